Context: an optimization exercise on an open-source flow, tuned for small area. The choices shown serve that exercise and are no tape-out recipe. Where RTL was checked, it was by simulation tests only, not by an equivalence proof against the original. Runs are listed by start time; runs that overlapped did not see each other's results, and the first one shown may already differ from the original design. Some runs may be left out. An edit can pass the tests and still lose a function that they never use. Function not checked in runs 1, 6 and 7: the RTL went through the layout flow alone. The clock port is modelled as an ideal driver; clocking choices that lean on that would not hold on a real chip. Power and IR drop assume default switching activity.

==> flow/design.v <==
module generic_adder_tree #(
    parameter INPUT_COUNT = 32,
    parameter DATA_WIDTH  = 16
) (
    input clk,
    input rst_n,
    input [INPUT_COUNT-1:0] [DATA_WIDTH-1:0] i_data,
    output reg [$clog2(INPUT_COUNT)+DATA_WIDTH-1:0] o_sum
);
    localparam STAGES = $clog2(INPUT_COUNT); 
    localparam FINAL_WIDTH = DATA_WIDTH + STAGES;
    wire [FINAL_WIDTH-1:0] sums_stage_0 [0:INPUT_COUNT-1];
    reg [FINAL_WIDTH-1:0] sums_pipe_reg [1:STAGES-1][0:INPUT_COUNT-1];
    genvar s, i;  
    generate
        for (i = 0; i < INPUT_COUNT; i = i + 1) begin : INPUT_PADDING
            assign sums_stage_0[i] = {{(FINAL_WIDTH-DATA_WIDTH){1'b0}}, i_data[i]};
        end
        for (s = 0; s < STAGES; s = s + 1) begin : STAGE_LOOP
            localparam NUM_ADDERS = INPUT_COUNT / (2**(s+1));
            for (i = 0; i < NUM_ADDERS; i = i + 1) begin : ADDER_LOOP
                wire [FINAL_WIDTH-1:0] in_a, in_b;
                assign in_a = (s == 0) ? sums_stage_0[2*i]   : sums_pipe_reg[s][2*i];
                assign in_b = (s == 0) ? sums_stage_0[2*i+1] : sums_pipe_reg[s][2*i+1];
                if (s == STAGES - 1) begin : FINAL_STAGE_REG
                    always @(posedge clk or negedge rst_n) begin
                        if (!rst_n) begin
                            o_sum <= 0;
                        end else begin
                            o_sum <= in_a + in_b;
                        end
                    end
                end else begin : INTERMEDIATE_STAGE_REG
                    always @(posedge clk or negedge rst_n) begin
                        if (!rst_n) begin
                            sums_pipe_reg[s+1][i] <= 0;
                        end else begin
                            sums_pipe_reg[s+1][i] <= in_a + in_b;
                        end
                    end
                end  
            end  
        end  
    endgenerate
endmodule
==> flow/run.sh <==
#!/bin/bash
# synth_recipe.tcl (not shown) runs the flow's synth.tcl, then flattens the netlist and writes it again
# the make line also repeats each setting of config.mk as NAME=value (left out here)
make -C /OpenROAD-flow-scripts/flow DESIGN_CONFIG=/design/flow/config.mk WORK_HOME=/design/flow/orfs CLKGATE_MAP_FILE= SYNTH_SCRIPT=/design/flow/synth_recipe.tcl finish
==> flow/config.mk <==
export PLATFORM = sky130hd
export DESIGN_NAME = generic_adder_tree
export DESIGN_NICKNAME = generic_adder_tree
export VERILOG_FILES = /design/flow/design.v
export SDC_FILE = /design/flow/constraint.sdc
export NUM_CORES = 4
export LEC_CHECK = 0
export CAP_MARGIN = 20
export CORE_MARGIN = 2
export CORE_UTILIZATION = 40
export SLEW_MARGIN = 20
==> flow/constraint.sdc <==
create_clock -name core_clock -period 4.0 [get_ports {clk}]
set_input_delay 0.8000 -clock core_clock [delete_from_list [all_inputs] [get_ports {clk}]]
set_output_delay 0.8000 -clock core_clock [all_outputs]
set_load 0.01 [all_outputs]
==> impl_metrics.yaml, run 1 <==
drt:
  drt_iter0_markers: 1555
  iteration_count_of_the_initial_detailed_routing_pass: 5
  via_count: 28260
  wirelength_um: 88800
  drt-wirelength-per-cell_um: 16.4
  per_cell_via_count_in_the_routed_design: 5.21
  drc: 0
  route.antenna.remaining_nets: 0
global_route:
  globalRouteMet2Util_pct: 31.0
  antenna_found_initial: 2
  grt_pass1_wl_um: 143000
  grt_start_max_net_pins: 105
  first_global_vias: 28193
  gr_util_all_layers_pct: 18.8
  met3_usage_pct: 3.01
  grt_most_used_layer: "met2"
  met1_usage_pct: 25.9
  gr-total-overflow: 0
min_path:
  timing.hold.worst.class: "in2async"
pwr:
  design_power_total_mw: 31.6
  switching_component_of_the_power_mw: 12.4
  power_leakage_nw: 20.6
  combinationalPowerShare_pct: 52.9
  pwr-share-clk_pct: 19.3
  power.share.switching_pct: 39.4
  power_per_cell_area_nw_per_um2: 694
  p_seq_share_pct: 27.9
  p_int_mw: 19.1
  worst_ir_drop_vdd_mv: 0.350
yosys:
  synth-async-reset-ratio_pct: 100
  ys.flop_type: "sky130_fd_sc_hd__dfrtp_1"
  synth_cell_type_count: 70
  post_synthesis_sequential_area_ratio_pct: 37.9
  synth-seq-cells: 553
  synthTopCellsByArea: "sky130_fd_sc_hd__dfrtp_1 38%, sky130_fd_sc_hd__ha_1 18%, sky130_fd_sc_hd__xnor2_1 6.3%"
  syn_area_um2: 36500
  synth_top_area_share_pct: 37.9
  postSynthNetCount: 4689
  most_frequently_used_cell_type_in_the_post_synthesis_netlist: "sky130_fd_sc_hd__dfrtp_1"
  count_of_flip_flops_with_a_built_in_enable_after_synthesis: 0
  ys.warnings.count: 2
  synth_common_cells: "553 x sky130_fd_sc_hd__dfrtp_1, 522 x sky130_fd_sc_hd__ha_1, 353 x sky130_fd_sc_hd__a21oi_1, 263 x sky130_fd_sc_hd__xnor2_1, 253 x sky130_fd_sc_hd__nor2_1"
  synthesis.area_per_instance_um2: 10.1
  syn-instance-count: 3622
  dominant_cell_type_by_area_after_synthesis: "sky130_fd_sc_hd__dfrtp_1"
finish:
  largest_register_ffs: 260
  fin_area_um2: 45500
  drive_gt1_share_pct: 3.70
  syn2layout_area_growth_pct: 24.8
  final_net_count: 5264
sta:
  rsz0062_at_grt: "false"
  fin_skew_ns: 0.0250
  fin_crit_sh_pct: 76.7
  fin_hold_ws_ns: 0.0751
  max-slew-margin-rel_pct: 48.8
  fin_crit_ns: 3.07
  finalMaxSlewViolations: 0
  timing_worst_slew_pin_value_ns: 0.748
  hold_viol_final: 0
  tns_ns: 0
  setup_viol_count_final: 0
  fmax_ghz: 0.326
critical_path:
  critPathArrivalTime_ns: 3.54
  reg2reg_slack_ns: 1.20
  path_class: "in2reg"
  max_stage_delay_ns: 0.43
  critPathCaptureType: "flip-flop"
  critical-path-slowest-cell: "sky130_fd_sc_hd__fa_1"
  crit_path_start_kind: "primary input"
  crit_path_cell_trace: "clkdlybuf4s50_1, ha_1, fa_1, a211o_1, a21oi_1, o21ai_1, o21ai_0, a211oi_1, a221o_1, a31o_2"
  worstPathRequired_ns: 4.48
  critical_path_peak_fanout: 3
clock_tree:
  numCtsBuffers: 66
  clk_pin_slew_ns: 0.06
  tritoncts_clock_tree: "built"
  clk_lat_worst_skew_ns: 0.59
  post_cts.repair.setup_buffers: 0
  cts_max_path_buffers: 3
  cts.repair.resized: 0
  clkSinkCount: 553
  clk_root_buffer_cell: "sky130_fd_sc_hd__clkbuf_16"
  cts-htree-levels: 3
  cts_hold_repair.buffers: 0
placed_design:
  placed_cell_area_um2: 43300
  gp_routability_congestion: 0.869
  dpl.hpwl_um: 72600
  port-buffer-count: 534
die:
  core_area_um2: 90300
  die_height_um: 306
  chipWidth_um: 306
  io-pin-count: 535
  row_count: 110
  die_area_um2: 93700
  initial_utilization_pct: 40.4
run_status:
  run_status: "finished clean"
run:
  max-cap-violations: 0
==> logic make-up (layout without fill, tap and decap cells) <==
logic type | count (synthesis) | count (layout) | synth area share (%)
muxes | 5 | 5 | 0.137
other | 0 | 3 | 0
AOI/OAI and AO/OA | 1162 | 1162 | 20.8
DFF | 553 | 553 | 37.9
buffers and inverters | 197 | 818 | 2.03
and+or+nand+nor | 746 | 746 | 9.78
xor gates and xnor gates | 406 | 406 | 9.74
adders and majority gates | 553 | 553 | 19.6
==> per-layer routing <==
layer  vias up  part of all wire, %
met5         -                    0
met4         0                  1.8
met3       102                  4.2
met2       518                   47
met1     13265                   47
li1      14375                    -
==> power groups by stage <==
stage	clock network [mW]	registers (mW)	logic (mW)
global placement	0	8.92	16.5
CTS	6.26	8.84	16.8
finish	6.09	8.80	16.7
floorplan	0	8.43	12.4
detailed placement	0	8.91	16.6
global route	6.49	9.00	18.8
==> layout make-up <==
cell class              count  area (µm²)
clock inverters            18         262
clock buffers              96        1960
inverters                 160         601
well taps                1176        1470
flip-flops and latches    553       13800
repair buffers            544        5480
fillers                  8394       44700
diodes                      3        7.51
multi-input cells        2872       21900
==> worst max-delay path, delay by kind of cell <==
kind                     cells  cell delay, ns
AO/OA/AOI/OAI                7            1.67
adder cells (fa/ha/maj)      2            0.66
buffers and inverters        1            0.41
==> path summary, 6_finish.rpt <==
kind | from | to | cells past startpoint
max | i_data[480] | STAGE_LOOP[1].ADDER_LOOP[7].in_b[16] | 10
min | rst_n | STAGE_LOOP[1].ADDER_LOOP[0].in_b[2] | 1
max reg2reg | sums_pipe_reg[96][0] | o_sum[18] | 9
min reg2reg | sums_pipe_reg[33][0] | sums_pipe_reg[64][0] | 1
max in group asynchronous | rst_n | sums_pipe_reg[34][8] | 3
min in group core_clock | sums_pipe_reg[33][0] | sums_pipe_reg[64][0] | 1
==> cells in the final DEF (no fill, tap or decap), types with 137 or more instances in the layout <==
| cell | Yosys | layout |
|---|---|---|
| sky130_fd_sc_hd__xnor2_1 | 263 | 263 |
| sky130_fd_sc_hd__inv_1 | 160 | 160 |
| sky130_fd_sc_hd__dfrtp_1 | 553 | 553 |
| sky130_fd_sc_hd__clkdlybuf4s50_1 | 0 | 533 |
| sky130_fd_sc_hd__xor2_1 | 143 | 143 |
| sky130_fd_sc_hd__ha_1 | 522 | 522 |
| sky130_fd_sc_hd__a21o_1 | 170 | 170 |
| sky130_fd_sc_hd__nor2_1 | 253 | 253 |
| sky130_fd_sc_hd__nand2_1 | 137 | 137 |
| sky130_fd_sc_hd__o21ai_0 | 175 | 175 |
| sky130_fd_sc_hd__a21oi_1 | 353 | 353 |
==> per-stage QoR <==
step / instances / utilization [%] / worst slack, ns
global route: 5420 / 50.4 / 0.789
CTS: 5419 / 50.4 / 0.965
finish: 5422 / 50.4 / 0.931
global placement: 5305 / 48.0 / 0.327
floorplan: 3622 / - / 1.04
detailed placement: 5305 / 48.0 / 0.323
==> inputs of run 2 (changes only) <==
==> flow/design.v (replaced) <==
module generic_adder_tree #(
    parameter INPUT_COUNT = 32,
    parameter DATA_WIDTH  = 16
) (
    input clk,
    input rst_n,
    input [INPUT_COUNT-1:0] [DATA_WIDTH-1:0] i_data,
    output [$clog2(INPUT_COUNT)+DATA_WIDTH-1:0] o_sum
);
reg [82:0] r1;
reg [32:0] r2;
reg [25:0] r3;
reg [20:0] r4;
reg [20:0] r5;
reg [4:0] vld;
always @(posedge clk or negedge rst_n)
    if (!rst_n) vld <= 5'd0;
    else vld <= {vld[3:0], 1'b1};
wire s1, c2;
adt_fa u_s1 (.a(i_data[0][0]), .b(i_data[1][0]), .c(i_data[2][0]), .s(s1), .co(c2));
wire s3, c4;
adt_fa u_s3 (.a(i_data[3][0]), .b(i_data[4][0]), .c(i_data[5][0]), .s(s3), .co(c4));
wire s5, c6;
adt_fa u_s5 (.a(i_data[6][0]), .b(i_data[7][0]), .c(i_data[8][0]), .s(s5), .co(c6));
wire s7, c8;
adt_fa u_s7 (.a(i_data[9][0]), .b(i_data[10][0]), .c(i_data[11][0]), .s(s7), .co(c8));
wire s9, c10;
adt_fa u_s9 (.a(i_data[12][0]), .b(i_data[13][0]), .c(i_data[14][0]), .s(s9), .co(c10));
wire s11, c12;
adt_fa u_s11 (.a(i_data[15][0]), .b(i_data[16][0]), .c(i_data[17][0]), .s(s11), .co(c12));
wire s13, c14;
adt_fa u_s13 (.a(i_data[18][0]), .b(i_data[19][0]), .c(i_data[20][0]), .s(s13), .co(c14));
wire s15, c16;
adt_fa u_s15 (.a(i_data[21][0]), .b(i_data[22][0]), .c(i_data[23][0]), .s(s15), .co(c16));
wire s17, c18;
adt_fa u_s17 (.a(i_data[24][0]), .b(i_data[25][0]), .c(i_data[26][0]), .s(s17), .co(c18));
wire s19, c20;
adt_fa u_s19 (.a(i_data[27][0]), .b(i_data[28][0]), .c(i_data[29][0]), .s(s19), .co(c20));
wire s21, c22;
adt_fa u_s21 (.a(i_data[30][0]), .b(i_data[31][0]), .c(s1), .s(s21), .co(c22));
wire s23, c24;
adt_fa u_s23 (.a(s3), .b(s5), .c(s7), .s(s23), .co(c24));
wire s25, c26;
adt_fa u_s25 (.a(s9), .b(s11), .c(s13), .s(s25), .co(c26));
wire s27, c28;
adt_fa u_s27 (.a(s15), .b(s17), .c(s19), .s(s27), .co(c28));
wire s29, c30;
adt_fa u_s29 (.a(s21), .b(s23), .c(s25), .s(s29), .co(c30));
wire s31, c32;
adt_ha u_s31 (.a(s27), .b(s29), .s(s31), .co(c32));
wire s33, c34;
adt_fa u_s33 (.a(i_data[0][1]), .b(i_data[1][1]), .c(i_data[2][1]), .s(s33), .co(c34));
wire s35, c36;
adt_fa u_s35 (.a(i_data[3][1]), .b(i_data[4][1]), .c(i_data[5][1]), .s(s35), .co(c36));
wire s37, c38;
adt_fa u_s37 (.a(i_data[6][1]), .b(i_data[7][1]), .c(i_data[8][1]), .s(s37), .co(c38));
wire s39, c40;
adt_fa u_s39 (.a(i_data[9][1]), .b(i_data[10][1]), .c(i_data[11][1]), .s(s39), .co(c40));
wire s41, c42;
adt_fa u_s41 (.a(i_data[12][1]), .b(i_data[13][1]), .c(i_data[14][1]), .s(s41), .co(c42));
wire s43, c44;
adt_fa u_s43 (.a(i_data[15][1]), .b(i_data[16][1]), .c(i_data[17][1]), .s(s43), .co(c44));
wire s45, c46;
adt_fa u_s45 (.a(i_data[18][1]), .b(i_data[19][1]), .c(i_data[20][1]), .s(s45), .co(c46));
wire s47, c48;
adt_fa u_s47 (.a(i_data[21][1]), .b(i_data[22][1]), .c(i_data[23][1]), .s(s47), .co(c48));
wire s49, c50;
adt_fa u_s49 (.a(i_data[24][1]), .b(i_data[25][1]), .c(i_data[26][1]), .s(s49), .co(c50));
wire s51, c52;
adt_fa u_s51 (.a(i_data[27][1]), .b(i_data[28][1]), .c(i_data[29][1]), .s(s51), .co(c52));
wire s53, c54;
adt_fa u_s53 (.a(i_data[30][1]), .b(i_data[31][1]), .c(c2), .s(s53), .co(c54));
wire s55, c56;
adt_fa u_s55 (.a(c4), .b(c6), .c(c8), .s(s55), .co(c56));
wire s57, c58;
adt_fa u_s57 (.a(c10), .b(c12), .c(c14), .s(s57), .co(c58));
wire s59, c60;
adt_fa u_s59 (.a(c16), .b(c18), .c(c20), .s(s59), .co(c60));
wire s61, c62;
adt_fa u_s61 (.a(s33), .b(s35), .c(s37), .s(s61), .co(c62));
wire s63, c64;
adt_fa u_s63 (.a(s39), .b(s41), .c(s43), .s(s63), .co(c64));
wire s65, c66;
adt_fa u_s65 (.a(s45), .b(s47), .c(s49), .s(s65), .co(c66));
wire s67, c68;
adt_fa u_s67 (.a(s51), .b(c22), .c(s53), .s(s67), .co(c68));
wire s69, c70;
adt_fa u_s69 (.a(c24), .b(c26), .c(c28), .s(s69), .co(c70));
wire s71, c72;
adt_fa u_s71 (.a(s55), .b(s57), .c(s59), .s(s71), .co(c72));
wire s73, c74;
adt_fa u_s73 (.a(s61), .b(s63), .c(s65), .s(s73), .co(c74));
wire s75, c76;
adt_fa u_s75 (.a(s67), .b(c30), .c(s69), .s(s75), .co(c76));
wire s77, c78;
adt_fa u_s77 (.a(s71), .b(s73), .c(c32), .s(s77), .co(c78));
wire s79, c80;
adt_fa u_s79 (.a(i_data[0][2]), .b(i_data[1][2]), .c(i_data[2][2]), .s(s79), .co(c80));
wire s81, c82;
adt_fa u_s81 (.a(i_data[3][2]), .b(i_data[4][2]), .c(i_data[5][2]), .s(s81), .co(c82));
wire s83, c84;
adt_fa u_s83 (.a(i_data[6][2]), .b(i_data[7][2]), .c(i_data[8][2]), .s(s83), .co(c84));
wire s85, c86;
adt_fa u_s85 (.a(i_data[9][2]), .b(i_data[10][2]), .c(i_data[11][2]), .s(s85), .co(c86));
wire s87, c88;
adt_fa u_s87 (.a(i_data[12][2]), .b(i_data[13][2]), .c(i_data[14][2]), .s(s87), .co(c88));
wire s89, c90;
adt_fa u_s89 (.a(i_data[15][2]), .b(i_data[16][2]), .c(i_data[17][2]), .s(s89), .co(c90));
wire s91, c92;
adt_fa u_s91 (.a(i_data[18][2]), .b(i_data[19][2]), .c(i_data[20][2]), .s(s91), .co(c92));
wire s93, c94;
adt_fa u_s93 (.a(i_data[21][2]), .b(i_data[22][2]), .c(i_data[23][2]), .s(s93), .co(c94));
wire s95, c96;
adt_fa u_s95 (.a(i_data[24][2]), .b(i_data[25][2]), .c(i_data[26][2]), .s(s95), .co(c96));
wire s97, c98;
adt_fa u_s97 (.a(i_data[27][2]), .b(i_data[28][2]), .c(i_data[29][2]), .s(s97), .co(c98));
wire s99, c100;
adt_fa u_s99 (.a(i_data[30][2]), .b(i_data[31][2]), .c(c34), .s(s99), .co(c100));
wire s101, c102;
adt_fa u_s101 (.a(c36), .b(c38), .c(c40), .s(s101), .co(c102));
wire s103, c104;
adt_fa u_s103 (.a(c42), .b(c44), .c(c46), .s(s103), .co(c104));
wire s105, c106;
adt_fa u_s105 (.a(c48), .b(c50), .c(c52), .s(s105), .co(c106));
wire s107, c108;
adt_fa u_s107 (.a(s79), .b(s81), .c(s83), .s(s107), .co(c108));
wire s109, c110;
adt_fa u_s109 (.a(s85), .b(s87), .c(s89), .s(s109), .co(c110));
wire s111, c112;
adt_fa u_s111 (.a(s91), .b(s93), .c(s95), .s(s111), .co(c112));
wire s113, c114;
adt_fa u_s113 (.a(s97), .b(c54), .c(c56), .s(s113), .co(c114));
wire s115, c116;
adt_fa u_s115 (.a(c58), .b(c60), .c(s99), .s(s115), .co(c116));
wire s117, c118;
adt_fa u_s117 (.a(c62), .b(c64), .c(c66), .s(s117), .co(c118));
wire s119, c120;
adt_fa u_s119 (.a(s101), .b(s103), .c(s105), .s(s119), .co(c120));
wire s121, c122;
adt_fa u_s121 (.a(s107), .b(s109), .c(s111), .s(s121), .co(c122));
wire s123, c124;
adt_fa u_s123 (.a(c68), .b(s113), .c(c70), .s(s123), .co(c124));
wire s125, c126;
adt_fa u_s125 (.a(c72), .b(s115), .c(c74), .s(s125), .co(c126));
wire s127, c128;
adt_fa u_s127 (.a(s117), .b(s119), .c(s121), .s(s127), .co(c128));
wire s129, c130;
adt_fa u_s129 (.a(c76), .b(s123), .c(s125), .s(s129), .co(c130));
wire s131, c132;
adt_fa u_s131 (.a(i_data[0][3]), .b(i_data[1][3]), .c(i_data[2][3]), .s(s131), .co(c132));
wire s133, c134;
adt_fa u_s133 (.a(i_data[3][3]), .b(i_data[4][3]), .c(i_data[5][3]), .s(s133), .co(c134));
wire s135, c136;
adt_fa u_s135 (.a(i_data[6][3]), .b(i_data[7][3]), .c(i_data[8][3]), .s(s135), .co(c136));
wire s137, c138;
adt_fa u_s137 (.a(i_data[9][3]), .b(i_data[10][3]), .c(i_data[11][3]), .s(s137), .co(c138));
wire s139, c140;
adt_fa u_s139 (.a(i_data[12][3]), .b(i_data[13][3]), .c(i_data[14][3]), .s(s139), .co(c140));
wire s141, c142;
adt_fa u_s141 (.a(i_data[15][3]), .b(i_data[16][3]), .c(i_data[17][3]), .s(s141), .co(c142));
wire s143, c144;
adt_fa u_s143 (.a(i_data[18][3]), .b(i_data[19][3]), .c(i_data[20][3]), .s(s143), .co(c144));
wire s145, c146;
adt_fa u_s145 (.a(i_data[21][3]), .b(i_data[22][3]), .c(i_data[23][3]), .s(s145), .co(c146));
wire s147, c148;
adt_fa u_s147 (.a(i_data[24][3]), .b(i_data[25][3]), .c(i_data[26][3]), .s(s147), .co(c148));
wire s149, c150;
adt_fa u_s149 (.a(i_data[27][3]), .b(i_data[28][3]), .c(i_data[29][3]), .s(s149), .co(c150));
wire s151, c152;
adt_fa u_s151 (.a(i_data[30][3]), .b(i_data[31][3]), .c(c80), .s(s151), .co(c152));
wire s153, c154;
adt_fa u_s153 (.a(c82), .b(c84), .c(c86), .s(s153), .co(c154));
wire s155, c156;
adt_fa u_s155 (.a(c88), .b(c90), .c(c92), .s(s155), .co(c156));
wire s157, c158;
adt_fa u_s157 (.a(c94), .b(c96), .c(c98), .s(s157), .co(c158));
wire s159, c160;
adt_fa u_s159 (.a(s131), .b(s133), .c(s135), .s(s159), .co(c160));
wire s161, c162;
adt_fa u_s161 (.a(s137), .b(s139), .c(s141), .s(s161), .co(c162));
wire s163, c164;
adt_fa u_s163 (.a(s143), .b(s145), .c(s147), .s(s163), .co(c164));
wire s165, c166;
adt_fa u_s165 (.a(s149), .b(c100), .c(c102), .s(s165), .co(c166));
wire s167, c168;
adt_fa u_s167 (.a(c104), .b(c106), .c(s151), .s(s167), .co(c168));
wire s169, c170;
adt_fa u_s169 (.a(c108), .b(c110), .c(c112), .s(s169), .co(c170));
wire s171, c172;
adt_fa u_s171 (.a(s153), .b(s155), .c(s157), .s(s171), .co(c172));
wire s173, c174;
adt_fa u_s173 (.a(s159), .b(s161), .c(s163), .s(s173), .co(c174));
wire s175, c176;
adt_fa u_s175 (.a(c114), .b(c116), .c(s165), .s(s175), .co(c176));
wire s177, c178;
adt_fa u_s177 (.a(c118), .b(c120), .c(s167), .s(s177), .co(c178));
wire s179, c180;
adt_fa u_s179 (.a(c122), .b(s169), .c(s171), .s(s179), .co(c180));
wire s181, c182;
adt_fa u_s181 (.a(s173), .b(c124), .c(s175), .s(s181), .co(c182));
wire s183, c184;
adt_fa u_s183 (.a(c126), .b(s177), .c(c128), .s(s183), .co(c184));
wire s185, c186;
adt_fa u_s185 (.a(i_data[0][4]), .b(i_data[1][4]), .c(i_data[2][4]), .s(s185), .co(c186));
wire s187, c188;
adt_fa u_s187 (.a(i_data[3][4]), .b(i_data[4][4]), .c(i_data[5][4]), .s(s187), .co(c188));
wire s189, c190;
adt_fa u_s189 (.a(i_data[6][4]), .b(i_data[7][4]), .c(i_data[8][4]), .s(s189), .co(c190));
wire s191, c192;
adt_fa u_s191 (.a(i_data[9][4]), .b(i_data[10][4]), .c(i_data[11][4]), .s(s191), .co(c192));
wire s193, c194;
adt_fa u_s193 (.a(i_data[12][4]), .b(i_data[13][4]), .c(i_data[14][4]), .s(s193), .co(c194));
wire s195, c196;
adt_fa u_s195 (.a(i_data[15][4]), .b(i_data[16][4]), .c(i_data[17][4]), .s(s195), .co(c196));
wire s197, c198;
adt_fa u_s197 (.a(i_data[18][4]), .b(i_data[19][4]), .c(i_data[20][4]), .s(s197), .co(c198));
wire s199, c200;
adt_fa u_s199 (.a(i_data[21][4]), .b(i_data[22][4]), .c(i_data[23][4]), .s(s199), .co(c200));
wire s201, c202;
adt_fa u_s201 (.a(i_data[24][4]), .b(i_data[25][4]), .c(i_data[26][4]), .s(s201), .co(c202));
wire s203, c204;
adt_fa u_s203 (.a(i_data[27][4]), .b(i_data[28][4]), .c(i_data[29][4]), .s(s203), .co(c204));
wire s205, c206;
adt_fa u_s205 (.a(i_data[30][4]), .b(i_data[31][4]), .c(c132), .s(s205), .co(c206));
wire s207, c208;
adt_fa u_s207 (.a(c134), .b(c136), .c(c138), .s(s207), .co(c208));
wire s209, c210;
adt_fa u_s209 (.a(c140), .b(c142), .c(c144), .s(s209), .co(c210));
wire s211, c212;
adt_fa u_s211 (.a(c146), .b(c148), .c(c150), .s(s211), .co(c212));
wire s213, c214;
adt_fa u_s213 (.a(s185), .b(s187), .c(s189), .s(s213), .co(c214));
wire s215, c216;
adt_fa u_s215 (.a(s191), .b(s193), .c(s195), .s(s215), .co(c216));
wire s217, c218;
adt_fa u_s217 (.a(s197), .b(s199), .c(s201), .s(s217), .co(c218));
wire s219, c220;
adt_fa u_s219 (.a(s203), .b(c152), .c(c154), .s(s219), .co(c220));
wire s221, c222;
adt_fa u_s221 (.a(c156), .b(c158), .c(s205), .s(s221), .co(c222));
wire s223, c224;
adt_fa u_s223 (.a(c160), .b(c162), .c(c164), .s(s223), .co(c224));
wire s225, c226;
adt_fa u_s225 (.a(s207), .b(s209), .c(s211), .s(s225), .co(c226));
wire s227, c228;
adt_fa u_s227 (.a(s213), .b(s215), .c(s217), .s(s227), .co(c228));
wire s229, c230;
adt_fa u_s229 (.a(c166), .b(c168), .c(s219), .s(s229), .co(c230));
wire s231, c232;
adt_fa u_s231 (.a(c170), .b(c172), .c(s221), .s(s231), .co(c232));
wire s233, c234;
adt_fa u_s233 (.a(c174), .b(s223), .c(s225), .s(s233), .co(c234));
wire s235, c236;
adt_fa u_s235 (.a(s227), .b(c176), .c(c178), .s(s235), .co(c236));
wire s237, c238;
adt_fa u_s237 (.a(s229), .b(c180), .c(s231), .s(s237), .co(c238));
wire s239, c240;
adt_fa u_s239 (.a(i_data[0][5]), .b(i_data[1][5]), .c(i_data[2][5]), .s(s239), .co(c240));
wire s241, c242;
adt_fa u_s241 (.a(i_data[3][5]), .b(i_data[4][5]), .c(i_data[5][5]), .s(s241), .co(c242));
wire s243, c244;
adt_fa u_s243 (.a(i_data[6][5]), .b(i_data[7][5]), .c(i_data[8][5]), .s(s243), .co(c244));
wire s245, c246;
adt_fa u_s245 (.a(i_data[9][5]), .b(i_data[10][5]), .c(i_data[11][5]), .s(s245), .co(c246));
wire s247, c248;
adt_fa u_s247 (.a(i_data[12][5]), .b(i_data[13][5]), .c(i_data[14][5]), .s(s247), .co(c248));
wire s249, c250;
adt_fa u_s249 (.a(i_data[15][5]), .b(i_data[16][5]), .c(i_data[17][5]), .s(s249), .co(c250));
wire s251, c252;
adt_fa u_s251 (.a(i_data[18][5]), .b(i_data[19][5]), .c(i_data[20][5]), .s(s251), .co(c252));
wire s253, c254;
adt_fa u_s253 (.a(i_data[21][5]), .b(i_data[22][5]), .c(i_data[23][5]), .s(s253), .co(c254));
wire s255, c256;
adt_fa u_s255 (.a(i_data[24][5]), .b(i_data[25][5]), .c(i_data[26][5]), .s(s255), .co(c256));
wire s257, c258;
adt_fa u_s257 (.a(i_data[27][5]), .b(i_data[28][5]), .c(i_data[29][5]), .s(s257), .co(c258));
wire s259, c260;
adt_fa u_s259 (.a(i_data[30][5]), .b(i_data[31][5]), .c(c186), .s(s259), .co(c260));
wire s261, c262;
adt_fa u_s261 (.a(c188), .b(c190), .c(c192), .s(s261), .co(c262));
wire s263, c264;
adt_fa u_s263 (.a(c194), .b(c196), .c(c198), .s(s263), .co(c264));
wire s265, c266;
adt_fa u_s265 (.a(c200), .b(c202), .c(c204), .s(s265), .co(c266));
wire s267, c268;
adt_fa u_s267 (.a(s239), .b(s241), .c(s243), .s(s267), .co(c268));
wire s269, c270;
adt_fa u_s269 (.a(s245), .b(s247), .c(s249), .s(s269), .co(c270));
wire s271, c272;
adt_fa u_s271 (.a(s251), .b(s253), .c(s255), .s(s271), .co(c272));
wire s273, c274;
adt_fa u_s273 (.a(s257), .b(c206), .c(c208), .s(s273), .co(c274));
wire s275, c276;
adt_fa u_s275 (.a(c210), .b(c212), .c(s259), .s(s275), .co(c276));
wire s277, c278;
adt_fa u_s277 (.a(c214), .b(c216), .c(c218), .s(s277), .co(c278));
wire s279, c280;
adt_fa u_s279 (.a(s261), .b(s263), .c(s265), .s(s279), .co(c280));
wire s281, c282;
adt_fa u_s281 (.a(s267), .b(s269), .c(s271), .s(s281), .co(c282));
wire s283, c284;
adt_fa u_s283 (.a(c220), .b(c222), .c(s273), .s(s283), .co(c284));
wire s285, c286;
adt_fa u_s285 (.a(c224), .b(c226), .c(s275), .s(s285), .co(c286));
wire s287, c288;
adt_fa u_s287 (.a(c228), .b(s277), .c(s279), .s(s287), .co(c288));
wire s289, c290;
adt_fa u_s289 (.a(s281), .b(c230), .c(c232), .s(s289), .co(c290));
wire s291, c292;
adt_fa u_s291 (.a(s283), .b(c234), .c(s285), .s(s291), .co(c292));
wire s293, c294;
adt_fa u_s293 (.a(i_data[0][6]), .b(i_data[1][6]), .c(i_data[2][6]), .s(s293), .co(c294));
wire s295, c296;
adt_fa u_s295 (.a(i_data[3][6]), .b(i_data[4][6]), .c(i_data[5][6]), .s(s295), .co(c296));
wire s297, c298;
adt_fa u_s297 (.a(i_data[6][6]), .b(i_data[7][6]), .c(i_data[8][6]), .s(s297), .co(c298));
wire s299, c300;
adt_fa u_s299 (.a(i_data[9][6]), .b(i_data[10][6]), .c(i_data[11][6]), .s(s299), .co(c300));
wire s301, c302;
adt_fa u_s301 (.a(i_data[12][6]), .b(i_data[13][6]), .c(i_data[14][6]), .s(s301), .co(c302));
wire s303, c304;
adt_fa u_s303 (.a(i_data[15][6]), .b(i_data[16][6]), .c(i_data[17][6]), .s(s303), .co(c304));
wire s305, c306;
adt_fa u_s305 (.a(i_data[18][6]), .b(i_data[19][6]), .c(i_data[20][6]), .s(s305), .co(c306));
wire s307, c308;
adt_fa u_s307 (.a(i_data[21][6]), .b(i_data[22][6]), .c(i_data[23][6]), .s(s307), .co(c308));
wire s309, c310;
adt_fa u_s309 (.a(i_data[24][6]), .b(i_data[25][6]), .c(i_data[26][6]), .s(s309), .co(c310));
wire s311, c312;
adt_fa u_s311 (.a(i_data[27][6]), .b(i_data[28][6]), .c(i_data[29][6]), .s(s311), .co(c312));
wire s313, c314;
adt_fa u_s313 (.a(i_data[30][6]), .b(i_data[31][6]), .c(c240), .s(s313), .co(c314));
wire s315, c316;
adt_fa u_s315 (.a(c242), .b(c244), .c(c246), .s(s315), .co(c316));
wire s317, c318;
adt_fa u_s317 (.a(c248), .b(c250), .c(c252), .s(s317), .co(c318));
wire s319, c320;
adt_fa u_s319 (.a(c254), .b(c256), .c(c258), .s(s319), .co(c320));
wire s321, c322;
adt_fa u_s321 (.a(s293), .b(s295), .c(s297), .s(s321), .co(c322));
wire s323, c324;
adt_fa u_s323 (.a(s299), .b(s301), .c(s303), .s(s323), .co(c324));
wire s325, c326;
adt_fa u_s325 (.a(s305), .b(s307), .c(s309), .s(s325), .co(c326));
wire s327, c328;
adt_fa u_s327 (.a(s311), .b(c260), .c(c262), .s(s327), .co(c328));
wire s329, c330;
adt_fa u_s329 (.a(c264), .b(c266), .c(s313), .s(s329), .co(c330));
wire s331, c332;
adt_fa u_s331 (.a(c268), .b(c270), .c(c272), .s(s331), .co(c332));
wire s333, c334;
adt_fa u_s333 (.a(s315), .b(s317), .c(s319), .s(s333), .co(c334));
wire s335, c336;
adt_fa u_s335 (.a(s321), .b(s323), .c(s325), .s(s335), .co(c336));
wire s337, c338;
adt_fa u_s337 (.a(c274), .b(c276), .c(s327), .s(s337), .co(c338));
wire s339, c340;
adt_fa u_s339 (.a(c278), .b(c280), .c(s329), .s(s339), .co(c340));
wire s341, c342;
adt_fa u_s341 (.a(c282), .b(s331), .c(s333), .s(s341), .co(c342));
wire s343, c344;
adt_fa u_s343 (.a(s335), .b(c284), .c(c286), .s(s343), .co(c344));
wire s345, c346;
adt_fa u_s345 (.a(s337), .b(c288), .c(s339), .s(s345), .co(c346));
wire s347, c348;
adt_fa u_s347 (.a(i_data[0][7]), .b(i_data[1][7]), .c(i_data[2][7]), .s(s347), .co(c348));
wire s349, c350;
adt_fa u_s349 (.a(i_data[3][7]), .b(i_data[4][7]), .c(i_data[5][7]), .s(s349), .co(c350));
wire s351, c352;
adt_fa u_s351 (.a(i_data[6][7]), .b(i_data[7][7]), .c(i_data[8][7]), .s(s351), .co(c352));
wire s353, c354;
adt_fa u_s353 (.a(i_data[9][7]), .b(i_data[10][7]), .c(i_data[11][7]), .s(s353), .co(c354));
wire s355, c356;
adt_fa u_s355 (.a(i_data[12][7]), .b(i_data[13][7]), .c(i_data[14][7]), .s(s355), .co(c356));
wire s357, c358;
adt_fa u_s357 (.a(i_data[15][7]), .b(i_data[16][7]), .c(i_data[17][7]), .s(s357), .co(c358));
wire s359, c360;
adt_fa u_s359 (.a(i_data[18][7]), .b(i_data[19][7]), .c(i_data[20][7]), .s(s359), .co(c360));
wire s361, c362;
adt_fa u_s361 (.a(i_data[21][7]), .b(i_data[22][7]), .c(i_data[23][7]), .s(s361), .co(c362));
wire s363, c364;
adt_fa u_s363 (.a(i_data[24][7]), .b(i_data[25][7]), .c(i_data[26][7]), .s(s363), .co(c364));
wire s365, c366;
adt_fa u_s365 (.a(i_data[27][7]), .b(i_data[28][7]), .c(i_data[29][7]), .s(s365), .co(c366));
wire s367, c368;
adt_fa u_s367 (.a(i_data[30][7]), .b(i_data[31][7]), .c(c294), .s(s367), .co(c368));
wire s369, c370;
adt_fa u_s369 (.a(c296), .b(c298), .c(c300), .s(s369), .co(c370));
wire s371, c372;
adt_fa u_s371 (.a(c302), .b(c304), .c(c306), .s(s371), .co(c372));
wire s373, c374;
adt_fa u_s373 (.a(c308), .b(c310), .c(c312), .s(s373), .co(c374));
wire s375, c376;
adt_fa u_s375 (.a(s347), .b(s349), .c(s351), .s(s375), .co(c376));
wire s377, c378;
adt_fa u_s377 (.a(s353), .b(s355), .c(s357), .s(s377), .co(c378));
wire s379, c380;
adt_fa u_s379 (.a(s359), .b(s361), .c(s363), .s(s379), .co(c380));
wire s381, c382;
adt_fa u_s381 (.a(s365), .b(c314), .c(c316), .s(s381), .co(c382));
wire s383, c384;
adt_fa u_s383 (.a(c318), .b(c320), .c(s367), .s(s383), .co(c384));
wire s385, c386;
adt_fa u_s385 (.a(c322), .b(c324), .c(c326), .s(s385), .co(c386));
wire s387, c388;
adt_fa u_s387 (.a(s369), .b(s371), .c(s373), .s(s387), .co(c388));
wire s389, c390;
adt_fa u_s389 (.a(s375), .b(s377), .c(s379), .s(s389), .co(c390));
wire s391, c392;
adt_fa u_s391 (.a(c328), .b(c330), .c(s381), .s(s391), .co(c392));
wire s393, c394;
adt_fa u_s393 (.a(c332), .b(c334), .c(s383), .s(s393), .co(c394));
wire s395, c396;
adt_fa u_s395 (.a(c336), .b(s385), .c(s387), .s(s395), .co(c396));
wire s397, c398;
adt_fa u_s397 (.a(s389), .b(c338), .c(c340), .s(s397), .co(c398));
wire s399, c400;
adt_fa u_s399 (.a(s391), .b(c342), .c(s393), .s(s399), .co(c400));
wire s401, c402;
adt_fa u_s401 (.a(i_data[0][8]), .b(i_data[1][8]), .c(i_data[2][8]), .s(s401), .co(c402));
wire s403, c404;
adt_fa u_s403 (.a(i_data[3][8]), .b(i_data[4][8]), .c(i_data[5][8]), .s(s403), .co(c404));
wire s405, c406;
adt_fa u_s405 (.a(i_data[6][8]), .b(i_data[7][8]), .c(i_data[8][8]), .s(s405), .co(c406));
wire s407, c408;
adt_fa u_s407 (.a(i_data[9][8]), .b(i_data[10][8]), .c(i_data[11][8]), .s(s407), .co(c408));
wire s409, c410;
adt_fa u_s409 (.a(i_data[12][8]), .b(i_data[13][8]), .c(i_data[14][8]), .s(s409), .co(c410));
wire s411, c412;
adt_fa u_s411 (.a(i_data[15][8]), .b(i_data[16][8]), .c(i_data[17][8]), .s(s411), .co(c412));
wire s413, c414;
adt_fa u_s413 (.a(i_data[18][8]), .b(i_data[19][8]), .c(i_data[20][8]), .s(s413), .co(c414));
wire s415, c416;
adt_fa u_s415 (.a(i_data[21][8]), .b(i_data[22][8]), .c(i_data[23][8]), .s(s415), .co(c416));
wire s417, c418;
adt_fa u_s417 (.a(i_data[24][8]), .b(i_data[25][8]), .c(i_data[26][8]), .s(s417), .co(c418));
wire s419, c420;
adt_fa u_s419 (.a(i_data[27][8]), .b(i_data[28][8]), .c(i_data[29][8]), .s(s419), .co(c420));
wire s421, c422;
adt_fa u_s421 (.a(i_data[30][8]), .b(i_data[31][8]), .c(c348), .s(s421), .co(c422));
wire s423, c424;
adt_fa u_s423 (.a(c350), .b(c352), .c(c354), .s(s423), .co(c424));
wire s425, c426;
adt_fa u_s425 (.a(c356), .b(c358), .c(c360), .s(s425), .co(c426));
wire s427, c428;
adt_fa u_s427 (.a(c362), .b(c364), .c(c366), .s(s427), .co(c428));
wire s429, c430;
adt_fa u_s429 (.a(s401), .b(s403), .c(s405), .s(s429), .co(c430));
wire s431, c432;
adt_fa u_s431 (.a(s407), .b(s409), .c(s411), .s(s431), .co(c432));
wire s433, c434;
adt_fa u_s433 (.a(s413), .b(s415), .c(s417), .s(s433), .co(c434));
wire s435, c436;
adt_fa u_s435 (.a(s419), .b(c368), .c(c370), .s(s435), .co(c436));
wire s437, c438;
adt_fa u_s437 (.a(c372), .b(c374), .c(s421), .s(s437), .co(c438));
wire s439, c440;
adt_fa u_s439 (.a(c376), .b(c378), .c(c380), .s(s439), .co(c440));
wire s441, c442;
adt_fa u_s441 (.a(s423), .b(s425), .c(s427), .s(s441), .co(c442));
wire s443, c444;
adt_fa u_s443 (.a(s429), .b(s431), .c(s433), .s(s443), .co(c444));
wire s445, c446;
adt_fa u_s445 (.a(c382), .b(c384), .c(s435), .s(s445), .co(c446));
wire s447, c448;
adt_fa u_s447 (.a(c386), .b(c388), .c(s437), .s(s447), .co(c448));
wire s449, c450;
adt_fa u_s449 (.a(c390), .b(s439), .c(s441), .s(s449), .co(c450));
wire s451, c452;
adt_fa u_s451 (.a(s443), .b(c392), .c(c394), .s(s451), .co(c452));
wire s453, c454;
adt_fa u_s453 (.a(s445), .b(c396), .c(s447), .s(s453), .co(c454));
wire s455, c456;
adt_fa u_s455 (.a(i_data[0][9]), .b(i_data[1][9]), .c(i_data[2][9]), .s(s455), .co(c456));
wire s457, c458;
adt_fa u_s457 (.a(i_data[3][9]), .b(i_data[4][9]), .c(i_data[5][9]), .s(s457), .co(c458));
wire s459, c460;
adt_fa u_s459 (.a(i_data[6][9]), .b(i_data[7][9]), .c(i_data[8][9]), .s(s459), .co(c460));
wire s461, c462;
adt_fa u_s461 (.a(i_data[9][9]), .b(i_data[10][9]), .c(i_data[11][9]), .s(s461), .co(c462));
wire s463, c464;
adt_fa u_s463 (.a(i_data[12][9]), .b(i_data[13][9]), .c(i_data[14][9]), .s(s463), .co(c464));
wire s465, c466;
adt_fa u_s465 (.a(i_data[15][9]), .b(i_data[16][9]), .c(i_data[17][9]), .s(s465), .co(c466));
wire s467, c468;
adt_fa u_s467 (.a(i_data[18][9]), .b(i_data[19][9]), .c(i_data[20][9]), .s(s467), .co(c468));
wire s469, c470;
adt_fa u_s469 (.a(i_data[21][9]), .b(i_data[22][9]), .c(i_data[23][9]), .s(s469), .co(c470));
wire s471, c472;
adt_fa u_s471 (.a(i_data[24][9]), .b(i_data[25][9]), .c(i_data[26][9]), .s(s471), .co(c472));
wire s473, c474;
adt_fa u_s473 (.a(i_data[27][9]), .b(i_data[28][9]), .c(i_data[29][9]), .s(s473), .co(c474));
wire s475, c476;
adt_fa u_s475 (.a(i_data[30][9]), .b(i_data[31][9]), .c(c402), .s(s475), .co(c476));
wire s477, c478;
adt_fa u_s477 (.a(c404), .b(c406), .c(c408), .s(s477), .co(c478));
wire s479, c480;
adt_fa u_s479 (.a(c410), .b(c412), .c(c414), .s(s479), .co(c480));
wire s481, c482;
adt_fa u_s481 (.a(c416), .b(c418), .c(c420), .s(s481), .co(c482));
wire s483, c484;
adt_fa u_s483 (.a(s455), .b(s457), .c(s459), .s(s483), .co(c484));
wire s485, c486;
adt_fa u_s485 (.a(s461), .b(s463), .c(s465), .s(s485), .co(c486));
wire s487, c488;
adt_fa u_s487 (.a(s467), .b(s469), .c(s471), .s(s487), .co(c488));
wire s489, c490;
adt_fa u_s489 (.a(s473), .b(c422), .c(c424), .s(s489), .co(c490));
wire s491, c492;
adt_fa u_s491 (.a(c426), .b(c428), .c(s475), .s(s491), .co(c492));
wire s493, c494;
adt_fa u_s493 (.a(c430), .b(c432), .c(c434), .s(s493), .co(c494));
wire s495, c496;
adt_fa u_s495 (.a(s477), .b(s479), .c(s481), .s(s495), .co(c496));
wire s497, c498;
adt_fa u_s497 (.a(s483), .b(s485), .c(s487), .s(s497), .co(c498));
wire s499, c500;
adt_fa u_s499 (.a(c436), .b(c438), .c(s489), .s(s499), .co(c500));
wire s501, c502;
adt_fa u_s501 (.a(c440), .b(c442), .c(s491), .s(s501), .co(c502));
wire s503, c504;
adt_fa u_s503 (.a(c444), .b(s493), .c(s495), .s(s503), .co(c504));
wire s505, c506;
adt_fa u_s505 (.a(s497), .b(c446), .c(c448), .s(s505), .co(c506));
wire s507, c508;
adt_fa u_s507 (.a(s499), .b(c450), .c(s501), .s(s507), .co(c508));
wire s509, c510;
adt_fa u_s509 (.a(i_data[0][10]), .b(i_data[1][10]), .c(i_data[2][10]), .s(s509), .co(c510));
wire s511, c512;
adt_fa u_s511 (.a(i_data[3][10]), .b(i_data[4][10]), .c(i_data[5][10]), .s(s511), .co(c512));
wire s513, c514;
adt_fa u_s513 (.a(i_data[6][10]), .b(i_data[7][10]), .c(i_data[8][10]), .s(s513), .co(c514));
wire s515, c516;
adt_fa u_s515 (.a(i_data[9][10]), .b(i_data[10][10]), .c(i_data[11][10]), .s(s515), .co(c516));
wire s517, c518;
adt_fa u_s517 (.a(i_data[12][10]), .b(i_data[13][10]), .c(i_data[14][10]), .s(s517), .co(c518));
wire s519, c520;
adt_fa u_s519 (.a(i_data[15][10]), .b(i_data[16][10]), .c(i_data[17][10]), .s(s519), .co(c520));
wire s521, c522;
adt_fa u_s521 (.a(i_data[18][10]), .b(i_data[19][10]), .c(i_data[20][10]), .s(s521), .co(c522));
wire s523, c524;
adt_fa u_s523 (.a(i_data[21][10]), .b(i_data[22][10]), .c(i_data[23][10]), .s(s523), .co(c524));
wire s525, c526;
adt_fa u_s525 (.a(i_data[24][10]), .b(i_data[25][10]), .c(i_data[26][10]), .s(s525), .co(c526));
wire s527, c528;
adt_fa u_s527 (.a(i_data[27][10]), .b(i_data[28][10]), .c(i_data[29][10]), .s(s527), .co(c528));
wire s529, c530;
adt_fa u_s529 (.a(i_data[30][10]), .b(i_data[31][10]), .c(c456), .s(s529), .co(c530));
wire s531, c532;
adt_fa u_s531 (.a(c458), .b(c460), .c(c462), .s(s531), .co(c532));
wire s533, c534;
adt_fa u_s533 (.a(c464), .b(c466), .c(c468), .s(s533), .co(c534));
wire s535, c536;
adt_fa u_s535 (.a(c470), .b(c472), .c(c474), .s(s535), .co(c536));
wire s537, c538;
adt_fa u_s537 (.a(s509), .b(s511), .c(s513), .s(s537), .co(c538));
wire s539, c540;
adt_fa u_s539 (.a(s515), .b(s517), .c(s519), .s(s539), .co(c540));
wire s541, c542;
adt_fa u_s541 (.a(s521), .b(s523), .c(s525), .s(s541), .co(c542));
wire s543, c544;
adt_fa u_s543 (.a(s527), .b(c476), .c(c478), .s(s543), .co(c544));
wire s545, c546;
adt_fa u_s545 (.a(c480), .b(c482), .c(s529), .s(s545), .co(c546));
wire s547, c548;
adt_fa u_s547 (.a(c484), .b(c486), .c(c488), .s(s547), .co(c548));
wire s549, c550;
adt_fa u_s549 (.a(s531), .b(s533), .c(s535), .s(s549), .co(c550));
wire s551, c552;
adt_fa u_s551 (.a(s537), .b(s539), .c(s541), .s(s551), .co(c552));
wire s553, c554;
adt_fa u_s553 (.a(c490), .b(c492), .c(s543), .s(s553), .co(c554));
wire s555, c556;
adt_fa u_s555 (.a(c494), .b(c496), .c(s545), .s(s555), .co(c556));
wire s557, c558;
adt_fa u_s557 (.a(c498), .b(s547), .c(s549), .s(s557), .co(c558));
wire s559, c560;
adt_fa u_s559 (.a(s551), .b(c500), .c(c502), .s(s559), .co(c560));
wire s561, c562;
adt_fa u_s561 (.a(s553), .b(c504), .c(s555), .s(s561), .co(c562));
wire s563, c564;
adt_fa u_s563 (.a(i_data[0][11]), .b(i_data[1][11]), .c(i_data[2][11]), .s(s563), .co(c564));
wire s565, c566;
adt_fa u_s565 (.a(i_data[3][11]), .b(i_data[4][11]), .c(i_data[5][11]), .s(s565), .co(c566));
wire s567, c568;
adt_fa u_s567 (.a(i_data[6][11]), .b(i_data[7][11]), .c(i_data[8][11]), .s(s567), .co(c568));
wire s569, c570;
adt_fa u_s569 (.a(i_data[9][11]), .b(i_data[10][11]), .c(i_data[11][11]), .s(s569), .co(c570));
wire s571, c572;
adt_fa u_s571 (.a(i_data[12][11]), .b(i_data[13][11]), .c(i_data[14][11]), .s(s571), .co(c572));
wire s573, c574;
adt_fa u_s573 (.a(i_data[15][11]), .b(i_data[16][11]), .c(i_data[17][11]), .s(s573), .co(c574));
wire s575, c576;
adt_fa u_s575 (.a(i_data[18][11]), .b(i_data[19][11]), .c(i_data[20][11]), .s(s575), .co(c576));
wire s577, c578;
adt_fa u_s577 (.a(i_data[21][11]), .b(i_data[22][11]), .c(i_data[23][11]), .s(s577), .co(c578));
wire s579, c580;
adt_fa u_s579 (.a(i_data[24][11]), .b(i_data[25][11]), .c(i_data[26][11]), .s(s579), .co(c580));
wire s581, c582;
adt_fa u_s581 (.a(i_data[27][11]), .b(i_data[28][11]), .c(i_data[29][11]), .s(s581), .co(c582));
wire s583, c584;
adt_fa u_s583 (.a(i_data[30][11]), .b(i_data[31][11]), .c(c510), .s(s583), .co(c584));
wire s585, c586;
adt_fa u_s585 (.a(c512), .b(c514), .c(c516), .s(s585), .co(c586));
wire s587, c588;
adt_fa u_s587 (.a(c518), .b(c520), .c(c522), .s(s587), .co(c588));
wire s589, c590;
adt_fa u_s589 (.a(c524), .b(c526), .c(c528), .s(s589), .co(c590));
wire s591, c592;
adt_fa u_s591 (.a(s563), .b(s565), .c(s567), .s(s591), .co(c592));
wire s593, c594;
adt_fa u_s593 (.a(s569), .b(s571), .c(s573), .s(s593), .co(c594));
wire s595, c596;
adt_fa u_s595 (.a(s575), .b(s577), .c(s579), .s(s595), .co(c596));
wire s597, c598;
adt_fa u_s597 (.a(s581), .b(c530), .c(c532), .s(s597), .co(c598));
wire s599, c600;
adt_fa u_s599 (.a(c534), .b(c536), .c(s583), .s(s599), .co(c600));
wire s601, c602;
adt_fa u_s601 (.a(c538), .b(c540), .c(c542), .s(s601), .co(c602));
wire s603, c604;
adt_fa u_s603 (.a(s585), .b(s587), .c(s589), .s(s603), .co(c604));
wire s605, c606;
adt_fa u_s605 (.a(s591), .b(s593), .c(s595), .s(s605), .co(c606));
wire s607, c608;
adt_fa u_s607 (.a(c544), .b(c546), .c(s597), .s(s607), .co(c608));
wire s609, c610;
adt_fa u_s609 (.a(c548), .b(c550), .c(s599), .s(s609), .co(c610));
wire s611, c612;
adt_fa u_s611 (.a(c552), .b(s601), .c(s603), .s(s611), .co(c612));
wire s613, c614;
adt_fa u_s613 (.a(s605), .b(c554), .c(c556), .s(s613), .co(c614));
wire s615, c616;
adt_fa u_s615 (.a(s607), .b(c558), .c(s609), .s(s615), .co(c616));
wire s617, c618;
adt_fa u_s617 (.a(i_data[0][12]), .b(i_data[1][12]), .c(i_data[2][12]), .s(s617), .co(c618));
wire s619, c620;
adt_fa u_s619 (.a(i_data[3][12]), .b(i_data[4][12]), .c(i_data[5][12]), .s(s619), .co(c620));
wire s621, c622;
adt_fa u_s621 (.a(i_data[6][12]), .b(i_data[7][12]), .c(i_data[8][12]), .s(s621), .co(c622));
wire s623, c624;
adt_fa u_s623 (.a(i_data[9][12]), .b(i_data[10][12]), .c(i_data[11][12]), .s(s623), .co(c624));
wire s625, c626;
adt_fa u_s625 (.a(i_data[12][12]), .b(i_data[13][12]), .c(i_data[14][12]), .s(s625), .co(c626));
wire s627, c628;
adt_fa u_s627 (.a(i_data[15][12]), .b(i_data[16][12]), .c(i_data[17][12]), .s(s627), .co(c628));
wire s629, c630;
adt_fa u_s629 (.a(i_data[18][12]), .b(i_data[19][12]), .c(i_data[20][12]), .s(s629), .co(c630));
wire s631, c632;
adt_fa u_s631 (.a(i_data[21][12]), .b(i_data[22][12]), .c(i_data[23][12]), .s(s631), .co(c632));
wire s633, c634;
adt_fa u_s633 (.a(i_data[24][12]), .b(i_data[25][12]), .c(i_data[26][12]), .s(s633), .co(c634));
wire s635, c636;
adt_fa u_s635 (.a(i_data[27][12]), .b(i_data[28][12]), .c(i_data[29][12]), .s(s635), .co(c636));
wire s637, c638;
adt_fa u_s637 (.a(i_data[30][12]), .b(i_data[31][12]), .c(c564), .s(s637), .co(c638));
wire s639, c640;
adt_fa u_s639 (.a(c566), .b(c568), .c(c570), .s(s639), .co(c640));
wire s641, c642;
adt_fa u_s641 (.a(c572), .b(c574), .c(c576), .s(s641), .co(c642));
wire s643, c644;
adt_fa u_s643 (.a(c578), .b(c580), .c(c582), .s(s643), .co(c644));
wire s645, c646;
adt_fa u_s645 (.a(s617), .b(s619), .c(s621), .s(s645), .co(c646));
wire s647, c648;
adt_fa u_s647 (.a(s623), .b(s625), .c(s627), .s(s647), .co(c648));
wire s649, c650;
adt_fa u_s649 (.a(s629), .b(s631), .c(s633), .s(s649), .co(c650));
wire s651, c652;
adt_fa u_s651 (.a(s635), .b(c584), .c(c586), .s(s651), .co(c652));
wire s653, c654;
adt_fa u_s653 (.a(c588), .b(c590), .c(s637), .s(s653), .co(c654));
wire s655, c656;
adt_fa u_s655 (.a(c592), .b(c594), .c(c596), .s(s655), .co(c656));
wire s657, c658;
adt_fa u_s657 (.a(s639), .b(s641), .c(s643), .s(s657), .co(c658));
wire s659, c660;
adt_fa u_s659 (.a(s645), .b(s647), .c(s649), .s(s659), .co(c660));
wire s661, c662;
adt_fa u_s661 (.a(c598), .b(c600), .c(s651), .s(s661), .co(c662));
wire s663, c664;
adt_fa u_s663 (.a(c602), .b(c604), .c(s653), .s(s663), .co(c664));
wire s665, c666;
adt_fa u_s665 (.a(c606), .b(s655), .c(s657), .s(s665), .co(c666));
wire s667, c668;
adt_fa u_s667 (.a(s659), .b(c608), .c(c610), .s(s667), .co(c668));
wire s669, c670;
adt_fa u_s669 (.a(s661), .b(c612), .c(s663), .s(s669), .co(c670));
wire s671, c672;
adt_fa u_s671 (.a(i_data[0][13]), .b(i_data[1][13]), .c(i_data[2][13]), .s(s671), .co(c672));
wire s673, c674;
adt_fa u_s673 (.a(i_data[3][13]), .b(i_data[4][13]), .c(i_data[5][13]), .s(s673), .co(c674));
wire s675, c676;
adt_fa u_s675 (.a(i_data[6][13]), .b(i_data[7][13]), .c(i_data[8][13]), .s(s675), .co(c676));
wire s677, c678;
adt_fa u_s677 (.a(i_data[9][13]), .b(i_data[10][13]), .c(i_data[11][13]), .s(s677), .co(c678));
wire s679, c680;
adt_fa u_s679 (.a(i_data[12][13]), .b(i_data[13][13]), .c(i_data[14][13]), .s(s679), .co(c680));
wire s681, c682;
adt_fa u_s681 (.a(i_data[15][13]), .b(i_data[16][13]), .c(i_data[17][13]), .s(s681), .co(c682));
wire s683, c684;
adt_fa u_s683 (.a(i_data[18][13]), .b(i_data[19][13]), .c(i_data[20][13]), .s(s683), .co(c684));
wire s685, c686;
adt_fa u_s685 (.a(i_data[21][13]), .b(i_data[22][13]), .c(i_data[23][13]), .s(s685), .co(c686));
wire s687, c688;
adt_fa u_s687 (.a(i_data[24][13]), .b(i_data[25][13]), .c(i_data[26][13]), .s(s687), .co(c688));
wire s689, c690;
adt_fa u_s689 (.a(i_data[27][13]), .b(i_data[28][13]), .c(i_data[29][13]), .s(s689), .co(c690));
wire s691, c692;
adt_fa u_s691 (.a(i_data[30][13]), .b(i_data[31][13]), .c(c618), .s(s691), .co(c692));
wire s693, c694;
adt_fa u_s693 (.a(c620), .b(c622), .c(c624), .s(s693), .co(c694));
wire s695, c696;
adt_fa u_s695 (.a(c626), .b(c628), .c(c630), .s(s695), .co(c696));
wire s697, c698;
adt_fa u_s697 (.a(c632), .b(c634), .c(c636), .s(s697), .co(c698));
wire s699, c700;
adt_fa u_s699 (.a(s671), .b(s673), .c(s675), .s(s699), .co(c700));
wire s701, c702;
adt_fa u_s701 (.a(s677), .b(s679), .c(s681), .s(s701), .co(c702));
wire s703, c704;
adt_fa u_s703 (.a(s683), .b(s685), .c(s687), .s(s703), .co(c704));
wire s705, c706;
adt_fa u_s705 (.a(s689), .b(c638), .c(c640), .s(s705), .co(c706));
wire s707, c708;
adt_fa u_s707 (.a(c642), .b(c644), .c(s691), .s(s707), .co(c708));
wire s709, c710;
adt_fa u_s709 (.a(c646), .b(c648), .c(c650), .s(s709), .co(c710));
wire s711, c712;
adt_fa u_s711 (.a(s693), .b(s695), .c(s697), .s(s711), .co(c712));
wire s713, c714;
adt_fa u_s713 (.a(s699), .b(s701), .c(s703), .s(s713), .co(c714));
wire s715, c716;
adt_fa u_s715 (.a(c652), .b(c654), .c(s705), .s(s715), .co(c716));
wire s717, c718;
adt_fa u_s717 (.a(c656), .b(c658), .c(s707), .s(s717), .co(c718));
wire s719, c720;
adt_fa u_s719 (.a(c660), .b(s709), .c(s711), .s(s719), .co(c720));
wire s721, c722;
adt_fa u_s721 (.a(s713), .b(c662), .c(c664), .s(s721), .co(c722));
wire s723, c724;
adt_fa u_s723 (.a(s715), .b(c666), .c(s717), .s(s723), .co(c724));
wire s725, c726;
adt_fa u_s725 (.a(i_data[0][14]), .b(i_data[1][14]), .c(i_data[2][14]), .s(s725), .co(c726));
wire s727, c728;
adt_fa u_s727 (.a(i_data[3][14]), .b(i_data[4][14]), .c(i_data[5][14]), .s(s727), .co(c728));
wire s729, c730;
adt_fa u_s729 (.a(i_data[6][14]), .b(i_data[7][14]), .c(i_data[8][14]), .s(s729), .co(c730));
wire s731, c732;
adt_fa u_s731 (.a(i_data[9][14]), .b(i_data[10][14]), .c(i_data[11][14]), .s(s731), .co(c732));
wire s733, c734;
adt_fa u_s733 (.a(i_data[12][14]), .b(i_data[13][14]), .c(i_data[14][14]), .s(s733), .co(c734));
wire s735, c736;
adt_fa u_s735 (.a(i_data[15][14]), .b(i_data[16][14]), .c(i_data[17][14]), .s(s735), .co(c736));
wire s737, c738;
adt_fa u_s737 (.a(i_data[18][14]), .b(i_data[19][14]), .c(i_data[20][14]), .s(s737), .co(c738));
wire s739, c740;
adt_fa u_s739 (.a(i_data[21][14]), .b(i_data[22][14]), .c(i_data[23][14]), .s(s739), .co(c740));
wire s741, c742;
adt_fa u_s741 (.a(i_data[24][14]), .b(i_data[25][14]), .c(i_data[26][14]), .s(s741), .co(c742));
wire s743, c744;
adt_fa u_s743 (.a(i_data[27][14]), .b(i_data[28][14]), .c(i_data[29][14]), .s(s743), .co(c744));
wire s745, c746;
adt_fa u_s745 (.a(i_data[30][14]), .b(i_data[31][14]), .c(c672), .s(s745), .co(c746));
wire s747, c748;
adt_fa u_s747 (.a(c674), .b(c676), .c(c678), .s(s747), .co(c748));
wire s749, c750;
adt_fa u_s749 (.a(c680), .b(c682), .c(c684), .s(s749), .co(c750));
wire s751, c752;
adt_fa u_s751 (.a(c686), .b(c688), .c(c690), .s(s751), .co(c752));
wire s753, c754;
adt_fa u_s753 (.a(s725), .b(s727), .c(s729), .s(s753), .co(c754));
wire s755, c756;
adt_fa u_s755 (.a(s731), .b(s733), .c(s735), .s(s755), .co(c756));
wire s757, c758;
adt_fa u_s757 (.a(s737), .b(s739), .c(s741), .s(s757), .co(c758));
wire s759, c760;
adt_fa u_s759 (.a(s743), .b(c692), .c(c694), .s(s759), .co(c760));
wire s761, c762;
adt_fa u_s761 (.a(c696), .b(c698), .c(s745), .s(s761), .co(c762));
wire s763, c764;
adt_fa u_s763 (.a(c700), .b(c702), .c(c704), .s(s763), .co(c764));
wire s765, c766;
adt_fa u_s765 (.a(s747), .b(s749), .c(s751), .s(s765), .co(c766));
wire s767, c768;
adt_fa u_s767 (.a(s753), .b(s755), .c(s757), .s(s767), .co(c768));
wire s769, c770;
adt_fa u_s769 (.a(c706), .b(c708), .c(s759), .s(s769), .co(c770));
wire s771, c772;
adt_fa u_s771 (.a(c710), .b(c712), .c(s761), .s(s771), .co(c772));
wire s773, c774;
adt_fa u_s773 (.a(c714), .b(s763), .c(s765), .s(s773), .co(c774));
wire s775, c776;
adt_fa u_s775 (.a(s767), .b(c716), .c(c718), .s(s775), .co(c776));
wire s777, c778;
adt_fa u_s777 (.a(s769), .b(c720), .c(s771), .s(s777), .co(c778));
wire s779, c780;
adt_fa u_s779 (.a(i_data[0][15]), .b(i_data[1][15]), .c(i_data[2][15]), .s(s779), .co(c780));
wire s781, c782;
adt_fa u_s781 (.a(i_data[3][15]), .b(i_data[4][15]), .c(i_data[5][15]), .s(s781), .co(c782));
wire s783, c784;
adt_fa u_s783 (.a(i_data[6][15]), .b(i_data[7][15]), .c(i_data[8][15]), .s(s783), .co(c784));
wire s785, c786;
adt_fa u_s785 (.a(i_data[9][15]), .b(i_data[10][15]), .c(i_data[11][15]), .s(s785), .co(c786));
wire s787, c788;
adt_fa u_s787 (.a(i_data[12][15]), .b(i_data[13][15]), .c(i_data[14][15]), .s(s787), .co(c788));
wire s789, c790;
adt_fa u_s789 (.a(i_data[15][15]), .b(i_data[16][15]), .c(i_data[17][15]), .s(s789), .co(c790));
wire s791, c792;
adt_fa u_s791 (.a(i_data[18][15]), .b(i_data[19][15]), .c(i_data[20][15]), .s(s791), .co(c792));
wire s793, c794;
adt_fa u_s793 (.a(i_data[21][15]), .b(i_data[22][15]), .c(i_data[23][15]), .s(s793), .co(c794));
wire s795, c796;
adt_fa u_s795 (.a(i_data[24][15]), .b(i_data[25][15]), .c(i_data[26][15]), .s(s795), .co(c796));
wire s797, c798;
adt_fa u_s797 (.a(i_data[27][15]), .b(i_data[28][15]), .c(i_data[29][15]), .s(s797), .co(c798));
wire s799, c800;
adt_fa u_s799 (.a(i_data[30][15]), .b(i_data[31][15]), .c(c726), .s(s799), .co(c800));
wire s801, c802;
adt_fa u_s801 (.a(c728), .b(c730), .c(c732), .s(s801), .co(c802));
wire s803, c804;
adt_fa u_s803 (.a(c734), .b(c736), .c(c738), .s(s803), .co(c804));
wire s805, c806;
adt_fa u_s805 (.a(c740), .b(c742), .c(c744), .s(s805), .co(c806));
wire s807, c808;
adt_fa u_s807 (.a(s779), .b(s781), .c(s783), .s(s807), .co(c808));
wire s809, c810;
adt_fa u_s809 (.a(s785), .b(s787), .c(s789), .s(s809), .co(c810));
wire s811, c812;
adt_fa u_s811 (.a(s791), .b(s793), .c(s795), .s(s811), .co(c812));
wire s813, c814;
adt_fa u_s813 (.a(s797), .b(c746), .c(c748), .s(s813), .co(c814));
wire s815, c816;
adt_fa u_s815 (.a(c750), .b(c752), .c(s799), .s(s815), .co(c816));
wire s817, c818;
adt_fa u_s817 (.a(c754), .b(c756), .c(c758), .s(s817), .co(c818));
wire s819, c820;
adt_fa u_s819 (.a(s801), .b(s803), .c(s805), .s(s819), .co(c820));
wire s821, c822;
adt_fa u_s821 (.a(s807), .b(s809), .c(s811), .s(s821), .co(c822));
wire s823, c824;
adt_fa u_s823 (.a(c760), .b(c762), .c(s813), .s(s823), .co(c824));
wire s825, c826;
adt_fa u_s825 (.a(c764), .b(c766), .c(s815), .s(s825), .co(c826));
wire s827, c828;
adt_fa u_s827 (.a(c768), .b(s817), .c(s819), .s(s827), .co(c828));
wire s829, c830;
adt_fa u_s829 (.a(s821), .b(c770), .c(c772), .s(s829), .co(c830));
wire s831, c832;
adt_fa u_s831 (.a(s823), .b(c774), .c(s825), .s(s831), .co(c832));
wire s833, c834;
adt_fa u_s833 (.a(c780), .b(c782), .c(c784), .s(s833), .co(c834));
wire s835, c836;
adt_fa u_s835 (.a(c786), .b(c788), .c(c790), .s(s835), .co(c836));
wire s837, c838;
adt_fa u_s837 (.a(c792), .b(c794), .c(c796), .s(s837), .co(c838));
wire s839, c840;
adt_fa u_s839 (.a(c798), .b(c800), .c(c802), .s(s839), .co(c840));
wire s841, c842;
adt_fa u_s841 (.a(c804), .b(c806), .c(c808), .s(s841), .co(c842));
wire s843, c844;
adt_fa u_s843 (.a(c810), .b(c812), .c(s833), .s(s843), .co(c844));
wire s845, c846;
adt_fa u_s845 (.a(s835), .b(s837), .c(c814), .s(s845), .co(c846));
wire s847, c848;
adt_fa u_s847 (.a(c816), .b(s839), .c(c818), .s(s847), .co(c848));
wire s849, c850;
adt_fa u_s849 (.a(c820), .b(s841), .c(c822), .s(s849), .co(c850));
wire s851, c852;
adt_fa u_s851 (.a(s843), .b(c824), .c(s845), .s(s851), .co(c852));
wire s853, c854;
adt_fa u_s853 (.a(c826), .b(s847), .c(c828), .s(s853), .co(c854));
wire s855, c856;
adt_fa u_s855 (.a(c834), .b(c836), .c(c838), .s(s855), .co(c856));
wire s857, c858;
adt_fa u_s857 (.a(c840), .b(c842), .c(c844), .s(s857), .co(c858));
wire s859, c860;
adt_fa u_s859 (.a(s855), .b(c846), .c(c848), .s(s859), .co(c860));
always @(posedge clk) r1 <= {c860, c858, c856, c854, s859, c852, s857, c850, s853, c832, s851, c830, s849, s831, c778, s829, c776, s827, s777, c724, s775, c722, s773, s723, c670, s721, c668, s719, s669, c616, s667, c614, s665, s615, c562, s613, c560, s611, s561, c508, s559, c506, s557, s507, c454, s505, c452, s503, s453, c400, s451, c398, s449, s399, c346, s397, c344, s395, s345, c292, s343, c290, s341, s291, c238, s289, c236, s287, s237, c184, s235, c182, s233, s183, c130, s181, s179, s129, c78, s127, s77, s75, s31};
wire s861, c862;
adt_ha u_s861 (.a(r1[1]), .b(r1[2]), .s(s861), .co(c862));
wire s863, c864;
adt_fa u_s863 (.a(r1[3]), .b(r1[4]), .c(r1[5]), .s(s863), .co(c864));
wire s865, c866;
adt_ha u_s865 (.a(c862), .b(s863), .s(s865), .co(c866));
wire s867, c868;
adt_fa u_s867 (.a(r1[6]), .b(r1[7]), .c(r1[8]), .s(s867), .co(c868));
wire s869, c870;
adt_fa u_s869 (.a(r1[9]), .b(c864), .c(s867), .s(s869), .co(c870));
wire s871, c872;
adt_ha u_s871 (.a(c866), .b(s869), .s(s871), .co(c872));
wire s873, c874;
adt_fa u_s873 (.a(r1[10]), .b(r1[11]), .c(r1[12]), .s(s873), .co(c874));
wire s875, c876;
adt_fa u_s875 (.a(r1[13]), .b(r1[14]), .c(c868), .s(s875), .co(c876));
wire s877, c878;
adt_fa u_s877 (.a(s873), .b(c870), .c(s875), .s(s877), .co(c878));
wire s879, c880;
adt_ha u_s879 (.a(c872), .b(s877), .s(s879), .co(c880));
wire s881, c882;
adt_fa u_s881 (.a(r1[15]), .b(r1[16]), .c(r1[17]), .s(s881), .co(c882));
wire s883, c884;
adt_fa u_s883 (.a(r1[18]), .b(r1[19]), .c(c874), .s(s883), .co(c884));
wire s885, c886;
adt_fa u_s885 (.a(s881), .b(c876), .c(s883), .s(s885), .co(c886));
wire s887, c888;
adt_fa u_s887 (.a(c878), .b(s885), .c(c880), .s(s887), .co(c888));
wire s889, c890;
adt_fa u_s889 (.a(r1[20]), .b(r1[21]), .c(r1[22]), .s(s889), .co(c890));
wire s891, c892;
adt_fa u_s891 (.a(r1[23]), .b(r1[24]), .c(c882), .s(s891), .co(c892));
wire s893, c894;
adt_fa u_s893 (.a(s889), .b(c884), .c(s891), .s(s893), .co(c894));
wire s895, c896;
adt_fa u_s895 (.a(c886), .b(s893), .c(c888), .s(s895), .co(c896));
wire s897, c898;
adt_fa u_s897 (.a(r1[25]), .b(r1[26]), .c(r1[27]), .s(s897), .co(c898));
wire s899, c900;
adt_fa u_s899 (.a(r1[28]), .b(r1[29]), .c(c890), .s(s899), .co(c900));
wire s901, c902;
adt_fa u_s901 (.a(s897), .b(c892), .c(s899), .s(s901), .co(c902));
wire s903, c904;
adt_fa u_s903 (.a(c894), .b(s901), .c(c896), .s(s903), .co(c904));
wire s905, c906;
adt_fa u_s905 (.a(r1[30]), .b(r1[31]), .c(r1[32]), .s(s905), .co(c906));
wire s907, c908;
adt_fa u_s907 (.a(r1[33]), .b(r1[34]), .c(c898), .s(s907), .co(c908));
wire s909, c910;
adt_fa u_s909 (.a(s905), .b(c900), .c(s907), .s(s909), .co(c910));
wire s911, c912;
adt_fa u_s911 (.a(r1[35]), .b(r1[36]), .c(r1[37]), .s(s911), .co(c912));
wire s913, c914;
adt_fa u_s913 (.a(r1[38]), .b(r1[39]), .c(c906), .s(s913), .co(c914));
wire s915, c916;
adt_fa u_s915 (.a(s911), .b(c908), .c(s913), .s(s915), .co(c916));
wire s917, c918;
adt_fa u_s917 (.a(r1[40]), .b(r1[41]), .c(r1[42]), .s(s917), .co(c918));
wire s919, c920;
adt_fa u_s919 (.a(r1[43]), .b(r1[44]), .c(c912), .s(s919), .co(c920));
wire s921, c922;
adt_fa u_s921 (.a(s917), .b(c914), .c(s919), .s(s921), .co(c922));
wire s923, c924;
adt_fa u_s923 (.a(r1[45]), .b(r1[46]), .c(r1[47]), .s(s923), .co(c924));
wire s925, c926;
adt_fa u_s925 (.a(r1[48]), .b(r1[49]), .c(c918), .s(s925), .co(c926));
wire s927, c928;
adt_fa u_s927 (.a(s923), .b(c920), .c(s925), .s(s927), .co(c928));
wire s929, c930;
adt_fa u_s929 (.a(r1[50]), .b(r1[51]), .c(r1[52]), .s(s929), .co(c930));
wire s931, c932;
adt_fa u_s931 (.a(r1[53]), .b(r1[54]), .c(c924), .s(s931), .co(c932));
wire s933, c934;
adt_fa u_s933 (.a(s929), .b(c926), .c(s931), .s(s933), .co(c934));
wire s935, c936;
adt_fa u_s935 (.a(r1[55]), .b(r1[56]), .c(r1[57]), .s(s935), .co(c936));
wire s937, c938;
adt_fa u_s937 (.a(r1[58]), .b(r1[59]), .c(c930), .s(s937), .co(c938));
wire s939, c940;
adt_fa u_s939 (.a(s935), .b(c932), .c(s937), .s(s939), .co(c940));
wire s941, c942;
adt_fa u_s941 (.a(r1[60]), .b(r1[61]), .c(r1[62]), .s(s941), .co(c942));
wire s943, c944;
adt_fa u_s943 (.a(r1[63]), .b(r1[64]), .c(c936), .s(s943), .co(c944));
wire s945, c946;
adt_fa u_s945 (.a(s941), .b(c938), .c(s943), .s(s945), .co(c946));
wire s947, c948;
adt_fa u_s947 (.a(r1[65]), .b(r1[66]), .c(r1[67]), .s(s947), .co(c948));
wire s949, c950;
adt_fa u_s949 (.a(r1[68]), .b(r1[69]), .c(c942), .s(s949), .co(c950));
wire s951, c952;
adt_fa u_s951 (.a(s947), .b(c944), .c(s949), .s(s951), .co(c952));
wire s953, c954;
adt_fa u_s953 (.a(r1[70]), .b(r1[71]), .c(r1[72]), .s(s953), .co(c954));
wire s955, c956;
adt_fa u_s955 (.a(r1[73]), .b(r1[74]), .c(c948), .s(s955), .co(c956));
wire s957, c958;
adt_fa u_s957 (.a(s953), .b(c950), .c(s955), .s(s957), .co(c958));
wire s959, c960;
adt_fa u_s959 (.a(r1[75]), .b(r1[76]), .c(r1[77]), .s(s959), .co(c960));
wire s961, c962;
adt_fa u_s961 (.a(r1[78]), .b(r1[79]), .c(c954), .s(s961), .co(c962));
wire s963, c964;
adt_fa u_s963 (.a(s959), .b(c956), .c(s961), .s(s963), .co(c964));
wire s965, c966;
adt_fa u_s965 (.a(r1[80]), .b(r1[81]), .c(r1[82]), .s(s965), .co(c966));
wire s967, c968;
adt_fa u_s967 (.a(c960), .b(s965), .c(c962), .s(s967), .co(c968));
always @(posedge clk) r2 <= {c968, c966, c964, s967, s963, c958, s957, c952, s951, c946, s945, c940, s939, c934, s933, c928, s927, c922, s921, c916, s915, c910, c904, s909, c902, s903, s895, s887, s879, s871, s865, s861, r1[0]};
wire s969, c970;
adt_fa u_s969 (.a(r2[8]), .b(r2[9]), .c(r2[10]), .s(s969), .co(c970));
wire s971, c972;
adt_fa u_s971 (.a(r2[11]), .b(r2[12]), .c(c970), .s(s971), .co(c972));
wire s973, c974;
adt_fa u_s973 (.a(r2[13]), .b(r2[14]), .c(c972), .s(s973), .co(c974));
wire s975, c976;
adt_fa u_s975 (.a(r2[15]), .b(r2[16]), .c(c974), .s(s975), .co(c976));
wire s977, c978;
adt_fa u_s977 (.a(r2[17]), .b(r2[18]), .c(c976), .s(s977), .co(c978));
wire s979, c980;
adt_fa u_s979 (.a(r2[19]), .b(r2[20]), .c(c978), .s(s979), .co(c980));
wire s981, c982;
adt_fa u_s981 (.a(r2[21]), .b(r2[22]), .c(c980), .s(s981), .co(c982));
always @(posedge clk) r3 <= {r2[32], r2[31], r2[30], r2[29], r2[28], r2[27], r2[26], r2[25], c982, r2[24], r2[23], s981, s979, s977, s975, s973, s971, s969, r2[7], r2[6], r2[5], r2[4], r2[3], r2[2], r2[1], r2[0]};
wire s983, c984;
adt_fa u_s983 (.a(r3[15]), .b(r3[16]), .c(r3[17]), .s(s983), .co(c984));
wire s985, c986;
adt_fa u_s985 (.a(r3[18]), .b(r3[19]), .c(c984), .s(s985), .co(c986));
wire s987, c988;
adt_fa u_s987 (.a(r3[20]), .b(r3[21]), .c(c986), .s(s987), .co(c988));
wire s989, c990;
adt_fa u_s989 (.a(r3[22]), .b(r3[23]), .c(c988), .s(s989), .co(c990));
wire s991, c992;
adt_fa u_s991 (.a(r3[24]), .b(r3[25]), .c(c990), .s(s991), .co(c992));
always @(posedge clk) r4 <= {c992, s991, s989, s987, s985, s983, r3[14], r3[13], r3[12], r3[11], r3[10], r3[9], r3[8], r3[7], r3[6], r3[5], r3[4], r3[3], r3[2], r3[1], r3[0]};
always @(posedge clk) r5 <= {r4[20], r4[19], r4[18], r4[17], r4[16], r4[15], r4[14], r4[13], r4[12], r4[11], r4[10], r4[9], r4[8], r4[7], r4[6], r4[5], r4[4], r4[3], r4[2], r4[1], r4[0]};
assign o_sum = {21{vld[4]}} & {r5[20], r5[19], r5[18], r5[17], r5[16], r5[15], r5[14], r5[13], r5[12], r5[11], r5[10], r5[9], r5[8], r5[7], r5[6], r5[5], r5[4], r5[3], r5[2], r5[1], r5[0]};
endmodule
module adt_fa (input a, input b, input c, output s, output co);
    assign s  = a ^ b ^ c;
    assign co = (a & b) | (c & (a | b));
endmodule
module adt_ha (input a, input b, output s, output co);
    assign s  = a ^ b;
    assign co = a & b;
endmodule
--- a/flow/config.mk
+++ b/flow/config.mk
@@ -9,3 +9,4 @@
 export CORE_MARGIN = 2
 export CORE_UTILIZATION = 40
 export SLEW_MARGIN = 20
+export SYNTH_HIERARCHICAL = 1
==> run 2 against run 1 <==
Still clean. Synthesized cell count fell by 80%. Global-route usage grew 2.0 points. Clock-buffer cell count down 77. First-iteration DRC count shrank 93%. Cell count shrank 68%. Synthesized area shrank 62%. Sequential cell count fell by 364. Combinational power shrank 59%. Clock power fell by 74%. Critical path depth decreased by 4. Via count down 73%. Register-to-register slack lost 0.46 ns. Critical path type unchanged.
==> impl_metrics.yaml, run 2 <==
sta:
  max-slew-margin-rel_pct: 60.4
  fin_crit_sh_pct: 86.5
  rsz0062_at_grt: "false"
  fin_skew_ns: 0.00696
  finalMaxSlewViolations: 0
  timing_worst_slew_pin_value_ns: 0.593
  fin_crit_ns: 3.46
  fin_hold_ws_ns: 0.323
  hold_viol_final: 0
  fmax_ghz: 0.289
  setup_viol_count_final: 0
  finalWorstSetupSlack_ns: 0.541
  tns_ns: 0
global_route:
  grt_start_max_net_pins: 22
  gr_util_all_layers_pct: 20.8
  grt_pass1_wl_um: 55300
  antenna_found_initial: 0
  first_global_vias: 10000
  gr-total-overflow: 0
critical_path:
  critical_path_depth: 6
  path_class: "in2reg"
  max_stage_delay_ns: 0.57
  cpMostUsedCell: "sky130_fd_sc_hd__fa_1"
  critPathTopFamily: "adder cells"
  worst-r2r-cell-count: 7
  crit_path_start_kind: "primary input"
  buffers_and_inverters_on_the_worst_path: 1
  critPathLaunch: "i_data[48]"
  critical_path_peak_fanout: 1
  critical_path.reg2reg.endpoint: "r2[7]"
  reg2reg_slack_ns: 0.74
  critPathArrivalTime_ns: 3.75
  critical-path-slowest-cell: "sky130_fd_sc_hd__fa_1"
  worstPathRequired_ns: 4.29
  critPathCaptureType: "flip-flop"
  crit_path_cell_trace: "clkdlybuf4s50_1, fa_1, fa_1, fa_1, fa_1, fa_1"
  worstSetupEndpoint: "r1[5]"
  r2r-start: "r1[6]"
die:
  chipWidth_um: 190
  die_height_um: 190
  core_area_um2: 34400
  row_count: 68
  io-pin-count: 535
  die_area_um2: 36200
  initial_utilization_pct: 40.4
run:
  max-cap-violations: 0
pwr:
  worst_ir_drop_vdd_mv: 0.435
  power_leakage_nw: 7.67
  power_per_cell_area_nw_per_um2: 590
finish:
  final_net_count: 2270
  layout.cells.most_common: "sky130_fd_sc_hd__clkdlybuf4s50_1"
  mostFrequentLayoutCells: "534 x sky130_fd_sc_hd__clkdlybuf4s50_1, 491 x sky130_fd_sc_hd__fa_1, 184 x sky130_fd_sc_hd__dfxtp_1, 17 x sky130_fd_sc_hd__clkbuf_16, 15 x sky130_fd_sc_hd__and2_2"
  largest_register_ffs: 83
  layout.cells.non_filler: 1728
  drive_gt1_share_pct: 3.61
  syn2layout_area_growth_pct: 46.6
  antennaDiodeCount: 0
yosys:
  synth-async-reset-ratio_pct: 2.65
  synth_common_cells: "491 x sky130_fd_sc_hd__fa_1, 184 x sky130_fd_sc_hd__dfxtp_1, 15 x sky130_fd_sc_hd__and2_2, 6 x sky130_fd_sc_hd__and2_1"
  post_synthesis_sequential_area_ratio_pct: 27.4
  postSynthNetCount: 1719
  synthesis.area_per_instance_um2: 19.6
  synth_cell_type_count: 8
  ys.flop_type: "sky130_fd_sc_hd__dfxtp_1"
  dominant_cell_type_by_area_after_synthesis: "sky130_fd_sc_hd__fa_1"
  synthTopCellsByArea: "sky130_fd_sc_hd__fa_1 71%, sky130_fd_sc_hd__dfxtp_1 27%, sky130_fd_sc_hd__dfrtp_1 0.90%"
  syn-instance-count: 709
  most_frequently_used_cell_type_in_the_post_synthesis_netlist: "sky130_fd_sc_hd__fa_1"
  syn_area_um2: 13900
  synth_top_area_share_pct: 70.8
  ys.warnings.count: 7
  count_of_flip_flops_with_a_built_in_enable_after_synthesis: 0
  synth-seq-cells: 189
clock_tree:
  clkSinkCount: 189
  post_cts.repair.setup_buffers: 0
  clk_pin_slew_ns: 0.07
  numCtsBuffers: 17
  cts.repair.resized: 0
  tritoncts_clock_tree: "built"
  clk_lat_worst_skew_ns: 0.42
  cts_max_path_buffers: 2
  clk_root_buffer_cell: "sky130_fd_sc_hd__clkbuf_16"
  cts-htree-levels: 4
  cts_hold_repair.buffers: 0
placed_design:
  pre_cts_ws_ns: 0.102
  post-place-cells: 1696
  port-buffer-count: 534
  gp_routability_congestion: 0.839
  dpl.hpwl_um: 34600
drt:
  iteration_count_of_the_initial_detailed_routing_pass: 6
  wirelength_um: 36000
  per_cell_via_count_in_the_routed_design: 4.41
  drt-wirelength-per-cell_um: 20.8
  drt_iter0_markers: 109
  drc: 0
  route.antenna.remaining_nets: 0
  via_count: 7612
min_path:
  timing.hold.worst.class: "reg2reg"
run_status:
  run_status: "finished clean"
## run 2: cell types whose count changed after synthesis, moves of 137 or more
cell | previous run | this run
sky130_fd_sc_hd__dfrtp_1 | 553 | 5
sky130_fd_sc_hd__a21oi_1 | 353 | 0
sky130_fd_sc_hd__a21o_1 | 170 | 0
sky130_fd_sc_hd__ha_1 | 522 | 5
sky130_fd_sc_hd__inv_1 | 160 | 0
sky130_fd_sc_hd__xnor2_1 | 263 | 0
sky130_fd_sc_hd__fa_1 | 31 | 491
sky130_fd_sc_hd__xor2_1 | 143 | 0
sky130_fd_sc_hd__o21ai_0 | 175 | 0
sky130_fd_sc_hd__dfxtp_1 | 0 | 184
sky130_fd_sc_hd__nor2_1 | 253 | 0
sky130_fd_sc_hd__nand2_1 | 137 | 0
## run 2: routing by layer
| layer | up-vias | wire, µm | global-route usage (%) |
|---|---|---|---|
| li1 | 3247 | - | - |
| met1 | 4034 | 13400 | 25.4 |
| met2 | 309 | 19900 | 38.6 |
| met3 | 22 | 2350 | 3.97 |
| met4 | 0 | 380 | 4.00 |
| met5 | - | 0 | 0 |
## run 2: worst min-delay path by stage
stage | start | end | slack, ns | cells past startpoint
2_1_floorplan | r1[0] | r2[0] | 0.31 | 0
3_3_place_gp | r4[4] | r5[4] | 0.31 | 0
3_5_place_dp | r2[7] | r3[7] | 0.31 | 0
4_1_cts | r2[32] | r3[25] | 0.32 | 0
5_1_grt | r2[32] | r3[25] | 0.32 | 0
6_report | r2[32] | r3[25] | 0.32 | 0
## run 2: final cells by class
class,count,area (µm²)
tap,455,569
timing repair buffer,534,5350
clock buffer,19,443
sequential,189,3810
fill,2679,14000
multi-input combinational,518,10000
clock inverter,13,136
## run 2: logic make-up (layout without fill, tap and decap cells)
| group | Yosys count | after routing | share of synthesized area (%) |
|---|---|---|---|
| buffers and inverters | 2 | 566 | 0.162 |
| AND/OR/NAND/NOR | 21 | 21 | 1.08 |
| flip-flops | 189 | 189 | 27.4 |
| other | 1 | 1 | 0.0270 |
| adder cells (fa/ha/maj) | 496 | 496 | 71.3 |
## run 2: metrics by stage
stage	power, mW	cell area (µm²)	util [%]
global route	13.5	20300	59.2
CTS	12.5	20300	59.2
detailed placement	10.7	19800	57.5
floorplan	7.76	13900	-
global placement	10.6	19800	57.5
finish	12.0	20300	59.2
## run 2: per-module statistics from Yosys (local to each module, per instance)
| module | cell area, µm² | copies in the design | flops+latches | cells |
|---|---|---|---|---|
| adt_fa | 20.0 | 491 | 0 | 1 |
| adt_ha | 12.5 | 5 | 0 | 1 |
| generic_adder_tree | 3990 | 1 | 189 | 213 |
## run 2: power by group
| group | internal [mW] | leakage (nW) | switching [mW] |
|---|---|---|---|
| logic | 3.52 | 5.78 | 3.32 |
| registers | 3.14 | 1.61 | 0.415 |
| clock network | 0.891 | 0.277 | 0.713 |
| total | 7.56 | 7.67 | 4.44 |
==> inputs of run 3 (changes only) <==
==> flow/flow/run.sh (new file) <==
#!/bin/bash
# Standard ORFS layout, with the port buffers made from the smallest buffer cell.
set -o pipefail
cp standard.sh standard_copy.sh.txt
export BUFFER_PORTS_ARGS="-buffer_cell sky130_fd_sc_hd__buf_1"
bash standard.sh > standard.log 2>&1
==> flow/standard.sh (new file) <==
#!/bin/bash
# synth_recipe.tcl (not shown) runs the flow's synth.tcl, then flattens the netlist and writes it again
# the make line also repeats each setting of config.mk as NAME=value (left out here)
make -C /OpenROAD-flow-scripts/flow DESIGN_CONFIG=/design/flow/config.mk WORK_HOME=/design/flow/orfs CLKGATE_MAP_FILE= SYNTH_SCRIPT=/design/flow/synth_recipe.tcl "${@:-finish}"
removed: flow/run.sh
==> run 3 against run 2 <==
Combinational power shrank 9.2%. Sequential share of layout area is 3.7 points higher. Synthesized cell count did not move. Utilization decreased by 9.7 points. Cell area shrank 16%. Non-clock buffer count unchanged. Global-route usage decreased by 3.4 points. Worst setup slack improved by 0.17 ns. Sequential cell count stayed put. Highest routed layer unchanged.
==> impl_metrics.yaml, run 3 <==
pwr:
  pwr-share-clk_pct: 14.3
  power.share.switching_pct: 38.4
  p_int_mw: 7.02
  combinationalPowerShare_pct: 54.5
  p_seq_share_pct: 31.2
  worst_ir_drop_vdd_mv: 0.323
  power_per_cell_area_nw_per_um2: 669
  power_leakage_nw: 6.22
  switching_component_of_the_power_mw: 4.37
yosys:
  synth_common_cells: "491 x sky130_fd_sc_hd__fa_1, 184 x sky130_fd_sc_hd__dfxtp_1, 15 x sky130_fd_sc_hd__and2_2, 6 x sky130_fd_sc_hd__and2_1"
  syn_area_um2: 13900
  ys.flop_type: "sky130_fd_sc_hd__dfxtp_1"
  dominant_cell_type_by_area_after_synthesis: "sky130_fd_sc_hd__fa_1"
  most_frequently_used_cell_type_in_the_post_synthesis_netlist: "sky130_fd_sc_hd__fa_1"
  synth-seq-cells: 189
  synthesis.area_per_instance_um2: 19.6
  synthTopCellsByArea: "sky130_fd_sc_hd__fa_1 71%, sky130_fd_sc_hd__dfxtp_1 27%, sky130_fd_sc_hd__dfrtp_1 0.90%"
  synth_cell_type_count: 8
  synth-async-reset-ratio_pct: 2.65
  syn-instance-count: 709
  ys.warnings.count: 7
  count_of_flip_flops_with_a_built_in_enable_after_synthesis: 0
  post_synthesis_sequential_area_ratio_pct: 27.4
  postSynthNetCount: 1719
  synth_top_area_share_pct: 70.8
finish:
  layout.cells.most_common: "sky130_fd_sc_hd__buf_1"
  mostFrequentLayoutCells: "534 x sky130_fd_sc_hd__buf_1, 491 x sky130_fd_sc_hd__fa_1, 184 x sky130_fd_sc_hd__dfxtp_1, 17 x sky130_fd_sc_hd__clkbuf_16, 15 x sky130_fd_sc_hd__and2_2"
  layout.core_utilization_pct: 49.5
  syn2layout_area_growth_pct: 22.6
  drive_gt1_share_pct: 3.69
  final_net_count: 2270
  largest_register_ffs: 83
  fin_area_um2: 17000
sta:
  rsz0062_at_grt: "false"
  finalWorstSetupSlack_ns: 0.714
  finalMaxSlewViolations: 0
  tns_ns: 0
  max-slew-margin-rel_pct: 61.9
  fmax_ghz: 0.304
  hold_viol_final: 0
  setup_viol_count_final: 0
  timing_worst_slew_pin_value_ns: 0.571
  fin_skew_ns: 0.00576
  fin_crit_sh_pct: 82.1
  fin_hold_ws_ns: 0.220
  fin_crit_ns: 3.29
placed_design:
  port-buffer-count: 534
  pre_cts_ws_ns: 0.473
  gp_routability_congestion: 0.840
  dpl.hpwl_um: 28900
  placed_cell_area_um2: 16400
critical_path:
  critPathArrivalTime_ns: 3.59
  path_class: "reg2reg"
  worstPathRequired_ns: 4.30
  critical_path_peak_fanout: 1
  crit_path_start_kind: "flip-flop"
  critPathCaptureType: "flip-flop"
run_status:
  run_status: "finished clean"
drt:
  via_count: 7407
  iteration_count_of_the_initial_detailed_routing_pass: 4
  route.antenna.remaining_nets: 0
  drc: 0
  drt-wirelength-per-cell_um: 17.3
  per_cell_via_count_in_the_routed_design: 4.28
  drt_iter0_markers: 165
  wirelength_um: 29900
min_path:
  timing.hold.worst.class: "in2async"
clock_tree:
  post_cts.repair.setup_buffers: 0
  clkSinkCount: 189
  cts_hold_repair.buffers: 0
  cts.repair.resized: 0
  cts-htree-levels: 4
  numCtsBuffers: 17
  cts_max_path_buffers: 2
  clk_pin_slew_ns: 0.07
  tritoncts_clock_tree: "built"
  clk_lat_worst_skew_ns: 0.42
  clk_root_buffer_cell: "sky130_fd_sc_hd__clkbuf_16"
die:
  chipWidth_um: 190
  die_height_um: 190
  core_area_um2: 34400
  io-pin-count: 535
  initial_utilization_pct: 40.4
  die_area_um2: 36200
  row_count: 68
global_route:
  gr-total-overflow: 0
  gr_util_all_layers_pct: 17.4
  grt_start_max_net_pins: 22
  antenna_found_initial: 1
  grt_pass1_wl_um: 46900
  first_global_vias: 9280
run:
  max-cap-violations: 0
## run 3: cell counts after synthesis
No cell type changed its count.
## run 3: power groups by stage
| stage | registers [mW] | logic, mW | clock network (mW) |
|---|---|---|---|
| after global routing | 3.69 | 7.51 | 1.78 |
| after floorplan | 3.50 | 4.26 | 0 |
| after CTS | 3.60 | 6.60 | 1.70 |
| after detailed placement | 3.63 | 6.49 | 0 |
| after global placement | 3.62 | 6.43 | 0 |
| final | 3.56 | 6.21 | 1.63 |
## run 3: logic make-up (layout without fill, tap and decap cells)
group / count (synthesis) / after routing / synth area share (%)
other: 1 / 2 / 0.0270
buffers and inverters: 2 / 566 / 0.162
DFF: 189 / 189 / 27.4
adders and majority gates: 496 / 496 / 71.3
and+or+nand+nor: 21 / 21 / 1.08
## run 3: critical path, stage by stage (launching register included)
cell and delay, ns:
sky130_fd_sc_hd__dfxtp_1 0.32, sky130_fd_sc_hd__fa_1 0.43, sky130_fd_sc_hd__fa_1 0.40, sky130_fd_sc_hd__fa_1 0.39, sky130_fd_sc_hd__fa_1 0.40, sky130_fd_sc_hd__fa_1 0.40, sky130_fd_sc_hd__fa_1 0.40, sky130_fd_sc_hd__fa_1 0.43
## run 3: cell type report
type / instances / area (µm²)
Antenna cell: 1 / 2.50
Timing Repair Buffer: 534 / 2000
Tap cell: 455 / 569
Fill cell: 3041 / 17400
Clock buffer: 18 / 439
Clock inverter: 14 / 150
Sequential cell: 189 / 3810
Multi-Input combinational cell: 518 / 10000
## run 3: layer usage
layer,routed length [µm],share of wire (%),up-vias,GRT usage [%]
li1,-,-,3251,-
met1,10700,36,3831,21.0
met2,16800,56,305,32.4
met3,1970,6.6,20,3.42
met4,393,1.3,0,3.64
met5,0,0,-,0
## run 3: final timing paths
path,startpoint,end,slack [ns],cells past startpoint
max,r2[8],r3[14],0.71,7
min,rst_n,vld[2],0.22,1
max reg2reg,r2[8],r3[14],0.71,7
min reg2reg,r2[0],r3[0],0.32,0
max in group asynchronous,rst_n,vld[3],3.56,1
min in group core_clock,r2[0],r3[0],0.32,0
## run 3: modules after synthesis, one instance, submodules excluded
module | area [µm²] | times used
generic_adder_tree | 3990 | 1
adt_fa | 20.0 | 491
adt_ha | 12.5 | 5
## run 3: per-stage QoR
step                std cells  power, mW
floorplan                 709       7.76
CTS                      1728       11.9
detailed placement       1696       10.1
global placement         1696       10.0
global route             1729       13.0
finish                   1729       11.4
==> inputs of run 4 (changes only) <==
==> flow/design.v (replaced) <==
module generic_adder_tree #(
    parameter INPUT_COUNT = 32,
    parameter DATA_WIDTH  = 16
) (
    input clk,
    input rst_n,
    input [INPUT_COUNT-1:0] [DATA_WIDTH-1:0] i_data,
    output [$clog2(INPUT_COUNT)+DATA_WIDTH-1:0] o_sum
);
reg [50:0] r1;
reg [28:0] r2;
reg [20:0] r3;
reg [20:0] r4;
reg [20:0] r5;
reg [4:0] vld;
always @(posedge clk or negedge rst_n)
    if (!rst_n) vld <= 5'd0;
    else vld <= {vld[3:0], 1'b1};
wire s1, c2;
adt_fa u_s1 (.a(i_data[0][0]), .b(i_data[1][0]), .c(i_data[2][0]), .s(s1), .co(c2));
wire s3, c4;
adt_fa u_s3 (.a(i_data[3][0]), .b(i_data[4][0]), .c(i_data[5][0]), .s(s3), .co(c4));
wire s5, c6;
adt_fa u_s5 (.a(i_data[6][0]), .b(i_data[7][0]), .c(i_data[8][0]), .s(s5), .co(c6));
wire s7, c8;
adt_fa u_s7 (.a(i_data[9][0]), .b(i_data[10][0]), .c(i_data[11][0]), .s(s7), .co(c8));
wire s9, c10;
adt_fa u_s9 (.a(i_data[12][0]), .b(i_data[13][0]), .c(i_data[14][0]), .s(s9), .co(c10));
wire s11, c12;
adt_fa u_s11 (.a(i_data[15][0]), .b(i_data[16][0]), .c(i_data[17][0]), .s(s11), .co(c12));
wire s13, c14;
adt_fa u_s13 (.a(i_data[18][0]), .b(i_data[19][0]), .c(i_data[20][0]), .s(s13), .co(c14));
wire s15, c16;
adt_fa u_s15 (.a(i_data[21][0]), .b(i_data[22][0]), .c(i_data[23][0]), .s(s15), .co(c16));
wire s17, c18;
adt_fa u_s17 (.a(i_data[24][0]), .b(i_data[25][0]), .c(i_data[26][0]), .s(s17), .co(c18));
wire s19, c20;
adt_fa u_s19 (.a(i_data[27][0]), .b(i_data[28][0]), .c(i_data[29][0]), .s(s19), .co(c20));
wire s21, c22;
adt_fa u_s21 (.a(i_data[30][0]), .b(i_data[31][0]), .c(s1), .s(s21), .co(c22));
wire s23, c24;
adt_fa u_s23 (.a(s3), .b(s5), .c(s7), .s(s23), .co(c24));
wire s25, c26;
adt_fa u_s25 (.a(s9), .b(s11), .c(s13), .s(s25), .co(c26));
wire s27, c28;
adt_fa u_s27 (.a(s15), .b(s17), .c(s19), .s(s27), .co(c28));
wire s29, c30;
adt_fa u_s29 (.a(s21), .b(s23), .c(s25), .s(s29), .co(c30));
wire s31, c32;
adt_ha u_s31 (.a(s27), .b(s29), .s(s31), .co(c32));
wire s33, c34;
adt_fa u_s33 (.a(i_data[0][1]), .b(i_data[1][1]), .c(i_data[2][1]), .s(s33), .co(c34));
wire s35, c36;
adt_fa u_s35 (.a(i_data[3][1]), .b(i_data[4][1]), .c(i_data[5][1]), .s(s35), .co(c36));
wire s37, c38;
adt_fa u_s37 (.a(i_data[6][1]), .b(i_data[7][1]), .c(i_data[8][1]), .s(s37), .co(c38));
wire s39, c40;
adt_fa u_s39 (.a(i_data[9][1]), .b(i_data[10][1]), .c(i_data[11][1]), .s(s39), .co(c40));
wire s41, c42;
adt_fa u_s41 (.a(i_data[12][1]), .b(i_data[13][1]), .c(i_data[14][1]), .s(s41), .co(c42));
wire s43, c44;
adt_fa u_s43 (.a(i_data[15][1]), .b(i_data[16][1]), .c(i_data[17][1]), .s(s43), .co(c44));
wire s45, c46;
adt_fa u_s45 (.a(i_data[18][1]), .b(i_data[19][1]), .c(i_data[20][1]), .s(s45), .co(c46));
wire s47, c48;
adt_fa u_s47 (.a(i_data[21][1]), .b(i_data[22][1]), .c(i_data[23][1]), .s(s47), .co(c48));
wire s49, c50;
adt_fa u_s49 (.a(i_data[24][1]), .b(i_data[25][1]), .c(i_data[26][1]), .s(s49), .co(c50));
wire s51, c52;
adt_fa u_s51 (.a(i_data[27][1]), .b(i_data[28][1]), .c(i_data[29][1]), .s(s51), .co(c52));
wire s53, c54;
adt_fa u_s53 (.a(i_data[30][1]), .b(i_data[31][1]), .c(c2), .s(s53), .co(c54));
wire s55, c56;
adt_fa u_s55 (.a(c4), .b(c6), .c(c8), .s(s55), .co(c56));
wire s57, c58;
adt_fa u_s57 (.a(c10), .b(c12), .c(c14), .s(s57), .co(c58));
wire s59, c60;
adt_fa u_s59 (.a(c16), .b(c18), .c(c20), .s(s59), .co(c60));
wire s61, c62;
adt_fa u_s61 (.a(s33), .b(s35), .c(s37), .s(s61), .co(c62));
wire s63, c64;
adt_fa u_s63 (.a(s39), .b(s41), .c(s43), .s(s63), .co(c64));
wire s65, c66;
adt_fa u_s65 (.a(s45), .b(s47), .c(s49), .s(s65), .co(c66));
wire s67, c68;
adt_fa u_s67 (.a(s51), .b(c22), .c(s53), .s(s67), .co(c68));
wire s69, c70;
adt_fa u_s69 (.a(c24), .b(c26), .c(c28), .s(s69), .co(c70));
wire s71, c72;
adt_fa u_s71 (.a(s55), .b(s57), .c(s59), .s(s71), .co(c72));
wire s73, c74;
adt_fa u_s73 (.a(s61), .b(s63), .c(s65), .s(s73), .co(c74));
wire s75, c76;
adt_fa u_s75 (.a(s67), .b(c30), .c(s69), .s(s75), .co(c76));
wire s77, c78;
adt_fa u_s77 (.a(s71), .b(s73), .c(c32), .s(s77), .co(c78));
wire s79, c80;
adt_ha u_s79 (.a(s75), .b(s77), .s(s79), .co(c80));
wire s81, c82;
adt_fa u_s81 (.a(i_data[0][2]), .b(i_data[1][2]), .c(i_data[2][2]), .s(s81), .co(c82));
wire s83, c84;
adt_fa u_s83 (.a(i_data[3][2]), .b(i_data[4][2]), .c(i_data[5][2]), .s(s83), .co(c84));
wire s85, c86;
adt_fa u_s85 (.a(i_data[6][2]), .b(i_data[7][2]), .c(i_data[8][2]), .s(s85), .co(c86));
wire s87, c88;
adt_fa u_s87 (.a(i_data[9][2]), .b(i_data[10][2]), .c(i_data[11][2]), .s(s87), .co(c88));
wire s89, c90;
adt_fa u_s89 (.a(i_data[12][2]), .b(i_data[13][2]), .c(i_data[14][2]), .s(s89), .co(c90));
wire s91, c92;
adt_fa u_s91 (.a(i_data[15][2]), .b(i_data[16][2]), .c(i_data[17][2]), .s(s91), .co(c92));
wire s93, c94;
adt_fa u_s93 (.a(i_data[18][2]), .b(i_data[19][2]), .c(i_data[20][2]), .s(s93), .co(c94));
wire s95, c96;
adt_fa u_s95 (.a(i_data[21][2]), .b(i_data[22][2]), .c(i_data[23][2]), .s(s95), .co(c96));
wire s97, c98;
adt_fa u_s97 (.a(i_data[24][2]), .b(i_data[25][2]), .c(i_data[26][2]), .s(s97), .co(c98));
wire s99, c100;
adt_fa u_s99 (.a(i_data[27][2]), .b(i_data[28][2]), .c(i_data[29][2]), .s(s99), .co(c100));
wire s101, c102;
adt_fa u_s101 (.a(i_data[30][2]), .b(i_data[31][2]), .c(c34), .s(s101), .co(c102));
wire s103, c104;
adt_fa u_s103 (.a(c36), .b(c38), .c(c40), .s(s103), .co(c104));
wire s105, c106;
adt_fa u_s105 (.a(c42), .b(c44), .c(c46), .s(s105), .co(c106));
wire s107, c108;
adt_fa u_s107 (.a(c48), .b(c50), .c(c52), .s(s107), .co(c108));
wire s109, c110;
adt_fa u_s109 (.a(s81), .b(s83), .c(s85), .s(s109), .co(c110));
wire s111, c112;
adt_fa u_s111 (.a(s87), .b(s89), .c(s91), .s(s111), .co(c112));
wire s113, c114;
adt_fa u_s113 (.a(s93), .b(s95), .c(s97), .s(s113), .co(c114));
wire s115, c116;
adt_fa u_s115 (.a(s99), .b(c54), .c(c56), .s(s115), .co(c116));
wire s117, c118;
adt_fa u_s117 (.a(c58), .b(c60), .c(s101), .s(s117), .co(c118));
wire s119, c120;
adt_fa u_s119 (.a(c62), .b(c64), .c(c66), .s(s119), .co(c120));
wire s121, c122;
adt_fa u_s121 (.a(s103), .b(s105), .c(s107), .s(s121), .co(c122));
wire s123, c124;
adt_fa u_s123 (.a(s109), .b(s111), .c(s113), .s(s123), .co(c124));
wire s125, c126;
adt_fa u_s125 (.a(c68), .b(s115), .c(c70), .s(s125), .co(c126));
wire s127, c128;
adt_fa u_s127 (.a(c72), .b(s117), .c(c74), .s(s127), .co(c128));
wire s129, c130;
adt_fa u_s129 (.a(s119), .b(s121), .c(s123), .s(s129), .co(c130));
wire s131, c132;
adt_fa u_s131 (.a(c76), .b(s125), .c(s127), .s(s131), .co(c132));
wire s133, c134;
adt_fa u_s133 (.a(s129), .b(c78), .c(c80), .s(s133), .co(c134));
wire s135, c136;
adt_ha u_s135 (.a(s131), .b(s133), .s(s135), .co(c136));
wire s137, c138;
adt_fa u_s137 (.a(i_data[0][3]), .b(i_data[1][3]), .c(i_data[2][3]), .s(s137), .co(c138));
wire s139, c140;
adt_fa u_s139 (.a(i_data[3][3]), .b(i_data[4][3]), .c(i_data[5][3]), .s(s139), .co(c140));
wire s141, c142;
adt_fa u_s141 (.a(i_data[6][3]), .b(i_data[7][3]), .c(i_data[8][3]), .s(s141), .co(c142));
wire s143, c144;
adt_fa u_s143 (.a(i_data[9][3]), .b(i_data[10][3]), .c(i_data[11][3]), .s(s143), .co(c144));
wire s145, c146;
adt_fa u_s145 (.a(i_data[12][3]), .b(i_data[13][3]), .c(i_data[14][3]), .s(s145), .co(c146));
wire s147, c148;
adt_fa u_s147 (.a(i_data[15][3]), .b(i_data[16][3]), .c(i_data[17][3]), .s(s147), .co(c148));
wire s149, c150;
adt_fa u_s149 (.a(i_data[18][3]), .b(i_data[19][3]), .c(i_data[20][3]), .s(s149), .co(c150));
wire s151, c152;
adt_fa u_s151 (.a(i_data[21][3]), .b(i_data[22][3]), .c(i_data[23][3]), .s(s151), .co(c152));
wire s153, c154;
adt_fa u_s153 (.a(i_data[24][3]), .b(i_data[25][3]), .c(i_data[26][3]), .s(s153), .co(c154));
wire s155, c156;
adt_fa u_s155 (.a(i_data[27][3]), .b(i_data[28][3]), .c(i_data[29][3]), .s(s155), .co(c156));
wire s157, c158;
adt_fa u_s157 (.a(i_data[30][3]), .b(i_data[31][3]), .c(c82), .s(s157), .co(c158));
wire s159, c160;
adt_fa u_s159 (.a(c84), .b(c86), .c(c88), .s(s159), .co(c160));
wire s161, c162;
adt_fa u_s161 (.a(c90), .b(c92), .c(c94), .s(s161), .co(c162));
wire s163, c164;
adt_fa u_s163 (.a(c96), .b(c98), .c(c100), .s(s163), .co(c164));
wire s165, c166;
adt_fa u_s165 (.a(s137), .b(s139), .c(s141), .s(s165), .co(c166));
wire s167, c168;
adt_fa u_s167 (.a(s143), .b(s145), .c(s147), .s(s167), .co(c168));
wire s169, c170;
adt_fa u_s169 (.a(s149), .b(s151), .c(s153), .s(s169), .co(c170));
wire s171, c172;
adt_fa u_s171 (.a(s155), .b(c102), .c(c104), .s(s171), .co(c172));
wire s173, c174;
adt_fa u_s173 (.a(c106), .b(c108), .c(s157), .s(s173), .co(c174));
wire s175, c176;
adt_fa u_s175 (.a(c110), .b(c112), .c(c114), .s(s175), .co(c176));
wire s177, c178;
adt_fa u_s177 (.a(s159), .b(s161), .c(s163), .s(s177), .co(c178));
wire s179, c180;
adt_fa u_s179 (.a(s165), .b(s167), .c(s169), .s(s179), .co(c180));
wire s181, c182;
adt_fa u_s181 (.a(c116), .b(c118), .c(s171), .s(s181), .co(c182));
wire s183, c184;
adt_fa u_s183 (.a(c120), .b(c122), .c(s173), .s(s183), .co(c184));
wire s185, c186;
adt_fa u_s185 (.a(c124), .b(s175), .c(s177), .s(s185), .co(c186));
wire s187, c188;
adt_fa u_s187 (.a(s179), .b(c126), .c(s181), .s(s187), .co(c188));
wire s189, c190;
adt_fa u_s189 (.a(c128), .b(s183), .c(c130), .s(s189), .co(c190));
wire s191, c192;
adt_fa u_s191 (.a(s185), .b(s187), .c(c132), .s(s191), .co(c192));
wire s193, c194;
adt_fa u_s193 (.a(s189), .b(c134), .c(s191), .s(s193), .co(c194));
wire s195, c196;
adt_fa u_s195 (.a(i_data[0][4]), .b(i_data[1][4]), .c(i_data[2][4]), .s(s195), .co(c196));
wire s197, c198;
adt_fa u_s197 (.a(i_data[3][4]), .b(i_data[4][4]), .c(i_data[5][4]), .s(s197), .co(c198));
wire s199, c200;
adt_fa u_s199 (.a(i_data[6][4]), .b(i_data[7][4]), .c(i_data[8][4]), .s(s199), .co(c200));
wire s201, c202;
adt_fa u_s201 (.a(i_data[9][4]), .b(i_data[10][4]), .c(i_data[11][4]), .s(s201), .co(c202));
wire s203, c204;
adt_fa u_s203 (.a(i_data[12][4]), .b(i_data[13][4]), .c(i_data[14][4]), .s(s203), .co(c204));
wire s205, c206;
adt_fa u_s205 (.a(i_data[15][4]), .b(i_data[16][4]), .c(i_data[17][4]), .s(s205), .co(c206));
wire s207, c208;
adt_fa u_s207 (.a(i_data[18][4]), .b(i_data[19][4]), .c(i_data[20][4]), .s(s207), .co(c208));
wire s209, c210;
adt_fa u_s209 (.a(i_data[21][4]), .b(i_data[22][4]), .c(i_data[23][4]), .s(s209), .co(c210));
wire s211, c212;
adt_fa u_s211 (.a(i_data[24][4]), .b(i_data[25][4]), .c(i_data[26][4]), .s(s211), .co(c212));
wire s213, c214;
adt_fa u_s213 (.a(i_data[27][4]), .b(i_data[28][4]), .c(i_data[29][4]), .s(s213), .co(c214));
wire s215, c216;
adt_fa u_s215 (.a(i_data[30][4]), .b(i_data[31][4]), .c(c138), .s(s215), .co(c216));
wire s217, c218;
adt_fa u_s217 (.a(c140), .b(c142), .c(c144), .s(s217), .co(c218));
wire s219, c220;
adt_fa u_s219 (.a(c146), .b(c148), .c(c150), .s(s219), .co(c220));
wire s221, c222;
adt_fa u_s221 (.a(c152), .b(c154), .c(c156), .s(s221), .co(c222));
wire s223, c224;
adt_fa u_s223 (.a(s195), .b(s197), .c(s199), .s(s223), .co(c224));
wire s225, c226;
adt_fa u_s225 (.a(s201), .b(s203), .c(s205), .s(s225), .co(c226));
wire s227, c228;
adt_fa u_s227 (.a(s207), .b(s209), .c(s211), .s(s227), .co(c228));
wire s229, c230;
adt_fa u_s229 (.a(s213), .b(c158), .c(c160), .s(s229), .co(c230));
wire s231, c232;
adt_fa u_s231 (.a(c162), .b(c164), .c(s215), .s(s231), .co(c232));
wire s233, c234;
adt_fa u_s233 (.a(c166), .b(c168), .c(c170), .s(s233), .co(c234));
wire s235, c236;
adt_fa u_s235 (.a(s217), .b(s219), .c(s221), .s(s235), .co(c236));
wire s237, c238;
adt_fa u_s237 (.a(s223), .b(s225), .c(s227), .s(s237), .co(c238));
wire s239, c240;
adt_fa u_s239 (.a(c172), .b(c174), .c(s229), .s(s239), .co(c240));
wire s241, c242;
adt_fa u_s241 (.a(c176), .b(c178), .c(s231), .s(s241), .co(c242));
wire s243, c244;
adt_fa u_s243 (.a(c180), .b(s233), .c(s235), .s(s243), .co(c244));
wire s245, c246;
adt_fa u_s245 (.a(s237), .b(c182), .c(c184), .s(s245), .co(c246));
wire s247, c248;
adt_fa u_s247 (.a(s239), .b(c186), .c(s241), .s(s247), .co(c248));
wire s249, c250;
adt_fa u_s249 (.a(s243), .b(c188), .c(s245), .s(s249), .co(c250));
wire s251, c252;
adt_fa u_s251 (.a(c190), .b(s247), .c(c192), .s(s251), .co(c252));
wire s253, c254;
adt_fa u_s253 (.a(i_data[0][5]), .b(i_data[1][5]), .c(i_data[2][5]), .s(s253), .co(c254));
wire s255, c256;
adt_fa u_s255 (.a(i_data[3][5]), .b(i_data[4][5]), .c(i_data[5][5]), .s(s255), .co(c256));
wire s257, c258;
adt_fa u_s257 (.a(i_data[6][5]), .b(i_data[7][5]), .c(i_data[8][5]), .s(s257), .co(c258));
wire s259, c260;
adt_fa u_s259 (.a(i_data[9][5]), .b(i_data[10][5]), .c(i_data[11][5]), .s(s259), .co(c260));
wire s261, c262;
adt_fa u_s261 (.a(i_data[12][5]), .b(i_data[13][5]), .c(i_data[14][5]), .s(s261), .co(c262));
wire s263, c264;
adt_fa u_s263 (.a(i_data[15][5]), .b(i_data[16][5]), .c(i_data[17][5]), .s(s263), .co(c264));
wire s265, c266;
adt_fa u_s265 (.a(i_data[18][5]), .b(i_data[19][5]), .c(i_data[20][5]), .s(s265), .co(c266));
wire s267, c268;
adt_fa u_s267 (.a(i_data[21][5]), .b(i_data[22][5]), .c(i_data[23][5]), .s(s267), .co(c268));
wire s269, c270;
adt_fa u_s269 (.a(i_data[24][5]), .b(i_data[25][5]), .c(i_data[26][5]), .s(s269), .co(c270));
wire s271, c272;
adt_fa u_s271 (.a(i_data[27][5]), .b(i_data[28][5]), .c(i_data[29][5]), .s(s271), .co(c272));
wire s273, c274;
adt_fa u_s273 (.a(i_data[30][5]), .b(i_data[31][5]), .c(c196), .s(s273), .co(c274));
wire s275, c276;
adt_fa u_s275 (.a(c198), .b(c200), .c(c202), .s(s275), .co(c276));
wire s277, c278;
adt_fa u_s277 (.a(c204), .b(c206), .c(c208), .s(s277), .co(c278));
wire s279, c280;
adt_fa u_s279 (.a(c210), .b(c212), .c(c214), .s(s279), .co(c280));
wire s281, c282;
adt_fa u_s281 (.a(s253), .b(s255), .c(s257), .s(s281), .co(c282));
wire s283, c284;
adt_fa u_s283 (.a(s259), .b(s261), .c(s263), .s(s283), .co(c284));
wire s285, c286;
adt_fa u_s285 (.a(s265), .b(s267), .c(s269), .s(s285), .co(c286));
wire s287, c288;
adt_fa u_s287 (.a(s271), .b(c216), .c(c218), .s(s287), .co(c288));
wire s289, c290;
adt_fa u_s289 (.a(c220), .b(c222), .c(s273), .s(s289), .co(c290));
wire s291, c292;
adt_fa u_s291 (.a(c224), .b(c226), .c(c228), .s(s291), .co(c292));
wire s293, c294;
adt_fa u_s293 (.a(s275), .b(s277), .c(s279), .s(s293), .co(c294));
wire s295, c296;
adt_fa u_s295 (.a(s281), .b(s283), .c(s285), .s(s295), .co(c296));
wire s297, c298;
adt_fa u_s297 (.a(c230), .b(c232), .c(s287), .s(s297), .co(c298));
wire s299, c300;
adt_fa u_s299 (.a(c234), .b(c236), .c(s289), .s(s299), .co(c300));
wire s301, c302;
adt_fa u_s301 (.a(c238), .b(s291), .c(s293), .s(s301), .co(c302));
wire s303, c304;
adt_fa u_s303 (.a(s295), .b(c240), .c(c242), .s(s303), .co(c304));
wire s305, c306;
adt_fa u_s305 (.a(s297), .b(c244), .c(s299), .s(s305), .co(c306));
wire s307, c308;
adt_fa u_s307 (.a(s301), .b(c246), .c(s303), .s(s307), .co(c308));
wire s309, c310;
adt_fa u_s309 (.a(c248), .b(s305), .c(c250), .s(s309), .co(c310));
wire s311, c312;
adt_fa u_s311 (.a(i_data[0][6]), .b(i_data[1][6]), .c(i_data[2][6]), .s(s311), .co(c312));
wire s313, c314;
adt_fa u_s313 (.a(i_data[3][6]), .b(i_data[4][6]), .c(i_data[5][6]), .s(s313), .co(c314));
wire s315, c316;
adt_fa u_s315 (.a(i_data[6][6]), .b(i_data[7][6]), .c(i_data[8][6]), .s(s315), .co(c316));
wire s317, c318;
adt_fa u_s317 (.a(i_data[9][6]), .b(i_data[10][6]), .c(i_data[11][6]), .s(s317), .co(c318));
wire s319, c320;
adt_fa u_s319 (.a(i_data[12][6]), .b(i_data[13][6]), .c(i_data[14][6]), .s(s319), .co(c320));
wire s321, c322;
adt_fa u_s321 (.a(i_data[15][6]), .b(i_data[16][6]), .c(i_data[17][6]), .s(s321), .co(c322));
wire s323, c324;
adt_fa u_s323 (.a(i_data[18][6]), .b(i_data[19][6]), .c(i_data[20][6]), .s(s323), .co(c324));
wire s325, c326;
adt_fa u_s325 (.a(i_data[21][6]), .b(i_data[22][6]), .c(i_data[23][6]), .s(s325), .co(c326));
wire s327, c328;
adt_fa u_s327 (.a(i_data[24][6]), .b(i_data[25][6]), .c(i_data[26][6]), .s(s327), .co(c328));
wire s329, c330;
adt_fa u_s329 (.a(i_data[27][6]), .b(i_data[28][6]), .c(i_data[29][6]), .s(s329), .co(c330));
wire s331, c332;
adt_fa u_s331 (.a(i_data[30][6]), .b(i_data[31][6]), .c(c254), .s(s331), .co(c332));
wire s333, c334;
adt_fa u_s333 (.a(c256), .b(c258), .c(c260), .s(s333), .co(c334));
wire s335, c336;
adt_fa u_s335 (.a(c262), .b(c264), .c(c266), .s(s335), .co(c336));
wire s337, c338;
adt_fa u_s337 (.a(c268), .b(c270), .c(c272), .s(s337), .co(c338));
wire s339, c340;
adt_fa u_s339 (.a(s311), .b(s313), .c(s315), .s(s339), .co(c340));
wire s341, c342;
adt_fa u_s341 (.a(s317), .b(s319), .c(s321), .s(s341), .co(c342));
wire s343, c344;
adt_fa u_s343 (.a(s323), .b(s325), .c(s327), .s(s343), .co(c344));
wire s345, c346;
adt_fa u_s345 (.a(s329), .b(c274), .c(c276), .s(s345), .co(c346));
wire s347, c348;
adt_fa u_s347 (.a(c278), .b(c280), .c(s331), .s(s347), .co(c348));
wire s349, c350;
adt_fa u_s349 (.a(c282), .b(c284), .c(c286), .s(s349), .co(c350));
wire s351, c352;
adt_fa u_s351 (.a(s333), .b(s335), .c(s337), .s(s351), .co(c352));
wire s353, c354;
adt_fa u_s353 (.a(s339), .b(s341), .c(s343), .s(s353), .co(c354));
wire s355, c356;
adt_fa u_s355 (.a(c288), .b(c290), .c(s345), .s(s355), .co(c356));
wire s357, c358;
adt_fa u_s357 (.a(c292), .b(c294), .c(s347), .s(s357), .co(c358));
wire s359, c360;
adt_fa u_s359 (.a(c296), .b(s349), .c(s351), .s(s359), .co(c360));
wire s361, c362;
adt_fa u_s361 (.a(s353), .b(c298), .c(c300), .s(s361), .co(c362));
wire s363, c364;
adt_fa u_s363 (.a(s355), .b(c302), .c(s357), .s(s363), .co(c364));
wire s365, c366;
adt_fa u_s365 (.a(s359), .b(c304), .c(s361), .s(s365), .co(c366));
wire s367, c368;
adt_fa u_s367 (.a(c306), .b(s363), .c(c308), .s(s367), .co(c368));
wire s369, c370;
adt_fa u_s369 (.a(i_data[0][7]), .b(i_data[1][7]), .c(i_data[2][7]), .s(s369), .co(c370));
wire s371, c372;
adt_fa u_s371 (.a(i_data[3][7]), .b(i_data[4][7]), .c(i_data[5][7]), .s(s371), .co(c372));
wire s373, c374;
adt_fa u_s373 (.a(i_data[6][7]), .b(i_data[7][7]), .c(i_data[8][7]), .s(s373), .co(c374));
wire s375, c376;
adt_fa u_s375 (.a(i_data[9][7]), .b(i_data[10][7]), .c(i_data[11][7]), .s(s375), .co(c376));
wire s377, c378;
adt_fa u_s377 (.a(i_data[12][7]), .b(i_data[13][7]), .c(i_data[14][7]), .s(s377), .co(c378));
wire s379, c380;
adt_fa u_s379 (.a(i_data[15][7]), .b(i_data[16][7]), .c(i_data[17][7]), .s(s379), .co(c380));
wire s381, c382;
adt_fa u_s381 (.a(i_data[18][7]), .b(i_data[19][7]), .c(i_data[20][7]), .s(s381), .co(c382));
wire s383, c384;
adt_fa u_s383 (.a(i_data[21][7]), .b(i_data[22][7]), .c(i_data[23][7]), .s(s383), .co(c384));
wire s385, c386;
adt_fa u_s385 (.a(i_data[24][7]), .b(i_data[25][7]), .c(i_data[26][7]), .s(s385), .co(c386));
wire s387, c388;
adt_fa u_s387 (.a(i_data[27][7]), .b(i_data[28][7]), .c(i_data[29][7]), .s(s387), .co(c388));
wire s389, c390;
adt_fa u_s389 (.a(i_data[30][7]), .b(i_data[31][7]), .c(c312), .s(s389), .co(c390));
wire s391, c392;
adt_fa u_s391 (.a(c314), .b(c316), .c(c318), .s(s391), .co(c392));
wire s393, c394;
adt_fa u_s393 (.a(c320), .b(c322), .c(c324), .s(s393), .co(c394));
wire s395, c396;
adt_fa u_s395 (.a(c326), .b(c328), .c(c330), .s(s395), .co(c396));
wire s397, c398;
adt_fa u_s397 (.a(s369), .b(s371), .c(s373), .s(s397), .co(c398));
wire s399, c400;
adt_fa u_s399 (.a(s375), .b(s377), .c(s379), .s(s399), .co(c400));
wire s401, c402;
adt_fa u_s401 (.a(s381), .b(s383), .c(s385), .s(s401), .co(c402));
wire s403, c404;
adt_fa u_s403 (.a(s387), .b(c332), .c(c334), .s(s403), .co(c404));
wire s405, c406;
adt_fa u_s405 (.a(c336), .b(c338), .c(s389), .s(s405), .co(c406));
wire s407, c408;
adt_fa u_s407 (.a(c340), .b(c342), .c(c344), .s(s407), .co(c408));
wire s409, c410;
adt_fa u_s409 (.a(s391), .b(s393), .c(s395), .s(s409), .co(c410));
wire s411, c412;
adt_fa u_s411 (.a(s397), .b(s399), .c(s401), .s(s411), .co(c412));
wire s413, c414;
adt_fa u_s413 (.a(c346), .b(c348), .c(s403), .s(s413), .co(c414));
wire s415, c416;
adt_fa u_s415 (.a(c350), .b(c352), .c(s405), .s(s415), .co(c416));
wire s417, c418;
adt_fa u_s417 (.a(c354), .b(s407), .c(s409), .s(s417), .co(c418));
wire s419, c420;
adt_fa u_s419 (.a(s411), .b(c356), .c(c358), .s(s419), .co(c420));
wire s421, c422;
adt_fa u_s421 (.a(s413), .b(c360), .c(s415), .s(s421), .co(c422));
wire s423, c424;
adt_fa u_s423 (.a(s417), .b(c362), .c(s419), .s(s423), .co(c424));
wire s425, c426;
adt_fa u_s425 (.a(c364), .b(s421), .c(c366), .s(s425), .co(c426));
wire s427, c428;
adt_fa u_s427 (.a(i_data[0][8]), .b(i_data[1][8]), .c(i_data[2][8]), .s(s427), .co(c428));
wire s429, c430;
adt_fa u_s429 (.a(i_data[3][8]), .b(i_data[4][8]), .c(i_data[5][8]), .s(s429), .co(c430));
wire s431, c432;
adt_fa u_s431 (.a(i_data[6][8]), .b(i_data[7][8]), .c(i_data[8][8]), .s(s431), .co(c432));
wire s433, c434;
adt_fa u_s433 (.a(i_data[9][8]), .b(i_data[10][8]), .c(i_data[11][8]), .s(s433), .co(c434));
wire s435, c436;
adt_fa u_s435 (.a(i_data[12][8]), .b(i_data[13][8]), .c(i_data[14][8]), .s(s435), .co(c436));
wire s437, c438;
adt_fa u_s437 (.a(i_data[15][8]), .b(i_data[16][8]), .c(i_data[17][8]), .s(s437), .co(c438));
wire s439, c440;
adt_fa u_s439 (.a(i_data[18][8]), .b(i_data[19][8]), .c(i_data[20][8]), .s(s439), .co(c440));
wire s441, c442;
adt_fa u_s441 (.a(i_data[21][8]), .b(i_data[22][8]), .c(i_data[23][8]), .s(s441), .co(c442));
wire s443, c444;
adt_fa u_s443 (.a(i_data[24][8]), .b(i_data[25][8]), .c(i_data[26][8]), .s(s443), .co(c444));
wire s445, c446;
adt_fa u_s445 (.a(i_data[27][8]), .b(i_data[28][8]), .c(i_data[29][8]), .s(s445), .co(c446));
wire s447, c448;
adt_fa u_s447 (.a(i_data[30][8]), .b(i_data[31][8]), .c(c370), .s(s447), .co(c448));
wire s449, c450;
adt_fa u_s449 (.a(c372), .b(c374), .c(c376), .s(s449), .co(c450));
wire s451, c452;
adt_fa u_s451 (.a(c378), .b(c380), .c(c382), .s(s451), .co(c452));
wire s453, c454;
adt_fa u_s453 (.a(c384), .b(c386), .c(c388), .s(s453), .co(c454));
wire s455, c456;
adt_fa u_s455 (.a(s427), .b(s429), .c(s431), .s(s455), .co(c456));
wire s457, c458;
adt_fa u_s457 (.a(s433), .b(s435), .c(s437), .s(s457), .co(c458));
wire s459, c460;
adt_fa u_s459 (.a(s439), .b(s441), .c(s443), .s(s459), .co(c460));
wire s461, c462;
adt_fa u_s461 (.a(s445), .b(c390), .c(c392), .s(s461), .co(c462));
wire s463, c464;
adt_fa u_s463 (.a(c394), .b(c396), .c(s447), .s(s463), .co(c464));
wire s465, c466;
adt_fa u_s465 (.a(c398), .b(c400), .c(c402), .s(s465), .co(c466));
wire s467, c468;
adt_fa u_s467 (.a(s449), .b(s451), .c(s453), .s(s467), .co(c468));
wire s469, c470;
adt_fa u_s469 (.a(s455), .b(s457), .c(s459), .s(s469), .co(c470));
wire s471, c472;
adt_fa u_s471 (.a(c404), .b(c406), .c(s461), .s(s471), .co(c472));
wire s473, c474;
adt_fa u_s473 (.a(c408), .b(c410), .c(s463), .s(s473), .co(c474));
wire s475, c476;
adt_fa u_s475 (.a(c412), .b(s465), .c(s467), .s(s475), .co(c476));
wire s477, c478;
adt_fa u_s477 (.a(s469), .b(c414), .c(c416), .s(s477), .co(c478));
wire s479, c480;
adt_fa u_s479 (.a(s471), .b(c418), .c(s473), .s(s479), .co(c480));
wire s481, c482;
adt_fa u_s481 (.a(s475), .b(c420), .c(s477), .s(s481), .co(c482));
wire s483, c484;
adt_fa u_s483 (.a(c422), .b(s479), .c(c424), .s(s483), .co(c484));
wire s485, c486;
adt_fa u_s485 (.a(i_data[0][9]), .b(i_data[1][9]), .c(i_data[2][9]), .s(s485), .co(c486));
wire s487, c488;
adt_fa u_s487 (.a(i_data[3][9]), .b(i_data[4][9]), .c(i_data[5][9]), .s(s487), .co(c488));
wire s489, c490;
adt_fa u_s489 (.a(i_data[6][9]), .b(i_data[7][9]), .c(i_data[8][9]), .s(s489), .co(c490));
wire s491, c492;
adt_fa u_s491 (.a(i_data[9][9]), .b(i_data[10][9]), .c(i_data[11][9]), .s(s491), .co(c492));
wire s493, c494;
adt_fa u_s493 (.a(i_data[12][9]), .b(i_data[13][9]), .c(i_data[14][9]), .s(s493), .co(c494));
wire s495, c496;
adt_fa u_s495 (.a(i_data[15][9]), .b(i_data[16][9]), .c(i_data[17][9]), .s(s495), .co(c496));
wire s497, c498;
adt_fa u_s497 (.a(i_data[18][9]), .b(i_data[19][9]), .c(i_data[20][9]), .s(s497), .co(c498));
wire s499, c500;
adt_fa u_s499 (.a(i_data[21][9]), .b(i_data[22][9]), .c(i_data[23][9]), .s(s499), .co(c500));
wire s501, c502;
adt_fa u_s501 (.a(i_data[24][9]), .b(i_data[25][9]), .c(i_data[26][9]), .s(s501), .co(c502));
wire s503, c504;
adt_fa u_s503 (.a(i_data[27][9]), .b(i_data[28][9]), .c(i_data[29][9]), .s(s503), .co(c504));
wire s505, c506;
adt_fa u_s505 (.a(i_data[30][9]), .b(i_data[31][9]), .c(c428), .s(s505), .co(c506));
wire s507, c508;
adt_fa u_s507 (.a(c430), .b(c432), .c(c434), .s(s507), .co(c508));
wire s509, c510;
adt_fa u_s509 (.a(c436), .b(c438), .c(c440), .s(s509), .co(c510));
wire s511, c512;
adt_fa u_s511 (.a(c442), .b(c444), .c(c446), .s(s511), .co(c512));
wire s513, c514;
adt_fa u_s513 (.a(s485), .b(s487), .c(s489), .s(s513), .co(c514));
wire s515, c516;
adt_fa u_s515 (.a(s491), .b(s493), .c(s495), .s(s515), .co(c516));
wire s517, c518;
adt_fa u_s517 (.a(s497), .b(s499), .c(s501), .s(s517), .co(c518));
wire s519, c520;
adt_fa u_s519 (.a(s503), .b(c448), .c(c450), .s(s519), .co(c520));
wire s521, c522;
adt_fa u_s521 (.a(c452), .b(c454), .c(s505), .s(s521), .co(c522));
wire s523, c524;
adt_fa u_s523 (.a(c456), .b(c458), .c(c460), .s(s523), .co(c524));
wire s525, c526;
adt_fa u_s525 (.a(s507), .b(s509), .c(s511), .s(s525), .co(c526));
wire s527, c528;
adt_fa u_s527 (.a(s513), .b(s515), .c(s517), .s(s527), .co(c528));
wire s529, c530;
adt_fa u_s529 (.a(c462), .b(c464), .c(s519), .s(s529), .co(c530));
wire s531, c532;
adt_fa u_s531 (.a(c466), .b(c468), .c(s521), .s(s531), .co(c532));
wire s533, c534;
adt_fa u_s533 (.a(c470), .b(s523), .c(s525), .s(s533), .co(c534));
wire s535, c536;
adt_fa u_s535 (.a(s527), .b(c472), .c(c474), .s(s535), .co(c536));
wire s537, c538;
adt_fa u_s537 (.a(s529), .b(c476), .c(s531), .s(s537), .co(c538));
wire s539, c540;
adt_fa u_s539 (.a(s533), .b(c478), .c(s535), .s(s539), .co(c540));
wire s541, c542;
adt_fa u_s541 (.a(c480), .b(s537), .c(c482), .s(s541), .co(c542));
wire s543, c544;
adt_fa u_s543 (.a(i_data[0][10]), .b(i_data[1][10]), .c(i_data[2][10]), .s(s543), .co(c544));
wire s545, c546;
adt_fa u_s545 (.a(i_data[3][10]), .b(i_data[4][10]), .c(i_data[5][10]), .s(s545), .co(c546));
wire s547, c548;
adt_fa u_s547 (.a(i_data[6][10]), .b(i_data[7][10]), .c(i_data[8][10]), .s(s547), .co(c548));
wire s549, c550;
adt_fa u_s549 (.a(i_data[9][10]), .b(i_data[10][10]), .c(i_data[11][10]), .s(s549), .co(c550));
wire s551, c552;
adt_fa u_s551 (.a(i_data[12][10]), .b(i_data[13][10]), .c(i_data[14][10]), .s(s551), .co(c552));
wire s553, c554;
adt_fa u_s553 (.a(i_data[15][10]), .b(i_data[16][10]), .c(i_data[17][10]), .s(s553), .co(c554));
wire s555, c556;
adt_fa u_s555 (.a(i_data[18][10]), .b(i_data[19][10]), .c(i_data[20][10]), .s(s555), .co(c556));
wire s557, c558;
adt_fa u_s557 (.a(i_data[21][10]), .b(i_data[22][10]), .c(i_data[23][10]), .s(s557), .co(c558));
wire s559, c560;
adt_fa u_s559 (.a(i_data[24][10]), .b(i_data[25][10]), .c(i_data[26][10]), .s(s559), .co(c560));
wire s561, c562;
adt_fa u_s561 (.a(i_data[27][10]), .b(i_data[28][10]), .c(i_data[29][10]), .s(s561), .co(c562));
wire s563, c564;
adt_fa u_s563 (.a(i_data[30][10]), .b(i_data[31][10]), .c(c486), .s(s563), .co(c564));
wire s565, c566;
adt_fa u_s565 (.a(c488), .b(c490), .c(c492), .s(s565), .co(c566));
wire s567, c568;
adt_fa u_s567 (.a(c494), .b(c496), .c(c498), .s(s567), .co(c568));
wire s569, c570;
adt_fa u_s569 (.a(c500), .b(c502), .c(c504), .s(s569), .co(c570));
wire s571, c572;
adt_fa u_s571 (.a(s543), .b(s545), .c(s547), .s(s571), .co(c572));
wire s573, c574;
adt_fa u_s573 (.a(s549), .b(s551), .c(s553), .s(s573), .co(c574));
wire s575, c576;
adt_fa u_s575 (.a(s555), .b(s557), .c(s559), .s(s575), .co(c576));
wire s577, c578;
adt_fa u_s577 (.a(s561), .b(c506), .c(c508), .s(s577), .co(c578));
wire s579, c580;
adt_fa u_s579 (.a(c510), .b(c512), .c(s563), .s(s579), .co(c580));
wire s581, c582;
adt_fa u_s581 (.a(c514), .b(c516), .c(c518), .s(s581), .co(c582));
wire s583, c584;
adt_fa u_s583 (.a(s565), .b(s567), .c(s569), .s(s583), .co(c584));
wire s585, c586;
adt_fa u_s585 (.a(s571), .b(s573), .c(s575), .s(s585), .co(c586));
wire s587, c588;
adt_fa u_s587 (.a(c520), .b(c522), .c(s577), .s(s587), .co(c588));
wire s589, c590;
adt_fa u_s589 (.a(c524), .b(c526), .c(s579), .s(s589), .co(c590));
wire s591, c592;
adt_fa u_s591 (.a(c528), .b(s581), .c(s583), .s(s591), .co(c592));
wire s593, c594;
adt_fa u_s593 (.a(s585), .b(c530), .c(c532), .s(s593), .co(c594));
wire s595, c596;
adt_fa u_s595 (.a(s587), .b(c534), .c(s589), .s(s595), .co(c596));
wire s597, c598;
adt_fa u_s597 (.a(s591), .b(c536), .c(s593), .s(s597), .co(c598));
wire s599, c600;
adt_fa u_s599 (.a(c538), .b(s595), .c(c540), .s(s599), .co(c600));
wire s601, c602;
adt_fa u_s601 (.a(i_data[0][11]), .b(i_data[1][11]), .c(i_data[2][11]), .s(s601), .co(c602));
wire s603, c604;
adt_fa u_s603 (.a(i_data[3][11]), .b(i_data[4][11]), .c(i_data[5][11]), .s(s603), .co(c604));
wire s605, c606;
adt_fa u_s605 (.a(i_data[6][11]), .b(i_data[7][11]), .c(i_data[8][11]), .s(s605), .co(c606));
wire s607, c608;
adt_fa u_s607 (.a(i_data[9][11]), .b(i_data[10][11]), .c(i_data[11][11]), .s(s607), .co(c608));
wire s609, c610;
adt_fa u_s609 (.a(i_data[12][11]), .b(i_data[13][11]), .c(i_data[14][11]), .s(s609), .co(c610));
wire s611, c612;
adt_fa u_s611 (.a(i_data[15][11]), .b(i_data[16][11]), .c(i_data[17][11]), .s(s611), .co(c612));
wire s613, c614;
adt_fa u_s613 (.a(i_data[18][11]), .b(i_data[19][11]), .c(i_data[20][11]), .s(s613), .co(c614));
wire s615, c616;
adt_fa u_s615 (.a(i_data[21][11]), .b(i_data[22][11]), .c(i_data[23][11]), .s(s615), .co(c616));
wire s617, c618;
adt_fa u_s617 (.a(i_data[24][11]), .b(i_data[25][11]), .c(i_data[26][11]), .s(s617), .co(c618));
wire s619, c620;
adt_fa u_s619 (.a(i_data[27][11]), .b(i_data[28][11]), .c(i_data[29][11]), .s(s619), .co(c620));
wire s621, c622;
adt_fa u_s621 (.a(i_data[30][11]), .b(i_data[31][11]), .c(c544), .s(s621), .co(c622));
wire s623, c624;
adt_fa u_s623 (.a(c546), .b(c548), .c(c550), .s(s623), .co(c624));
wire s625, c626;
adt_fa u_s625 (.a(c552), .b(c554), .c(c556), .s(s625), .co(c626));
wire s627, c628;
adt_fa u_s627 (.a(c558), .b(c560), .c(c562), .s(s627), .co(c628));
wire s629, c630;
adt_fa u_s629 (.a(s601), .b(s603), .c(s605), .s(s629), .co(c630));
wire s631, c632;
adt_fa u_s631 (.a(s607), .b(s609), .c(s611), .s(s631), .co(c632));
wire s633, c634;
adt_fa u_s633 (.a(s613), .b(s615), .c(s617), .s(s633), .co(c634));
wire s635, c636;
adt_fa u_s635 (.a(s619), .b(c564), .c(c566), .s(s635), .co(c636));
wire s637, c638;
adt_fa u_s637 (.a(c568), .b(c570), .c(s621), .s(s637), .co(c638));
wire s639, c640;
adt_fa u_s639 (.a(c572), .b(c574), .c(c576), .s(s639), .co(c640));
wire s641, c642;
adt_fa u_s641 (.a(s623), .b(s625), .c(s627), .s(s641), .co(c642));
wire s643, c644;
adt_fa u_s643 (.a(s629), .b(s631), .c(s633), .s(s643), .co(c644));
wire s645, c646;
adt_fa u_s645 (.a(c578), .b(c580), .c(s635), .s(s645), .co(c646));
wire s647, c648;
adt_fa u_s647 (.a(c582), .b(c584), .c(s637), .s(s647), .co(c648));
wire s649, c650;
adt_fa u_s649 (.a(c586), .b(s639), .c(s641), .s(s649), .co(c650));
wire s651, c652;
adt_fa u_s651 (.a(s643), .b(c588), .c(c590), .s(s651), .co(c652));
wire s653, c654;
adt_fa u_s653 (.a(s645), .b(c592), .c(s647), .s(s653), .co(c654));
wire s655, c656;
adt_fa u_s655 (.a(s649), .b(c594), .c(s651), .s(s655), .co(c656));
wire s657, c658;
adt_fa u_s657 (.a(c596), .b(s653), .c(c598), .s(s657), .co(c658));
wire s659, c660;
adt_fa u_s659 (.a(i_data[0][12]), .b(i_data[1][12]), .c(i_data[2][12]), .s(s659), .co(c660));
wire s661, c662;
adt_fa u_s661 (.a(i_data[3][12]), .b(i_data[4][12]), .c(i_data[5][12]), .s(s661), .co(c662));
wire s663, c664;
adt_fa u_s663 (.a(i_data[6][12]), .b(i_data[7][12]), .c(i_data[8][12]), .s(s663), .co(c664));
wire s665, c666;
adt_fa u_s665 (.a(i_data[9][12]), .b(i_data[10][12]), .c(i_data[11][12]), .s(s665), .co(c666));
wire s667, c668;
adt_fa u_s667 (.a(i_data[12][12]), .b(i_data[13][12]), .c(i_data[14][12]), .s(s667), .co(c668));
wire s669, c670;
adt_fa u_s669 (.a(i_data[15][12]), .b(i_data[16][12]), .c(i_data[17][12]), .s(s669), .co(c670));
wire s671, c672;
adt_fa u_s671 (.a(i_data[18][12]), .b(i_data[19][12]), .c(i_data[20][12]), .s(s671), .co(c672));
wire s673, c674;
adt_fa u_s673 (.a(i_data[21][12]), .b(i_data[22][12]), .c(i_data[23][12]), .s(s673), .co(c674));
wire s675, c676;
adt_fa u_s675 (.a(i_data[24][12]), .b(i_data[25][12]), .c(i_data[26][12]), .s(s675), .co(c676));
wire s677, c678;
adt_fa u_s677 (.a(i_data[27][12]), .b(i_data[28][12]), .c(i_data[29][12]), .s(s677), .co(c678));
wire s679, c680;
adt_fa u_s679 (.a(i_data[30][12]), .b(i_data[31][12]), .c(c602), .s(s679), .co(c680));
wire s681, c682;
adt_fa u_s681 (.a(c604), .b(c606), .c(c608), .s(s681), .co(c682));
wire s683, c684;
adt_fa u_s683 (.a(c610), .b(c612), .c(c614), .s(s683), .co(c684));
wire s685, c686;
adt_fa u_s685 (.a(c616), .b(c618), .c(c620), .s(s685), .co(c686));
wire s687, c688;
adt_fa u_s687 (.a(s659), .b(s661), .c(s663), .s(s687), .co(c688));
wire s689, c690;
adt_fa u_s689 (.a(s665), .b(s667), .c(s669), .s(s689), .co(c690));
wire s691, c692;
adt_fa u_s691 (.a(s671), .b(s673), .c(s675), .s(s691), .co(c692));
wire s693, c694;
adt_fa u_s693 (.a(s677), .b(c622), .c(c624), .s(s693), .co(c694));
wire s695, c696;
adt_fa u_s695 (.a(c626), .b(c628), .c(s679), .s(s695), .co(c696));
wire s697, c698;
adt_fa u_s697 (.a(c630), .b(c632), .c(c634), .s(s697), .co(c698));
wire s699, c700;
adt_fa u_s699 (.a(s681), .b(s683), .c(s685), .s(s699), .co(c700));
wire s701, c702;
adt_fa u_s701 (.a(s687), .b(s689), .c(s691), .s(s701), .co(c702));
wire s703, c704;
adt_fa u_s703 (.a(c636), .b(c638), .c(s693), .s(s703), .co(c704));
wire s705, c706;
adt_fa u_s705 (.a(c640), .b(c642), .c(s695), .s(s705), .co(c706));
wire s707, c708;
adt_fa u_s707 (.a(c644), .b(s697), .c(s699), .s(s707), .co(c708));
wire s709, c710;
adt_fa u_s709 (.a(s701), .b(c646), .c(c648), .s(s709), .co(c710));
wire s711, c712;
adt_fa u_s711 (.a(s703), .b(c650), .c(s705), .s(s711), .co(c712));
wire s713, c714;
adt_fa u_s713 (.a(s707), .b(c652), .c(s709), .s(s713), .co(c714));
wire s715, c716;
adt_fa u_s715 (.a(c654), .b(s711), .c(c656), .s(s715), .co(c716));
wire s717, c718;
adt_fa u_s717 (.a(i_data[0][13]), .b(i_data[1][13]), .c(i_data[2][13]), .s(s717), .co(c718));
wire s719, c720;
adt_fa u_s719 (.a(i_data[3][13]), .b(i_data[4][13]), .c(i_data[5][13]), .s(s719), .co(c720));
wire s721, c722;
adt_fa u_s721 (.a(i_data[6][13]), .b(i_data[7][13]), .c(i_data[8][13]), .s(s721), .co(c722));
wire s723, c724;
adt_fa u_s723 (.a(i_data[9][13]), .b(i_data[10][13]), .c(i_data[11][13]), .s(s723), .co(c724));
wire s725, c726;
adt_fa u_s725 (.a(i_data[12][13]), .b(i_data[13][13]), .c(i_data[14][13]), .s(s725), .co(c726));
wire s727, c728;
adt_fa u_s727 (.a(i_data[15][13]), .b(i_data[16][13]), .c(i_data[17][13]), .s(s727), .co(c728));
wire s729, c730;
adt_fa u_s729 (.a(i_data[18][13]), .b(i_data[19][13]), .c(i_data[20][13]), .s(s729), .co(c730));
wire s731, c732;
adt_fa u_s731 (.a(i_data[21][13]), .b(i_data[22][13]), .c(i_data[23][13]), .s(s731), .co(c732));
wire s733, c734;
adt_fa u_s733 (.a(i_data[24][13]), .b(i_data[25][13]), .c(i_data[26][13]), .s(s733), .co(c734));
wire s735, c736;
adt_fa u_s735 (.a(i_data[27][13]), .b(i_data[28][13]), .c(i_data[29][13]), .s(s735), .co(c736));
wire s737, c738;
adt_fa u_s737 (.a(i_data[30][13]), .b(i_data[31][13]), .c(c660), .s(s737), .co(c738));
wire s739, c740;
adt_fa u_s739 (.a(c662), .b(c664), .c(c666), .s(s739), .co(c740));
wire s741, c742;
adt_fa u_s741 (.a(c668), .b(c670), .c(c672), .s(s741), .co(c742));
wire s743, c744;
adt_fa u_s743 (.a(c674), .b(c676), .c(c678), .s(s743), .co(c744));
wire s745, c746;
adt_fa u_s745 (.a(s717), .b(s719), .c(s721), .s(s745), .co(c746));
wire s747, c748;
adt_fa u_s747 (.a(s723), .b(s725), .c(s727), .s(s747), .co(c748));
wire s749, c750;
adt_fa u_s749 (.a(s729), .b(s731), .c(s733), .s(s749), .co(c750));
wire s751, c752;
adt_fa u_s751 (.a(s735), .b(c680), .c(c682), .s(s751), .co(c752));
wire s753, c754;
adt_fa u_s753 (.a(c684), .b(c686), .c(s737), .s(s753), .co(c754));
wire s755, c756;
adt_fa u_s755 (.a(c688), .b(c690), .c(c692), .s(s755), .co(c756));
wire s757, c758;
adt_fa u_s757 (.a(s739), .b(s741), .c(s743), .s(s757), .co(c758));
wire s759, c760;
adt_fa u_s759 (.a(s745), .b(s747), .c(s749), .s(s759), .co(c760));
wire s761, c762;
adt_fa u_s761 (.a(c694), .b(c696), .c(s751), .s(s761), .co(c762));
wire s763, c764;
adt_fa u_s763 (.a(c698), .b(c700), .c(s753), .s(s763), .co(c764));
wire s765, c766;
adt_fa u_s765 (.a(c702), .b(s755), .c(s757), .s(s765), .co(c766));
wire s767, c768;
adt_fa u_s767 (.a(s759), .b(c704), .c(c706), .s(s767), .co(c768));
wire s769, c770;
adt_fa u_s769 (.a(s761), .b(c708), .c(s763), .s(s769), .co(c770));
wire s771, c772;
adt_fa u_s771 (.a(s765), .b(c710), .c(s767), .s(s771), .co(c772));
wire s773, c774;
adt_fa u_s773 (.a(c712), .b(s769), .c(c714), .s(s773), .co(c774));
wire s775, c776;
adt_fa u_s775 (.a(i_data[0][14]), .b(i_data[1][14]), .c(i_data[2][14]), .s(s775), .co(c776));
wire s777, c778;
adt_fa u_s777 (.a(i_data[3][14]), .b(i_data[4][14]), .c(i_data[5][14]), .s(s777), .co(c778));
wire s779, c780;
adt_fa u_s779 (.a(i_data[6][14]), .b(i_data[7][14]), .c(i_data[8][14]), .s(s779), .co(c780));
wire s781, c782;
adt_fa u_s781 (.a(i_data[9][14]), .b(i_data[10][14]), .c(i_data[11][14]), .s(s781), .co(c782));
wire s783, c784;
adt_fa u_s783 (.a(i_data[12][14]), .b(i_data[13][14]), .c(i_data[14][14]), .s(s783), .co(c784));
wire s785, c786;
adt_fa u_s785 (.a(i_data[15][14]), .b(i_data[16][14]), .c(i_data[17][14]), .s(s785), .co(c786));
wire s787, c788;
adt_fa u_s787 (.a(i_data[18][14]), .b(i_data[19][14]), .c(i_data[20][14]), .s(s787), .co(c788));
wire s789, c790;
adt_fa u_s789 (.a(i_data[21][14]), .b(i_data[22][14]), .c(i_data[23][14]), .s(s789), .co(c790));
wire s791, c792;
adt_fa u_s791 (.a(i_data[24][14]), .b(i_data[25][14]), .c(i_data[26][14]), .s(s791), .co(c792));
wire s793, c794;
adt_fa u_s793 (.a(i_data[27][14]), .b(i_data[28][14]), .c(i_data[29][14]), .s(s793), .co(c794));
wire s795, c796;
adt_fa u_s795 (.a(i_data[30][14]), .b(i_data[31][14]), .c(c718), .s(s795), .co(c796));
wire s797, c798;
adt_fa u_s797 (.a(c720), .b(c722), .c(c724), .s(s797), .co(c798));
wire s799, c800;
adt_fa u_s799 (.a(c726), .b(c728), .c(c730), .s(s799), .co(c800));
wire s801, c802;
adt_fa u_s801 (.a(c732), .b(c734), .c(c736), .s(s801), .co(c802));
wire s803, c804;
adt_fa u_s803 (.a(s775), .b(s777), .c(s779), .s(s803), .co(c804));
wire s805, c806;
adt_fa u_s805 (.a(s781), .b(s783), .c(s785), .s(s805), .co(c806));
wire s807, c808;
adt_fa u_s807 (.a(s787), .b(s789), .c(s791), .s(s807), .co(c808));
wire s809, c810;
adt_fa u_s809 (.a(s793), .b(c738), .c(c740), .s(s809), .co(c810));
wire s811, c812;
adt_fa u_s811 (.a(c742), .b(c744), .c(s795), .s(s811), .co(c812));
wire s813, c814;
adt_fa u_s813 (.a(c746), .b(c748), .c(c750), .s(s813), .co(c814));
wire s815, c816;
adt_fa u_s815 (.a(s797), .b(s799), .c(s801), .s(s815), .co(c816));
wire s817, c818;
adt_fa u_s817 (.a(s803), .b(s805), .c(s807), .s(s817), .co(c818));
wire s819, c820;
adt_fa u_s819 (.a(c752), .b(c754), .c(s809), .s(s819), .co(c820));
wire s821, c822;
adt_fa u_s821 (.a(c756), .b(c758), .c(s811), .s(s821), .co(c822));
wire s823, c824;
adt_fa u_s823 (.a(c760), .b(s813), .c(s815), .s(s823), .co(c824));
wire s825, c826;
adt_fa u_s825 (.a(s817), .b(c762), .c(c764), .s(s825), .co(c826));
wire s827, c828;
adt_fa u_s827 (.a(s819), .b(c766), .c(s821), .s(s827), .co(c828));
wire s829, c830;
adt_fa u_s829 (.a(s823), .b(c768), .c(s825), .s(s829), .co(c830));
wire s831, c832;
adt_fa u_s831 (.a(c770), .b(s827), .c(c772), .s(s831), .co(c832));
wire s833, c834;
adt_fa u_s833 (.a(i_data[0][15]), .b(i_data[1][15]), .c(i_data[2][15]), .s(s833), .co(c834));
wire s835, c836;
adt_fa u_s835 (.a(i_data[3][15]), .b(i_data[4][15]), .c(i_data[5][15]), .s(s835), .co(c836));
wire s837, c838;
adt_fa u_s837 (.a(i_data[6][15]), .b(i_data[7][15]), .c(i_data[8][15]), .s(s837), .co(c838));
wire s839, c840;
adt_fa u_s839 (.a(i_data[9][15]), .b(i_data[10][15]), .c(i_data[11][15]), .s(s839), .co(c840));
wire s841, c842;
adt_fa u_s841 (.a(i_data[12][15]), .b(i_data[13][15]), .c(i_data[14][15]), .s(s841), .co(c842));
wire s843, c844;
adt_fa u_s843 (.a(i_data[15][15]), .b(i_data[16][15]), .c(i_data[17][15]), .s(s843), .co(c844));
wire s845, c846;
adt_fa u_s845 (.a(i_data[18][15]), .b(i_data[19][15]), .c(i_data[20][15]), .s(s845), .co(c846));
wire s847, c848;
adt_fa u_s847 (.a(i_data[21][15]), .b(i_data[22][15]), .c(i_data[23][15]), .s(s847), .co(c848));
wire s849, c850;
adt_fa u_s849 (.a(i_data[24][15]), .b(i_data[25][15]), .c(i_data[26][15]), .s(s849), .co(c850));
wire s851, c852;
adt_fa u_s851 (.a(i_data[27][15]), .b(i_data[28][15]), .c(i_data[29][15]), .s(s851), .co(c852));
wire s853, c854;
adt_fa u_s853 (.a(i_data[30][15]), .b(i_data[31][15]), .c(c776), .s(s853), .co(c854));
wire s855, c856;
adt_fa u_s855 (.a(c778), .b(c780), .c(c782), .s(s855), .co(c856));
wire s857, c858;
adt_fa u_s857 (.a(c784), .b(c786), .c(c788), .s(s857), .co(c858));
wire s859, c860;
adt_fa u_s859 (.a(c790), .b(c792), .c(c794), .s(s859), .co(c860));
wire s861, c862;
adt_fa u_s861 (.a(s833), .b(s835), .c(s837), .s(s861), .co(c862));
wire s863, c864;
adt_fa u_s863 (.a(s839), .b(s841), .c(s843), .s(s863), .co(c864));
wire s865, c866;
adt_fa u_s865 (.a(s845), .b(s847), .c(s849), .s(s865), .co(c866));
wire s867, c868;
adt_fa u_s867 (.a(s851), .b(c796), .c(c798), .s(s867), .co(c868));
wire s869, c870;
adt_fa u_s869 (.a(c800), .b(c802), .c(s853), .s(s869), .co(c870));
wire s871, c872;
adt_fa u_s871 (.a(c804), .b(c806), .c(c808), .s(s871), .co(c872));
wire s873, c874;
adt_fa u_s873 (.a(s855), .b(s857), .c(s859), .s(s873), .co(c874));
wire s875, c876;
adt_fa u_s875 (.a(s861), .b(s863), .c(s865), .s(s875), .co(c876));
wire s877, c878;
adt_fa u_s877 (.a(c810), .b(c812), .c(s867), .s(s877), .co(c878));
wire s879, c880;
adt_fa u_s879 (.a(c814), .b(c816), .c(s869), .s(s879), .co(c880));
wire s881, c882;
adt_fa u_s881 (.a(c818), .b(s871), .c(s873), .s(s881), .co(c882));
wire s883, c884;
adt_fa u_s883 (.a(s875), .b(c820), .c(c822), .s(s883), .co(c884));
wire s885, c886;
adt_fa u_s885 (.a(s877), .b(c824), .c(s879), .s(s885), .co(c886));
wire s887, c888;
adt_fa u_s887 (.a(s881), .b(c826), .c(s883), .s(s887), .co(c888));
wire s889, c890;
adt_fa u_s889 (.a(c828), .b(s885), .c(c830), .s(s889), .co(c890));
wire s891, c892;
adt_fa u_s891 (.a(c834), .b(c836), .c(c838), .s(s891), .co(c892));
wire s893, c894;
adt_fa u_s893 (.a(c840), .b(c842), .c(c844), .s(s893), .co(c894));
wire s895, c896;
adt_fa u_s895 (.a(c846), .b(c848), .c(c850), .s(s895), .co(c896));
wire s897, c898;
adt_fa u_s897 (.a(c852), .b(c854), .c(c856), .s(s897), .co(c898));
wire s899, c900;
adt_fa u_s899 (.a(c858), .b(c860), .c(c862), .s(s899), .co(c900));
wire s901, c902;
adt_fa u_s901 (.a(c864), .b(c866), .c(s891), .s(s901), .co(c902));
wire s903, c904;
adt_fa u_s903 (.a(s893), .b(s895), .c(c868), .s(s903), .co(c904));
wire s905, c906;
adt_fa u_s905 (.a(c870), .b(s897), .c(c872), .s(s905), .co(c906));
wire s907, c908;
adt_fa u_s907 (.a(c874), .b(s899), .c(c876), .s(s907), .co(c908));
wire s909, c910;
adt_fa u_s909 (.a(s901), .b(c878), .c(s903), .s(s909), .co(c910));
wire s911, c912;
adt_fa u_s911 (.a(c880), .b(s905), .c(c882), .s(s911), .co(c912));
wire s913, c914;
adt_fa u_s913 (.a(s907), .b(c884), .c(s909), .s(s913), .co(c914));
wire s915, c916;
adt_fa u_s915 (.a(c886), .b(s911), .c(c888), .s(s915), .co(c916));
wire s917, c918;
adt_fa u_s917 (.a(c892), .b(c894), .c(c896), .s(s917), .co(c918));
wire s919, c920;
adt_fa u_s919 (.a(c898), .b(c900), .c(c902), .s(s919), .co(c920));
wire s921, c922;
adt_fa u_s921 (.a(s917), .b(c904), .c(c906), .s(s921), .co(c922));
wire s923, c924;
adt_fa u_s923 (.a(c908), .b(s919), .c(c910), .s(s923), .co(c924));
wire s925, c926;
adt_fa u_s925 (.a(s921), .b(c912), .c(c914), .s(s925), .co(c926));
wire s927, c928;
adt_fa u_s927 (.a(c918), .b(c920), .c(c922), .s(s927), .co(c928));
always @(posedge clk) r1 <= {c928, c926, s927, c924, s925, c916, s923, s915, c890, s913, s889, c832, s887, s831, c774, s829, s773, c716, s771, s715, c658, s713, s657, c600, s655, s599, c542, s597, s541, c484, s539, s483, c426, s481, s425, c368, s423, s367, c310, s365, s309, c252, s307, c194, s251, s249, s193, c136, s135, s79, s31};
wire s929, c930;
adt_ha u_s929 (.a(r1[3]), .b(r1[4]), .s(s929), .co(c930));
wire s931, c932;
adt_fa u_s931 (.a(r1[5]), .b(r1[6]), .c(r1[7]), .s(s931), .co(c932));
wire s933, c934;
adt_ha u_s933 (.a(c930), .b(s931), .s(s933), .co(c934));
wire s935, c936;
adt_fa u_s935 (.a(r1[8]), .b(r1[9]), .c(r1[10]), .s(s935), .co(c936));
wire s937, c938;
adt_fa u_s937 (.a(c932), .b(s935), .c(c934), .s(s937), .co(c938));
wire s939, c940;
adt_fa u_s939 (.a(r1[11]), .b(r1[12]), .c(r1[13]), .s(s939), .co(c940));
wire s941, c942;
adt_fa u_s941 (.a(c936), .b(s939), .c(c938), .s(s941), .co(c942));
wire s943, c944;
adt_fa u_s943 (.a(r1[14]), .b(r1[15]), .c(r1[16]), .s(s943), .co(c944));
wire s945, c946;
adt_fa u_s945 (.a(c940), .b(s943), .c(c942), .s(s945), .co(c946));
wire s947, c948;
adt_fa u_s947 (.a(r1[17]), .b(r1[18]), .c(r1[19]), .s(s947), .co(c948));
wire s949, c950;
adt_fa u_s949 (.a(c944), .b(s947), .c(c946), .s(s949), .co(c950));
wire s951, c952;
adt_fa u_s951 (.a(r1[20]), .b(r1[21]), .c(r1[22]), .s(s951), .co(c952));
wire s953, c954;
adt_fa u_s953 (.a(c948), .b(s951), .c(c950), .s(s953), .co(c954));
wire s955, c956;
adt_fa u_s955 (.a(r1[23]), .b(r1[24]), .c(r1[25]), .s(s955), .co(c956));
wire s957, c958;
adt_fa u_s957 (.a(c952), .b(s955), .c(c954), .s(s957), .co(c958));
wire s959, c960;
adt_fa u_s959 (.a(r1[26]), .b(r1[27]), .c(r1[28]), .s(s959), .co(c960));
wire s961, c962;
adt_fa u_s961 (.a(c956), .b(s959), .c(c958), .s(s961), .co(c962));
wire s963, c964;
adt_fa u_s963 (.a(r1[29]), .b(r1[30]), .c(r1[31]), .s(s963), .co(c964));
wire s965, c966;
adt_fa u_s965 (.a(r1[32]), .b(r1[33]), .c(r1[34]), .s(s965), .co(c966));
wire s967, c968;
adt_fa u_s967 (.a(r1[35]), .b(r1[36]), .c(r1[37]), .s(s967), .co(c968));
wire s969, c970;
adt_fa u_s969 (.a(r1[38]), .b(r1[39]), .c(r1[40]), .s(s969), .co(c970));
wire s971, c972;
adt_fa u_s971 (.a(r1[41]), .b(r1[42]), .c(r1[43]), .s(s971), .co(c972));
wire s973, c974;
adt_fa u_s973 (.a(r1[44]), .b(r1[45]), .c(r1[46]), .s(s973), .co(c974));
wire s975, c976;
adt_fa u_s975 (.a(r1[47]), .b(r1[48]), .c(r1[49]), .s(s975), .co(c976));
always @(posedge clk) r2 <= {c976, r1[50], s975, c974, s973, c972, s971, c970, s969, c968, s967, c966, s965, c964, c962, s963, c960, s961, s957, s953, s949, s945, s941, s937, s933, s929, r1[2], r1[1], r1[0]};
wire s977, c978;
adt_fa u_s977 (.a(r2[12]), .b(r2[13]), .c(r2[14]), .s(s977), .co(c978));
wire s979, c980;
adt_fa u_s979 (.a(r2[15]), .b(r2[16]), .c(c978), .s(s979), .co(c980));
wire s981, c982;
adt_fa u_s981 (.a(r2[17]), .b(r2[18]), .c(c980), .s(s981), .co(c982));
wire s983, c984;
adt_fa u_s983 (.a(r2[19]), .b(r2[20]), .c(c982), .s(s983), .co(c984));
wire s985, c986;
adt_fa u_s985 (.a(r2[21]), .b(r2[22]), .c(c984), .s(s985), .co(c986));
wire s987, c988;
adt_fa u_s987 (.a(r2[23]), .b(r2[24]), .c(c986), .s(s987), .co(c988));
wire s989, c990;
adt_fa u_s989 (.a(r2[25]), .b(r2[26]), .c(c988), .s(s989), .co(c990));
wire s991, c992;
adt_fa u_s991 (.a(r2[27]), .b(r2[28]), .c(c990), .s(s991), .co(c992));
always @(posedge clk) r3 <= {c992, s991, s989, s987, s985, s983, s981, s979, s977, r2[11], r2[10], r2[9], r2[8], r2[7], r2[6], r2[5], r2[4], r2[3], r2[2], r2[1], r2[0]};
always @(posedge clk) r4 <= {r3[20], r3[19], r3[18], r3[17], r3[16], r3[15], r3[14], r3[13], r3[12], r3[11], r3[10], r3[9], r3[8], r3[7], r3[6], r3[5], r3[4], r3[3], r3[2], r3[1], r3[0]};
always @(posedge clk) r5 <= {r4[20], r4[19], r4[18], r4[17], r4[16], r4[15], r4[14], r4[13], r4[12], r4[11], r4[10], r4[9], r4[8], r4[7], r4[6], r4[5], r4[4], r4[3], r4[2], r4[1], r4[0]};
assign o_sum = {21{vld[4]}} & {r5[20], r5[19], r5[18], r5[17], r5[16], r5[15], r5[14], r5[13], r5[12], r5[11], r5[10], r5[9], r5[8], r5[7], r5[6], r5[5], r5[4], r5[3], r5[2], r5[1], r5[0]};
endmodule
module adt_fa (input a, input b, input c, output s, output co);
    assign s  = a ^ b ^ c;
    assign co = (a & b) | (c & (a | b));
endmodule
module adt_ha (input a, input b, output s, output co);
    assign s  = a ^ b;
    assign co = a & b;
endmodule
==> flow/flow/run.sh (replaced) <==
#!/bin/bash
# Standard ORFS layout (standard.sh, standard synthesis unchanged) with:
#  - port buffers made from the smallest buffer cell, buf_1;
#  - clock tree built from clkbuf_4 without dummy balancing loads.
set -o pipefail
export BUFFER_PORTS_ARGS="-buffer_cell sky130_fd_sc_hd__buf_1"
export CTS_ARGS="-sink_clustering_enable -repair_clock_nets -dont_use_dummy_load -buf_list sky130_fd_sc_hd__clkbuf_4 -root_buf sky130_fd_sc_hd__clkbuf_4"
bash standard.sh > standard.log 2>&1
--- a/flow/config.mk
+++ b/flow/config.mk
@@ -7,6 +7,7 @@
 export LEC_CHECK = 0
 export CAP_MARGIN = 20
 export CORE_MARGIN = 2
-export CORE_UTILIZATION = 40
+export CORE_UTILIZATION = 70
+export PLACE_DENSITY = 0.8
 export SLEW_MARGIN = 20
 export SYNTH_HIERARCHICAL = 1
==> run 4 against run 3 <==
The flow now stops in I/O pin placement (3_2_place_iop). Synthesized cell count decreased by 5.8%. Synthesized area decreased by 5.9%.
==> impl_metrics.yaml, run 4 <==
yosys:
  syn_area_um2: 13100
  ys.flop_type: "sky130_fd_sc_hd__dfxtp_1"
  postSynthNetCount: 1678
  synth_common_cells: "491 x sky130_fd_sc_hd__fa_1, 143 x sky130_fd_sc_hd__dfxtp_1, 15 x sky130_fd_sc_hd__and2_2, 6 x sky130_fd_sc_hd__and2_1"
  count_of_flip_flops_with_a_built_in_enable_after_synthesis: 0
  most_frequently_used_cell_type_in_the_post_synthesis_netlist: "sky130_fd_sc_hd__fa_1"
  syn-instance-count: 668
  synth_cell_type_count: 8
  post_synthesis_sequential_area_ratio_pct: 22.9
  synth-seq-cells: 148
  synth_top_area_share_pct: 75.3
  dominant_cell_type_by_area_after_synthesis: "sky130_fd_sc_hd__fa_1"
  ys.warnings.count: 7
  synthTopCellsByArea: "sky130_fd_sc_hd__fa_1 75%, sky130_fd_sc_hd__dfxtp_1 22%, sky130_fd_sc_hd__dfrtp_1 0.96%"
  synthesis.area_per_instance_um2: 19.5
  synth-async-reset-ratio_pct: 3.38
die:
  initial_utilization_pct: 71.9
  row_count: 49
  die_height_um: 141
  chipWidth_um: 141
run_status:
  run_status: "stopped before the end"
  last-stage-reached: "I/O pin placement (3_2_place_iop)"
  firstError: "[ERROR PPL-0024] Number of IO pins (535) exceeds maximum number of available positions (502). Increase the die perimeter from 562.28um to 727.60um."
-- run 4: changes by cell type after synthesis --
cell,change
sky130_fd_sc_hd__dfxtp_1,-41
-- run 4: cells by family after synthesis --
family	share of synthesized area [%]
other cells	0.0287
fa+ha+maj	75.8
flops	22.9
simple gates	1.15
buf+inv	0.172
-- run 4: Yosys stat by module, one instance, submodules excluded --
module | cells inside | flops+latches | cell area, µm²
generic_adder_tree | 172 | 148 | 3160
adt_ha | 1 | 0 | 12.5
adt_fa | 1 | 0 | 20.0
==> inputs of run 5 (changes only) <==
==> flow/flow/run.sh (replaced) <==
#!/bin/bash
# Standard ORFS layout (standard.sh, standard synthesis unchanged) with:
#  - port buffers made from the smallest buffer cell, buf_1;
#  - a clock tree of clkbuf_4 without dummy balancing loads, whose buffers
#    that drive slow clock edges are then upsized (flow/fixclk.tcl).
set -o pipefail
export BUFFER_PORTS_ARGS="-buffer_cell sky130_fd_sc_hd__buf_1"
export CTS_ARGS="-sink_clustering_enable -repair_clock_nets -dont_use_dummy_load -wire_unit 20 -buf_list sky130_fd_sc_hd__clkbuf_4 -root_buf sky130_fd_sc_hd__clkbuf_4"
export POST_CTS_TCL="$PWD/flow/fixclk.tcl"
bash standard.sh > standard.log 2>&1
==> flow/flow/fixclk.tcl (new file) <==
# Upsize clock buffers whose sinks see a slow clock edge.
estimate_parasitics -placement
set_propagated_clock [all_clocks]
set changed 0
foreach inst [get_cells -filter "ref_name==sky130_fd_sc_hd__clkbuf_4"] {
  set out [get_pins -of $inst -filter "direction==output"]
  set mx 0
  foreach l [get_pins -of [get_nets -of $out] -filter "direction==input"] {
    set s [get_property $l slew_max]; if {$s > $mx} {set mx $s}
  }
  if {$mx > 0.100} {
    puts "upsizing [get_property $inst name] (sink slew $mx)"
    replace_cell $inst sky130_fd_sc_hd__clkbuf_8
    incr changed
  }
}
if {$changed} { detailed_placement; check_placement -verbose }
--- a/flow/config.mk
+++ b/flow/config.mk
@@ -6,8 +6,9 @@
 export NUM_CORES = 4
 export LEC_CHECK = 0
 export CAP_MARGIN = 20
-export CORE_MARGIN = 2
-export CORE_UTILIZATION = 70
+export CORE_AREA = 2 2 253 84
+export DIE_AREA = 0 0 255 86
 export PLACE_DENSITY = 0.8
+export SETUP_SLACK_MARGIN = 0.1
 export SLEW_MARGIN = 20
 export SYNTH_HIERARCHICAL = 1
==> run 5 against run 4 <==
Synthesized cell count is the same. The run now finishes clean. Synthesized area did not move.
==> impl_metrics.yaml, run 5 <==
drt:
  drt-wirelength-per-cell_um: 22.5
  per_cell_via_count_in_the_routed_design: 5.11
  drt_iter0_markers: 289
  drc: 0
  via_count: 7654
  iteration_count_of_the_initial_detailed_routing_pass: 5
  route.antenna.remaining_nets: 0
  wirelength_um: 33600
run_status:
  run_status: "finished clean"
global_route:
  first_global_vias: 9673
  gr_util_all_layers_pct: 33.6
  gr-total-overflow: 0
  grt_pass1_wl_um: 51500
  antenna_found_initial: 1
  grt_start_max_net_pins: 22
yosys:
  ys.warnings.count: 7
  post_synthesis_sequential_area_ratio_pct: 22.9
  synth-seq-cells: 148
  syn_area_um2: 13100
  syn-instance-count: 668
  synth_top_area_share_pct: 75.3
  synth-async-reset-ratio_pct: 3.38
  synthTopCellsByArea: "sky130_fd_sc_hd__fa_1 75%, sky130_fd_sc_hd__dfxtp_1 22%, sky130_fd_sc_hd__dfrtp_1 0.96%"
  most_frequently_used_cell_type_in_the_post_synthesis_netlist: "sky130_fd_sc_hd__fa_1"
  ys.flop_type: "sky130_fd_sc_hd__dfxtp_1"
  dominant_cell_type_by_area_after_synthesis: "sky130_fd_sc_hd__fa_1"
  postSynthNetCount: 1678
  count_of_flip_flops_with_a_built_in_enable_after_synthesis: 0
  synth_cell_type_count: 8
  synth_common_cells: "491 x sky130_fd_sc_hd__fa_1, 143 x sky130_fd_sc_hd__dfxtp_1, 15 x sky130_fd_sc_hd__and2_2, 6 x sky130_fd_sc_hd__and2_1"
  synthesis.area_per_instance_um2: 19.5
sta:
  hold_viol_final: 0
  fin_crit_ns: 3.88
  timing_worst_slew_pin_value_ns: 0.509
  finalMaxSlewViolations: 0
  fin_hold_ws_ns: 0.227
  fin_crit_sh_pct: 97.0
  rsz0062_at_grt: "true"
  fin_skew_ns: 0.0333
  max-slew-margin-rel_pct: 66.1
  setup_viol_count_final: 0
  fmax_ghz: 0.258
critical_path:
  crit_path_start_kind: "primary input"
  r2r-start: "r1[5]"
  buffers_and_inverters_on_the_worst_path: 1
  critical_path.reg2reg.endpoint: "r2[11]"
  crit_path_cell_trace: "buf_1, fa_2, fa_2, fa_2, fa_1, fa_2, fa_1, fa_1"
  worst-r2r-cell-count: 9
  max_stage_delay_ns: 0.61
  reg2reg_slack_ns: 0.19
  worstPathRequired_ns: 4.29
  critical_path_peak_fanout: 1
  critical_path_depth: 8
  critPathCaptureType: "flip-flop"
  cpMostUsedCell: "sky130_fd_sc_hd__fa_2"
  critical-path-slowest-cell: "sky130_fd_sc_hd__fa_2"
  critPathArrivalTime_ns: 4.17
  path_class: "in2reg"
  critPathTopFamily: "adder cells"
clock_tree:
  clkSinkCount: 148
  clk_pin_slew_ns: 0.07
  tritoncts_clock_tree: "built"
  clk_lat_worst_skew_ns: 0.43
finish:
  filler_cell_count: 1096
  largest_register_ffs: 51
  mostFrequentLayoutCells: "533 x sky130_fd_sc_hd__buf_1, 400 x sky130_fd_sc_hd__fa_1, 143 x sky130_fd_sc_hd__dfxtp_1, 91 x sky130_fd_sc_hd__fa_2, 15 x sky130_fd_sc_hd__and2_2"
  final_net_count: 2229
  syn2layout_area_growth_pct: 21.0
  multiInputGateArea_um2: 10300
  drive_gt1_share_pct: 10.4
  layout.cells.most_common: "sky130_fd_sc_hd__buf_1"
  register_area_um2: 2990
pwr:
  combinationalPowerShare_pct: 71.4
  power_leakage_nw: 5.62
  power_per_cell_area_nw_per_um2: 788
  power.share.switching_pct: 42.6
  design_power_total_mw: 12.5
  pwr-share-clk_pct: 5.6
  p_int_mw: 7.15
  switching_component_of_the_power_mw: 5.30
  worst_ir_drop_vdd_mv: 0.471
  p_seq_share_pct: 23.0
min_path:
  timing.hold.worst.class: "in2async"
placed_design:
  dpl.hpwl_um: 32300
  gp_routability_congestion: 0.934
  port-buffer-count: 534
die:
  initial_utilization_pct: 66.0
  io-pin-count: 535
  die_area_um2: 21900
  chipWidth_um: 255
  core_area_um2: 19800
  die_height_um: 86
  row_count: 29
run:
  max-cap-violations: 0
## run 5: cell counts after synthesis
No cell type changed its count.
## run 5: how the worst max path moves through the flow
stage	from	endpoint	slack, ns
finish	i_data[97]	r1[4]	0.12
floorplan	i_data[240]	r1[4]	-0.02
detailed placement	i_data[97]	r1[4]	-0.33
global route	r1[5]	r2[11]	0.07
global placement	i_data[49]	r1[4]	-0.28
## run 5: modules after synthesis (local to each module, per instance)
| module | flip-flops and latches | cells inside | copies in the design |
|---|---|---|---|
| generic_adder_tree | 148 | 172 | 1 |
| adt_fa | 0 | 1 | 491 |
| adt_ha | 0 | 1 | 5 |
## run 5: layout make-up
| class | count | area share, % |
|---|---|---|
| antenna | 1 | 0.0158 |
| clock buffer | 17 | 1.09 |
| multi-input combinational | 518 | 65.1 |
| sequential | 148 | 18.9 |
| tap | 279 | 2.21 |
| timing repair buffer | 534 | 12.7 |
## run 5: stage by stage
stage	worst slack (ns)	utilization (%)	TNS, ns	instance area [µm²]	std cells
after global routing	0.0690	79.9	0	15800	1497
after floorplan	-0.0237	-	-0.0237	13300	668
after detailed placement	-0.327	78.9	-5.85	15600	1479
after global placement	-0.284	78.9	-4.13	15600	1479
final	0.121	79.9	0	15800	1497
## run 5: power by group through the flow
stage	Combinational (mW)	Clock (mW)	Sequential (mW)
finish	8.88	0.698	2.87
global route	10.2	0.782	2.94
detailed placement	8.92	0	2.91
global placement	8.18	0	2.87
floorplan	5.71	0	2.81
## run 5: logic make-up after synthesis
kind of cell	synth area share, %
fa+ha+maj	75.8
buf+inv	0.172
flops	22.9
other cells	0.0287
simple gates	1.15
## run 5: per-layer routing
layer / GRT usage [%] / wire length, µm
met1: 43.9 / 12600
met2: 55.1 / 17300
met3: 8.19 / 2170
met4: 15.8 / 1530
met5: 0 / 0
==> inputs of run 6 (changes only) <==
--- a/flow/design.v
+++ b/flow/design.v
@@ -12,10 +12,11 @@
 reg [20:0] r3;
 reg [20:0] r4;
 reg [20:0] r5;
-reg [4:0] vld;
+reg [2:0] vcnt;
 always @(posedge clk or negedge rst_n)
-    if (!rst_n) vld <= 5'd0;
-    else vld <= {vld[3:0], 1'b1};
+    if (!rst_n) vcnt <= 3'b000;
+    else vcnt <= {vcnt[1] | vcnt[2], vcnt[0], ~vcnt[2]};
+wire valid = vcnt[2] & ~vcnt[1];
 wire s1, c2;
 adt_fa u_s1 (.a(i_data[0][0]), .b(i_data[1][0]), .c(i_data[2][0]), .s(s1), .co(c2));
 wire s3, c4;
@@ -1013,7 +1014,7 @@
 always @(posedge clk) r3 <= {c992, s991, s989, s987, s985, s983, s981, s979, s977, r2[11], r2[10], r2[9], r2[8], r2[7], r2[6], r2[5], r2[4], r2[3], r2[2], r2[1], r2[0]};
 always @(posedge clk) r4 <= {r3[20], r3[19], r3[18], r3[17], r3[16], r3[15], r3[14], r3[13], r3[12], r3[11], r3[10], r3[9], r3[8], r3[7], r3[6], r3[5], r3[4], r3[3], r3[2], r3[1], r3[0]};
 always @(posedge clk) r5 <= {r4[20], r4[19], r4[18], r4[17], r4[16], r4[15], r4[14], r4[13], r4[12], r4[11], r4[10], r4[9], r4[8], r4[7], r4[6], r4[5], r4[4], r4[3], r4[2], r4[1], r4[0]};
-assign o_sum = {21{vld[4]}} & {r5[20], r5[19], r5[18], r5[17], r5[16], r5[15], r5[14], r5[13], r5[12], r5[11], r5[10], r5[9], r5[8], r5[7], r5[6], r5[5], r5[4], r5[3], r5[2], r5[1], r5[0]};
+assign o_sum = {21{valid}} & {r5[20], r5[19], r5[18], r5[17], r5[16], r5[15], r5[14], r5[13], r5[12], r5[11], r5[10], r5[9], r5[8], r5[7], r5[6], r5[5], r5[4], r5[3], r5[2], r5[1], r5[0]};
 endmodule
 module adt_fa (input a, input b, input c, output s, output co);
     assign s  = a ^ b ^ c;
--- a/flow/config.mk
+++ b/flow/config.mk
@@ -9,6 +9,6 @@
 export CORE_AREA = 2 2 253 84
 export DIE_AREA = 0 0 255 86
 export PLACE_DENSITY = 0.8
-export SETUP_SLACK_MARGIN = 0.1
+export SETUP_SLACK_MARGIN = 0.05
 export SLEW_MARGIN = 20
 export SYNTH_HIERARCHICAL = 1
==> run 6 against run 5 <==
Clock skew down 0.0044 ns. Routed wire length down 7.7%. Clock-buffer cell count unchanged. Worst setup slack worse by 0.0048 ns. Clock power down 2%.
==> impl_metrics.yaml, run 6 <==
finish:
  mostFrequentLayoutCells: "534 x sky130_fd_sc_hd__buf_1, 425 x sky130_fd_sc_hd__fa_1, 142 x sky130_fd_sc_hd__dfxtp_1, 66 x sky130_fd_sc_hd__fa_2, 19 x sky130_fd_sc_hd__and3b_1"
  largest_register_ffs: 51
  drive_gt1_share_pct: 7.15
  multiInputGateArea_um2: 10300
  syn2layout_area_growth_pct: 20.4
  register_area_um2: 2940
  final_net_count: 2229
  layout.cells.most_common: "sky130_fd_sc_hd__buf_1"
  filler_cell_count: 1128
  layout.cells.non_filler: 1499
global_route:
  gr-total-overflow: 0
  first_global_vias: 9416
  grt_pass1_wl_um: 48400
  grt_start_max_net_pins: 24
  antenna_found_initial: 3
  gr_util_all_layers_pct: 31.1
sta:
  fin_crit_sh_pct: 97.1
  hold_viol_final: 0
  setup_viol_count_final: 0
  fin_crit_ns: 3.88
  timing_worst_slew_pin_value_ns: 0.558
  rsz0062_at_grt: "false"
  max-slew-margin-rel_pct: 62.8
  fin_hold_ws_ns: 0.300
  finalMaxSlewViolations: 0
  fmax_ghz: 0.257
  fin_skew_ns: 0.0289
yosys:
  syn-instance-count: 669
  synth-async-reset-ratio_pct: 2.05
  syn_area_um2: 13100
  count_of_flip_flops_with_a_built_in_enable_after_synthesis: 0
  postSynthNetCount: 1679
  post_synthesis_sequential_area_ratio_pct: 22.5
  dominant_cell_type_by_area_after_synthesis: "sky130_fd_sc_hd__fa_1"
  synthesis.area_per_instance_um2: 19.5
  synth_cell_type_count: 9
  synthTopCellsByArea: "sky130_fd_sc_hd__fa_1 75%, sky130_fd_sc_hd__dfxtp_1 22%, sky130_fd_sc_hd__and3b_1 1.3%"
  synth_common_cells: "491 x sky130_fd_sc_hd__fa_1, 143 x sky130_fd_sc_hd__dfxtp_1, 19 x sky130_fd_sc_hd__and3b_1, 5 x sky130_fd_sc_hd__ha_1, 4 x sky130_fd_sc_hd__buf_6"
  most_frequently_used_cell_type_in_the_post_synthesis_netlist: "sky130_fd_sc_hd__fa_1"
  ys.flop_type: "sky130_fd_sc_hd__dfxtp_1"
  synth-seq-cells: 146
  ys.warnings.count: 7
  synth_top_area_share_pct: 75.2
critical_path:
  worst-r2r-cell-count: 9
  path_class: "in2reg"
  critical_path_peak_fanout: 1
  critPathCaptureType: "flip-flop"
  critPathArrivalTime_ns: 4.19
  crit_path_start_kind: "primary input"
  worstPathRequired_ns: 4.30
drt:
  drt-wirelength-per-cell_um: 20.7
  wirelength_um: 31100
  drt_iter0_markers: 364
  route.antenna.remaining_nets: 0
  via_count: 7481
  drc: 0
  iteration_count_of_the_initial_detailed_routing_pass: 6
  per_cell_via_count_in_the_routed_design: 4.99
clock_tree:
  tritoncts_clock_tree: "built"
  clk_pin_slew_ns: 0.09
  clk_lat_worst_skew_ns: 0.42
  clkSinkCount: 146
placed_design:
  gp_routability_congestion: 0.893
  post-place-cells: 1478
  port-buffer-count: 534
  dpl.hpwl_um: 29500
run_status:
  run_status: "finished clean"
run:
  max-cap-violations: 0
pwr:
  worst_ir_drop_vdd_mv: 0.442
  power_per_cell_area_nw_per_um2: 771
  power_leakage_nw: 5.65
die:
  die_height_um: 86
  io-pin-count: 535
  chipWidth_um: 255
  die_area_um2: 21900
  row_count: 29
  core_area_um2: 19800
  initial_utilization_pct: 66.1
min_path:
  timing.hold.worst.class: "reg2reg"
  hold-path-cell-count: 0
## run 6: logic make-up (layout without fill, tap and decap cells)
| logic type | count (synthesis) | in the layout | share of synthesized area [%] |
|---|---|---|---|
| flip-flops | 146 | 146 | 22.5 |
| AND/OR/NAND/NOR | 22 | 22 | 1.47 |
| adder cells (fa/ha/maj) | 496 | 496 | 75.7 |
| other | 0 | 3 | 0 |
| buffers and inverters | 5 | 553 | 0.373 |
## run 6: cell type report
class                           instances  share of cell area [%]
Tap cell                              279                    2.22
Inverter                                1                  0.0239
Clock buffer                           17                    1.05
Antenna cell                            3                  0.0477
Multi-Input combinational cell        518                    65.2
Timing Repair Buffer                  535                    12.8
Sequential cell                       146                    18.7
## run 6: path summary, 6_finish.rpt
| kind | from | to | slack [ns] |
|---|---|---|---|
| max reg2reg | r1[5] | r2[11] | 0.13 |
| min in group asynchronous | rst_n | vcnt[2] | 0.72 |
| max | i_data[1] | r1[4] | 0.12 |
| min reg2reg | r3[9] | r4[9] | 0.30 |
| min | r3[9] | r4[9] | 0.30 |
| max in group asynchronous | rst_n | vcnt[0] | 3.12 |
## run 6: modules after synthesis (local to each module, per instance)
| module | flip-flops and latches | cells inside | area, µm² |
|---|---|---|---|
| generic_adder_tree | 146 | 173 | 3180 |
| adt_fa | 0 | 1 | 20.0 |
| adt_ha | 0 | 1 | 12.5 |
## run 6: where the power goes
| part | leakage, nW | switching, mW | internal, mW |
|---|---|---|---|
| registers | 1.24 | 0.288 | 2.55 |
| clock network | 0.0938 | 0.420 | 0.261 |
| logic | 4.31 | 4.46 | 4.15 |
## run 6: metrics by stage
step | area, µm² | util (%) | power, mW | setup TNS, ns | setup slack, ns
floorplan | 13200 | - | 8.42 | -0.0373 | -0.0373
global placement | 15500 | 78.6 | 11.1 | -4.72 | -0.247
detailed placement | 15500 | 78.6 | 11.5 | -6.14 | -0.289
global route | 15700 | 79.6 | 13.7 | 0 | 0.0577
finish | 15700 | 79.6 | 12.1 | 0 | 0.116
## run 6: worst max-delay path, stage by stage
cell                    delay, ns
sky130_fd_sc_hd__buf_1       0.09
sky130_fd_sc_hd__fa_2        0.42
sky130_fd_sc_hd__fa_2        0.39
sky130_fd_sc_hd__fa_1        0.55
sky130_fd_sc_hd__fa_1        0.45
sky130_fd_sc_hd__fa_1        0.50
sky130_fd_sc_hd__fa_1        0.55
sky130_fd_sc_hd__fa_1        0.43
## run 6: per-layer routing
metal,GRT usage [%],vias up,share of wire (%)
li1,-,3135,-
met1,42.1,3998,39
met2,53.6,296,53
met3,5.80,52,5.6
met4,8.29,0,2.2
met5,0,-,0
==> inputs of run 7 (changes only) <==
--- a/flow/design.v
+++ b/flow/design.v
@@ -7,8 +7,8 @@
     input [INPUT_COUNT-1:0] [DATA_WIDTH-1:0] i_data,
     output [$clog2(INPUT_COUNT)+DATA_WIDTH-1:0] o_sum
 );
-reg [50:0] r1;
-reg [28:0] r2;
+reg [48:0] r1;
+reg [27:0] r2;
 reg [20:0] r3;
 reg [20:0] r4;
 reg [20:0] r5;
@@ -264,7 +264,7 @@
 wire s245, c246;
 adt_fa u_s245 (.a(s237), .b(c182), .c(c184), .s(s245), .co(c246));
 wire s247, c248;
-adt_fa u_s247 (.a(s239), .b(c186), .c(s241), .s(s247), .co(c248));
+adt_fa u_s247 (.a(s239), .b(s241), .c(c186), .s(s247), .co(c248));
 wire s249, c250;
 adt_fa u_s249 (.a(s243), .b(c188), .c(s245), .s(s249), .co(c250));
 wire s251, c252;
@@ -322,7 +322,7 @@
 wire s303, c304;
 adt_fa u_s303 (.a(s295), .b(c240), .c(c242), .s(s303), .co(c304));
 wire s305, c306;
-adt_fa u_s305 (.a(s297), .b(c244), .c(s299), .s(s305), .co(c306));
+adt_fa u_s305 (.a(s297), .b(s299), .c(c244), .s(s305), .co(c306));
 wire s307, c308;
 adt_fa u_s307 (.a(s301), .b(c246), .c(s303), .s(s307), .co(c308));
 wire s309, c310;
@@ -380,7 +380,7 @@
 wire s361, c362;
 adt_fa u_s361 (.a(s353), .b(c298), .c(c300), .s(s361), .co(c362));
 wire s363, c364;
-adt_fa u_s363 (.a(s355), .b(c302), .c(s357), .s(s363), .co(c364));
+adt_fa u_s363 (.a(s355), .b(s357), .c(c302), .s(s363), .co(c364));
 wire s365, c366;
 adt_fa u_s365 (.a(s359), .b(c304), .c(s361), .s(s365), .co(c366));
 wire s367, c368;
@@ -438,7 +438,7 @@
 wire s419, c420;
 adt_fa u_s419 (.a(s411), .b(c356), .c(c358), .s(s419), .co(c420));
 wire s421, c422;
-adt_fa u_s421 (.a(s413), .b(c360), .c(s415), .s(s421), .co(c422));
+adt_fa u_s421 (.a(s413), .b(s415), .c(c360), .s(s421), .co(c422));
 wire s423, c424;
 adt_fa u_s423 (.a(s417), .b(c362), .c(s419), .s(s423), .co(c424));
 wire s425, c426;
@@ -496,7 +496,7 @@
 wire s477, c478;
 adt_fa u_s477 (.a(s469), .b(c414), .c(c416), .s(s477), .co(c478));
 wire s479, c480;
-adt_fa u_s479 (.a(s471), .b(c418), .c(s473), .s(s479), .co(c480));
+adt_fa u_s479 (.a(s471), .b(s473), .c(c418), .s(s479), .co(c480));
 wire s481, c482;
 adt_fa u_s481 (.a(s475), .b(c420), .c(s477), .s(s481), .co(c482));
 wire s483, c484;
@@ -554,7 +554,7 @@
 wire s535, c536;
 adt_fa u_s535 (.a(s527), .b(c472), .c(c474), .s(s535), .co(c536));
 wire s537, c538;
-adt_fa u_s537 (.a(s529), .b(c476), .c(s531), .s(s537), .co(c538));
+adt_fa u_s537 (.a(s529), .b(s531), .c(c476), .s(s537), .co(c538));
 wire s539, c540;
 adt_fa u_s539 (.a(s533), .b(c478), .c(s535), .s(s539), .co(c540));
 wire s541, c542;
@@ -612,7 +612,7 @@
 wire s593, c594;
 adt_fa u_s593 (.a(s585), .b(c530), .c(c532), .s(s593), .co(c594));
 wire s595, c596;
-adt_fa u_s595 (.a(s587), .b(c534), .c(s589), .s(s595), .co(c596));
+adt_fa u_s595 (.a(s587), .b(s589), .c(c534), .s(s595), .co(c596));
 wire s597, c598;
 adt_fa u_s597 (.a(s591), .b(c536), .c(s593), .s(s597), .co(c598));
 wire s599, c600;
@@ -670,7 +670,7 @@
 wire s651, c652;
 adt_fa u_s651 (.a(s643), .b(c588), .c(c590), .s(s651), .co(c652));
 wire s653, c654;
-adt_fa u_s653 (.a(s645), .b(c592), .c(s647), .s(s653), .co(c654));
+adt_fa u_s653 (.a(s645), .b(s647), .c(c592), .s(s653), .co(c654));
 wire s655, c656;
 adt_fa u_s655 (.a(s649), .b(c594), .c(s651), .s(s655), .co(c656));
 wire s657, c658;
@@ -728,7 +728,7 @@
 wire s709, c710;
 adt_fa u_s709 (.a(s701), .b(c646), .c(c648), .s(s709), .co(c710));
 wire s711, c712;
-adt_fa u_s711 (.a(s703), .b(c650), .c(s705), .s(s711), .co(c712));
+adt_fa u_s711 (.a(s703), .b(s705), .c(c650), .s(s711), .co(c712));
 wire s713, c714;
 adt_fa u_s713 (.a(s707), .b(c652), .c(s709), .s(s713), .co(c714));
 wire s715, c716;
@@ -786,7 +786,7 @@
 wire s767, c768;
 adt_fa u_s767 (.a(s759), .b(c704), .c(c706), .s(s767), .co(c768));
 wire s769, c770;
-adt_fa u_s769 (.a(s761), .b(c708), .c(s763), .s(s769), .co(c770));
+adt_fa u_s769 (.a(s761), .b(s763), .c(c708), .s(s769), .co(c770));
 wire s771, c772;
 adt_fa u_s771 (.a(s765), .b(c710), .c(s767), .s(s771), .co(c772));
 wire s773, c774;
@@ -844,7 +844,7 @@
 wire s825, c826;
 adt_fa u_s825 (.a(s817), .b(c762), .c(c764), .s(s825), .co(c826));
 wire s827, c828;
-adt_fa u_s827 (.a(s819), .b(c766), .c(s821), .s(s827), .co(c828));
+adt_fa u_s827 (.a(s819), .b(s821), .c(c766), .s(s827), .co(c828));
 wire s829, c830;
 adt_fa u_s829 (.a(s823), .b(c768), .c(s825), .s(s829), .co(c830));
 wire s831, c832;
@@ -902,7 +902,7 @@
 wire s883, c884;
 adt_fa u_s883 (.a(s875), .b(c820), .c(c822), .s(s883), .co(c884));
 wire s885, c886;
-adt_fa u_s885 (.a(s877), .b(c824), .c(s879), .s(s885), .co(c886));
+adt_fa u_s885 (.a(s877), .b(s879), .c(c824), .s(s885), .co(c886));
 wire s887, c888;
 adt_fa u_s887 (.a(s881), .b(c826), .c(s883), .s(s887), .co(c888));
 wire s889, c890;
@@ -944,82 +944,85 @@
 wire s925, c926;
 adt_fa u_s925 (.a(s921), .b(c912), .c(c914), .s(s925), .co(c926));
 wire s927, c928;
-adt_fa u_s927 (.a(c918), .b(c920), .c(c922), .s(s927), .co(c928));
-always @(posedge clk) r1 <= {c928, c926, s927, c924, s925, c916, s923, s915, c890, s913, s889, c832, s887, s831, c774, s829, s773, c716, s771, s715, c658, s713, s657, c600, s655, s599, c542, s597, s541, c484, s539, s483, c426, s481, s425, c368, s423, s367, c310, s365, s309, c252, s307, c194, s251, s249, s193, c136, s135, s79, s31};
+adt_fa u_s927 (.a(s923), .b(c916), .c(s925), .s(s927), .co(c928));
 wire s929, c930;
-adt_ha u_s929 (.a(r1[3]), .b(r1[4]), .s(s929), .co(c930));
+adt_fa u_s929 (.a(c918), .b(c920), .c(c922), .s(s929), .co(c930));
 wire s931, c932;
-adt_fa u_s931 (.a(r1[5]), .b(r1[6]), .c(r1[7]), .s(s931), .co(c932));
+adt_fa u_s931 (.a(c924), .b(s929), .c(c926), .s(s931), .co(c932));
+always @(posedge clk) r1 <= {c932, c930, s931, c928, s927, s915, c890, s913, s889, c832, s887, s831, c774, s829, s773, c716, s771, s715, c658, s713, s657, c600, s655, s599, c542, s597, s541, c484, s539, s483, c426, s481, s425, c368, s423, s367, c310, s365, s309, c252, s307, c194, s251, s249, s193, c136, s135, s79, s31};
 wire s933, c934;
-adt_ha u_s933 (.a(c930), .b(s931), .s(s933), .co(c934));
+adt_ha u_s933 (.a(r1[3]), .b(r1[4]), .s(s933), .co(c934));
 wire s935, c936;
-adt_fa u_s935 (.a(r1[8]), .b(r1[9]), .c(r1[10]), .s(s935), .co(c936));
+adt_fa u_s935 (.a(r1[5]), .b(r1[6]), .c(r1[7]), .s(s935), .co(c936));
 wire s937, c938;
-adt_fa u_s937 (.a(c932), .b(s935), .c(c934), .s(s937), .co(c938));
+adt_ha u_s937 (.a(c934), .b(s935), .s(s937), .co(c938));
 wire s939, c940;
-adt_fa u_s939 (.a(r1[11]), .b(r1[12]), .c(r1[13]), .s(s939), .co(c940));
+adt_fa u_s939 (.a(r1[8]), .b(r1[9]), .c(r1[10]), .s(s939), .co(c940));
 wire s941, c942;
 adt_fa u_s941 (.a(c936), .b(s939), .c(c938), .s(s941), .co(c942));
 wire s943, c944;
-adt_fa u_s943 (.a(r1[14]), .b(r1[15]), .c(r1[16]), .s(s943), .co(c944));
+adt_fa u_s943 (.a(r1[11]), .b(r1[12]), .c(r1[13]), .s(s943), .co(c944));
 wire s945, c946;
 adt_fa u_s945 (.a(c940), .b(s943), .c(c942), .s(s945), .co(c946));
 wire s947, c948;
-adt_fa u_s947 (.a(r1[17]), .b(r1[18]), .c(r1[19]), .s(s947), .co(c948));
+adt_fa u_s947 (.a(r1[14]), .b(r1[15]), .c(r1[16]), .s(s947), .co(c948));
 wire s949, c950;
 adt_fa u_s949 (.a(c944), .b(s947), .c(c946), .s(s949), .co(c950));
 wire s951, c952;
-adt_fa u_s951 (.a(r1[20]), .b(r1[21]), .c(r1[22]), .s(s951), .co(c952));
+adt_fa u_s951 (.a(r1[17]), .b(r1[18]), .c(r1[19]), .s(s951), .co(c952));
 wire s953, c954;
 adt_fa u_s953 (.a(c948), .b(s951), .c(c950), .s(s953), .co(c954));
 wire s955, c956;
-adt_fa u_s955 (.a(r1[23]), .b(r1[24]), .c(r1[25]), .s(s955), .co(c956));
+adt_fa u_s955 (.a(r1[20]), .b(r1[21]), .c(r1[22]), .s(s955), .co(c956));
 wire s957, c958;
 adt_fa u_s957 (.a(c952), .b(s955), .c(c954), .s(s957), .co(c958));
 wire s959, c960;
-adt_fa u_s959 (.a(r1[26]), .b(r1[27]), .c(r1[28]), .s(s959), .co(c960));
+adt_fa u_s959 (.a(r1[23]), .b(r1[24]), .c(r1[25]), .s(s959), .co(c960));
 wire s961, c962;
 adt_fa u_s961 (.a(c956), .b(s959), .c(c958), .s(s961), .co(c962));
 wire s963, c964;
-adt_fa u_s963 (.a(r1[29]), .b(r1[30]), .c(r1[31]), .s(s963), .co(c964));
+adt_fa u_s963 (.a(r1[26]), .b(r1[27]), .c(r1[28]), .s(s963), .co(c964));
 wire s965, c966;
-adt_fa u_s965 (.a(r1[32]), .b(r1[33]), .c(r1[34]), .s(s965), .co(c966));
+adt_fa u_s965 (.a(c960), .b(s963), .c(c962), .s(s965), .co(c966));
 wire s967, c968;
-adt_fa u_s967 (.a(r1[35]), .b(r1[36]), .c(r1[37]), .s(s967), .co(c968));
+adt_fa u_s967 (.a(r1[29]), .b(r1[30]), .c(r1[31]), .s(s967), .co(c968));
 wire s969, c970;
-adt_fa u_s969 (.a(r1[38]), .b(r1[39]), .c(r1[40]), .s(s969), .co(c970));
+adt_fa u_s969 (.a(c964), .b(s967), .c(c966), .s(s969), .co(c970));
 wire s971, c972;
-adt_fa u_s971 (.a(r1[41]), .b(r1[42]), .c(r1[43]), .s(s971), .co(c972));
+adt_fa u_s971 (.a(r1[32]), .b(r1[33]), .c(r1[34]), .s(s971), .co(c972));
 wire s973, c974;
-adt_fa u_s973 (.a(r1[44]), .b(r1[45]), .c(r1[46]), .s(s973), .co(c974));
+adt_fa u_s973 (.a(r1[35]), .b(r1[36]), .c(r1[37]), .s(s973), .co(c974));
 wire s975, c976;
-adt_fa u_s975 (.a(r1[47]), .b(r1[48]), .c(r1[49]), .s(s975), .co(c976));
-always @(posedge clk) r2 <= {c976, r1[50], s975, c974, s973, c972, s971, c970, s969, c968, s967, c966, s965, c964, c962, s963, c960, s961, s957, s953, s949, s945, s941, s937, s933, s929, r1[2], r1[1], r1[0]};
+adt_fa u_s975 (.a(r1[38]), .b(r1[39]), .c(r1[40]), .s(s975), .co(c976));
 wire s977, c978;
-adt_fa u_s977 (.a(r2[12]), .b(r2[13]), .c(r2[14]), .s(s977), .co(c978));
+adt_fa u_s977 (.a(r1[41]), .b(r1[42]), .c(r1[43]), .s(s977), .co(c978));
+always @(posedge clk) r2 <= {r1[48], r1[47], r1[46], r1[45], c978, r1[44], s977, c976, s975, c974, s973, c972, c970, s971, c968, s969, s965, s961, s957, s953, s949, s945, s941, s937, s933, r1[2], r1[1], r1[0]};
 wire s979, c980;
-adt_fa u_s979 (.a(r2[15]), .b(r2[16]), .c(c978), .s(s979), .co(c980));
+adt_fa u_s979 (.a(r2[13]), .b(r2[14]), .c(r2[15]), .s(s979), .co(c980));
 wire s981, c982;
-adt_fa u_s981 (.a(r2[17]), .b(r2[18]), .c(c980), .s(s981), .co(c982));
+adt_fa u_s981 (.a(r2[16]), .b(r2[17]), .c(c980), .s(s981), .co(c982));
 wire s983, c984;
-adt_fa u_s983 (.a(r2[19]), .b(r2[20]), .c(c982), .s(s983), .co(c984));
+adt_fa u_s983 (.a(r2[18]), .b(r2[19]), .c(c982), .s(s983), .co(c984));
 wire s985, c986;
-adt_fa u_s985 (.a(r2[21]), .b(r2[22]), .c(c984), .s(s985), .co(c986));
+adt_fa u_s985 (.a(r2[20]), .b(r2[21]), .c(c984), .s(s985), .co(c986));
 wire s987, c988;
-adt_fa u_s987 (.a(r2[23]), .b(r2[24]), .c(c986), .s(s987), .co(c988));
+adt_fa u_s987 (.a(r2[22]), .b(r2[23]), .c(c986), .s(s987), .co(c988));
 wire s989, c990;
-adt_fa u_s989 (.a(r2[25]), .b(r2[26]), .c(c988), .s(s989), .co(c990));
+adt_fa u_s989 (.a(r2[24]), .b(r2[25]), .c(c988), .s(s989), .co(c990));
 wire s991, c992;
-adt_fa u_s991 (.a(r2[27]), .b(r2[28]), .c(c990), .s(s991), .co(c992));
-always @(posedge clk) r3 <= {c992, s991, s989, s987, s985, s983, s981, s979, s977, r2[11], r2[10], r2[9], r2[8], r2[7], r2[6], r2[5], r2[4], r2[3], r2[2], r2[1], r2[0]};
+adt_fa u_s991 (.a(r2[26]), .b(r2[27]), .c(c990), .s(s991), .co(c992));
+always @(posedge clk) r3 <= {c992, s991, s989, s987, s985, s983, s981, s979, r2[12], r2[11], r2[10], r2[9], r2[8], r2[7], r2[6], r2[5], r2[4], r2[3], r2[2], r2[1], r2[0]};
 always @(posedge clk) r4 <= {r3[20], r3[19], r3[18], r3[17], r3[16], r3[15], r3[14], r3[13], r3[12], r3[11], r3[10], r3[9], r3[8], r3[7], r3[6], r3[5], r3[4], r3[3], r3[2], r3[1], r3[0]};
 always @(posedge clk) r5 <= {r4[20], r4[19], r4[18], r4[17], r4[16], r4[15], r4[14], r4[13], r4[12], r4[11], r4[10], r4[9], r4[8], r4[7], r4[6], r4[5], r4[4], r4[3], r4[2], r4[1], r4[0]};
-assign o_sum = {21{valid}} & {r5[20], r5[19], r5[18], r5[17], r5[16], r5[15], r5[14], r5[13], r5[12], r5[11], r5[10], r5[9], r5[8], r5[7], r5[6], r5[5], r5[4], r5[3], r5[2], r5[1], r5[0]};
+adt_gate u_gate (.v(valid), .d({r5[20], r5[19], r5[18], r5[17], r5[16], r5[15], r5[14], r5[13], r5[12], r5[11], r5[10], r5[9], r5[8], r5[7], r5[6], r5[5], r5[4], r5[3], r5[2], r5[1], r5[0]}), .o(o_sum));
 endmodule
 module adt_fa (input a, input b, input c, output s, output co);
     assign s  = a ^ b ^ c;
     assign co = (a & b) | (c & (a | b));
 endmodule
+module adt_gate (input v, input [20:0] d, output [20:0] o);
+    assign o = {21{v}} & d;
+endmodule
 module adt_ha (input a, input b, output s, output co);
     assign s  = a ^ b;
     assign co = a & b;
==> run 7 against run 6 <==
Now fails the layout checks on setup timing. Largest cell class unchanged. Total power rose by 8.3%. Worst setup slack worse by 0.17 ns. Combinational power is 12% higher. Clock skew fell by 0.0035 ns. Clock-buffer cell count is the same. Critical endpoint is now r1[44]. Die area is the same. Cell area increased by 0.49%. Sequential share of layout area fell by 0.47 points.
==> impl_metrics.yaml, run 7 <==
run_status:
  run_status: "complete, but fails checks"
  violations: "setup timing"
finish:
  layout.core_utilization_pct: 79.9
  mostFrequentLayoutCells: "533 x sky130_fd_sc_hd__buf_1, 373 x sky130_fd_sc_hd__fa_1, 139 x sky130_fd_sc_hd__dfxtp_1, 118 x sky130_fd_sc_hd__fa_2, 15 x sky130_fd_sc_hd__and2_2"
  drive_gt1_share_pct: 12.8
  largest_register_ffs: 49
  layout.cells.non_filler: 1499
  syn2layout_area_growth_pct: 22.0
  fin_area_um2: 15800
  layout.cells.most_common: "sky130_fd_sc_hd__buf_1"
  final_net_count: 2227
drt:
  drt_iter0_markers: 380
  route.antenna.remaining_nets: 0
  iteration_count_of_the_initial_detailed_routing_pass: 5
  drc: 0
  per_cell_via_count_in_the_routed_design: 5.21
  wirelength_um: 34700
  drt-wirelength-per-cell_um: 23.2
  via_count: 7814
yosys:
  syn_area_um2: 13000
  synth_common_cells: "491 x sky130_fd_sc_hd__fa_1, 140 x sky130_fd_sc_hd__dfxtp_1, 15 x sky130_fd_sc_hd__and2_2, 6 x sky130_fd_sc_hd__and2_1, 5 x sky130_fd_sc_hd__ha_1"
  synth_top_area_share_pct: 75.8
  synth-async-reset-ratio_pct: 2.10
  synth_cell_type_count: 10
  syn-instance-count: 665
  synthAdderAreaFrac_pct: 76.3
  synthesis.area_per_instance_um2: 19.5
  ys.flop_type: "sky130_fd_sc_hd__dfxtp_1"
  most_frequently_used_cell_type_in_the_post_synthesis_netlist: "sky130_fd_sc_hd__fa_1"
  synth.area.mux_share_pct: 0
  basic_gate_share_of_the_synthesized_area_counting_and_or_nand_and_nor_cells_pct: 1.27
  postSynthNetCount: 1675
  count_of_flip_flops_with_a_built_in_enable_after_synthesis: 0
  post_synthesis_sequential_area_ratio_pct: 22.2
  ys.warnings.count: 7
  compound_gate_fraction_of_synth_area_pct: 0
  synthTopCellsByArea: "sky130_fd_sc_hd__fa_1 76%, sky130_fd_sc_hd__dfxtp_1 22%, sky130_fd_sc_hd__and2_2 0.87%"
  synth_top_family_by_area: "adder cells"
  synth-seq-cells: 143
  synth_xor_xnor_area_share_pct: 0
  dominant_cell_type_by_area_after_synthesis: "sky130_fd_sc_hd__fa_1"
global_route:
  met1_usage_pct: 40.3
  grt_pass1_wl_um: 52100
  gr-total-overflow: 0
  antenna_found_initial: 4
  grt_most_used_layer: "met2"
  first_global_vias: 9903
  grt_start_max_net_pins: 22
  globalRouteMet2Util_pct: 58.0
  gr_util_all_layers_pct: 33.9
  met3_usage_pct: 8.25
critical_path:
  cpMostUsedCell: "sky130_fd_sc_hd__fa_2"
  crit_path_start_kind: "primary input"
  critical_path_peak_fanout: 1
  critPathArrivalTime_ns: 4.34
  crit_path_cell_trace: "buf_6, fa_2, fa_2, fa_2, fa_1, fa_1, fa_2, fa_2, fa_1"
  critical-path-slowest-cell: "sky130_fd_sc_hd__fa_2"
  critPathTopFamily: "adder cells"
  path_class: "in2reg"
  max_stage_delay_ns: 0.54
  worstPathRequired_ns: 4.28
  critPathCaptureType: "flip-flop"
  buffers_and_inverters_on_the_worst_path: 1
clock_tree:
  clk_lat_worst_skew_ns: 0.42
  clk_pin_slew_ns: 0.08
  tritoncts_clock_tree: "built"
  clkSinkCount: 143
sta:
  fin_crit_ns: 4.05
  finalMaxSlewViolations: 0
  hold_viol_final: 0
  timing_worst_slew_pin_value_ns: 0.314
  fin_crit_sh_pct: 101
  fin_skew_ns: 0.0255
  max-slew-margin-rel_pct: 79.1
  rsz0062_at_grt: "true"
  finalWorstSetupSlack_ns: -0.0512
  fmax_ghz: 0.247
  setup_viol_count_final: 2
placed_design:
  port-buffer-count: 534
  pre_cts_ws_ns: -0.505
  placed_cell_area_um2: 15600
  post-place-cells: 1476
  gp_routability_congestion: 0.921
  dpl.hpwl_um: 32300
die:
  chipWidth_um: 255
  core_area_um2: 19800
  initial_utilization_pct: 65.5
  die_height_um: 86
  io-pin-count: 535
  die_area_um2: 21900
  row_count: 29
pwr:
  power_per_cell_area_nw_per_um2: 831
  power_leakage_nw: 5.55
  worst_ir_drop_vdd_mv: 0.566
run:
  max-cap-violations: 0
min_path:
  timing.hold.worst.class: "reg2reg"
==> run 7: path summary, 6_finish.rpt <==
kind / from / to / slack [ns] / cells past startpoint
max: i_data[61] / r1[44] / -0.05 / 9
min: r4[12] / r5[12] / 0.32 / 0
max reg2reg: r1[5] / r2[12] / -0.04 / 10
min reg2reg: r4[12] / r5[12] / 0.32 / 0
max in group asynchronous: rst_n / vcnt[0] / 3.14 / 2
min in group asynchronous: rst_n / vcnt[1] / 0.72 / 2
==> run 7: final cells by class <==
cell class,instances,area (µm²)
multi-input combinational,519,10400
fill,1095,3970
sequential,143,2880
timing repair buffer,535,2020
tap,279,349
clock buffer,17,171
antenna,5,12.5
inverter,1,3.75
==> run 7: where the power goes <==
part           switching [mW]  total, mW  internal [mW]
Combinational            4.96       9.67           4.72
Clock                   0.413      0.685          0.271
Sequential              0.265       2.78           2.51
Total                    5.64       13.1           7.50
==> run 7: routing by layer <==
metal | wire length (µm) | vias up
met1 | 12300 | 4111
met3 | 2540 | 159
met2 | 17800 | 435
met5 | 63 | -
met4 | 2040 | 2
li1 | - | 3107
==> run 7: through the flow <==
| step | TNS (ns) | power [mW] | hold WS (ns) |
|---|---|---|---|
| floorplan | -0.493 | 8.72 | 0.310 |
| global placement | -5.75 | 11.7 | 0.310 |
| detailed placement | -7.63 | 12.1 | 0.312 |
| global route | -0.229 | 14.6 | 0.327 |
| finish | -0.0931 | 13.1 | 0.320 |
==> run 7: cell families after synthesis <==
| family | count (synthesis) |
|---|---|
| buf+inv | 3 |
| flops | 143 |
| simple gates | 23 |
| fa+ha+maj | 496 |
==> run 7: per-module statistics from Yosys, one instance, submodules excluded <==
module | flip-flops and latches | cells inside | area (µm²) | times used
generic_adder_tree | 143 | 146 | 2900 | 1
adt_gate | 0 | 23 | 173 | 1
adt_ha | 0 | 1 | 12.5 | 5
adt_fa | 0 | 1 | 20.0 | 491
==> inputs of run 8 (changes only) <==
--- a/flow/design.v
+++ b/flow/design.v
@@ -7,8 +7,8 @@
     input [INPUT_COUNT-1:0] [DATA_WIDTH-1:0] i_data,
     output [$clog2(INPUT_COUNT)+DATA_WIDTH-1:0] o_sum
 );
-reg [48:0] r1;
-reg [27:0] r2;
+reg [50:0] r1;
+reg [28:0] r2;
 reg [20:0] r3;
 reg [20:0] r4;
 reg [20:0] r5;
@@ -264,7 +264,7 @@
 wire s245, c246;
 adt_fa u_s245 (.a(s237), .b(c182), .c(c184), .s(s245), .co(c246));
 wire s247, c248;
-adt_fa u_s247 (.a(s239), .b(s241), .c(c186), .s(s247), .co(c248));
+adt_fa u_s247 (.a(s239), .b(c186), .c(s241), .s(s247), .co(c248));
 wire s249, c250;
 adt_fa u_s249 (.a(s243), .b(c188), .c(s245), .s(s249), .co(c250));
 wire s251, c252;
@@ -322,7 +322,7 @@
 wire s303, c304;
 adt_fa u_s303 (.a(s295), .b(c240), .c(c242), .s(s303), .co(c304));
 wire s305, c306;
-adt_fa u_s305 (.a(s297), .b(s299), .c(c244), .s(s305), .co(c306));
+adt_fa u_s305 (.a(s297), .b(c244), .c(s299), .s(s305), .co(c306));
 wire s307, c308;
 adt_fa u_s307 (.a(s301), .b(c246), .c(s303), .s(s307), .co(c308));
 wire s309, c310;
@@ -380,7 +380,7 @@
 wire s361, c362;
 adt_fa u_s361 (.a(s353), .b(c298), .c(c300), .s(s361), .co(c362));
 wire s363, c364;
-adt_fa u_s363 (.a(s355), .b(s357), .c(c302), .s(s363), .co(c364));
+adt_fa u_s363 (.a(s355), .b(c302), .c(s357), .s(s363), .co(c364));
 wire s365, c366;
 adt_fa u_s365 (.a(s359), .b(c304), .c(s361), .s(s365), .co(c366));
 wire s367, c368;
@@ -438,7 +438,7 @@
 wire s419, c420;
 adt_fa u_s419 (.a(s411), .b(c356), .c(c358), .s(s419), .co(c420));
 wire s421, c422;
-adt_fa u_s421 (.a(s413), .b(s415), .c(c360), .s(s421), .co(c422));
+adt_fa u_s421 (.a(s413), .b(c360), .c(s415), .s(s421), .co(c422));
 wire s423, c424;
 adt_fa u_s423 (.a(s417), .b(c362), .c(s419), .s(s423), .co(c424));
 wire s425, c426;
@@ -496,7 +496,7 @@
 wire s477, c478;
 adt_fa u_s477 (.a(s469), .b(c414), .c(c416), .s(s477), .co(c478));
 wire s479, c480;
-adt_fa u_s479 (.a(s471), .b(s473), .c(c418), .s(s479), .co(c480));
+adt_fa u_s479 (.a(s471), .b(c418), .c(s473), .s(s479), .co(c480));
 wire s481, c482;
 adt_fa u_s481 (.a(s475), .b(c420), .c(s477), .s(s481), .co(c482));
 wire s483, c484;
@@ -554,7 +554,7 @@
 wire s535, c536;
 adt_fa u_s535 (.a(s527), .b(c472), .c(c474), .s(s535), .co(c536));
 wire s537, c538;
-adt_fa u_s537 (.a(s529), .b(s531), .c(c476), .s(s537), .co(c538));
+adt_fa u_s537 (.a(s529), .b(c476), .c(s531), .s(s537), .co(c538));
 wire s539, c540;
 adt_fa u_s539 (.a(s533), .b(c478), .c(s535), .s(s539), .co(c540));
 wire s541, c542;
@@ -612,7 +612,7 @@
 wire s593, c594;
 adt_fa u_s593 (.a(s585), .b(c530), .c(c532), .s(s593), .co(c594));
 wire s595, c596;
-adt_fa u_s595 (.a(s587), .b(s589), .c(c534), .s(s595), .co(c596));
+adt_fa u_s595 (.a(s587), .b(c534), .c(s589), .s(s595), .co(c596));
 wire s597, c598;
 adt_fa u_s597 (.a(s591), .b(c536), .c(s593), .s(s597), .co(c598));
 wire s599, c600;
@@ -670,7 +670,7 @@
 wire s651, c652;
 adt_fa u_s651 (.a(s643), .b(c588), .c(c590), .s(s651), .co(c652));
 wire s653, c654;
-adt_fa u_s653 (.a(s645), .b(s647), .c(c592), .s(s653), .co(c654));
+adt_fa u_s653 (.a(s645), .b(c592), .c(s647), .s(s653), .co(c654));
 wire s655, c656;
 adt_fa u_s655 (.a(s649), .b(c594), .c(s651), .s(s655), .co(c656));
 wire s657, c658;
@@ -728,7 +728,7 @@
 wire s709, c710;
 adt_fa u_s709 (.a(s701), .b(c646), .c(c648), .s(s709), .co(c710));
 wire s711, c712;
-adt_fa u_s711 (.a(s703), .b(s705), .c(c650), .s(s711), .co(c712));
+adt_fa u_s711 (.a(s703), .b(c650), .c(s705), .s(s711), .co(c712));
 wire s713, c714;
 adt_fa u_s713 (.a(s707), .b(c652), .c(s709), .s(s713), .co(c714));
 wire s715, c716;
@@ -786,7 +786,7 @@
 wire s767, c768;
 adt_fa u_s767 (.a(s759), .b(c704), .c(c706), .s(s767), .co(c768));
 wire s769, c770;
-adt_fa u_s769 (.a(s761), .b(s763), .c(c708), .s(s769), .co(c770));
+adt_fa u_s769 (.a(s761), .b(c708), .c(s763), .s(s769), .co(c770));
 wire s771, c772;
 adt_fa u_s771 (.a(s765), .b(c710), .c(s767), .s(s771), .co(c772));
 wire s773, c774;
@@ -844,7 +844,7 @@
 wire s825, c826;
 adt_fa u_s825 (.a(s817), .b(c762), .c(c764), .s(s825), .co(c826));
 wire s827, c828;
-adt_fa u_s827 (.a(s819), .b(s821), .c(c766), .s(s827), .co(c828));
+adt_fa u_s827 (.a(s819), .b(c766), .c(s821), .s(s827), .co(c828));
 wire s829, c830;
 adt_fa u_s829 (.a(s823), .b(c768), .c(s825), .s(s829), .co(c830));
 wire s831, c832;
@@ -902,7 +902,7 @@
 wire s883, c884;
 adt_fa u_s883 (.a(s875), .b(c820), .c(c822), .s(s883), .co(c884));
 wire s885, c886;
-adt_fa u_s885 (.a(s877), .b(s879), .c(c824), .s(s885), .co(c886));
+adt_fa u_s885 (.a(s877), .b(c824), .c(s879), .s(s885), .co(c886));
 wire s887, c888;
 adt_fa u_s887 (.a(s881), .b(c826), .c(s883), .s(s887), .co(c888));
 wire s889, c890;
@@ -926,7 +926,7 @@
 wire s907, c908;
 adt_fa u_s907 (.a(c874), .b(s899), .c(c876), .s(s907), .co(c908));
 wire s909, c910;
-adt_fa u_s909 (.a(s901), .b(c878), .c(s903), .s(s909), .co(c910));
+adt_fa u_s909 (.a(s901), .b(s903), .c(c878), .s(s909), .co(c910));
 wire s911, c912;
 adt_fa u_s911 (.a(c880), .b(s905), .c(c882), .s(s911), .co(c912));
 wire s913, c914;
@@ -944,74 +944,74 @@
 wire s925, c926;
 adt_fa u_s925 (.a(s921), .b(c912), .c(c914), .s(s925), .co(c926));
 wire s927, c928;
-adt_fa u_s927 (.a(s923), .b(c916), .c(s925), .s(s927), .co(c928));
+adt_fa u_s927 (.a(c918), .b(c920), .c(c922), .s(s927), .co(c928));
+always @(posedge clk) r1 <= {c928, c926, s927, c924, s925, c916, s923, s915, c890, s913, s889, c832, s887, s831, c774, s829, s773, c716, s771, s715, c658, s713, s657, c600, s655, s599, c542, s597, s541, c484, s539, s483, c426, s481, s425, c368, s423, s367, c310, s365, s309, c252, s307, c194, s251, s249, s193, c136, s135, s79, s31};
 wire s929, c930;
-adt_fa u_s929 (.a(c918), .b(c920), .c(c922), .s(s929), .co(c930));
+adt_ha u_s929 (.a(r1[3]), .b(r1[4]), .s(s929), .co(c930));
 wire s931, c932;
-adt_fa u_s931 (.a(c924), .b(s929), .c(c926), .s(s931), .co(c932));
-always @(posedge clk) r1 <= {c932, c930, s931, c928, s927, s915, c890, s913, s889, c832, s887, s831, c774, s829, s773, c716, s771, s715, c658, s713, s657, c600, s655, s599, c542, s597, s541, c484, s539, s483, c426, s481, s425, c368, s423, s367, c310, s365, s309, c252, s307, c194, s251, s249, s193, c136, s135, s79, s31};
+adt_fa u_s931 (.a(r1[5]), .b(r1[6]), .c(r1[7]), .s(s931), .co(c932));
 wire s933, c934;
-adt_ha u_s933 (.a(r1[3]), .b(r1[4]), .s(s933), .co(c934));
+adt_ha u_s933 (.a(c930), .b(s931), .s(s933), .co(c934));
 wire s935, c936;
-adt_fa u_s935 (.a(r1[5]), .b(r1[6]), .c(r1[7]), .s(s935), .co(c936));
+adt_fa u_s935 (.a(r1[8]), .b(r1[9]), .c(r1[10]), .s(s935), .co(c936));
 wire s937, c938;
-adt_ha u_s937 (.a(c934), .b(s935), .s(s937), .co(c938));
+adt_fa u_s937 (.a(c932), .b(s935), .c(c934), .s(s937), .co(c938));
 wire s939, c940;
-adt_fa u_s939 (.a(r1[8]), .b(r1[9]), .c(r1[10]), .s(s939), .co(c940));
+adt_fa u_s939 (.a(r1[11]), .b(r1[12]), .c(r1[13]), .s(s939), .co(c940));
 wire s941, c942;
 adt_fa u_s941 (.a(c936), .b(s939), .c(c938), .s(s941), .co(c942));
 wire s943, c944;
-adt_fa u_s943 (.a(r1[11]), .b(r1[12]), .c(r1[13]), .s(s943), .co(c944));
+adt_fa u_s943 (.a(r1[14]), .b(r1[15]), .c(r1[16]), .s(s943), .co(c944));
 wire s945, c946;
 adt_fa u_s945 (.a(c940), .b(s943), .c(c942), .s(s945), .co(c946));
 wire s947, c948;
-adt_fa u_s947 (.a(r1[14]), .b(r1[15]), .c(r1[16]), .s(s947), .co(c948));
+adt_fa u_s947 (.a(r1[17]), .b(r1[18]), .c(r1[19]), .s(s947), .co(c948));
 wire s949, c950;
 adt_fa u_s949 (.a(c944), .b(s947), .c(c946), .s(s949), .co(c950));
 wire s951, c952;
-adt_fa u_s951 (.a(r1[17]), .b(r1[18]), .c(r1[19]), .s(s951), .co(c952));
+adt_fa u_s951 (.a(r1[20]), .b(r1[21]), .c(r1[22]), .s(s951), .co(c952));
 wire s953, c954;
 adt_fa u_s953 (.a(c948), .b(s951), .c(c950), .s(s953), .co(c954));
 wire s955, c956;
-adt_fa u_s955 (.a(r1[20]), .b(r1[21]), .c(r1[22]), .s(s955), .co(c956));
+adt_fa u_s955 (.a(r1[23]), .b(r1[24]), .c(r1[25]), .s(s955), .co(c956));
 wire s957, c958;
 adt_fa u_s957 (.a(c952), .b(s955), .c(c954), .s(s957), .co(c958));
 wire s959, c960;
-adt_fa u_s959 (.a(r1[23]), .b(r1[24]), .c(r1[25]), .s(s959), .co(c960));
+adt_fa u_s959 (.a(r1[26]), .b(r1[27]), .c(r1[28]), .s(s959), .co(c960));
 wire s961, c962;
 adt_fa u_s961 (.a(c956), .b(s959), .c(c958), .s(s961), .co(c962));
 wire s963, c964;
-adt_fa u_s963 (.a(r1[26]), .b(r1[27]), .c(r1[28]), .s(s963), .co(c964));
+adt_fa u_s963 (.a(r1[29]), .b(r1[30]), .c(r1[31]), .s(s963), .co(c964));
 wire s965, c966;
-adt_fa u_s965 (.a(c960), .b(s963), .c(c962), .s(s965), .co(c966));
+adt_fa u_s965 (.a(r1[32]), .b(r1[33]), .c(r1[34]), .s(s965), .co(c966));
 wire s967, c968;
-adt_fa u_s967 (.a(r1[29]), .b(r1[30]), .c(r1[31]), .s(s967), .co(c968));
+adt_fa u_s967 (.a(r1[35]), .b(r1[36]), .c(r1[37]), .s(s967), .co(c968));
 wire s969, c970;
-adt_fa u_s969 (.a(c964), .b(s967), .c(c966), .s(s969), .co(c970));
+adt_fa u_s969 (.a(r1[38]), .b(r1[39]), .c(r1[40]), .s(s969), .co(c970));
 wire s971, c972;
-adt_fa u_s971 (.a(r1[32]), .b(r1[33]), .c(r1[34]), .s(s971), .co(c972));
+adt_fa u_s971 (.a(r1[41]), .b(r1[42]), .c(r1[43]), .s(s971), .co(c972));
 wire s973, c974;
-adt_fa u_s973 (.a(r1[35]), .b(r1[36]), .c(r1[37]), .s(s973), .co(c974));
+adt_fa u_s973 (.a(r1[44]), .b(r1[45]), .c(r1[46]), .s(s973), .co(c974));
 wire s975, c976;
-adt_fa u_s975 (.a(r1[38]), .b(r1[39]), .c(r1[40]), .s(s975), .co(c976));
+adt_fa u_s975 (.a(r1[47]), .b(r1[48]), .c(r1[49]), .s(s975), .co(c976));
+always @(posedge clk) r2 <= {c976, r1[50], s975, c974, s973, c972, s971, c970, s969, c968, s967, c966, s965, c964, c962, s963, c960, s961, s957, s953, s949, s945, s941, s937, s933, s929, r1[2], r1[1], r1[0]};
 wire s977, c978;
-adt_fa u_s977 (.a(r1[41]), .b(r1[42]), .c(r1[43]), .s(s977), .co(c978));
-always @(posedge clk) r2 <= {r1[48], r1[47], r1[46], r1[45], c978, r1[44], s977, c976, s975, c974, s973, c972, c970, s971, c968, s969, s965, s961, s957, s953, s949, s945, s941, s937, s933, r1[2], r1[1], r1[0]};
+adt_fa u_s977 (.a(r2[12]), .b(r2[13]), .c(r2[14]), .s(s977), .co(c978));
 wire s979, c980;
-adt_fa u_s979 (.a(r2[13]), .b(r2[14]), .c(r2[15]), .s(s979), .co(c980));
+adt_fa u_s979 (.a(r2[15]), .b(r2[16]), .c(c978), .s(s979), .co(c980));
 wire s981, c982;
-adt_fa u_s981 (.a(r2[16]), .b(r2[17]), .c(c980), .s(s981), .co(c982));
+adt_fa u_s981 (.a(r2[17]), .b(r2[18]), .c(c980), .s(s981), .co(c982));
 wire s983, c984;
-adt_fa u_s983 (.a(r2[18]), .b(r2[19]), .c(c982), .s(s983), .co(c984));
+adt_fa u_s983 (.a(r2[19]), .b(r2[20]), .c(c982), .s(s983), .co(c984));
 wire s985, c986;
-adt_fa u_s985 (.a(r2[20]), .b(r2[21]), .c(c984), .s(s985), .co(c986));
+adt_fa u_s985 (.a(r2[21]), .b(r2[22]), .c(c984), .s(s985), .co(c986));
 wire s987, c988;
-adt_fa u_s987 (.a(r2[22]), .b(r2[23]), .c(c986), .s(s987), .co(c988));
+adt_fa u_s987 (.a(r2[23]), .b(r2[24]), .c(c986), .s(s987), .co(c988));
 wire s989, c990;
-adt_fa u_s989 (.a(r2[24]), .b(r2[25]), .c(c988), .s(s989), .co(c990));
+adt_fa u_s989 (.a(r2[25]), .b(r2[26]), .c(c988), .s(s989), .co(c990));
 wire s991, c992;
-adt_fa u_s991 (.a(r2[26]), .b(r2[27]), .c(c990), .s(s991), .co(c992));
-always @(posedge clk) r3 <= {c992, s991, s989, s987, s985, s983, s981, s979, r2[12], r2[11], r2[10], r2[9], r2[8], r2[7], r2[6], r2[5], r2[4], r2[3], r2[2], r2[1], r2[0]};
+adt_fa u_s991 (.a(r2[27]), .b(r2[28]), .c(c990), .s(s991), .co(c992));
+always @(posedge clk) r3 <= {c992, s991, s989, s987, s985, s983, s981, s979, s977, r2[11], r2[10], r2[9], r2[8], r2[7], r2[6], r2[5], r2[4], r2[3], r2[2], r2[1], r2[0]};
 always @(posedge clk) r4 <= {r3[20], r3[19], r3[18], r3[17], r3[16], r3[15], r3[14], r3[13], r3[12], r3[11], r3[10], r3[9], r3[8], r3[7], r3[6], r3[5], r3[4], r3[3], r3[2], r3[1], r3[0]};
 always @(posedge clk) r5 <= {r4[20], r4[19], r4[18], r4[17], r4[16], r4[15], r4[14], r4[13], r4[12], r4[11], r4[10], r4[9], r4[8], r4[7], r4[6], r4[5], r4[4], r4[3], r4[2], r4[1], r4[0]};
 adt_gate u_gate (.v(valid), .d({r5[20], r5[19], r5[18], r5[17], r5[16], r5[15], r5[14], r5[13], r5[12], r5[11], r5[10], r5[9], r5[8], r5[7], r5[6], r5[5], r5[4], r5[3], r5[2], r5[1], r5[0]}), .o(o_sum));
==> run 8 against run 7 <==
Now clean on timing, DRC and antenna. Worst hold slack got worse by 0.021 ns. Global-route usage down 1.6 points. Utilization fell by 0.51 points. Fmax up 4.4%. Non-clock buffer count is the same. Worst setup slack gained 0.17 ns. Cell area shrank 0.64%. Clock-buffer cell count unchanged. First-iteration DRC count shrank 9.5%. Routed wire length fell by 7.4%. Die area stayed put. Register-to-register slack better by 0.20 ns. Critical endpoint is now r1[4]. Largest power group unchanged.
==> impl_metrics.yaml, run 8 <==
global_route:
  first_global_vias: 9305
  gr-total-overflow: 0
  gr_util_all_layers_pct: 32.3
  grt_pass1_wl_um: 49600
  grt_most_used_layer: "met2"
  grt_start_max_net_pins: 22
  antenna_found_initial: 1
  met3_usage_pct: 8.95
  globalRouteMet2Util_pct: 56.1
  met1_usage_pct: 41.6
sta:
  setup_viol_count_final: 0
  max-slew-margin-rel_pct: 77.7
  fin_crit_sh_pct: 97.0
  tns_ns: 0
  rsz0062_at_grt: "false"
  timing_worst_slew_pin_value_ns: 0.335
  finalMaxSlewViolations: 0
  finalWorstSetupSlack_ns: 0.121
  hold_viol_final: 0
  fmax_ghz: 0.258
  fin_skew_ns: 0.0256
  fin_crit_ns: 3.88
pwr:
  p_int_mw: 7.01
  power.share.switching_pct: 42.8
  power_leakage_nw: 5.62
  p_seq_share_pct: 23.2
  combinationalPowerShare_pct: 71.1
  switching_component_of_the_power_mw: 5.25
  pwr-share-clk_pct: 5.6
  worst_ir_drop_vdd_mv: 0.429
  power_per_cell_area_nw_per_um2: 780
critical_path:
  critPathCaptureType: "flip-flop"
  crit_path_start_kind: "primary input"
  worst-r2r-cell-count: 9
  worstPathRequired_ns: 4.30
  critPathLaunch: "i_data[49]"
  r2r-start: "r1[7]"
  path_class: "in2reg"
  critPathArrivalTime_ns: 4.17
  critical_path_peak_fanout: 1
yosys:
  synth_common_cells: "491 x sky130_fd_sc_hd__fa_1, 143 x sky130_fd_sc_hd__dfxtp_1, 15 x sky130_fd_sc_hd__and2_2, 6 x sky130_fd_sc_hd__and2_1, 5 x sky130_fd_sc_hd__ha_1"
  synth-seq-cells: 146
  ys.flop_type: "sky130_fd_sc_hd__dfxtp_1"
  syn-instance-count: 668
  postSynthNetCount: 1678
  synthTopCellsByArea: "sky130_fd_sc_hd__fa_1 75%, sky130_fd_sc_hd__dfxtp_1 22%, sky130_fd_sc_hd__and2_2 0.86%"
  syn_area_um2: 13000
  count_of_flip_flops_with_a_built_in_enable_after_synthesis: 0
  ys.warnings.count: 7
  synth-async-reset-ratio_pct: 2.05
  synth_top_area_share_pct: 75.5
  synth_cell_type_count: 10
  dominant_cell_type_by_area_after_synthesis: "sky130_fd_sc_hd__fa_1"
  post_synthesis_sequential_area_ratio_pct: 22.6
  synthesis.area_per_instance_um2: 19.5
  most_frequently_used_cell_type_in_the_post_synthesis_netlist: "sky130_fd_sc_hd__fa_1"
placed_design:
  gp_routability_congestion: 0.923
  placed_cell_area_um2: 15500
  post-place-cells: 1479
  port-buffer-count: 534
  dpl.hpwl_um: 31000
  pre_cts_ws_ns: -0.330
min_path:
  timing.hold.worst.class: "reg2reg"
  hold-path-cell-count: 0
  min-delay-start: "r3[4]"
clock_tree:
  clkSinkCount: 146
  clk_lat_worst_skew_ns: 0.42
  tritoncts_clock_tree: "built"
  clk_pin_slew_ns: 0.09
finish:
  syn2layout_area_growth_pct: 20.6
  drive_gt1_share_pct: 8.29
  fin_area_um2: 15700
  layout.cells.non_filler: 1498
  layout.core_utilization_pct: 79.4
  mostFrequentLayoutCells: "534 x sky130_fd_sc_hd__buf_1, 425 x sky130_fd_sc_hd__fa_1, 143 x sky130_fd_sc_hd__dfxtp_1, 66 x sky130_fd_sc_hd__fa_2, 15 x sky130_fd_sc_hd__and2_2"
  final_net_count: 2230
  layout.cells.most_common: "sky130_fd_sc_hd__buf_1"
  largest_register_ffs: 51
drt:
  route.antenna.remaining_nets: 0
  drt_iter0_markers: 344
  per_cell_via_count_in_the_routed_design: 4.97
  drc: 0
  wirelength_um: 32100
  drt-wirelength-per-cell_um: 21.4
  via_count: 7439
  iteration_count_of_the_initial_detailed_routing_pass: 4
run_status:
  run_status: "finished clean"
die:
  initial_utilization_pct: 65.8
  die_height_um: 86
  row_count: 29
  die_area_um2: 21900
  core_area_um2: 19800
  io-pin-count: 535
  chipWidth_um: 255
run:
  max-cap-violations: 0
## run 8: cell type report
cell class / count / area (µm²)
multi-input combinational: 519 / 10200
fill: 1135 / 4070
sequential: 146 / 2940
timing repair buffer: 535 / 2010
tap: 279 / 349
clock buffer: 17 / 171
inverter: 1 / 3.75
antenna: 1 / 2.50
## run 8: through the flow
stage / hold slack [ns] / power [mW]
final: 0.298 / 12.3
after global routing: 0.317 / 13.6
after detailed placement: 0.312 / 11.6
after global placement: 0.310 / 10.9
after floorplan: 0.310 / 8.43
## run 8: critical path: stages
cell and delay [ns]:
sky130_fd_sc_hd__buf_1 0.09, sky130_fd_sc_hd__fa_2 0.41, sky130_fd_sc_hd__fa_2 0.40, sky130_fd_sc_hd__fa_2 0.58, sky130_fd_sc_hd__fa_1 0.45, sky130_fd_sc_hd__fa_1 0.49, sky130_fd_sc_hd__fa_1 0.54, sky130_fd_sc_hd__fa_1 0.42
## run 8: final timing paths
path | end | slack (ns)
worst min register to register | r4[4] | 0.30
min in group asynchronous | vcnt[0] | 0.72
worst min-delay path | r4[4] | 0.30
worst max-delay path | r1[4] | 0.12
max in group asynchronous | vcnt[2] | 3.12
worst max register to register | r2[11] | 0.16
## run 8: Yosys stat by module (local to each module, per instance)
module / cells / flip-flops and latches / copies in the design
adt_fa: 1 / 0 / 491
adt_ha: 1 / 0 / 5
generic_adder_tree: 149 / 146 / 1
adt_gate: 23 / 0 / 1
## run 8: kinds of logic (layout without fill, tap and decap cells)
family | after synthesis | in the layout | share of synthesized area [%]
buffers and inverters | 3 | 553 | 0.202
and+or+nand+nor | 23 | 23 | 1.27
adders and majority gates | 496 | 496 | 76.0
DFF | 146 | 146 | 22.6
other | 0 | 1 | 0
## run 8: power groups by stage
stage / Combinational, mW / Sequential [mW] / Clock (mW)
2_1_floorplan: 5.65 / 2.79 / 0
3_3_place_gp: 8.06 / 2.84 / 0
3_5_place_dp: 8.76 / 2.89 / 0
5_1_grt: 9.95 / 2.92 / 0.768
6_report: 8.72 / 2.85 / 0.690
## run 8: per-layer routing
metal | up-vias | share of wire [%] | wire [µm]
met5 | - | 0 | 0
met4 | 0 | 2.0 | 653
met3 | 49 | 8.0 | 2570
met2 | 317 | 53 | 17200
met1 | 3962 | 37 | 11700
li1 | 3111 | - | -
==> inputs of run 9 (changes only) <==
--- a/flow/config.mk
+++ b/flow/config.mk
@@ -6,9 +6,9 @@
 export NUM_CORES = 4
 export LEC_CHECK = 0
 export CAP_MARGIN = 20
-export CORE_AREA = 2 2 253 84
-export DIE_AREA = 0 0 255 86
-export PLACE_DENSITY = 0.8
+export CORE_AREA = 2 2 243 82
+export DIE_AREA = 0 0 245 84
+export PLACE_DENSITY = 0.86
 export SETUP_SLACK_MARGIN = 0.05
 export SLEW_MARGIN = 20
 export SYNTH_HIERARCHICAL = 1
==> run 9 against run 8 <==
Critical path depth unchanged. Global-route usage rose by 5.8 points. Sequential power is essentially flat. Clock-buffer cell count unchanged. Cell area down 0.14%. Die area fell by 6.2%. Critical endpoint unchanged.
==> impl_metrics.yaml, run 9 <==
pwr:
  p_seq_share_pct: 22.5
  worst_ir_drop_vdd_mv: 0.473
  pwr-share-clk_pct: 5.5
  power_leakage_nw: 5.60
  power.share.switching_pct: 43.6
  p_int_mw: 7.17
  switching_component_of_the_power_mw: 5.54
  combinationalPowerShare_pct: 72.0
  power_per_cell_area_nw_per_um2: 810
yosys:
  synth_cell_type_count: 10
  count_of_flip_flops_with_a_built_in_enable_after_synthesis: 0
  synthAdderAreaFrac_pct: 76.0
  ys.flop_type: "sky130_fd_sc_hd__dfxtp_1"
  synth-async-reset-ratio_pct: 2.05
  synth_xor_xnor_area_share_pct: 0
  dominant_cell_type_by_area_after_synthesis: "sky130_fd_sc_hd__fa_1"
  postSynthNetCount: 1678
  syn-instance-count: 668
  syn_area_um2: 13000
  synth_common_cells: "491 x sky130_fd_sc_hd__fa_1, 143 x sky130_fd_sc_hd__dfxtp_1, 15 x sky130_fd_sc_hd__and2_2, 6 x sky130_fd_sc_hd__and2_1, 5 x sky130_fd_sc_hd__ha_1"
  ys.warnings.count: 7
  post_synthesis_sequential_area_ratio_pct: 22.6
  compound_gate_fraction_of_synth_area_pct: 0
  synth.area.mux_share_pct: 0
  basic_gate_share_of_the_synthesized_area_counting_and_or_nand_and_nor_cells_pct: 1.27
  synthTopCellsByArea: "sky130_fd_sc_hd__fa_1 75%, sky130_fd_sc_hd__dfxtp_1 22%, sky130_fd_sc_hd__and2_2 0.86%"
  most_frequently_used_cell_type_in_the_post_synthesis_netlist: "sky130_fd_sc_hd__fa_1"
  synth-seq-cells: 146
  synth_top_family_by_area: "adder cells"
  synthesis.area_per_instance_um2: 19.5
  synth_top_area_share_pct: 75.5
min_path:
  timing.hold.worst.class: "in2async"
sta:
  fin_skew_ns: 0.0301
  fin_hold_ws_ns: 0.180
  finalWorstSetupSlack_ns: 0.125
  setup_viol_count_final: 0
  rsz0062_at_grt: "false"
  fin_crit_ns: 3.87
  hold_viol_final: 0
  fin_crit_sh_pct: 96.9
  timing_worst_slew_pin_value_ns: 0.322
  fmax_ghz: 0.258
  max-slew-margin-rel_pct: 78.5
  finalMaxSlewViolations: 0
clock_tree:
  clkSinkCount: 146
  tritoncts_clock_tree: "built"
  clk_pin_slew_ns: 0.08
  clk_lat_worst_skew_ns: 0.42
critical_path:
  worst-r2r-cell-count: 9
  r2r-start: "r1[7]"
  critical_path_peak_fanout: 1
  critPathLaunch: "i_data[1]"
  critPathCaptureType: "flip-flop"
  worstPathRequired_ns: 4.29
  path_class: "in2reg"
  critical_path.reg2reg.endpoint: "r2[11]"
  crit_path_start_kind: "primary input"
  reg2reg_slack_ns: 0.19
  critPathArrivalTime_ns: 4.16
global_route:
  grt_most_used_layer: "met2"
  grt_start_max_net_pins: 22
  grt_pass1_wl_um: 54800
  antenna_found_initial: 1
  met1_usage_pct: 48.5
  met3_usage_pct: 8.36
  gr_util_all_layers_pct: 38.1
  gr-total-overflow: 0
  first_global_vias: 9917
  globalRouteMet2Util_pct: 64.7
die:
  row_count: 29
  chipWidth_um: 245
  core_area_um2: 19000
  die_area_um2: 20600
  die_height_um: 84
  io-pin-count: 535
  initial_utilization_pct: 68.6
drt:
  drc: 0
  drt-wirelength-per-cell_um: 23.9
  drt_iter0_markers: 393
  via_count: 7820
  wirelength_um: 35400
  per_cell_via_count_in_the_routed_design: 5.28
  iteration_count_of_the_initial_detailed_routing_pass: 6
  route.antenna.remaining_nets: 0
finish:
  drive_gt1_share_pct: 8.79
  layout.cells.most_common: "sky130_fd_sc_hd__buf_1"
  layout.cells.non_filler: 1481
  filler_cell_count: 952
  syn2layout_area_growth_pct: 20.5
  largest_register_ffs: 51
  layout.core_utilization_pct: 82.7
  final_net_count: 2229
  fin_area_um2: 15700
  mostFrequentLayoutCells: "534 x sky130_fd_sc_hd__buf_1, 419 x sky130_fd_sc_hd__fa_1, 143 x sky130_fd_sc_hd__dfxtp_1, 72 x sky130_fd_sc_hd__fa_2, 15 x sky130_fd_sc_hd__and2_2"
placed_design:
  pre_cts_ws_ns: -0.337
  gp_routability_congestion: 0.949
  port-buffer-count: 534
  post-place-cells: 1463
  placed_cell_area_um2: 15500
  dpl.hpwl_um: 32900
run_status:
  run_status: "finished clean"
run:
  max-cap-violations: 0
[run 9: cell counts after synthesis]
No cell type changed its count.
[run 9: Yosys stat by module (local to each module, per instance)]
module / flops+latches / copies in the design / cells
generic_adder_tree: 146 / 1 / 149
adt_gate: 0 / 1 / 23
adt_fa: 0 / 491 / 1
adt_ha: 0 / 5 / 1
[run 9: logic make-up (layout without fill, tap and decap cells)]
kind of cell	Yosys count	in the layout
buffers and inverters	3	552
flip-flops	146	146
other	0	1
adder cells (fa/ha/maj)	496	496
AND/OR/NAND/NOR	23	23
[run 9: layout make-up]
type | count | area (µm²) | area share [%]
antenna | 1 | 2.50 | 0.0160
clock buffer | 17 | 165 | 1.05
inverter | 1 | 3.75 | 0.0239
multi-input combinational | 519 | 10200 | 65.3
sequential | 146 | 2940 | 18.7
tap | 263 | 329 | 2.10
timing repair buffer | 534 | 2000 | 12.8
[run 9: worst max path at each step]
| stage | depth (start not counted) | to | slack (ns) |
|---|---|---|---|
| detailed placement | 8 | r1[4] | -0.34 |
| global route | 9 | r1[4] | 0.06 |
| floorplan | 7 | r1[4] | -0.04 |
| finish | 8 | r1[4] | 0.13 |
| global placement | 8 | r1[4] | -0.26 |
[run 9: stage by stage]
step	total power [mW]	setup TNS [ns]
after floorplan	8.43	-0.0373
after global placement	10.9	-4.55
after detailed placement	11.8	-6.88
after global routing	14.0	0
final	12.7	0
[run 9: metal layers]
layer  wire, µm  part of all wire [%]  up-vias
met5          0                     0        -
met4       1510                   4.3        0
met3       2410                   6.8      102
met2      18800                    53      445
met1      12700                    36     4162
li1           -                     -     3111
[run 9: power by group through the flow]
stage,logic (mW),clock network (mW),registers [mW]
after floorplan,5.65,0,2.79
after global placement,8.10,0,2.83
after detailed placement,8.96,0,2.89
after global routing,10.3,0.760,2.93
final,9.15,0.694,2.87
[run 9: critical path: stages]
cell                    delay [ns]
sky130_fd_sc_hd__buf_1        0.10
sky130_fd_sc_hd__fa_2         0.41
sky130_fd_sc_hd__fa_2         0.38
sky130_fd_sc_hd__fa_1         0.56
sky130_fd_sc_hd__fa_1         0.45
sky130_fd_sc_hd__fa_1         0.49
sky130_fd_sc_hd__fa_1         0.55
sky130_fd_sc_hd__fa_1         0.42
==> inputs of run 10 (changes only) <==
==> flow/flow/run.sh (replaced) <==
#!/bin/bash
# Standard ORFS layout (standard.sh, standard synthesis unchanged) with:
#  - port buffers made from the smallest buffer cell, buf_1;
#  - a clock tree of clkbuf_4 without dummy balancing loads, whose buffers
#    that drive slow clock edges are then upsized (flow/fixclk.tcl);
#  - after global routing, non-critical cells downsized (RECOVER_POWER).
set -o pipefail
export BUFFER_PORTS_ARGS="-buffer_cell sky130_fd_sc_hd__buf_1"
export CTS_ARGS="-sink_clustering_enable -repair_clock_nets -dont_use_dummy_load -wire_unit 20 -buf_list sky130_fd_sc_hd__clkbuf_4 -root_buf sky130_fd_sc_hd__clkbuf_4"
export RECOVER_POWER=100
export POST_CTS_TCL="$PWD/flow/fixclk.tcl"
bash standard.sh > standard.log 2>&1
--- a/flow/config.mk
+++ b/flow/config.mk
@@ -6,9 +6,9 @@
 export NUM_CORES = 4
 export LEC_CHECK = 0
 export CAP_MARGIN = 20
-export CORE_AREA = 2 2 243 82
-export DIE_AREA = 0 0 245 84
-export PLACE_DENSITY = 0.86
+export CORE_AREA = 2 2 253 84
+export DIE_AREA = 0 0 255 86
+export PLACE_DENSITY = 0.8
 export SETUP_SLACK_MARGIN = 0.05
 export SLEW_MARGIN = 20
 export SYNTH_HIERARCHICAL = 1
==> run 10 against run 9 <==
Still clean on timing, DRC and antenna. Sequential cell count stayed put. Register-to-register slack worse by 0.05 ns. Cell area barely moved. Via count is 4.8% lower. Largest power group unchanged.
==> impl_metrics.yaml, run 10 <==
yosys:
  syn-instance-count: 668
  post_synthesis_sequential_area_ratio_pct: 22.6
  synth-seq-cells: 146
  ys.flop_type: "sky130_fd_sc_hd__dfxtp_1"
  postSynthNetCount: 1678
  ys.warnings.count: 7
  syn_area_um2: 13000
  dominant_cell_type_by_area_after_synthesis: "sky130_fd_sc_hd__fa_1"
  synth-async-reset-ratio_pct: 2.05
  synthesis.area_per_instance_um2: 19.5
  synthTopCellsByArea: "sky130_fd_sc_hd__fa_1 75%, sky130_fd_sc_hd__dfxtp_1 22%, sky130_fd_sc_hd__and2_2 0.86%"
  count_of_flip_flops_with_a_built_in_enable_after_synthesis: 0
  most_frequently_used_cell_type_in_the_post_synthesis_netlist: "sky130_fd_sc_hd__fa_1"
  synth_top_area_share_pct: 75.5
  synth_common_cells: "491 x sky130_fd_sc_hd__fa_1, 143 x sky130_fd_sc_hd__dfxtp_1, 15 x sky130_fd_sc_hd__and2_2, 6 x sky130_fd_sc_hd__and2_1, 5 x sky130_fd_sc_hd__ha_1"
  synth_cell_type_count: 10
finish:
  layout.cells.most_common: "sky130_fd_sc_hd__buf_1"
  filler_cell_count: 1137
  final_net_count: 2230
  syn2layout_area_growth_pct: 20.5
  largest_register_ffs: 51
  drive_gt1_share_pct: 7.88
  mostFrequentLayoutCells: "533 x sky130_fd_sc_hd__buf_1, 426 x sky130_fd_sc_hd__fa_1, 143 x sky130_fd_sc_hd__dfxtp_1, 65 x sky130_fd_sc_hd__fa_2, 14 x sky130_fd_sc_hd__and2_2"
  layout.core_utilization_pct: 79.4
  fin_area_um2: 15700
drt:
  via_count: 7441
  wirelength_um: 32200
  per_cell_via_count_in_the_routed_design: 4.97
  iteration_count_of_the_initial_detailed_routing_pass: 4
  route.antenna.remaining_nets: 0
  drt-wirelength-per-cell_um: 21.5
  drc: 0
  drt_iter0_markers: 302
die:
  core_area_um2: 19800
  initial_utilization_pct: 65.8
  chipWidth_um: 255
  io-pin-count: 535
  row_count: 29
  die_area_um2: 21900
  die_height_um: 86
critical_path:
  critical_path.reg2reg.endpoint: "r2[11]"
  critPathCaptureType: "flip-flop"
  critPathArrivalTime_ns: 4.20
  reg2reg_slack_ns: 0.14
  buffers_and_inverters_on_the_worst_path: 1
  crit_path_start_kind: "primary input"
  max_stage_delay_ns: 0.61
  cpMostUsedCell: "sky130_fd_sc_hd__fa_1"
  critical-path-slowest-cell: "sky130_fd_sc_hd__fa_2"
  critical_path_peak_fanout: 1
  path_class: "in2reg"
  crit_path_cell_trace: "buf_1, fa_1, fa_2, fa_1, ha_1, fa_1, ha_1, fa_2, fa_1"
  worstPathRequired_ns: 4.29
  r2r-start: "r1[7]"
  worst-r2r-cell-count: 9
  critPathTopFamily: "adder cells"
min_path:
  timing.hold.worst.class: "reg2reg"
  hold-path-cell-count: 0
  min-delay-start: "r3[4]"
  worstHoldEndpoint: "r4[4]"
pwr:
  power_leakage_nw: 5.62
  worst_ir_drop_vdd_mv: 0.429
  power_per_cell_area_nw_per_um2: 780
  design_power_total_mw: 12.2
clock_tree:
  clkSinkCount: 146
  clk_pin_slew_ns: 0.09
  tritoncts_clock_tree: "built"
  clk_lat_worst_skew_ns: 0.42
global_route:
  gr-total-overflow: 0
  gr_util_all_layers_pct: 32.3
  grt_pass1_wl_um: 49600
  antenna_found_initial: 1
  grt_start_max_net_pins: 22
  first_global_vias: 9305
sta:
  fmax_ghz: 0.256
  finalWorstSetupSlack_ns: 0.0914
  setup_viol_count_final: 0
  fin_hold_ws_ns: 0.299
  fin_crit_ns: 3.91
  fin_skew_ns: 0.0253
  finalMaxSlewViolations: 0
  hold_viol_final: 0
  fin_crit_sh_pct: 97.7
  timing_worst_slew_pin_value_ns: 0.616
  max-slew-margin-rel_pct: 58.9
  rsz0062_at_grt: "false"
run:
  max-cap-violations: 0
placed_design:
  gp_routability_congestion: 0.923
  port-buffer-count: 534
  dpl.hpwl_um: 31000
  pre_cts_ws_ns: -0.330
  placed_cell_area_um2: 15500
run_status:
  run_status: "finished clean"
==> run 10: changes by cell type in the layout (fill, tap and decap cells not counted), moves of 2 or more <==
cell / change
sky130_fd_sc_hd__fa_1: +7
sky130_fd_sc_hd__ha_1: +2
sky130_fd_sc_hd__ha_2: -2
sky130_fd_sc_hd__and2_1: -2
sky130_fd_sc_hd__and2_0: +3
sky130_fd_sc_hd__fa_2: -7
==> run 10: per-stage QoR <==
stage,setup TNS [ns],instances
final,0,1498
after global routing,0,1498
after detailed placement,-6.96,1479
after global placement,-5.07,1479
after floorplan,-0.0373,668
==> run 10: cells by family after synthesis <==
group,share of synthesized area [%]
adder cells (fa/ha/maj),76.0
flip-flops,22.6
AND/OR/NAND/NOR,1.27
buffers and inverters,0.202
==> run 10: worst max path at each step <==
stage | slack (ns) | endpoint | startpoint | cells past startpoint
final | 0.09 | r1[4] | i_data[176] | 9
after global routing | 0.02 | r2[11] | r1[7] | 9
after detailed placement | -0.33 | r1[4] | i_data[1] | 8
after global placement | -0.27 | r1[4] | i_data[1] | 8
after floorplan | -0.04 | r1[4] | i_data[0] | 7
==> run 10: area by class of cell <==
type / instances / area, µm² / area share, %
tap: 279 / 349 / 2.22
timing repair buffer: 535 / 2010 / 12.8
inverter: 1 / 3.75 / 0.0239
clock buffer: 17 / 171 / 1.09
sequential: 146 / 2940 / 18.7
antenna: 1 / 2.50 / 0.0159
multi-input combinational: 519 / 10200 / 65.1
==> run 10: where the power goes <==
part	internal (mW)	switching (mW)	total, mW	leakage (nW)
Sequential	2.55	0.296	2.85	1.24
Combinational	4.17	4.54	8.71	4.28
Clock	0.271	0.420	0.691	0.0963
==> run 10: per-module statistics from Yosys (local to each module, per instance) <==
| module | flops+latches | cells inside |
|---|---|---|
| adt_gate | 0 | 23 |
| adt_ha | 0 | 1 |
| generic_adder_tree | 146 | 149 |
| adt_fa | 0 | 1 |
==> run 10: metal layers <==
| layer | vias up | track usage, % | wire length [µm] |
|---|---|---|---|
| li1 | 3111 | - | - |
| met1 | 3969 | 41.6 | 11800 |
| met2 | 313 | 56.1 | 17200 |
| met3 | 48 | 8.95 | 2490 |
| met4 | 0 | 7.76 | 651 |
| met5 | - | 0 | 0 |
==> run 10: worst reg2reg max path: stages (launching register included) <==
cell and delay (ns):
sky130_fd_sc_hd__dfxtp_1 0.33, sky130_fd_sc_hd__fa_1 0.51, sky130_fd_sc_hd__ha_1 0.23, sky130_fd_sc_hd__fa_1 0.39, sky130_fd_sc_hd__fa_1 0.40, sky130_fd_sc_hd__fa_2 0.37
sky130_fd_sc_hd__fa_2 0.36, sky130_fd_sc_hd__fa_1 0.39, sky130_fd_sc_hd__fa_2 0.35, sky130_fd_sc_hd__fa_1 0.42
==> inputs of run 11 (changes only) <==
==> flow/flow/run.sh (replaced) <==
#!/bin/bash
# Standard ORFS layout (standard.sh, standard synthesis unchanged) with:
#  - port buffers made from the smallest buffer cell, buf_1;
#  - a clock tree of clkbuf_4 without dummy balancing loads, whose buffers
#    that drive slow clock edges are then upsized (flow/fixclk.tcl).
set -o pipefail
export BUFFER_PORTS_ARGS="-buffer_cell sky130_fd_sc_hd__buf_1"
export CTS_ARGS="-sink_clustering_enable -repair_clock_nets -dont_use_dummy_load -wire_unit 20 -buf_list sky130_fd_sc_hd__clkbuf_4 -root_buf sky130_fd_sc_hd__clkbuf_4"
export POST_CTS_TCL="$PWD/flow/fixclk.tcl"
bash standard.sh > standard.log 2>&1
--- a/flow/config.mk
+++ b/flow/config.mk
@@ -8,6 +8,7 @@
 export CAP_MARGIN = 20
 export CORE_AREA = 2 2 253 84
 export DIE_AREA = 0 0 255 86
+export GPL_TIMING_DRIVEN = 1
 export PLACE_DENSITY = 0.8
 export SETUP_SLACK_MARGIN = 0.05
 export SLEW_MARGIN = 20
==> run 11 against run 10 <==
Still clean. First-iteration DRC count up 14%. Fmax is 0.77% higher. Clock power barely moved. Global-route usage did not move. Combinational power hardly changed. Routed wire length down 0.11%. Total power about the same. Critical path depth fell by 1. Cell count unchanged. Sequential cell count unchanged. Worst setup slack better by 0.030 ns. Critical path type unchanged.
==> impl_metrics.yaml, run 11 <==
yosys:
  ys.flop_type: "sky130_fd_sc_hd__dfxtp_1"
  synthTopCellsByArea: "sky130_fd_sc_hd__fa_1 75%, sky130_fd_sc_hd__dfxtp_1 22%, sky130_fd_sc_hd__and2_2 0.86%"
  count_of_flip_flops_with_a_built_in_enable_after_synthesis: 0
  basic_gate_share_of_the_synthesized_area_counting_and_or_nand_and_nor_cells_pct: 1.27
  synthAdderAreaFrac_pct: 76.0
  synth-seq-cells: 146
  synth_cell_type_count: 10
  synth_xor_xnor_area_share_pct: 0
  synth_common_cells: "491 x sky130_fd_sc_hd__fa_1, 143 x sky130_fd_sc_hd__dfxtp_1, 15 x sky130_fd_sc_hd__and2_2, 6 x sky130_fd_sc_hd__and2_1, 5 x sky130_fd_sc_hd__ha_1"
  synth-async-reset-ratio_pct: 2.05
  syn-instance-count: 668
  ys.warnings.count: 7
  synth_top_area_share_pct: 75.5
  synth.area.mux_share_pct: 0
  post_synthesis_sequential_area_ratio_pct: 22.6
  most_frequently_used_cell_type_in_the_post_synthesis_netlist: "sky130_fd_sc_hd__fa_1"
  postSynthNetCount: 1678
  synthesis.area_per_instance_um2: 19.5
  synth_top_family_by_area: "adder cells"
  dominant_cell_type_by_area_after_synthesis: "sky130_fd_sc_hd__fa_1"
  syn_area_um2: 13000
  compound_gate_fraction_of_synth_area_pct: 0
sta:
  fmax_ghz: 0.258
  setup_viol_count_final: 0
  max-slew-margin-rel_pct: 77.7
  fin_crit_ns: 3.88
  rsz0062_at_grt: "false"
  finalMaxSlewViolations: 0
  fin_skew_ns: 0.0256
  finalWorstSetupSlack_ns: 0.121
  fin_hold_ws_ns: 0.298
  hold_viol_final: 0
  timing_worst_slew_pin_value_ns: 0.335
  fin_crit_sh_pct: 97.0
global_route:
  gr-total-overflow: 0
  gr_util_all_layers_pct: 32.3
  first_global_vias: 9305
  grt_start_max_net_pins: 22
  antenna_found_initial: 1
  grt_pass1_wl_um: 49600
finish:
  layout.core_utilization_pct: 79.4
  final_net_count: 2230
  drive_gt1_share_pct: 8.29
  largest_register_ffs: 51
  mostFrequentLayoutCells: "534 x sky130_fd_sc_hd__buf_1, 425 x sky130_fd_sc_hd__fa_1, 143 x sky130_fd_sc_hd__dfxtp_1, 66 x sky130_fd_sc_hd__fa_2, 15 x sky130_fd_sc_hd__and2_2"
  layout.cells.most_common: "sky130_fd_sc_hd__buf_1"
  syn2layout_area_growth_pct: 20.6
critical_path:
  critPathArrivalTime_ns: 4.17
  critical_path_peak_fanout: 1
  crit_path_cell_trace: "buf_1, fa_2, fa_2, fa_2, fa_1, fa_1, fa_1, fa_1"
  critical-path-slowest-cell: "sky130_fd_sc_hd__fa_2"
  crit_path_start_kind: "primary input"
  cpMostUsedCell: "sky130_fd_sc_hd__fa_1"
  r2r-start: "r1[7]"
  worstPathRequired_ns: 4.30
  critPathTopFamily: "adder cells"
  critPathLaunch: "i_data[49]"
  critPathCaptureType: "flip-flop"
  buffers_and_inverters_on_the_worst_path: 1
  path_class: "in2reg"
  max_stage_delay_ns: 0.58
drt:
  drc: 0
  per_cell_via_count_in_the_routed_design: 4.97
  iteration_count_of_the_initial_detailed_routing_pass: 4
  drt-wirelength-per-cell_um: 21.4
  via_count: 7439
  drt_iter0_markers: 344
  wirelength_um: 32100
  route.antenna.remaining_nets: 0
pwr:
  power_leakage_nw: 5.62
  design_power_total_mw: 12.3
  power_per_cell_area_nw_per_um2: 780
  worst_ir_drop_vdd_mv: 0.429
die:
  die_height_um: 86
  chipWidth_um: 255
  row_count: 29
  io-pin-count: 535
  die_area_um2: 21900
  core_area_um2: 19800
  initial_utilization_pct: 65.8
placed_design:
  port-buffer-count: 534
  pre_cts_ws_ns: -0.330
  dpl.hpwl_um: 31000
  gp_routability_congestion: 0.923
clock_tree:
  tritoncts_clock_tree: "built"
  clkSinkCount: 146
  clk_lat_worst_skew_ns: 0.42
  clk_pin_slew_ns: 0.09
run_status:
  run_status: "finished clean"
min_path:
  min-delay-start: "r3[4]"
  timing.hold.worst.class: "reg2reg"
run:
  max-cap-violations: 0
==> run 11: cell count changes in the layout (fill, tap and decap cells not counted), sizes merged <==
cell	delta
clkbuf	-1
buf	+1
==> run 11: path summary, 6_finish.rpt <==
| kind | end | slack, ns | cells past startpoint |
|---|---|---|---|
| min in group asynchronous | vcnt[0] | 0.72 | 2 |
| worst min-delay path | r4[4] | 0.30 | 0 |
| worst min register to register | r4[4] | 0.30 | 0 |
| worst max-delay path | r1[4] | 0.12 | 8 |
| max in group asynchronous | vcnt[2] | 3.12 | 2 |
| worst max register to register | r2[11] | 0.16 | 9 |
==> run 11: kinds of logic after synthesis <==
group,after synthesis
adder cells (fa/ha/maj),496
buffers and inverters,3
flip-flops,146
AND/OR/NAND/NOR,23
==> run 11: final cells by class <==
type                    instances  area (µm²)
clock buffers                  17         171
inverters                       1        3.75
fillers                      1135        4070
well taps                     279         349
diodes                          1        2.50
flip-flops and latches        146        2940
multi-input cells             519       10200
repair buffers                535        2010
==> run 11: Yosys stat by module, one instance, submodules excluded <==
| module | copies in the design | cells inside | flops+latches |
|---|---|---|---|
| adt_ha | 5 | 1 | 0 |
| adt_gate | 1 | 23 | 0 |
| adt_fa | 491 | 1 | 0 |
| generic_adder_tree | 1 | 149 | 146 |
==> run 11: routing by layer <==
layer  GRT usage [%]  up-vias  part of all wire [%]
met5               0        -                     0
met4            7.76        0                   2.0
met3            8.95       49                   8.0
met2            56.1      317                    53
met1            41.6     3962                    37
li1                -     3111                     -
==> run 11: report_power, final <==
part | leakage, nW | internal (mW) | switching (mW)
Clock | 0.0963 | 0.271 | 0.419
Combinational | 4.28 | 4.19 | 4.53
Sequential | 1.24 | 2.55 | 0.296
==> run 11: per-stage QoR <==
| step | instances | area (µm²) | TNS, ns |
|---|---|---|---|
| 3_5_place_dp | 1479 | 15500 | -6.96 |
| 2_1_floorplan | 668 | 13200 | -0.0373 |
| 6_report | 1498 | 15700 | 0 |
| 3_3_place_gp | 1479 | 15500 | -5.07 |
| 5_1_grt | 1498 | 15700 | 0 |
==> inputs of run 12 (changes only) <==
--- a/flow/config.mk
+++ b/flow/config.mk
@@ -8,8 +8,7 @@
 export CAP_MARGIN = 20
 export CORE_AREA = 2 2 253 84
 export DIE_AREA = 0 0 255 86
-export GPL_TIMING_DRIVEN = 1
-export PLACE_DENSITY = 0.8
+export PLACE_DENSITY = 0.7
 export SETUP_SLACK_MARGIN = 0.05
 export SLEW_MARGIN = 20
 export SYNTH_HIERARCHICAL = 1
==> run 12 against run 11 <==
Cell area about the same. Synthesized area unchanged. Utilization hardly changed. Combinational power grew 5.4%. Routed wire length increased by 10%. Via count increased by 3.7%. Sequential power is essentially flat. Critical path type unchanged. Highest routed layer unchanged.
==> impl_metrics.yaml, run 12 <==
run_status:
  run_status: "finished clean"
sta:
  hold_viol_final: 0
  fin_crit_sh_pct: 97.5
  rsz0062_at_grt: "false"
  finalMaxSlewViolations: 0
  fmax_ghz: 0.256
  timing_worst_slew_pin_value_ns: 0.321
  fin_hold_ws_ns: 0.178
  finalWorstSetupSlack_ns: 0.0989
  fin_skew_ns: 0.0289
  max-slew-margin-rel_pct: 78.6
  setup_viol_count_final: 0
  fin_crit_ns: 3.90
die:
  core_area_um2: 19800
  row_count: 29
  io-pin-count: 535
  die_height_um: 86
  die_area_um2: 21900
  initial_utilization_pct: 65.8
  chipWidth_um: 255
clock_tree:
  clk_lat_worst_skew_ns: 0.41
  clkSinkCount: 146
  clk_pin_slew_ns: 0.10
  tritoncts_clock_tree: "built"
global_route:
  grt_start_max_net_pins: 22
  grt_pass1_wl_um: 52000
  antenna_found_initial: 3
  met1_usage_pct: 45.0
  grt_most_used_layer: "met2"
  globalRouteMet2Util_pct: 57.9
  met3_usage_pct: 9.98
  gr_util_all_layers_pct: 34.8
  first_global_vias: 9368
  gr-total-overflow: 0
yosys:
  synth-async-reset-ratio_pct: 2.05
  post_synthesis_sequential_area_ratio_pct: 22.6
  synthTopCellsByArea: "sky130_fd_sc_hd__fa_1 75%, sky130_fd_sc_hd__dfxtp_1 22%, sky130_fd_sc_hd__and2_2 0.86%"
  ys.warnings.count: 7
  synth-seq-cells: 146
  ys.flop_type: "sky130_fd_sc_hd__dfxtp_1"
  synthesis.area_per_instance_um2: 19.5
  synth_common_cells: "491 x sky130_fd_sc_hd__fa_1, 143 x sky130_fd_sc_hd__dfxtp_1, 15 x sky130_fd_sc_hd__and2_2, 6 x sky130_fd_sc_hd__and2_1, 5 x sky130_fd_sc_hd__ha_1"
  syn_area_um2: 13000
  syn-instance-count: 668
  dominant_cell_type_by_area_after_synthesis: "sky130_fd_sc_hd__fa_1"
  count_of_flip_flops_with_a_built_in_enable_after_synthesis: 0
  postSynthNetCount: 1678
  most_frequently_used_cell_type_in_the_post_synthesis_netlist: "sky130_fd_sc_hd__fa_1"
  synth_top_area_share_pct: 75.5
  synth_cell_type_count: 10
critical_path:
  critical-path-slowest-cell: "sky130_fd_sc_hd__fa_1"
  critPathTopFamily: "adder cells"
  worstPathRequired_ns: 4.26
  crit_path_cell_trace: "buf_1, fa_1, fa_2, fa_1, fa_1, fa_1, fa_1, fa_1"
  cpMostUsedCell: "sky130_fd_sc_hd__fa_1"
  path_class: "in2reg"
  max_stage_delay_ns: 0.55
  critPathCaptureType: "flip-flop"
  crit_path_start_kind: "primary input"
  critPathArrivalTime_ns: 4.17
  buffers_and_inverters_on_the_worst_path: 1
  critical_path_peak_fanout: 1
placed_design:
  gp_routability_congestion: 0.933
  port-buffer-count: 534
  dpl.hpwl_um: 33500
  pre_cts_ws_ns: -0.362
drt:
  drt_iter0_markers: 360
  route.antenna.remaining_nets: 0
  per_cell_via_count_in_the_routed_design: 5.14
  iteration_count_of_the_initial_detailed_routing_pass: 4
  drt-wirelength-per-cell_um: 23.6
  drc: 0
  wirelength_um: 35500
  via_count: 7711
pwr:
  power_leakage_nw: 5.61
  power_per_cell_area_nw_per_um2: 809
  worst_ir_drop_vdd_mv: 0.435
finish:
  final_net_count: 2229
  mostFrequentLayoutCells: "533 x sky130_fd_sc_hd__buf_1, 419 x sky130_fd_sc_hd__fa_1, 143 x sky130_fd_sc_hd__dfxtp_1, 72 x sky130_fd_sc_hd__fa_2, 15 x sky130_fd_sc_hd__and2_2"
  syn2layout_area_growth_pct: 20.6
  layout.cells.most_common: "sky130_fd_sc_hd__buf_1"
  drive_gt1_share_pct: 8.79
  filler_cell_count: 1080
  largest_register_ffs: 51
run:
  max-cap-violations: 0
min_path:
  timing.hold.worst.class: "in2async"
-- run 12: worst paths after layout --
path	start	endpoint	slack [ns]	cells after the start
hold / removal	rst_n	vcnt[1]	0.18	1
max in group asynchronous	rst_n	vcnt[2]	3.64	1
min in group core_clock	r2[5]	r3[5]	0.30	0
setup / recovery	i_data[145]	r1[4]	0.1	8
hold reg to reg	r2[5]	r3[5]	0.30	0
setup reg to reg	r1[5]	r2[11]	0.16	9
-- run 12: logic make-up (layout without fill, tap and decap cells) --
| logic type | count (synthesis) | count (layout) | share of synthesized area [%] |
|---|---|---|---|
| DFF | 146 | 146 | 22.6 |
| adders and majority gates | 496 | 496 | 76.0 |
| and+or+nand+nor | 23 | 23 | 1.27 |
| buffers and inverters | 3 | 552 | 0.202 |
| other | 0 | 4 | 0 |
-- run 12: modules after synthesis (local to each module, per instance) --
module	area, µm²	cells inside	flip-flops and latches	times used
adt_ha	12.5	1	0	5
adt_gate	173	23	0	1
generic_adder_tree	2960	149	146	1
adt_fa	20.0	1	0	491
-- run 12: metrics by stage --
step                      area (µm²)  setup TNS [ns]  utilization, %  total power, mW  instances
after detailed placement       15500           -7.18            78.4             11.9       1479
after global placement         15500           -5.29            78.4             11.0       1479
after floorplan                13200         -0.0373               -             8.43        668
final                          15700               0            79.4             12.7       1500
after global routing           15700               0            79.4             14.0       1499
-- run 12: where the power goes --
part           internal (mW)  switching, mW  total, mW  leakage (nW)
sequential              2.55          0.298       2.85          1.24
clock                  0.251          0.413      0.664        0.0912
combinational           4.35           4.83       9.19          4.27
-- run 12: area by class of cell --
cell class / count / area [µm²] / area share, %
Sequential cell: 146 / 2940 / 18.7
Clock buffer: 17 / 159 / 1.01
Antenna cell: 4 / 10.0 / 0.0637
Tap cell: 279 / 349 / 2.22
Inverter: 1 / 3.75 / 0.0239
Timing Repair Buffer: 534 / 2010 / 12.8
Multi-Input combinational cell: 519 / 10200 / 65.2
-- run 12: routing by layer --
| layer | part of all wire (%) | vias up |
|---|---|---|
| met5 | 0 | - |
| met1 | 37 | 4142 |
| met2 | 52 | 383 |
| met4 | 3.2 | 0 |
| met3 | 8.0 | 72 |
| li1 | - | 3114 |

port drivers added, routing unchanged:
The results above use ideal ports. As a check the final layouts listed here were re-extracted and re-timed, cells and wires unchanged.
Step 1: set_driving_cell puts a clkbuf_16 on clk and a buf_2 on each other input, an assumption about the parent block.
Step 2 adds t to the input delays and takes it off the output delays; t is the mean of the earliest and latest rising clock arrival at the registers after step 1. Input paths then give back, and output paths get back, about the clock's delay inside the block.
Three values: no drivers, after step 1, after step 2; two values: the first two.
| run | t, ns | setup WS [ns] | hold slack, ns | worst setup path at the end | slew at the worst register clock pin (ns) |
|---|---|---|---|---|---|
| run 1 | 0.643 | 0.931 / 0.971 / 0.327 | 0.075 / 0.070 / 0.465 | input to register | 0.06 / 0.06 |
| run 2 | 0.451 | 0.541 / 0.536 / 0.086 | 0.323 / 0.323 / 0.323 | input to register | 0.07 / 0.07 |
| run 3 | 0.454 | 0.714 / 0.714 / 0.480 | 0.220 / 0.202 / 0.324 | input to register | 0.07 / 0.07 |
| run 5 | 0.447 | 0.121 / 0.133 / -0.314 | 0.227 / 0.216 / 0.299 | input to register | 0.10 / 0.10 |
| run 6 | 0.443 | 0.116 / 0.128 / -0.314 | 0.300 / 0.300 / 0.300 | input to register | 0.10 / 0.10 |
| run 7 | 0.428 | -0.051 / -0.091 / -0.519 | 0.320 / 0.320 / 0.320 | input to register | 0.09 / 0.09 |
| run 8 | 0.442 | 0.121 / 0.119 / -0.323 | 0.298 / 0.298 / 0.298 | input to register | 0.09 / 0.09 |
| run 9 | 0.439 | 0.125 / 0.136 / -0.302 | 0.180 / 0.179 / 0.299 | input to register | 0.10 / 0.10 |
| run 10 | 0.443 | 0.091 / 0.101 / -0.342 | 0.299 / 0.299 / 0.299 | input to register | 0.09 / 0.09 |
| run 11 | 0.442 | 0.121 / 0.119 / -0.323 | 0.298 / 0.298 / 0.298 | input to register | 0.09 / 0.09 |
| run 12 | 0.436 | 0.099 / 0.114 / -0.322 | 0.178 / 0.163 / 0.298 | input to register | 0.10 / 0.10 |
Met with ideal ports but missed after step 2: setup timing in 7 of these runs. For run 1, which loses most, drivers alone change the setup slack by +0.040 ns; drivers and shift together by -0.604 ns.
